Context: an optimization exercise on an open-source flow, tuned for small area, a short achievable clock period and few clock cycles. The choices shown serve that exercise and are no tape-out recipe. At most, simulation tests tie the RTL to the original design; equivalence was not proved. Order is by start time. A run may have started before the one above it ended, and the first run may already hold edits. Not every run is shown, and edits may drop behaviour that the tests do not exercise. Only the layout flow was run in runs 9 and 13 to 15; the RTL was not checked for function there.

===== flow/design.v =====
module twos_complement(
    input [7:0] in,
    output [7:0] out);
        assign out = in[7] ? ~in + 1 : in ;
endmodule
module shift_left(
  input [7:0] in,
  output reg [14:0] out,
  input clk,
  input en,
  input load
  );
  always @(posedge clk) begin
    if (load) begin
      out <= in;
    end else if (en) begin
      out <= {out[13:0], 1'b0};
      end
  end
endmodule
module shift_right(
  input [7:0] in,
  output reg [7:0] out,
  input clk,
  input en,
  input load
  );
  always @(posedge clk) begin
    if (load) begin
      out <= in;
    end else if (en) begin
      out <= {1'b0, out[7:1]};
    end
  end
endmodule
module unsigned_multiplier(
  input [7:0] multiplier,
  input [7:0] multiplicand,
  input clk,  
  input shift_en,  
  input reg_en,  
  input load,  
  input psel,  
  output reg [14:0] product,
  output zflag
);
  wire [7:0] shifted_multiplier;
  wire [14:0] shifted_multiplicand;
  shift_left sl(.in(multiplicand), .out(shifted_multiplicand), .clk(clk), .en(shift_en), .load(load));
  shift_right sr(.in(multiplier), .out(shifted_multiplier), .clk(clk), .en(shift_en), .load(load));
  assign zflag = (shifted_multiplier == 8'b0);
  always @(posedge clk) begin
    if (reg_en && psel) begin  
        product <=  shifted_multiplier[0]? product + shifted_multiplicand : product;
    end else if (reg_en && !psel) begin
        product <= 0;
    end
  end
endmodule
module signed_multiplier(
  input [7:0] multiplier,
  input [7:0] multiplicand,
  input clk,  
  input shift_en,  
  input reg_en,  
  input load,  
  input psel,  
  output [14:0] product,
  output reg sign,
  output  zflag
  );
  always @(posedge clk) begin
    if (load) begin
        if(multiplicand == 0 || multiplier == 0) begin
            sign <=0;    
        end else
             sign <= multiplicand[7] ^ multiplier[7];
    end
  end
  wire [7:0] comp_multiplier;
  wire [7:0] comp_multiplicand;
  twos_complement tc_multiplier(.in(multiplier), .out(comp_multiplier));
  twos_complement tc_multiplicand(.in(multiplicand), .out(comp_multiplicand));
  unsigned_multiplier um(comp_multiplier, comp_multiplicand,
    clk, shift_en, reg_en, load, psel, product, zflag);
endmodule
module ctrl_unit(
  input BTNC,
  input z_flag_multiplier,
  input clk,
  input rst,  
  output shift_en,
  output reg_en,
  output load,
  output psel,
  output led
);
reg [1:0] state;
reg [1:0] next;
parameter [1:0] A = 2'b00;
parameter [1:0] B = 2'b01;
parameter [1:0] C = 2'b10;
parameter [1:0] D = 2'b11;
always @(*) begin
  case (state)
    A: begin
      if (BTNC) begin
        next = B;
      end else begin
        next = A;
      end
    end
    B: begin
      if (BTNC) begin
        next = B;
      end else begin
        next = C;
      end
    end
    C: begin
      if (BTNC) begin
        next = B;
      end else if (z_flag_multiplier) begin
        next = D;
      end else begin
        next = C;
      end
    end
    D: begin
      if (BTNC) begin
        next = B;
      end else begin
        next = D;
      end
    end
  endcase
end
always @(posedge clk) begin
    if (rst)
      state <= A;
    else
      state <= next;
end
assign shift_en = (state == C) ? 1'b1 : 1'b0 ; 
assign reg_en = (state == C || state == B) ? 1'b1 : 1'b0 ; 
assign load = (state == B) ? 1'b1 : 1'b0 ; 
assign psel = (state == C || state == D) ? 1'b1 : 1'b0 ; 
assign led = (state == D) ? 1'b1 : 1'b0 ; 
endmodule
module bin_to_bcd #(parameter W = 18) (
    input[14:0] in,
    output reg [19:0] bcd
    );
    integer i;
    always @(in) begin
        bcd = 20'b0;
        for (i = 14; i >= 0; i = i - 1) begin
            if (bcd[3:0] > 4) begin
                bcd[3:0] = bcd[3:0] + 3;
            end if (bcd[7:4] > 4) begin
                bcd[7:4] = bcd[7:4] + 3;
            end if (bcd[11:8] > 4) begin
                bcd[11:8] = bcd[11:8] + 3;
            end if (bcd[15:12] > 4) begin
                bcd[15:12] = bcd[15:12] + 3;
            end if (bcd[19:16] > 4) begin
                bcd[19:16] = bcd[19:16] + 3;
            end
            bcd = {bcd[18:0], in[i]};
        end
    end
endmodule
module seq_signed_mult(
  input         clk,
  input         rst,           
  input         start,         
  input  [7:0]  multiplier,    
  input  [7:0]  multiplicand,  
  output [14:0] product,       
  output [19:0] bcd,           
  output        sign,          
  output        done           
);
  wire shift_en, reg_en, load, psel, zflag;
  ctrl_unit cu(.BTNC(start), .z_flag_multiplier(zflag), .clk(clk), .rst(rst),
    .shift_en(shift_en), .reg_en(reg_en), .load(load), .psel(psel), .led(done));
  signed_multiplier sm(.multiplier(multiplier), .multiplicand(multiplicand),
    .clk(clk), .shift_en(shift_en), .reg_en(reg_en), .load(load), .psel(psel),
    .product(product), .sign(sign), .zflag(zflag));
  bin_to_bcd binary_bcd(.in(product), .bcd(bcd));
endmodule

===== flow/run.sh =====
#!/bin/bash
# synth_recipe.tcl (not shown) runs the flow's synth.tcl, then flattens the netlist and writes it again
# the make line also repeats each setting of config.mk as NAME=value (left out here)
make -C /OpenROAD-flow-scripts/flow DESIGN_CONFIG=/design/flow/config.mk WORK_HOME=/design/flow/orfs CLKGATE_MAP_FILE= SYNTH_SCRIPT=/design/flow/synth_recipe.tcl finish

===== flow/config.mk =====
export PLATFORM = sky130hd
export DESIGN_NAME = seq_signed_mult
export DESIGN_NICKNAME = seq_signed_mult
export VERILOG_FILES = /design/flow/design.v
export SDC_FILE = /design/flow/constraint.sdc
export NUM_CORES = 4
export LEC_CHECK = 0
export CAP_MARGIN = 20
export CORE_MARGIN = 2
export CORE_UTILIZATION = 40
export SLEW_MARGIN = 20

===== flow/constraint.sdc =====
create_clock -name core_clock -period 12.0 [get_ports {clk}]
set_input_delay 2.4000 -clock core_clock [delete_from_list [all_inputs] [get_ports {clk}]]
set_output_delay 2.4000 -clock core_clock [all_outputs]
set_load 0.01 [all_outputs]

==> impl_metrics.toml, run 1 <==
[cts]
cts.htree.levels = 2
cts_tree = "yes"
clk_pin_slew_worst_paths_ns = 0.06
clockRootBuffer = "clkbuf_16"
cts_buffers = 5
cts_num_sinks = 41
cts_hold_buf = 0
clock_tree.buffer_depth = 2
clk-insertion-delay-late_ns = 0.29

[yosys]
yosys-top-cells-area = "edfxtp_1, ha_1, a21oi_1"
synth_area_leader_cell = "edfxtp_1"
synthDistinctLibCells = 105
synth_top_cell_area_share = 0.138
syn_area_sq_mm = 0.00698
synth-seq-cells = 41
synth_edf_count = 32
ys_warn_count = 6
synthArstFlopShare = 0
ys_seq_area_frac = 0.164
synth.avg_cell_area_sq_um = 7.94
synthFlopType = "edfxtp_1"
synth_cells = 878

[sta]
timing.fmax_ghz = 0.0871
fin_crit_sh = 0.957
tightest_slew_ns = 0.689
setup_viol = 0
clock_skew_ns = 0.00564
finalHoldViolCount = 0
rsz0062_at_grt = "yes"
period_needed_ns = 11.49
slew-limit-headroom = 0.537
fin_setup_tns_ns = 0
final_max_slew_viol_count = 0

[drt]
drt_first_pass_iters = 6
vias = 6782
drcViolationCount = 0
viasPerCell = 5.89
detail_route.iter0.violations = 299
wirelength_mm = 16.7
final_antenna_net_count = 0
wl_per_cell_microns = 14.5

[worst_hold_path]
holdPathStages = 2
min_path_type = "reg2reg"

[worst_setup_path]
cp_common_cell = "inv_1"
cp_slowest_stage_delay_ns = 0.57
crit_path_end_kind = "output port"
startpoint_type = "flip-flop"
path_class = "reg2out"
crit_arrival_ns = 9.09
crit_slowest_cell = "clkdlybuf4s50_1"
crit_fanout = 12
path_buf_inv = 6
required_ns = 9.60
worstRegToRegCells = 17
path_depth = 39
path_delay_family = "simple AND/OR/NAND/NOR gates"

[cells_and_area]
final_cell_count_no_fill = 1152
layout-drive-gt1-share = 0.147
syn2layout_area_growth_pct = 18.1
final_cell_mix = "nor2_1, a21oi_1, clkdlybuf4s50_1, nand2_1, ha_1"
finalNetCount = 998
nFillCells = 1711
layout_commonest_cell = "nor2_1"
antenna_cells = 0

[placement]
gp_congestion = 0.855
io_buffers = 54
placed_cells = 1136
dp_hpwl_mm = 12.4

[floorplan]
chipWidth_microns = 136
design.die.area_sq_mm = 0.0185
boundaryPins = 56
initial_core_util = 0.406
core-area_sq_mm = 0.0172
die_h_microns = 136
rows = 48

[grt]
antenna_found_initial = 0
overflow = 0
grt_pass1_wl_mm = 28.2
grt_max_degree = 35
grt.total_usage = 0.178
first_global_vias = 6157

[run]
cap_violations = 0

[run_status]
status = "no timing/DRC/antenna violations"
==> cells in the mapped netlist (15+ instances only) <==
master and instances:
ha_1 52, inv_1 43, nand2_1 50, nor3_1 30, clkbuf_1 27, o21ai_1 15, nor2_1 70, xor2_1 21
edfxtp_1 32, a21oi_1 61, nand4_1 18, and2_1 24, nand3_1 29, xnor2_1 30, o21ai_0 27, nand2b_1 16
o211ai_1 15, mux2i_1 24
==> logic make-up (layout without fill, tap and decap cells) <==
logic type	count (synthesis)	after routing	synth area share
buf+inv	91	140	0.0578
mux	37	37	0.0560
xor+xnor	53	53	0.0696
flops	41	41	0.164
fa+ha+maj	53	53	0.0961
other cells	1	1	0.000538
compound gates	291	291	0.317
simple gates	311	311	0.239
==> metal layers <==
| layer | routed length (microns) | track usage | vias to the layer above | share of wire |
|---|---|---|---|---|
| met4 | 213 | 0.0475 | 0 | 0.013 |
| met5 | 0 | 0 | - | 0 |
| li1 | - | - | 3467 | - |
| met2 | 8010 | 0.307 | 126 | 0.48 |
| met1 | 7960 | 0.236 | 3171 | 0.48 |
| met3 | 485 | 0.0183 | 18 | 0.029 |
==> path summary, 6_finish.rpt <==
kind	from	to	slack [ns]
worst min register to register	sm.um.sl.out[7]	sm.um.sl.out[8]	0.51
worst max register to register	sm.um.product[1]	sm.um.product[14]	8.69
worst min-delay path	sm.um.sl.out[7]	sm.um.sl.out[8]	0.51
worst max-delay path	sm.um.product[13]	bcd[14]	0.51
==> final cells by class <==
cell class	count	area [sq um]	share of cell area
repair buffers	88	796	0.0966
clock buffers	7	154	0.0187
well taps	225	282	0.0342
flip-flops and latches	41	1140	0.139
clock inverters	1	5.00	0.000608
multi-input cells	746	5690	0.691
inverters	44	165	0.0201
==> through the flow <==
stage	utilization	worst slack (ns)	hold WS (ns)	area, sq um
final	0.479	0.513	0.514	8240
after global placement	0.452	0.387	0.498	7760
after floorplan	-	0.417	0.481	6980
after CTS	0.463	0.0168	0.524	7960
after global routing	0.479	-0.0738	0.552	8240
after detailed placement	0.452	0.126	0.514	7760
==> worst reg2reg max path: cells and delay by family, from the launching register on <==
family / cells / cell delay, ns
flops: 1 / 0.43
xor+xnor: 1 / 0.12
compound gates: 11 / 1.54
simple gates: 3 / 0.42
fa+ha+maj: 1 / 0.45
buf+inv: 1 / 0.12
==> sequential cells by signal, summed over array words and instances (netlist names) <==
name and count:
cu.state 2, sm.um.product 15, sm.um.sr.out 8, sm.um.sl.out 15, sm.sign 1
==> timing repair <==
item,in CTS,in global routing
setup buffers,0,8
setup endpoints to repair,3,16
gates resized for setup,7,42
pin swaps,0,11
Testbench counts, summed over its fixed seeds: cycles 28,971.
Power of run 1 is not shown: the default activity estimate is doubtful for this run.
==> run 2: changes to the inputs <==
==> flow/design.v (replaced) <==
module unsigned_multiplier(
  input  [7:0]  multiplier,
  input  [7:0]  multiplicand,
  output [14:0] product
);
  wire sa = multiplier[7];
  wire sb = multiplicand[7];
  wire [6:0] a = multiplier[6:0] ^ {7{sa}};
  wire [6:0] b = multiplicand[6:0] ^ {7{sb}};
  wire pp_0_0 = a[0] & b[0];
  wire pp_0_1 = a[0] & b[1];
  wire pp_0_2 = a[0] & b[2];
  wire pp_0_3 = a[0] & b[3];
  wire pp_0_4 = a[0] & b[4];
  wire pp_0_5 = a[0] & b[5];
  wire pp_0_6 = a[0] & b[6];
  wire pp_1_0 = a[1] & b[0];
  wire pp_1_1 = a[1] & b[1];
  wire pp_1_2 = a[1] & b[2];
  wire pp_1_3 = a[1] & b[3];
  wire pp_1_4 = a[1] & b[4];
  wire pp_1_5 = a[1] & b[5];
  wire pp_1_6 = a[1] & b[6];
  wire pp_2_0 = a[2] & b[0];
  wire pp_2_1 = a[2] & b[1];
  wire pp_2_2 = a[2] & b[2];
  wire pp_2_3 = a[2] & b[3];
  wire pp_2_4 = a[2] & b[4];
  wire pp_2_5 = a[2] & b[5];
  wire pp_2_6 = a[2] & b[6];
  wire pp_3_0 = a[3] & b[0];
  wire pp_3_1 = a[3] & b[1];
  wire pp_3_2 = a[3] & b[2];
  wire pp_3_3 = a[3] & b[3];
  wire pp_3_4 = a[3] & b[4];
  wire pp_3_5 = a[3] & b[5];
  wire pp_3_6 = a[3] & b[6];
  wire pp_4_0 = a[4] & b[0];
  wire pp_4_1 = a[4] & b[1];
  wire pp_4_2 = a[4] & b[2];
  wire pp_4_3 = a[4] & b[3];
  wire pp_4_4 = a[4] & b[4];
  wire pp_4_5 = a[4] & b[5];
  wire pp_4_6 = a[4] & b[6];
  wire pp_5_0 = a[5] & b[0];
  wire pp_5_1 = a[5] & b[1];
  wire pp_5_2 = a[5] & b[2];
  wire pp_5_3 = a[5] & b[3];
  wire pp_5_4 = a[5] & b[4];
  wire pp_5_5 = a[5] & b[5];
  wire pp_5_6 = a[5] & b[6];
  wire pp_6_0 = a[6] & b[0];
  wire pp_6_1 = a[6] & b[1];
  wire pp_6_2 = a[6] & b[2];
  wire pp_6_3 = a[6] & b[3];
  wire pp_6_4 = a[6] & b[4];
  wire pp_6_5 = a[6] & b[5];
  wire pp_6_6 = a[6] & b[6];
  wire ca_0 = sa & b[0];
  wire cb_0 = sb & a[0];
  wire ca_1 = sa & b[1];
  wire cb_1 = sb & a[1];
  wire ca_2 = sa & b[2];
  wire cb_2 = sb & a[2];
  wire ca_3 = sa & b[3];
  wire cb_3 = sb & a[3];
  wire ca_4 = sa & b[4];
  wire cb_4 = sb & a[4];
  wire ca_5 = sa & b[5];
  wire cb_5 = sb & a[5];
  wire ca_6 = sa & b[6];
  wire cb_6 = sb & a[6];
  wire cab = sa & sb;
  wire s1, c2;
  mul_ha u_s1(.a(pp_0_4), .b(pp_1_3), .s(s1), .co(c2));
  wire s3, c4;
  mul_fa u_s3(.a(pp_0_5), .b(pp_1_4), .c(pp_2_3), .s(s3), .co(c4));
  wire s5, c6;
  mul_ha u_s5(.a(pp_3_2), .b(pp_4_1), .s(s5), .co(c6));
  wire s7, c8;
  mul_fa u_s7(.a(pp_0_6), .b(pp_1_5), .c(pp_2_4), .s(s7), .co(c8));
  wire s9, c10;
  mul_fa u_s9(.a(pp_3_3), .b(pp_4_2), .c(pp_5_1), .s(s9), .co(c10));
  wire s11, c12;
  mul_ha u_s11(.a(pp_6_0), .b(ca_6), .s(s11), .co(c12));
  wire s13, c14;
  mul_fa u_s13(.a(pp_1_6), .b(pp_2_5), .c(pp_3_4), .s(s13), .co(c14));
  wire s15, c16;
  mul_ha u_s15(.a(pp_4_3), .b(pp_5_2), .s(s15), .co(c16));
  wire s17, c18;
  mul_ha u_s17(.a(pp_2_6), .b(pp_3_5), .s(s17), .co(c18));
  wire s19, c20;
  mul_ha u_s19(.a(pp_0_2), .b(pp_1_1), .s(s19), .co(c20));
  wire s21, c22;
  mul_fa u_s21(.a(pp_0_3), .b(pp_1_2), .c(pp_2_1), .s(s21), .co(c22));
  wire s23, c24;
  mul_ha u_s23(.a(pp_3_0), .b(ca_3), .s(s23), .co(c24));
  wire s25, c26;
  mul_fa u_s25(.a(s1), .b(pp_2_2), .c(pp_3_1), .s(s25), .co(c26));
  wire s27, c28;
  mul_fa u_s27(.a(pp_4_0), .b(ca_4), .c(cb_4), .s(s27), .co(c28));
  wire s29, c30;
  mul_fa u_s29(.a(c2), .b(s3), .c(s5), .s(s29), .co(c30));
  wire s31, c32;
  mul_fa u_s31(.a(pp_5_0), .b(ca_5), .c(cb_5), .s(s31), .co(c32));
  wire s33, c34;
  mul_fa u_s33(.a(c4), .b(c6), .c(s7), .s(s33), .co(c34));
  wire s35, c36;
  mul_fa u_s35(.a(s9), .b(s11), .c(cb_6), .s(s35), .co(c36));
  wire s37, c38;
  mul_fa u_s37(.a(c8), .b(c10), .c(c12), .s(s37), .co(c38));
  wire s39, c40;
  mul_fa u_s39(.a(s13), .b(s15), .c(pp_6_1), .s(s39), .co(c40));
  wire s41, c42;
  mul_fa u_s41(.a(c14), .b(c16), .c(s17), .s(s41), .co(c42));
  wire s43, c44;
  mul_fa u_s43(.a(pp_4_4), .b(pp_5_3), .c(pp_6_2), .s(s43), .co(c44));
  wire s45, c46;
  mul_fa u_s45(.a(c18), .b(pp_3_6), .c(pp_4_5), .s(s45), .co(c46));
  wire s47, c48;
  mul_ha u_s47(.a(pp_5_4), .b(pp_6_3), .s(s47), .co(c48));
  wire s49, c50;
  mul_ha u_s49(.a(pp_4_6), .b(pp_5_5), .s(s49), .co(c50));
  wire s51, c52;
  mul_ha u_s51(.a(pp_0_0), .b(ca_0), .s(s51), .co(c52));
  wire s53, c54;
  mul_fa u_s53(.a(pp_0_1), .b(pp_1_0), .c(ca_1), .s(s53), .co(c54));
  wire s55, c56;
  mul_fa u_s55(.a(s19), .b(pp_2_0), .c(ca_2), .s(s55), .co(c56));
  wire s57, c58;
  mul_fa u_s57(.a(c20), .b(s21), .c(s23), .s(s57), .co(c58));
  wire s59, c60;
  mul_fa u_s59(.a(c22), .b(c24), .c(s25), .s(s59), .co(c60));
  wire s61, c62;
  mul_fa u_s61(.a(c26), .b(c28), .c(s29), .s(s61), .co(c62));
  wire s63, c64;
  mul_fa u_s63(.a(c30), .b(c32), .c(s33), .s(s63), .co(c64));
  wire s65, c66;
  mul_fa u_s65(.a(c34), .b(c36), .c(s37), .s(s65), .co(c66));
  wire s67, c68;
  mul_fa u_s67(.a(c38), .b(c40), .c(s41), .s(s67), .co(c68));
  wire s69, c70;
  mul_fa u_s69(.a(c42), .b(c44), .c(s45), .s(s69), .co(c70));
  wire s71, c72;
  mul_fa u_s71(.a(c46), .b(c48), .c(s49), .s(s71), .co(c72));
  wire s73, c74;
  mul_ha u_s73(.a(c50), .b(pp_5_6), .s(s73), .co(c74));
  wire s75, c76;
  mul_ha u_s75(.a(s51), .b(cb_0), .s(s75), .co(c76));
  wire s77, c78;
  mul_fa u_s77(.a(c52), .b(s53), .c(cb_1), .s(s77), .co(c78));
  wire s79, c80;
  mul_fa u_s79(.a(c54), .b(s55), .c(cb_2), .s(s79), .co(c80));
  wire s81, c82;
  mul_fa u_s81(.a(c56), .b(s57), .c(cb_3), .s(s81), .co(c82));
  wire s83, c84;
  mul_fa u_s83(.a(c58), .b(s59), .c(s27), .s(s83), .co(c84));
  wire s85, c86;
  mul_fa u_s85(.a(c60), .b(s61), .c(s31), .s(s85), .co(c86));
  wire s87, c88;
  mul_fa u_s87(.a(c62), .b(s63), .c(s35), .s(s87), .co(c88));
  wire s89, c90;
  mul_fa u_s89(.a(c64), .b(s65), .c(s39), .s(s89), .co(c90));
  wire s91, c92;
  mul_fa u_s91(.a(c66), .b(s67), .c(s43), .s(s91), .co(c92));
  wire s93, c94;
  mul_fa u_s93(.a(c68), .b(s69), .c(s47), .s(s93), .co(c94));
  wire s95, c96;
  mul_fa u_s95(.a(c70), .b(s71), .c(pp_6_4), .s(s95), .co(c96));
  wire s97, c98;
  mul_fa u_s97(.a(c72), .b(s73), .c(pp_6_5), .s(s97), .co(c98));
  wire s99, c100;
  mul_ha u_s99(.a(c74), .b(pp_6_6), .s(s99), .co(c100));
  wire [14:0] r0 = {1'b0, c100, c98, c96, c94, c92, c90, c88, c86, c84, c82, c80, c78, c76, s75};
  wire [14:0] r1 = {1'b0, 1'b0, s99, s97, s95, s93, s91, s89, s87, s85, s83, s81, s79, s77, cab};
  assign product = r0 + r1;
endmodule
module mul_fa(input a, input b, input c, output s, output co);
  assign s = a ^ b ^ c;
  assign co = (a & b) | (a & c) | (b & c);
endmodule
module mul_ha(input a, input b, output s, output co);
  assign s = a ^ b;
  assign co = a & b;
endmodule
module bin_to_bcd(
    input  [14:0] in,
    output [19:0] bcd
    );
  function [3:0] add3(input [3:0] i);
    begin
      add3[3] = i[3] | (i[2] & (i[1] | i[0]));
      add3[2] = (i[2] & ~i[1] & ~i[0]) | (i[3] & i[0]);
      add3[1] = (i[1] & (~i[2] | i[0])) | (i[3] & ~i[0]);
      add3[0] = (~i[3] & ~i[2] & i[0]) | (i[2] & i[1] & ~i[0]) | (i[3] & ~i[0]);
    end
  endfunction
  reg [19:0] st;
  integer k;
  always @(*) begin
    st = 20'd0;
    for (k = 13; k >= 0; k = k - 1) begin
      st = {add3(st[19:16]), add3(st[15:12]), add3(st[11:8]), add3(st[7:4]), add3(st[3:0])};
      st = {st[18:0], in[k]};
    end
  end
  assign bcd = st | (in[14] ? 20'h16384 : 20'h0);
endmodule
module seq_signed_mult(
  input         clk,
  input         rst,           
  input         start,         
  input  [7:0]  multiplier,    
  input  [7:0]  multiplicand,  
  output [14:0] product,       
  output [19:0] bcd,           
  output        sign,          
  output        done           
);
  wire [14:0] mag;
  unsigned_multiplier um(.multiplier(multiplier), .multiplicand(multiplicand),
    .product(mag));
  reg [14:0] product_r;
  reg        sign_r;
  reg        done_r;
  always @(posedge clk) begin
    if (start) begin
      product_r <= mag;
      sign_r    <= (multiplier[7] ^ multiplicand[7]) &&
                   (multiplier != 8'd0) && (multiplicand != 8'd0);
    end
  end
  always @(posedge clk) begin
    if (rst)
      done_r <= 1'b0;
    else if (start)
      done_r <= 1'b1;
  end
  bin_to_bcd binary_bcd(.in(product_r), .bcd(bcd));
  assign product = product_r;
  assign sign    = sign_r;
  assign done    = done_r;
endmodule
--- a/flow/config.mk
+++ b/flow/config.mk
@@ -5,7 +5,10 @@
 export SDC_FILE = /design/flow/constraint.sdc
 export NUM_CORES = 4
 export LEC_CHECK = 0
+export ABC_AREA = 1
 export CAP_MARGIN = 20
 export CORE_MARGIN = 2
-export CORE_UTILIZATION = 40
+export CORE_UTILIZATION = 60
 export SLEW_MARGIN = 20
+export SYNTH_HIERARCHICAL = 1
+export SYNTH_MINIMUM_KEEP_SIZE = 0
==> impl_metrics.toml, run 2 <==
[run_status]
status = "no timing/DRC/antenna violations"

[grt]
grt.total_usage = 0.260
grt_max_degree = 18
overflow = 0
grt_pass1_wl_mm = 18.7
first_global_vias = 4546
antenna_found_initial = 0

[drt]
detail_route.iter0.violations = 200
wirelength_mm = 10.5
final_antenna_net_count = 0
dr_wl_met2_mm = 5.51
wl_per_cell_microns = 12.0
wl_met3_microns = 281
vias = 4690
drcViolationCount = 0
met1_length_mm = 4.49
top_layer_used = "met4"
viasPerCell = 5.37
drt_first_pass_iters = 4

[floorplan]
boundaryPins = 56
rows = 32
die_h_microns = 92.7
core-area_sq_mm = 0.00769
design.die.area_sq_mm = 0.00859
initial_core_util = 0.614
chipWidth_microns = 92.7

[worst_setup_path]
crit_arrival_ns = 6.90
worstRegToRegCells = 2
path_class = "in2reg"
required_ns = 12.01
crit_path_end_kind = "flip-flop"
crit_fanout = 11
startpoint_type = "primary input"

[cts]
cts_buffers = 3
cts_num_sinks = 17
clock_tree.buffer_depth = 2
cts_resized = 0
cts_tree = "yes"
cts_hold_buf = 0
cts.htree.levels = 1
post_cts_buffers = 0
clk_pin_slew_worst_paths_ns = 0.06
clockRootBuffer = "clkbuf_8"
clk-insertion-delay-late_ns = 0.24

[yosys]
yosysMostFrequentCell = "nand2_1"
synthArstFlopShare = 0
synth_area_leader_cell = "nand2_1"
synth_top_cell_area_share = 0.168
ys_seq_area_frac = 0.106
ys_warn_count = 8
synth-seq-cells = 17
syn_area_sq_mm = 0.00472
synthDistinctLibCells = 38
synth_cells = 719
synthFlopType = "edfxtp_1"
synth_commonest_cells = "nand2_1, nor2_1, inv_1, nand3_1, fa_1"
yosys-top-cells-area = "nand2_1, fa_1, nor2_1"
synth_edf_count = 16
synth.avg_cell_area_sq_um = 6.56

[cells_and_area]
syn2layout_area_growth_pct = 13.8
finalNetCount = 856
final_cell_mix = "nand2_1, nor2_1, inv_1, nand3_1, clkdlybuf4s50_1"
layout-drive-gt1-share = 0.105
layout_commonest_cell = "nand2_1"
largest_reg_flops = 15
antenna_cells = 0

[worst_hold_path]
holdPathStages = 2
min_path_type = "reg2reg"

[sta]
clock_skew_ns = 0
fin_crit_sh = 0.574
final_max_slew_viol_count = 0
finalHoldViolCount = 0
period_needed_ns = 6.89
slew-limit-headroom = 0.469
fin_setup_tns_ns = 0
setup_viol = 0
timing.fmax_ghz = 0.145
rsz0062_at_grt = "no"
tightest_slew_ns = 0.793

[run]
cap_violations = 0

[placement]
dp_hpwl_mm = 9.05
gp_congestion = 0.898
io_buffers = 52
run 2: cell count changes in the layout (fill, tap and decap cells not counted), moves of 22 or more:
cell | before | now
buf_4 | 34 | 1
nand3_1 | 28 | 67
inv_1 | 42 | 70
fa_1 | 1 | 38
mux2i_1 | 24 | 0
nand2_1 | 49 | 211
a21oi_1 | 60 | 23
nor3_1 | 30 | 1
xnor2_1 | 25 | 3
nor2_1 | 67 | 132
run 2: area by class of cell:
class | count | area (sq um)
inverter | 82 | 308
clock buffer | 3 | 41.3
multi-input combinational | 616 | 3860
clock inverter | 1 | 5.00
timing repair buffer | 53 | 528
fill | 672 | 2320
sequential | 17 | 500
tap | 102 | 128
run 2: worst paths after layout:
kind                            slack, ns            end             from
worst min-delay path                 0.48         done_r           done_r
worst max register to register      11.44         done_r           done_r
worst max-delay path                 5.11  product_r[13]  multiplicand[7]
worst min register to register       0.48         done_r           done_r
run 2: cell families after synthesis:
logic type      after synthesis  synth area share
simple gates                470             0.431
buf+inv                      88            0.0775
other cells                   1          0.000795
compound gates               57            0.0743
xor+xnor                     22            0.0798
fa+ha+maj                    64             0.230
flops                        17             0.106
run 2: stage by stage:
stage                     cell area (sq um)   util  setup WS, ns  hold slack, ns  std cells
after floorplan                        4720      -          5.95           0.503        721
after global placement                 5320  0.692          4.91           0.448        870
after detailed placement               5320  0.692          4.82           0.466        870
after CTS                              5370  0.698          5.10           0.481        874
after global routing                   5370  0.698          4.69           0.549        874
final                                  5370  0.698          5.11           0.480        874
run 2: layer usage:
metal / global-route usage / vias to the layer above
li1: - / 2411
met1: 0.312 / 2174
met2: 0.495 / 87
met3: 0.0114 / 18
met4: 0.0846 / 0
met5: 0 / -
run 2: critical path, stage by stage:
cell	delay, ns
clkdlybuf4s50_1	0.81
xnor2_2	0.57
nor2_1	0.12
fa_1	0.52
fa_1	0.44
fa_1	0.60
fa_1	0.45
ha_1	0.35
nand2_1	0.08
nand2_1	0.06
nand2_1	0.07
nand2_1	0.08
a21oi_1	0.17
nand2_1	0.07
nand2_1	0.06
nand2_1	0.04
run 2: per-module statistics from Yosys, one instance, submodules excluded:
module,area [sq um],flops+latches,cells,times used
mul_ha,12.5,0,1,13
mul_fa,20.0,0,1,37
unsigned_multiplier,1380,0,232,1
bin_to_bcd,1860,0,402,1
seq_signed_mult,574,17,35,1
Testbench counts for the RTL of run 2, summed over its fixed seeds: cycles 3,200.
Power of run 2 is not shown: default switching activity piles up to over one toggle a cycle in this logic, so the estimate is an artifact.
==> run 3: changes to the inputs <==
==> flow/flow/run.sh (new file) <==
#!/bin/bash
# The standard layout, with plain buffers (not delay buffers) on the ports.
set -euo pipefail
export BUFFER_PORTS_ARGS="-buffer_cell sky130_fd_sc_hd__buf_2"
bash standard.sh > standard_flow.log 2>&1
==> flow/standard.sh (new file) <==
#!/bin/bash
# synth_recipe.tcl (not shown) runs the flow's synth.tcl, then flattens the netlist and writes it again
# the make line also repeats each setting of config.mk as NAME=value (left out here)
make -C /OpenROAD-flow-scripts/flow DESIGN_CONFIG=/design/flow/config.mk WORK_HOME=/design/flow/orfs CLKGATE_MAP_FILE= SYNTH_SCRIPT=/design/flow/synth_recipe.tcl "${@:-finish}"
--- a/flow/config.mk
+++ b/flow/config.mk
@@ -9,6 +9,7 @@
 export CAP_MARGIN = 20
 export CORE_MARGIN = 2
 export CORE_UTILIZATION = 60
+export SETUP_SLACK_MARGIN = 5
 export SLEW_MARGIN = 20
 export SYNTH_HIERARCHICAL = 1
 export SYNTH_MINIMUM_KEEP_SIZE = 0
removed: flow/run.sh
==> impl_metrics.toml, run 3 <==
[worst_setup_path]
regToRegStartpoint = "done_r"
r2r_slack_ns = 11.44
crit_path_end_kind = "output port"
required_ns = 9.60
crit_arrival_ns = 3.94
startpoint_type = "flip-flop"
setup.worst_path.end = "bcd[14]"
path_class = "reg2out"
critPathLaunch = "product_r[13]"
r2r-end = "done_r"
worstRegToRegCells = 2
crit_fanout = 8

[worst_hold_path]
min_path_type = "reg2reg"

[floorplan]
rows = 32
design.die.area_sq_mm = 0.00859
core-area_sq_mm = 0.00769
boundaryPins = 56
die_h_microns = 92.7
chipWidth_microns = 92.7
initial_core_util = 0.614

[yosys]
synth_top_cell_area_share = 0.168
yosys-top-cells-area = "nand2_1, fa_1, nor2_1"
ys_warn_count = 8
synth_cells = 719
synth_xor_area_frac = 0.0798
synth_edf_count = 16
syn_area_sq_mm = 0.00472
synthArstFlopShare = 0
synthDistinctLibCells = 38
synth_compound_area_frac = 0.0743
synth_area_leader_cell = "nand2_1"
yosysMostFrequentCell = "nand2_1"
synth_top_family_by_area = "simple AND/OR/NAND/NOR gates"
synth-adder-area-share = 0.230
muxShareOfSynthArea = 0
synthSimpleGateAreaFrac = 0.431
synth.avg_cell_area_sq_um = 6.56
ys_seq_area_frac = 0.106
synth-seq-cells = 17
synth_commonest_cells = "nand2_1, nor2_1, inv_1, nand3_1, fa_1"
synthFlopType = "edfxtp_1"

[sta]
final_max_slew_viol_count = 0
fin_crit_sh = 0.528
rsz0062_at_grt = "no"
fin_setup_tns_ns = 0
period_needed_ns = 6.34
slew-limit-headroom = 0.540
timing.fmax_ghz = 0.158
hold_ws_ns = 0.498
setup_viol = 0
setup_slack_ns = 5.66
clock_skew_ns = 0
finalHoldViolCount = 0
tightest_slew_ns = 0.690

[cts]
cts_buffers = 3
cts.htree.levels = 1
clk-insertion-delay-late_ns = 0.25
clk_pin_slew_worst_paths_ns = 0.07
cts_resized = 0
clock_tree.buffer_depth = 2
post_cts_buffers = 0
cts_hold_buf = 0
cts_num_sinks = 17
clockRootBuffer = "clkbuf_8"
cts_tree = "yes"

[drt]
wirelength_mm = 10.6
final_antenna_net_count = 0
drcViolationCount = 0
vias = 4671
viasPerCell = 5.35
wl_per_cell_microns = 12.1
drt_first_pass_iters = 5
detail_route.iter0.violations = 178

[placement]
io_buffers = 52
post-place-ws_ns = 5.48
gp_congestion = 0.865
placed_cells = 869
dp_hpwl_mm = 9.01

[grt]
grt.total_usage = 0.259
antenna_found_initial = 0
grt_max_degree = 18
first_global_vias = 4520
overflow = 0
grt_pass1_wl_mm = 18.7

[cells_and_area]
antenna_cells = 0
syn2layout_area_growth_pct = 8.14
layout-drive-gt1-share = 0.171
final_cell_count_no_fill = 873
final_cell_mix = "nand2_1, nor2_1, inv_1, nand3_1, buf_2"
layout_commonest_cell = "nand2_1"
finalNetCount = 855
largest_reg_flops = 15
nFillCells = 687

[run]
cap_violations = 0

[run_status]
status = "no timing/DRC/antenna violations"
run 3: changes by cell type in the layout (fill, tap and decap cells not counted):
| cell | delta |
|---|---|
| buf_2 | +52 |
| buf_4 | -1 |
| clkdlybuf4s50_1 | -52 |
run 3: stage by stage:
step / area [sq um] / util
final: 5100 / 0.664
after CTS: 5100 / 0.664
after global routing: 5100 / 0.664
after floorplan: 4720 / -
after detailed placement: 5050 / 0.658
after global placement: 5050 / 0.658
run 3: critical path, cell delays in order, from the launching register on:
cell and delay, ns:
edfxtp_1 0.51, inv_2 0.13, a21oi_1 0.08, nand2_1 0.14, nand2_1 0.09, inv_2 0.11
nor2_4 0.04, nor2_2 0.22, nand3_1 0.16, nand3_1 0.15, nand2_1 0.07, nand2_1 0.12
nor2_1 0.06, nor2_1 0.17, nand3_1 0.14, a21oi_2 0.21, nand2_1 0.07, nand2_1 0.10
nand2_1 0.12, nand2_1 0.11, nand3_1 0.14, o21ai_1 0.25, nand2_1 0.14, o21ai_1 0.14
nand2_1 0.06, buf_2 0.14
run 3: Yosys stat by module (local to each module, per instance):
module               cells inside  cell area (sq um)
bin_to_bcd                    402               1860
mul_fa                          1               20.0
mul_ha                          1               12.5
seq_signed_mult                35                574
unsigned_multiplier           232               1380
run 3: worst min-delay path by stage:
stage,slack [ns],from,depth (start not counted),end
2_1_floorplan,0.50,done_r,2,done_r
4_1_cts,0.51,done_r,2,done_r
3_5_place_dp,0.50,done_r,2,done_r
6_report,0.50,done_r,2,done_r
3_3_place_gp,0.44,done_r,2,done_r
5_1_grt,0.54,done_r,2,done_r
run 3: logic make-up (layout without fill, tap and decap cells):
family                     count (synthesis)  count (layout)
AOI/OAI and AO/OA                         57              57
xor gates and xnor gates                  22              22
adders and majority gates                 64              64
buffers and inverters                     88             138
DFF                                       17              17
other                                      1               3
and+or+nand+nor                          470             470
run 3: layer usage:
metal  routed length, microns  global-route usage
met2                     5630               0.506
met1                     4470               0.309
met3                      292              0.0114
met4                      185              0.0674
met5                        0                   0
run 3: layout make-up:
class                   instances  area [sq um]  share of cell area
clock buffers                   3          41.3             0.00809
well taps                     102           128              0.0250
inverters                      82           308              0.0603
clock inverters                 1          5.00            0.000981
repair buffers                 52           260              0.0510
multi-input cells             616          3860               0.756
flip-flops and latches         17           500              0.0981
Power of run 3 is left out for the same reason.
==> run 4: changes to the inputs <==
==> flow/flow/run.sh (replaced) <==
#!/bin/bash
# The standard layout, with plain buffers (not delay buffers) on the ports, and
# timing repair aiming at a slack margin beyond what the clock period asks.
set -euo pipefail
export BUFFER_PORTS_ARGS="-buffer_cell sky130_fd_sc_hd__buf_2"
export SETUP_SLACK_MARGIN=6.8
bash standard.sh > standard_flow.log 2>&1
--- a/flow/config.mk
+++ b/flow/config.mk
@@ -9,7 +9,6 @@
 export CAP_MARGIN = 20
 export CORE_MARGIN = 2
 export CORE_UTILIZATION = 60
-export SETUP_SLACK_MARGIN = 5
 export SLEW_MARGIN = 20
 export SYNTH_HIERARCHICAL = 1
 export SYNTH_MINIMUM_KEEP_SIZE = 0
==> impl_metrics.toml, run 4 <==
[cells_and_area]
nFillCells = 251
antenna_cells = 0
finalNetCount = 931
syn2layout_area_growth_pct = 51.6
largest_reg_flops = 15
layout-drive-gt1-share = 0.506
final_cell_mix = "nand2_1, nor2_1, nand2_2, buf_4, inv_1"
layout_commonest_cell = "nand2_1"

[yosys]
synthDistinctLibCells = 38
synthFlopType = "edfxtp_1"
synth_top_cell_area_share = 0.168
synthArstFlopShare = 0
ys_seq_area_frac = 0.106
synth.avg_cell_area_sq_um = 6.56
synth_area_leader_cell = "nand2_1"
synth_cells = 719
synth_edf_count = 16
yosysMostFrequentCell = "nand2_1"
yosys-top-cells-area = "nand2_1, fa_1, nor2_1"
syn_area_sq_mm = 0.00472
synth-seq-cells = 17
ys_warn_count = 8
synth_commonest_cells = "nand2_1, nor2_1, inv_1, nand3_1, fa_1"

[cts]
clockRootBuffer = "clkbuf_8"
cts.htree.levels = 1
clk_pin_slew_worst_paths_ns = 0.08
cts_tree = "yes"
cts_buffers = 3
clock_tree.buffer_depth = 2
cts_num_sinks = 17
clk-insertion-delay-late_ns = 0.26

[worst_hold_path]
min_path_type = "reg2reg"

[sta]
fin_setup_tns_ns = 0
final_max_slew_viol_count = 0
period_needed_ns = 6.79
fin_crit_sh = 0.566
timing.fmax_ghz = 0.147
finalHoldViolCount = 0
clock_skew_ns = 0
rsz0062_at_grt = "yes"
setup_viol = 0

[drt]
wirelength_mm = 21.3
detail_route.iter0.violations = 608
wl_per_cell_microns = 22.5
viasPerCell = 6.69
drcViolationCount = 0
vias = 6345
drt_first_pass_iters = 6
final_antenna_net_count = 0

[grt]
grt_max_degree = 18
antenna_found_initial = 0
first_global_vias = 5341
grt_pass1_wl_mm = 24.2
overflow = 0
grt.total_usage = 0.348

[run]
cap_violations = 0

[worst_setup_path]
setup.worst_path.end = "bcd[7]"
path_class = "reg2out"
cp_common_cell = "nor2_4"
r2r-end = "done_r"
path_depth = 27
regToRegStartpoint = "done_r"
crit_arrival_ns = 4.39
path_delay_family = "simple AND/OR/NAND/NOR gates"
startpoint_type = "flip-flop"
r2r_slack_ns = 11.36
worstRegToRegCells = 2
path_buf_inv = 3
crit_fanout = 6
cp_slowest_stage_delay_ns = 0.53
required_ns = 9.60
crit_path_end_kind = "output port"
critPathLaunch = "product_r[11]"
crit_slowest_cell = "edfxtp_1"

[placement]
io_buffers = 52
dp_hpwl_mm = 9.35
gp_congestion = 0.939

[floorplan]
initial_core_util = 0.614
die_h_microns = 92.7
design.die.area_sq_mm = 0.00859
boundaryPins = 56
rows = 32
core-area_sq_mm = 0.00769
chipWidth_microns = 92.7

[run_status]
status = "no timing/DRC/antenna violations"
## run 4: per-module statistics from Yosys (local to each module, per instance)
module               area [sq um]  flip-flops and latches
mul_fa                       20.0                       0
mul_ha                       12.5                       0
unsigned_multiplier          1380                       0
bin_to_bcd                   1860                       0
seq_signed_mult               574                      17
## run 4: worst min-delay path by stage
stage / endpoint / slack (ns) / cells after the start / start
2_1_floorplan: done_r / 0.50 / 2 / done_r
3_3_place_gp: done_r / 0.44 / 2 / done_r
3_5_place_dp: done_r / 0.45 / 2 / done_r
4_1_cts: done_r / 0.47 / 2 / done_r
5_1_grt: done_r / 0.58 / 2 / done_r
6_report: done_r / 0.55 / 2 / done_r
## run 4: worst register-to-register path, cell delays in order (launching register included)
cell     delay [ns]
dfxtp_1        0.31
nor2_1         0.14
nor2_1         0.07
## run 4: repair_timing
action	CTS	global route
endpoints found under the hold margin	0	0
setup endpoints to repair	28	28
buffers inserted	55	20
hold buffers	0	0
gates cloned	1	0
pin swaps	100	98
gates resized for setup	145	118
## run 4: kinds of logic (layout without fill, tap and decap cells)
family,count (synthesis),count (layout),synth area share
DFF,17,17,0.106
adders and majority gates,64,64,0.230
other,1,3,0.000795
and+or+nand+nor,470,470,0.431
AOI/OAI and AO/OA,57,57,0.0743
buffers and inverters,88,214,0.0775
xor gates and xnor gates,22,22,0.0798
## run 4: per-stage QoR
stage	utilization	hold WS [ns]	area, sq um	cells	setup WS, ns
2_1_floorplan	-	0.503	5160	721	6.20
3_3_place_gp	0.713	0.444	5480	869	5.64
3_5_place_dp	0.713	0.453	5480	869	5.61
4_1_cts	0.849	0.471	6530	929	5.87
5_1_grt	0.930	0.582	7150	949	4.95
6_report	0.930	0.547	7150	949	5.21
## run 4: per-layer routing
layer  global-route usage  routed length [microns]  vias to the layer above
met5                    0                        0                        -
met4                0.168                     2390                        0
met3               0.0195                     2120                      233
met2                0.681                    10100                      631
met1                0.379                     6710                     2912
li1                     -                        -                     2569
## run 4: layout make-up
type / instances / area, sq um / share of cell area
clock inverters: 1 / 5.00 / 0.000700
repair buffers: 128 / 1000 / 0.140
clock buffers: 3 / 41.3 / 0.00577
inverters: 82 / 318 / 0.0444
well taps: 102 / 128 / 0.0178
multi-input cells: 616 / 5150 / 0.721
flip-flops and latches: 17 / 500 / 0.0700
Power of run 4 is left out for the same reason.
==> run 5: changes to the inputs <==
==> flow/flow/run.sh (replaced) <==
#!/bin/bash
# The standard layout, with plain buffers (not delay buffers) on the ports, and
# timing repair aiming at a slack margin beyond what the clock period asks.
set -euo pipefail
export BUFFER_PORTS_ARGS="-buffer_cell sky130_fd_sc_hd__buf_2"
export SETUP_SLACK_MARGIN=6.0
bash standard.sh > standard_flow.log 2>&1
==> impl_metrics.toml, run 5 <==
[drt]
viasPerCell = 6.03
drcViolationCount = 0
drt_first_pass_iters = 8
wl_per_cell_microns = 16.6
vias = 5653
final_antenna_net_count = 0
wirelength_mm = 15.5
detail_route.iter0.violations = 339

[cts]
clk-insertion-delay-late_ns = 0.26
clk_pin_slew_worst_paths_ns = 0.07
cts_tree = "yes"
cts_hold_buf = 0
clock_tree.buffer_depth = 2
cts_buffers = 3
clockRootBuffer = "clkbuf_8"
cts_num_sinks = 17
cts.htree.levels = 1

[floorplan]
die_h_microns = 92.7
chipWidth_microns = 92.7
initial_core_util = 0.614
core-area_sq_mm = 0.00769
boundaryPins = 56
rows = 32
design.die.area_sq_mm = 0.00859

[sta]
final_max_slew_viol_count = 0
tightest_slew_ns = 0.532
fin_setup_tns_ns = 0
rsz0062_at_grt = "yes"
timing.fmax_ghz = 0.151
slew-limit-headroom = 0.641
setup_viol = 0
period_needed_ns = 6.63
finalHoldViolCount = 0
fin_crit_sh = 0.553
clock_skew_ns = 0

[yosys]
synthArstFlopShare = 0
ys_warn_count = 8
yosysMostFrequentCell = "nand2_1"
synth.avg_cell_area_sq_um = 6.56
synth_commonest_cells = "nand2_1, nor2_1, inv_1, nand3_1, fa_1"
synthFlopType = "edfxtp_1"
ys_seq_area_frac = 0.106
synth-seq-cells = 17
synth_edf_count = 16
yosys-top-cells-area = "nand2_1, fa_1, nor2_1"
synth_cells = 719
synth_area_leader_cell = "nand2_1"
synth_top_cell_area_share = 0.168
synthDistinctLibCells = 38
syn_area_sq_mm = 0.00472

[cells_and_area]
finalNetCount = 919
final_util = 0.841
final_cell_mix = "nand2_1, nor2_1, inv_1, buf_4, nand2_2"
final_cell_count_no_fill = 937
layout-drive-gt1-share = 0.392
syn2layout_area_growth_pct = 37.1
antenna_cells = 0
layout_commonest_cell = "nand2_1"
largest_reg_flops = 15

[placement]
placed_cells = 869
gp_congestion = 0.885
io_buffers = 52
dp_hpwl_mm = 9.28

[worst_setup_path]
r2r_slack_ns = 11.45
crit_slowest_cell = "edfxtp_1"
cp_common_cell = "nand2_4"
crit_arrival_ns = 4.23
required_ns = 9.60
path_class = "reg2out"
cp_slowest_stage_delay_ns = 0.56
crit_path_end_kind = "output port"
crit_fanout = 5
startpoint_type = "flip-flop"

[grt]
first_global_vias = 4847
grt_max_degree = 18
overflow = 0
grt_pass1_wl_mm = 20.9
antenna_found_initial = 0
grt.total_usage = 0.293

[run_status]
status = "no timing/DRC/antenna violations"

[worst_hold_path]
min_path_type = "reg2reg"

[run]
cap_violations = 0
run 5: cell counts after synthesis:
No cell type changed its count.
run 5: final timing paths:
| kind | from | to | cells after the start |
|---|---|---|---|
| max reg2reg | done_r | done_r | 2 |
| min | done_r | done_r | 2 |
| min reg2reg | done_r | done_r | 2 |
| max | product_r[11] | bcd[9] | 34 |
run 5: routing by layer:
| metal | track usage | share of wire | vias to the layer above |
|---|---|---|---|
| li1 | - | - | 2551 |
| met1 | 0.333 | 0.37 | 2646 |
| met3 | 0.0163 | 0.059 | 104 |
| met4 | 0.115 | 0.052 | 0 |
| met5 | 0 | 0 | - |
| met2 | 0.569 | 0.51 | 352 |
run 5: cells by family (layout without fill, tap and decap cells):
family / after synthesis / count (layout) / synth area share
AND/OR/NAND/NOR: 470 / 470 / 0.431
XOR/XNOR: 22 / 22 / 0.0798
buffers and inverters: 88 / 202 / 0.0775
AO/OA/AOI/OAI: 57 / 57 / 0.0743
adder cells (fa/ha/maj): 64 / 64 / 0.230
flip-flops: 17 / 17 / 0.106
other: 1 / 3 / 0.000795
run 5: worst max-delay path: cells and delay by family (launching register included):
family / cells / cell delay, ns
AND/OR/NAND/NOR: 28 / 2.94
flip-flops: 1 / 0.56
buffers and inverters: 6 / 0.45
run 5: what timing repair did:
action                                  in CTS  in global routing
endpoints found under the setup margin      25                 24
hold endpoints to repair                     0                  0
setup buffers                               23                 41
pin swaps                                   54                 85
gates resized for setup                     81                125
run 5: per-stage QoR:
| stage | setup slack (ns) | instance area (sq um) | hold slack [ns] |
|---|---|---|---|
| floorplan | 6.04 | 4800 | 0.503 |
| global placement | 5.52 | 5120 | 0.451 |
| detailed placement | 5.47 | 5120 | 0.464 |
| CTS | 5.86 | 5670 | 0.483 |
| global route | 5.15 | 6470 | 0.511 |
| finish | 5.37 | 6470 | 0.478 |
run 5: area by class of cell:
class	count	area [sq um]
Fill cell	437	1220
Inverter	82	310
Clock buffer	3	41.3
Sequential cell	17	500
Timing Repair Buffer	116	787
Multi-Input combinational cell	616	4700
Tap cell	102	128
Clock inverter	1	5.00
run 5: per-module statistics from Yosys, one instance, submodules excluded:
| module | flops+latches | cells | cell area, sq um | copies in the design |
|---|---|---|---|---|
| mul_fa | 0 | 1 | 20.0 | 37 |
| seq_signed_mult | 17 | 35 | 574 | 1 |
| unsigned_multiplier | 0 | 232 | 1380 | 1 |
| mul_ha | 0 | 1 | 12.5 | 13 |
| bin_to_bcd | 0 | 402 | 1860 | 1 |
Power of run 5 is left out for the same reason.
==> run 6: changes to the inputs <==
==> flow/flow/run.sh (replaced) <==
#!/bin/bash
# The standard layout, with plain buffers (not delay buffers) on the ports.
set -euo pipefail
export BUFFER_PORTS_ARGS="-buffer_cell sky130_fd_sc_hd__buf_2"
bash standard.sh > standard_flow.log 2>&1
==> impl_metrics.toml, run 6 <==
[cells_and_area]
finalNetCount = 855
syn2layout_area_growth_pct = 8.14
final_cell_mix = "nand2_1, nor2_1, inv_1, nand3_1, buf_2"
layout-drive-gt1-share = 0.171
largest_reg_flops = 15
antenna_cells = 0
layout_commonest_cell = "nand2_1"

[sta]
rsz0062_at_grt = "no"
finalHoldViolCount = 0
fin_setup_tns_ns = 0
period_needed_ns = 6.34
clock_skew_ns = 0
timing.fmax_ghz = 0.158
final_max_slew_viol_count = 0
fin_crit_sh = 0.528
setup_viol = 0
tightest_slew_ns = 0.690
slew-limit-headroom = 0.540

[worst_setup_path]
cp_common_cell = "nand2_1"
crit_arrival_ns = 3.94
path_delay_family = "simple AND/OR/NAND/NOR gates"
startpoint_type = "flip-flop"
crit_fanout = 8
crit_slowest_cell = "edfxtp_1"
path_class = "reg2out"
crit_path_end_kind = "output port"
required_ns = 9.60
path_buf_inv = 3
cp_slowest_stage_delay_ns = 0.51

[floorplan]
core-area_sq_mm = 0.00769
design.die.area_sq_mm = 0.00859
initial_core_util = 0.614
boundaryPins = 56
chipWidth_microns = 92.7
rows = 32
die_h_microns = 92.7

[yosys]
synth.avg_cell_area_sq_um = 6.56
synth_top_cell_area_share = 0.168
yosys-top-cells-area = "nand2_1, fa_1, nor2_1"
synth_edf_count = 16
ys_warn_count = 8
ys_seq_area_frac = 0.106
synth_commonest_cells = "nand2_1, nor2_1, inv_1, nand3_1, fa_1"
synthArstFlopShare = 0
synth_cells = 719
yosysMostFrequentCell = "nand2_1"
syn_area_sq_mm = 0.00472
synthFlopType = "edfxtp_1"
synthDistinctLibCells = 38
synth-seq-cells = 17
synth_area_leader_cell = "nand2_1"

[cts]
cts_tree = "yes"
post_cts_buffers = 0
clk_pin_slew_worst_paths_ns = 0.07
clockRootBuffer = "clkbuf_8"
cts_buffers = 3
cts_resized = 0
cts_num_sinks = 17
clk-insertion-delay-late_ns = 0.25
cts_hold_buf = 0
clock_tree.buffer_depth = 2
cts.htree.levels = 1

[run_status]
status = "no timing/DRC/antenna violations"

[grt]
grt.total_usage = 0.259
grt_pass1_wl_mm = 18.7
first_global_vias = 4520
antenna_found_initial = 0
grt_max_degree = 18
overflow = 0

[drt]
drt_first_pass_iters = 5
final_antenna_net_count = 0
viasPerCell = 5.35
vias = 4671
wirelength_mm = 10.6
drcViolationCount = 0
detail_route.iter0.violations = 178
wl_per_cell_microns = 12.1

[placement]
io_buffers = 52
dp_hpwl_mm = 9.01
gp_congestion = 0.865

[worst_hold_path]
min_path_type = "reg2reg"

[run]
cap_violations = 0
==> run 6: cell count changes in the layout (fill, tap and decap cells not counted), sizes merged <==
cell | previous run | this run
buf | 116 | 52
==> run 6: cell type report <==
cell class,count,area (sq um)
multi-input combinational,616,3860
fill,687,2590
sequential,17,500
inverter,82,308
timing repair buffer,52,260
tap,102,128
clock buffer,3,41.3
clock inverter,1,5.00
==> run 6: cell families (layout without fill, tap and decap cells) <==
group | after synthesis | count (layout) | share of synthesized area
and+or+nand+nor | 470 | 470 | 0.431
buffers and inverters | 88 | 138 | 0.0775
adders and majority gates | 64 | 64 | 0.230
AOI/OAI and AO/OA | 57 | 57 | 0.0743
xor gates and xnor gates | 22 | 22 | 0.0798
DFF | 17 | 17 | 0.106
other | 1 | 3 | 0.000795
==> run 6: metrics by stage <==
step / instances / hold slack (ns) / setup slack (ns) / util / instance area, sq um
global route: 873 / 0.543 / 5.11 / 0.664 / 5100
CTS: 873 / 0.506 / 5.68 / 0.664 / 5100
detailed placement: 869 / 0.496 / 5.48 / 0.658 / 5050
floorplan: 721 / 0.503 / 5.95 / - / 4720
finish: 873 / 0.498 / 5.66 / 0.664 / 5100
global placement: 869 / 0.445 / 5.57 / 0.658 / 5050
==> run 6: routing by layer <==
layer	wire length (microns)	share of wire	GRT usage
met1	4470	0.42	0.309
met2	5630	0.53	0.506
met3	292	0.028	0.0114
met4	185	0.017	0.0674
met5	0	0	0
==> run 6: per-module statistics from Yosys, one instance, submodules excluded <==
module               cell area (sq um)  copies in the design  cells
bin_to_bcd                        1860                     1    402
unsigned_multiplier               1380                     1    232
seq_signed_mult                    574                     1     35
mul_fa                            20.0                    37      1
mul_ha                            12.5                    13      1
==> run 6: path summary, 6_finish.rpt <==
check	to	cells after the start	start	slack (ns)
setup / recovery	bcd[14]	25	product_r[13]	5.66
hold / removal	done_r	2	done_r	0.50
setup reg to reg	done_r	2	done_r	11.44
hold reg to reg	done_r	2	done_r	0.50
==> run 6: worst reg2reg max path, delay by kind of cell, from the launching register on <==
family | cells | cell delay [ns]
flip-flops | 1 | 0.32
AND/OR/NAND/NOR | 2 | 0.15
Power of run 6 is left out for the same reason.
==> run 7: changes to the inputs <==
--- a/flow/config.mk
+++ b/flow/config.mk
@@ -8,7 +8,7 @@
 export ABC_AREA = 1
 export CAP_MARGIN = 20
 export CORE_MARGIN = 2
-export CORE_UTILIZATION = 60
+export CORE_UTILIZATION = 75
 export SLEW_MARGIN = 20
 export SYNTH_HIERARCHICAL = 1
 export SYNTH_MINIMUM_KEEP_SIZE = 0
==> impl_metrics.toml, run 7 <==
[run_status]
status = "no timing/DRC/antenna violations"

[cts]
post_cts_buffers = 0
cts_tree = "yes"
cts_resized = 0
cts_hold_buf = 0
clk-insertion-delay-late_ns = 0.25
cts.htree.levels = 1
cts_num_sinks = 17
cts_buffers = 3
clock_tree.buffer_depth = 2
clockRootBuffer = "clkbuf_8"
clk_pin_slew_worst_paths_ns = 0.06

[worst_setup_path]
crit_slowest_cell = "edfxtp_1"
path_class = "reg2out"
setup.worst_path.end = "bcd[2]"
r2r_slack_ns = 11.45
cp_slowest_stage_delay_ns = 0.47
critPathLaunch = "product_r[11]"
startpoint_type = "flip-flop"
crit_fanout = 6
crit_path_end_kind = "output port"
worstRegToRegCells = 2
required_ns = 9.60
regToRegStartpoint = "done_r"
crit_arrival_ns = 3.93
r2r-end = "done_r"

[placement]
gp_congestion = 0.901
io_buffers = 52
dp_hpwl_mm = 9.18

[drt]
final_antenna_net_count = 0
wl_per_cell_microns = 13.1
drcViolationCount = 0
vias = 4778
detail_route.iter0.violations = 316
viasPerCell = 5.65
drt_first_pass_iters = 5
wirelength_mm = 11.1

[worst_hold_path]
min_path_type = "reg2reg"

[yosys]
syn_area_sq_mm = 0.00472
synth_cells = 719
synth_edf_count = 16
ys_warn_count = 8
ys_seq_area_frac = 0.106
synthArstFlopShare = 0
yosysMostFrequentCell = "nand2_1"
synth_commonest_cells = "nand2_1, nor2_1, inv_1, nand3_1, fa_1"
synth_area_leader_cell = "nand2_1"
synth.avg_cell_area_sq_um = 6.56
synthDistinctLibCells = 38
synthFlopType = "edfxtp_1"
yosys-top-cells-area = "nand2_1, fa_1, nor2_1"
synth_top_cell_area_share = 0.168
synth-seq-cells = 17

[sta]
slew-limit-headroom = 0.539
tightest_slew_ns = 0.692
final_max_slew_viol_count = 0
rsz0062_at_grt = "no"
period_needed_ns = 6.33
timing.fmax_ghz = 0.158
fin_setup_tns_ns = 0
clock_skew_ns = 0
fin_crit_sh = 0.528
finalHoldViolCount = 0
setup_viol = 0

[floorplan]
design.die.area_sq_mm = 0.00694
core-area_sq_mm = 0.00599
chipWidth_microns = 83.3
initial_core_util = 0.787
die_h_microns = 83.3
boundaryPins = 56
rows = 28

[grt]
grt_max_degree = 18
use_met2 = 0.638
grt_pass1_wl_mm = 19.6
grtUsageMet1 = 0.386
grt.total_usage = 0.332
overflow = 0
grt.busiest_layer = "met2"
antenna_found_initial = 0
met3_usage = 0.0169
first_global_vias = 4653

[run]
cap_violations = 0

[cells_and_area]
final_cell_mix = "nand2_1, nor2_1, inv_1, nand3_1, buf_2"
layout_commonest_cell = "nand2_1"
finalNetCount = 855
largest_reg_flops = 15
antenna_cells = 0
layout-drive-gt1-share = 0.171
syn2layout_area_growth_pct = 7.43
-- run 7: cell counts after synthesis --
Identical to the previous run, type by type.
-- run 7: final cells by class --
type                            count  area (sq um)
Clock inverter                      1          5.00
Clock buffer                        3          41.3
Multi-Input combinational cell    616          3860
Fill cell                         405           923
Sequential cell                    17           500
Timing Repair Buffer               52           260
Inverter                           82           308
Tap cell                           75          93.8
-- run 7: critical path, delay by kind of cell, from the launching register on --
family | cells | cell delay, ns
simple gates | 20 | 2.36
compound gates | 3 | 0.51
buf+inv | 4 | 0.31
flops | 1 | 0.47
-- run 7: layer usage --
metal | wire (microns) | part of all wire | up-vias
li1 | - | - | 2407
met1 | 4430 | 0.40 | 2190
met2 | 5890 | 0.53 | 152
met3 | 474 | 0.043 | 29
met4 | 292 | 0.026 | 0
met5 | 0 | 0 | -
-- run 7: worst min-delay path by stage --
| stage | slack [ns] | endpoint | depth (start not counted) | startpoint |
|---|---|---|---|---|
| floorplan | 0.50 | done_r | 2 | done_r |
| global placement | 0.44 | done_r | 2 | done_r |
| detailed placement | 0.47 | done_r | 2 | done_r |
| CTS | 0.48 | done_r | 2 | done_r |
| global route | 0.50 | done_r | 2 | done_r |
| finish | 0.48 | done_r | 2 | done_r |
-- run 7: cells by family after synthesis --
group | Yosys count | share of synthesized area
other | 1 | 0.000795
XOR/XNOR | 22 | 0.0798
adder cells (fa/ha/maj) | 64 | 0.230
AND/OR/NAND/NOR | 470 | 0.431
AO/OA/AOI/OAI | 57 | 0.0743
flip-flops | 17 | 0.106
buffers and inverters | 88 | 0.0775
-- run 7: per-module statistics from Yosys (local to each module, per instance) --
module / times used / cells
mul_ha: 13 / 1
bin_to_bcd: 1 / 402
mul_fa: 37 / 1
unsigned_multiplier: 1 / 232
seq_signed_mult: 1 / 35
-- run 7: stage by stage --
stage	utilization	setup slack (ns)	cells	area [sq um]	hold slack, ns
global route	0.846	5.18	846	5070	0.498
detailed placement	0.838	5.47	842	5020	0.465
CTS	0.846	5.70	846	5070	0.480
floorplan	-	5.95	721	4720	0.503
finish	0.846	5.67	846	5070	0.476
global placement	0.838	5.60	842	5020	0.444
Power of run 7 is left out for the same reason.
==> run 8: changes to the inputs <==
==> flow/flow/run.sh (replaced) <==
#!/bin/bash
# The standard layout, with plain buffers (not delay buffers) on the ports.
set -euo pipefail
export BUFFER_PORTS_ARGS="-buffer_cell sky130_fd_sc_hd__buf_1"
bash standard.sh > standard_flow.log 2>&1
--- a/flow/config.mk
+++ b/flow/config.mk
@@ -8,7 +8,7 @@
 export ABC_AREA = 1
 export CAP_MARGIN = 20
 export CORE_MARGIN = 2
-export CORE_UTILIZATION = 75
+export CORE_UTILIZATION = 60
 export SLEW_MARGIN = 20
 export SYNTH_HIERARCHICAL = 1
 export SYNTH_MINIMUM_KEEP_SIZE = 0
==> impl_metrics.toml, run 8 <==
[run_status]
status = "no timing/DRC/antenna violations"

[cts]
cts_resized = 0
clock_tree.buffer_depth = 2
cts_tree = "yes"
cts_hold_buf = 0
cts.htree.levels = 1
cts_num_sinks = 17
post_cts_buffers = 0
cts_buffers = 3
clk_pin_slew_worst_paths_ns = 0.06
clk-insertion-delay-late_ns = 0.25
clockRootBuffer = "clkbuf_8"

[yosys]
ys_warn_count = 8
syn_area_sq_mm = 0.00472
synthFlopType = "edfxtp_1"
muxShareOfSynthArea = 0
synth_top_family_by_area = "simple AND/OR/NAND/NOR gates"
synth-seq-cells = 17
synth_xor_area_frac = 0.0798
synthArstFlopShare = 0
ys_seq_area_frac = 0.106
yosysMostFrequentCell = "nand2_1"
synth_compound_area_frac = 0.0743
synth_cells = 719
synth.avg_cell_area_sq_um = 6.56
synth_area_leader_cell = "nand2_1"
synthSimpleGateAreaFrac = 0.431
synth-adder-area-share = 0.230
synth_commonest_cells = "nand2_1, nor2_1, inv_1, nand3_1, fa_1"
yosys-top-cells-area = "nand2_1, fa_1, nor2_1"
synth_edf_count = 16
synthDistinctLibCells = 38
synth_top_cell_area_share = 0.168

[worst_hold_path]
hold_start = "done_r"
min_path_type = "reg2reg"
hold_end = "done_r"
holdPathStages = 2

[run]
cap_violations = 0

[grt]
grt.total_usage = 0.252
grt_max_degree = 18
antenna_found_initial = 0
first_global_vias = 4286
grt_pass1_wl_mm = 18.1
overflow = 0

[drt]
viasPerCell = 5.30
wl_per_cell_microns = 12.1
drcViolationCount = 0
wirelength_mm = 10.5
detail_route.iter0.violations = 145
vias = 4625
drt_first_pass_iters = 5
final_antenna_net_count = 0

[placement]
post-place-ws_ns = 5.22
gp_congestion = 0.938
placed_cells = 869
io_buffers = 52
dp_hpwl_mm = 8.92

[sta]
clock_skew_ns = 0
fin_crit_sh = 0.545
tightest_slew_ns = 0.951
setup_slack_ns = 5.46
period_needed_ns = 6.54
timing.fmax_ghz = 0.153
rsz0062_at_grt = "no"
finalHoldViolCount = 0
final_max_slew_viol_count = 0
setup_viol = 0
fin_setup_tns_ns = 0
slew-limit-headroom = 0.366

[cells_and_area]
final_cell_mix = "nand2_1, nor2_1, inv_1, nand3_1, buf_1"
largest_reg_flops = 15
finalNetCount = 855
antenna_cells = 0
layout_commonest_cell = "nand2_1"
layout-drive-gt1-share = 0.104
nFillCells = 703
final_cell_count_no_fill = 873
syn2layout_area_growth_pct = 6.76

[worst_setup_path]
required_ns = 12.01
crit_arrival_ns = 6.54
path_class = "in2reg"
crit_path_end_kind = "flip-flop"
r2r_slack_ns = 11.42
crit_fanout = 11
regToRegStartpoint = "done_r"
worstRegToRegCells = 2
startpoint_type = "primary input"
r2r-end = "done_r"

[floorplan]
design.die.area_sq_mm = 0.00859
rows = 32
core-area_sq_mm = 0.00769
chipWidth_microns = 92.7
boundaryPins = 56
initial_core_util = 0.614
die_h_microns = 92.7
-- run 8: area by class of cell --
type                            instances  area (sq um)  share of cell area
Timing Repair Buffer                   52           196              0.0390
Clock buffer                            4          45.0             0.00894
Inverter                               82           308              0.0611
Tap cell                              102           128              0.0253
Sequential cell                        17           500              0.0994
Multi-Input combinational cell        616          3860               0.766
-- run 8: worst max-delay path by stage --
| stage | cells past startpoint | startpoint | end | slack [ns] |
|---|---|---|---|---|
| finish | 16 | multiplicand[7] | product_r[10] | 5.46 |
| global route | 26 | product_r[13] | bcd[11] | 5.08 |
| CTS | 16 | multiplicand[7] | product_r[10] | 5.48 |
| detailed placement | 16 | multiplicand[7] | product_r[10] | 5.22 |
| global placement | 16 | multiplicand[7] | product_r[13] | 5.27 |
| floorplan | 16 | multiplicand[7] | product_r[13] | 5.95 |
-- run 8: worst max-delay path: stages --
cell,delay (ns)
buf_1,0.69
xnor2_2,0.31
nor2_1,0.22
fa_1,0.46
fa_1,0.53
fa_1,0.44
fa_1,0.47
ha_1,0.34
nand2_1,0.15
inv_1,0.09
nand2_1,0.07
nand2_1,0.05
nand2_1,0.10
nand3_1,0.11
nand2_1,0.07
nand2_1,0.05
-- run 8: stage by stage --
stage	util	hold slack [ns]	cell area (sq um)
global placement	0.649	0.449	4990
detailed placement	0.649	0.497	4990
floorplan	-	0.503	4720
CTS	0.655	0.509	5040
global route	0.655	0.556	5040
finish	0.655	0.508	5040
-- run 8: modules after synthesis (local to each module, per instance) --
module               times used  cells  area, sq um
bin_to_bcd                    1    402         1860
seq_signed_mult               1     35          574
unsigned_multiplier           1    232         1380
mul_ha                       13      1         12.5
mul_fa                       37      1         20.0
-- run 8: layer usage --
| layer | global-route usage | part of all wire | up-vias |
|---|---|---|---|
| li1 | - | - | 2404 |
| met1 | 0.301 | 0.42 | 2115 |
| met2 | 0.500 | 0.54 | 94 |
| met3 | 0.00407 | 0.024 | 12 |
| met4 | 0.0588 | 0.014 | 0 |
| met5 | 0 | 0 | - |
-- run 8: logic make-up after synthesis --
kind of cell             after synthesis
other                                  1
adder cells (fa/ha/maj)               64
AO/OA/AOI/OAI                         57
AND/OR/NAND/NOR                      470
flip-flops                            17
XOR/XNOR                              22
buffers and inverters                 88
Power of run 8 is left out for the same reason.
==> run 9: changes to the inputs <==
--- a/flow/design.v
+++ b/flow/design.v
@@ -223,12 +223,13 @@
   reg [14:0] product_r;
   reg        sign_r;
   reg        done_r;
+  wire        sign_d = (multiplier[7] ^ multiplicand[7]) &&
+                       (multiplier != 8'd0) && (multiplicand != 8'd0);
+  wire [15:0] next_r;
+  hold_mux #(.W(16)) hm(.sel(start), .a({sign_d, mag}), .b({sign_r, product_r}),
+    .y(next_r));
   always @(posedge clk) begin
-    if (start) begin
-      product_r <= mag;
-      sign_r    <= (multiplier[7] ^ multiplicand[7]) &&
-                   (multiplier != 8'd0) && (multiplicand != 8'd0);
-    end
+    {sign_r, product_r} <= next_r;
   end
   always @(posedge clk) begin
     if (rst)
@@ -241,3 +242,11 @@
   assign sign    = sign_r;
   assign done    = done_r;
 endmodule
+module hold_mux #(parameter W = 1) (
+  input          sel,
+  input  [W-1:0] a,
+  input  [W-1:0] b,
+  output [W-1:0] y
+);
+  assign y = sel ? a : b;
+endmodule
==> flow/flow/run.sh (replaced) <==
#!/bin/bash
# The standard layout, with plain buffers (not delay buffers) on the ports.
set -euo pipefail
export BUFFER_PORTS_ARGS="-buffer_cell sky130_fd_sc_hd__buf_2"
bash standard.sh > standard_flow.log 2>&1
==> impl_metrics.toml, run 9 <==
[drt]
drcViolationCount = 0
vias = 4900
drt_first_pass_iters = 5
wirelength_mm = 10.9
final_antenna_net_count = 0
viasPerCell = 5.31
detail_route.iter0.violations = 188
wl_per_cell_microns = 11.8

[cells_and_area]
layout-drive-gt1-share = 0.168
largest_reg_flops = 15
antenna_cells = 0
syn2layout_area_growth_pct = 7.11
final_util = 0.665
finalNetCount = 904
layout_commonest_cell = "nand2_1"
final_cell_mix = "nand2_1, nor2_1, inv_1, nand3_1, buf_2"
nFillCells = 707
final_cell_count_no_fill = 922

[cts]
post_cts_buffers = 0
cts_resized = 0
cts_tree = "yes"
cts_buffers = 3
cts.htree.levels = 1
clock_tree.buffer_depth = 2
clk_pin_slew_worst_paths_ns = 0.07
clk-insertion-delay-late_ns = 0.26
cts_num_sinks = 17
clockRootBuffer = "clkbuf_8"
cts_hold_buf = 0

[sta]
fin_crit_sh = 0.532
slew-limit-headroom = 0.544
finalHoldViolCount = 0
rsz0062_at_grt = "no"
final_max_slew_viol_count = 0
setup_viol = 0
timing.fmax_ghz = 0.157
hold_ws_ns = 0.452
clock_skew_ns = 0
period_needed_ns = 6.38
fin_setup_tns_ns = 0
tightest_slew_ns = 0.684

[yosys]
synth_area_leader_cell = "nand2_1"
synthSimpleGateAreaFrac = 0.464
synthFlopType = "dfxtp_1"
syn_area_sq_mm = 0.00480
synth-adder-area-share = 0.226
muxShareOfSynthArea = 0
synth_compound_area_frac = 0.0730
synth_top_family_by_area = "simple AND/OR/NAND/NOR gates"
synth_commonest_cells = "nand2_1, nor2_1, inv_1, nand3_1, fa_1"
synth_cells = 771
synthArstFlopShare = 0
synth_top_cell_area_share = 0.199
synth_edf_count = 0
synth.avg_cell_area_sq_um = 6.23
ys_seq_area_frac = 0.0709
yosysMostFrequentCell = "nand2_1"
synthDistinctLibCells = 39
synth-seq-cells = 17
ys_warn_count = 8
synth_xor_area_frac = 0.0784
yosys-top-cells-area = "nand2_1, fa_1, nor2_1"

[worst_hold_path]
min_path_type = "reg2reg"

[floorplan]
design.die.area_sq_mm = 0.00873
boundaryPins = 56
die_h_microns = 93.5
rows = 32
initial_core_util = 0.621
chipWidth_microns = 93.5
core-area_sq_mm = 0.00773

[placement]
gp_congestion = 0.918
placed_cells = 918
io_buffers = 52
dp_hpwl_mm = 9.28

[worst_setup_path]
crit_arrival_ns = 3.98
cp_common_cell = "nand2_1"
required_ns = 9.60
cp_slowest_stage_delay_ns = 0.52
startpoint_type = "flip-flop"
path_class = "reg2out"
crit_fanout = 9
crit_path_end_kind = "output port"
crit_slowest_cell = "dfxtp_1"

[run]
cap_violations = 0

[grt]
antenna_found_initial = 0
first_global_vias = 4627
grt_pass1_wl_mm = 19.2
grt_max_degree = 19
grt.total_usage = 0.262
overflow = 0

[run_status]
status = "no timing/DRC/antenna violations"
[run 9: Yosys stat by module (local to each module, per instance), excerpt]
module	copies in the design	flops+latches
mul_fa	37	0
seq_signed_mult	1	17
mul_ha	13	0
unsigned_multiplier	1	0
bin_to_bcd	1	0
[run 9: worst max-delay path: cells and delay by family (launching register included)]
kind                   cells  cell delay (ns)
buffers and inverters      3             0.33
AO/OA/AOI/OAI              3             0.61
flip-flops                 1             0.52
AND/OR/NAND/NOR           22             2.27
[run 9: metrics by stage]
step / cell area, sq um / setup WS (ns)
after floorplan: 4810 / 6.00
after global placement: 5100 / 5.61
after detailed placement: 5100 / 5.54
after CTS: 5140 / 5.76
after global routing: 5140 / 5.18
final: 5140 / 5.62
[run 9: path summary, 6_finish.rpt]
kind	start	to	slack [ns]	depth (start not counted)
worst max-delay path	product_r[13]	bcd[14]	5.62	28
worst min-delay path	sign_r	sign_r	0.45	2
worst max register to register	product_r[14]	product_r[14]	11.26	2
worst min register to register	sign_r	sign_r	0.45	2
[run 9: layer usage]
metal / up-vias / global-route usage / wire (microns)
li1: 2542 / - / -
met1: 2240 / 0.311 / 4710
met2: 106 / 0.517 / 5730
met3: 12 / 0.0121 / 302
met4: 0 / 0.0539 / 110
met5: - / 0 / 0
[run 9: cell families (layout without fill, tap and decap cells)]
kind of cell	after synthesis	in the layout
other	1	3
flip-flops	17	17
AND/OR/NAND/NOR	518	518
XOR/XNOR	22	22
adder cells (fa/ha/maj)	64	64
AO/OA/AOI/OAI	57	57
buffers and inverters	92	139
[run 9: final cells by class]
class	instances	area, sq um	area share
timing repair buffer	52	260	0.0506
tap	102	128	0.0248
inverter	83	317	0.0616
clock buffer	3	41.3	0.00803
clock inverter	1	5.00	0.000973
multi-input combinational	664	4050	0.788
sequential	17	340	0.0662
Power of run 9 is left out for the same reason.
==> run 10: changes to the inputs <==
--- a/flow/design.v
+++ b/flow/design.v
@@ -5,72 +5,158 @@
 );
   wire sa = multiplier[7];
   wire sb = multiplicand[7];
-  wire [6:0] a = multiplier[6:0] ^ {7{sa}};
-  wire [6:0] b = multiplicand[6:0] ^ {7{sb}};
-  wire pp_0_0 = a[0] & b[0];
-  wire pp_0_1 = a[0] & b[1];
-  wire pp_0_2 = a[0] & b[2];
-  wire pp_0_3 = a[0] & b[3];
-  wire pp_0_4 = a[0] & b[4];
-  wire pp_0_5 = a[0] & b[5];
-  wire pp_0_6 = a[0] & b[6];
-  wire pp_1_0 = a[1] & b[0];
-  wire pp_1_1 = a[1] & b[1];
-  wire pp_1_2 = a[1] & b[2];
-  wire pp_1_3 = a[1] & b[3];
-  wire pp_1_4 = a[1] & b[4];
-  wire pp_1_5 = a[1] & b[5];
-  wire pp_1_6 = a[1] & b[6];
-  wire pp_2_0 = a[2] & b[0];
-  wire pp_2_1 = a[2] & b[1];
-  wire pp_2_2 = a[2] & b[2];
-  wire pp_2_3 = a[2] & b[3];
-  wire pp_2_4 = a[2] & b[4];
-  wire pp_2_5 = a[2] & b[5];
-  wire pp_2_6 = a[2] & b[6];
-  wire pp_3_0 = a[3] & b[0];
-  wire pp_3_1 = a[3] & b[1];
-  wire pp_3_2 = a[3] & b[2];
-  wire pp_3_3 = a[3] & b[3];
-  wire pp_3_4 = a[3] & b[4];
-  wire pp_3_5 = a[3] & b[5];
-  wire pp_3_6 = a[3] & b[6];
-  wire pp_4_0 = a[4] & b[0];
-  wire pp_4_1 = a[4] & b[1];
-  wire pp_4_2 = a[4] & b[2];
-  wire pp_4_3 = a[4] & b[3];
-  wire pp_4_4 = a[4] & b[4];
-  wire pp_4_5 = a[4] & b[5];
-  wire pp_4_6 = a[4] & b[6];
-  wire pp_5_0 = a[5] & b[0];
-  wire pp_5_1 = a[5] & b[1];
-  wire pp_5_2 = a[5] & b[2];
-  wire pp_5_3 = a[5] & b[3];
-  wire pp_5_4 = a[5] & b[4];
-  wire pp_5_5 = a[5] & b[5];
-  wire pp_5_6 = a[5] & b[6];
-  wire pp_6_0 = a[6] & b[0];
-  wire pp_6_1 = a[6] & b[1];
-  wire pp_6_2 = a[6] & b[2];
-  wire pp_6_3 = a[6] & b[3];
-  wire pp_6_4 = a[6] & b[4];
-  wire pp_6_5 = a[6] & b[5];
-  wire pp_6_6 = a[6] & b[6];
-  wire ca_0 = sa & b[0];
-  wire cb_0 = sb & a[0];
-  wire ca_1 = sa & b[1];
-  wire cb_1 = sb & a[1];
-  wire ca_2 = sa & b[2];
-  wire cb_2 = sb & a[2];
-  wire ca_3 = sa & b[3];
-  wire cb_3 = sb & a[3];
-  wire ca_4 = sa & b[4];
-  wire cb_4 = sb & a[4];
-  wire ca_5 = sa & b[5];
-  wire cb_5 = sb & a[5];
-  wire ca_6 = sa & b[6];
-  wire cb_6 = sb & a[6];
-  wire cab = sa & sb;
+  wire na0, nb0;
+  mul_xnor ua0(.a(multiplier[0]), .b(sa), .y(na0));
+  mul_xnor ub0(.a(multiplicand[0]), .b(sb), .y(nb0));
+  wire na1, nb1;
+  mul_xnor ua1(.a(multiplier[1]), .b(sa), .y(na1));
+  mul_xnor ub1(.a(multiplicand[1]), .b(sb), .y(nb1));
+  wire na2, nb2;
+  mul_xnor ua2(.a(multiplier[2]), .b(sa), .y(na2));
+  mul_xnor ub2(.a(multiplicand[2]), .b(sb), .y(nb2));
+  wire na3, nb3;
+  mul_xnor ua3(.a(multiplier[3]), .b(sa), .y(na3));
+  mul_xnor ub3(.a(multiplicand[3]), .b(sb), .y(nb3));
+  wire na4, nb4;
+  mul_xnor ua4(.a(multiplier[4]), .b(sa), .y(na4));
+  mul_xnor ub4(.a(multiplicand[4]), .b(sb), .y(nb4));
+  wire na5, nb5;
+  mul_xnor ua5(.a(multiplier[5]), .b(sa), .y(na5));
+  mul_xnor ub5(.a(multiplicand[5]), .b(sb), .y(nb5));
+  wire na6, nb6;
+  mul_xnor ua6(.a(multiplier[6]), .b(sa), .y(na6));
+  mul_xnor ub6(.a(multiplicand[6]), .b(sb), .y(nb6));
+  wire nsa, nsb;
+  mul_inv usa(.a(sa), .y(nsa));
+  mul_inv usb(.a(sb), .y(nsb));
+  wire pp_0_0;
+  mul_nor u_pp_0_0(.a(na0), .b(nb0), .y(pp_0_0));
+  wire pp_0_1;
+  mul_nor u_pp_0_1(.a(na0), .b(nb1), .y(pp_0_1));
+  wire pp_0_2;
+  mul_nor u_pp_0_2(.a(na0), .b(nb2), .y(pp_0_2));
+  wire pp_0_3;
+  mul_nor u_pp_0_3(.a(na0), .b(nb3), .y(pp_0_3));
+  wire pp_0_4;
+  mul_nor u_pp_0_4(.a(na0), .b(nb4), .y(pp_0_4));
+  wire pp_0_5;
+  mul_nor u_pp_0_5(.a(na0), .b(nb5), .y(pp_0_5));
+  wire pp_0_6;
+  mul_nor u_pp_0_6(.a(na0), .b(nb6), .y(pp_0_6));
+  wire pp_1_0;
+  mul_nor u_pp_1_0(.a(na1), .b(nb0), .y(pp_1_0));
+  wire pp_1_1;
+  mul_nor u_pp_1_1(.a(na1), .b(nb1), .y(pp_1_1));
+  wire pp_1_2;
+  mul_nor u_pp_1_2(.a(na1), .b(nb2), .y(pp_1_2));
+  wire pp_1_3;
+  mul_nor u_pp_1_3(.a(na1), .b(nb3), .y(pp_1_3));
+  wire pp_1_4;
+  mul_nor u_pp_1_4(.a(na1), .b(nb4), .y(pp_1_4));
+  wire pp_1_5;
+  mul_nor u_pp_1_5(.a(na1), .b(nb5), .y(pp_1_5));
+  wire pp_1_6;
+  mul_nor u_pp_1_6(.a(na1), .b(nb6), .y(pp_1_6));
+  wire pp_2_0;
+  mul_nor u_pp_2_0(.a(na2), .b(nb0), .y(pp_2_0));
+  wire pp_2_1;
+  mul_nor u_pp_2_1(.a(na2), .b(nb1), .y(pp_2_1));
+  wire pp_2_2;
+  mul_nor u_pp_2_2(.a(na2), .b(nb2), .y(pp_2_2));
+  wire pp_2_3;
+  mul_nor u_pp_2_3(.a(na2), .b(nb3), .y(pp_2_3));
+  wire pp_2_4;
+  mul_nor u_pp_2_4(.a(na2), .b(nb4), .y(pp_2_4));
+  wire pp_2_5;
+  mul_nor u_pp_2_5(.a(na2), .b(nb5), .y(pp_2_5));
+  wire pp_2_6;
+  mul_nor u_pp_2_6(.a(na2), .b(nb6), .y(pp_2_6));
+  wire pp_3_0;
+  mul_nor u_pp_3_0(.a(na3), .b(nb0), .y(pp_3_0));
+  wire pp_3_1;
+  mul_nor u_pp_3_1(.a(na3), .b(nb1), .y(pp_3_1));
+  wire pp_3_2;
+  mul_nor u_pp_3_2(.a(na3), .b(nb2), .y(pp_3_2));
+  wire pp_3_3;
+  mul_nor u_pp_3_3(.a(na3), .b(nb3), .y(pp_3_3));
+  wire pp_3_4;
+  mul_nor u_pp_3_4(.a(na3), .b(nb4), .y(pp_3_4));
+  wire pp_3_5;
+  mul_nor u_pp_3_5(.a(na3), .b(nb5), .y(pp_3_5));
+  wire pp_3_6;
+  mul_nor u_pp_3_6(.a(na3), .b(nb6), .y(pp_3_6));
+  wire pp_4_0;
+  mul_nor u_pp_4_0(.a(na4), .b(nb0), .y(pp_4_0));
+  wire pp_4_1;
+  mul_nor u_pp_4_1(.a(na4), .b(nb1), .y(pp_4_1));
+  wire pp_4_2;
+  mul_nor u_pp_4_2(.a(na4), .b(nb2), .y(pp_4_2));
+  wire pp_4_3;
+  mul_nor u_pp_4_3(.a(na4), .b(nb3), .y(pp_4_3));
+  wire pp_4_4;
+  mul_nor u_pp_4_4(.a(na4), .b(nb4), .y(pp_4_4));
+  wire pp_4_5;
+  mul_nor u_pp_4_5(.a(na4), .b(nb5), .y(pp_4_5));
+  wire pp_4_6;
+  mul_nor u_pp_4_6(.a(na4), .b(nb6), .y(pp_4_6));
+  wire pp_5_0;
+  mul_nor u_pp_5_0(.a(na5), .b(nb0), .y(pp_5_0));
+  wire pp_5_1;
+  mul_nor u_pp_5_1(.a(na5), .b(nb1), .y(pp_5_1));
+  wire pp_5_2;
+  mul_nor u_pp_5_2(.a(na5), .b(nb2), .y(pp_5_2));
+  wire pp_5_3;
+  mul_nor u_pp_5_3(.a(na5), .b(nb3), .y(pp_5_3));
+  wire pp_5_4;
+  mul_nor u_pp_5_4(.a(na5), .b(nb4), .y(pp_5_4));
+  wire pp_5_5;
+  mul_nor u_pp_5_5(.a(na5), .b(nb5), .y(pp_5_5));
+  wire pp_5_6;
+  mul_nor u_pp_5_6(.a(na5), .b(nb6), .y(pp_5_6));
+  wire pp_6_0;
+  mul_nor u_pp_6_0(.a(na6), .b(nb0), .y(pp_6_0));
+  wire pp_6_1;
+  mul_nor u_pp_6_1(.a(na6), .b(nb1), .y(pp_6_1));
+  wire pp_6_2;
+  mul_nor u_pp_6_2(.a(na6), .b(nb2), .y(pp_6_2));
+  wire pp_6_3;
+  mul_nor u_pp_6_3(.a(na6), .b(nb3), .y(pp_6_3));
+  wire pp_6_4;
+  mul_nor u_pp_6_4(.a(na6), .b(nb4), .y(pp_6_4));
+  wire pp_6_5;
+  mul_nor u_pp_6_5(.a(na6), .b(nb5), .y(pp_6_5));
+  wire pp_6_6;
+  mul_nor u_pp_6_6(.a(na6), .b(nb6), .y(pp_6_6));
+  wire ca_0;
+  mul_nor u_ca_0(.a(nsa), .b(nb0), .y(ca_0));
+  wire cb_0;
+  mul_nor u_cb_0(.a(nsb), .b(na0), .y(cb_0));
+  wire ca_1;
+  mul_nor u_ca_1(.a(nsa), .b(nb1), .y(ca_1));
+  wire cb_1;
+  mul_nor u_cb_1(.a(nsb), .b(na1), .y(cb_1));
+  wire ca_2;
+  mul_nor u_ca_2(.a(nsa), .b(nb2), .y(ca_2));
+  wire cb_2;
+  mul_nor u_cb_2(.a(nsb), .b(na2), .y(cb_2));
+  wire ca_3;
+  mul_nor u_ca_3(.a(nsa), .b(nb3), .y(ca_3));
+  wire cb_3;
+  mul_nor u_cb_3(.a(nsb), .b(na3), .y(cb_3));
+  wire ca_4;
+  mul_nor u_ca_4(.a(nsa), .b(nb4), .y(ca_4));
+  wire cb_4;
+  mul_nor u_cb_4(.a(nsb), .b(na4), .y(cb_4));
+  wire ca_5;
+  mul_nor u_ca_5(.a(nsa), .b(nb5), .y(ca_5));
+  wire cb_5;
+  mul_nor u_cb_5(.a(nsb), .b(na5), .y(cb_5));
+  wire ca_6;
+  mul_nor u_ca_6(.a(nsa), .b(nb6), .y(ca_6));
+  wire cb_6;
+  mul_nor u_cb_6(.a(nsb), .b(na6), .y(cb_6));
+  wire cab;
+  mul_nor u_cab(.a(nsa), .b(nsb), .y(cab));
   wire s1, c2;
   mul_ha u_s1(.a(pp_0_4), .b(pp_1_3), .s(s1), .co(c2));
   wire s3, c4;
@@ -183,6 +269,15 @@
   assign s = a ^ b;
   assign co = a & b;
 endmodule
+module mul_xnor(input a, input b, output y);
+  assign y = ~(a ^ b);
+endmodule
+module mul_nor(input a, input b, output y);
+  assign y = ~(a | b);
+endmodule
+module mul_inv(input a, output y);
+  assign y = ~a;
+endmodule
 module bin_to_bcd(
     input  [14:0] in,
     output [19:0] bcd
@@ -223,13 +318,12 @@
   reg [14:0] product_r;
   reg        sign_r;
   reg        done_r;
-  wire        sign_d = (multiplier[7] ^ multiplicand[7]) &&
-                       (multiplier != 8'd0) && (multiplicand != 8'd0);
-  wire [15:0] next_r;
-  hold_mux #(.W(16)) hm(.sel(start), .a({sign_d, mag}), .b({sign_r, product_r}),
-    .y(next_r));
   always @(posedge clk) begin
-    {sign_r, product_r} <= next_r;
+    if (start) begin
+      product_r <= mag;
+      sign_r    <= (multiplier[7] ^ multiplicand[7]) &&
+                   (multiplier != 8'd0) && (multiplicand != 8'd0);
+    end
   end
   always @(posedge clk) begin
     if (rst)
@@ -242,11 +336,3 @@
   assign sign    = sign_r;
   assign done    = done_r;
 endmodule
-module hold_mux #(parameter W = 1) (
-  input          sel,
-  input  [W-1:0] a,
-  input  [W-1:0] b,
-  output [W-1:0] y
-);
-  assign y = sel ? a : b;
-endmodule
--- a/flow/config.mk
+++ b/flow/config.mk
@@ -9,6 +9,7 @@
 export CAP_MARGIN = 20
 export CORE_MARGIN = 2
 export CORE_UTILIZATION = 60
+export PLACE_DENSITY = 0.8
 export SLEW_MARGIN = 20
 export SYNTH_HIERARCHICAL = 1
 export SYNTH_MINIMUM_KEEP_SIZE = 0
==> impl_metrics.toml, run 10 <==
[cells_and_area]
layout-drive-gt1-share = 0.134
final_util = 0.685
seqCellArea_sq_um = 500
final_cell_mix = "nand2_1, nor2_1, inv_1, nand3_1, buf_2"
final_cell_area_sq_mm = 0.00502
nFillCells = 650
largest_reg_flops = 15
syn2layout_area_growth_pct = 8.84
layout_commonest_cell = "nand2_1"
multiInputGateArea_sq_mm = 0.00369
antenna_cells = 0
finalNetCount = 907

[yosys]
synth-seq-cells = 17
synth_top_cell_area_share = 0.205
yosysMostFrequentCell = "nand2_1"
synthFlopType = "edfxtp_1"
synth_commonest_cells = "nand2_1, nor2_1, inv_1, nand3_1, fa_1"
synthDistinctLibCells = 34
ys_warn_count = 8
syn_area_sq_mm = 0.00461
synthArstFlopShare = 0
synth_cells = 769
yosys-top-cells-area = "nand2_1, fa_1, nor2_1"
synth.avg_cell_area_sq_um = 6.00
ys_seq_area_frac = 0.109
synth_edf_count = 16
synth_area_leader_cell = "nand2_1"

[grt]
antenna_found_initial = 0
grt_max_degree = 18
first_global_vias = 4551
grt.total_usage = 0.264
grt_pass1_wl_mm = 18.8
overflow = 0

[cts]
cts_num_sinks = 17
clk_pin_slew_worst_paths_ns = 0.07
cts_buffers = 3
clock_tree.buffer_depth = 2
post_cts_buffers = 0
clockRootBuffer = "clkbuf_8"
cts.htree.levels = 1
clk-insertion-delay-late_ns = 0.25
cts_tree = "yes"
cts_resized = 0
cts_hold_buf = 0

[drt]
wirelength_mm = 10.6
vias = 4829
drt_first_pass_iters = 5
drcViolationCount = 0
detail_route.iter0.violations = 140
final_antenna_net_count = 0
viasPerCell = 5.24
wl_per_cell_microns = 11.5

[sta]
slew-limit-headroom = 0.646
period_needed_ns = 6.35
setup_viol = 0
clock_skew_ns = 0
fin_crit_sh = 0.529
tightest_slew_ns = 0.526
fin_setup_tns_ns = 0
timing.fmax_ghz = 0.158
final_max_slew_viol_count = 0
finalHoldViolCount = 0
rsz0062_at_grt = "no"

[worst_setup_path]
regToRegStartpoint = "done_r"
critPathLaunch = "product_r[13]"
r2r_slack_ns = 11.45
startpoint_type = "flip-flop"
crit_path_end_kind = "output port"
crit_arrival_ns = 3.95
worstRegToRegCells = 2
r2r-end = "done_r"
crit_fanout = 8
setup.worst_path.end = "bcd[14]"
path_class = "reg2out"
required_ns = 9.60

[floorplan]
die_h_microns = 91.7
rows = 31
initial_core_util = 0.629
design.die.area_sq_mm = 0.00840
boundaryPins = 56
core-area_sq_mm = 0.00733
chipWidth_microns = 91.7

[run]
cap_violations = 0

[placement]
placed_area_sq_mm = 0.00497
gp_congestion = 0.894
dp_hpwl_mm = 8.99
io_buffers = 52

[worst_hold_path]
min_path_type = "reg2reg"

[run_status]
status = "no timing/DRC/antenna violations"
run 10: cell count changes in the layout (fill, tap and decap cells not counted), sizes merged:
cell / previous run / this run
a21oi: 31 / 32
clkinv: 2 / 1
dfxtp: 17 / 1
edfxtp: 0 / 16
inv: 82 / 107
nand2: 278 / 269
nor2: 142 / 143
xnor2: 17 / 3
run 10: through the flow:
step | hold slack, ns | std cells | setup WS (ns)
after global placement | 0.444 | 918 | 5.73
after CTS | 0.479 | 922 | 5.72
final | 0.475 | 922 | 5.65
after floorplan | 0.503 | 771 | 6.26
after global routing | 0.521 | 922 | 5.04
after detailed placement | 0.462 | 918 | 5.63
run 10: how the worst min path moves through the flow:
stage,start,to,cells after the start
after global placement,done_r,done_r,2
after detailed placement,done_r,done_r,2
after global routing,done_r,done_r,2
final,done_r,done_r,2
after floorplan,done_r,done_r,2
after CTS,done_r,done_r,2
run 10: kinds of logic (layout without fill, tap and decap cells):
logic type                 count (synthesis)  count (layout)  synth area share
and+or+nand+nor                          510             510             0.469
buffers and inverters                    111             163            0.0936
adders and majority gates                 64              64             0.235
AOI/OAI and AO/OA                         58              58            0.0771
DFF                                       17              17             0.109
xor gates and xnor gates                   8               8            0.0152
other                                      1               3          0.000813
run 10: critical path: stages, from the launching register on:
cell      delay (ns)
edfxtp_1        0.51
inv_2           0.14
a21oi_1         0.08
nand2_1         0.12
nand2_1         0.10
inv_2           0.11
nor2_4          0.04
nor2_2          0.22
nand3_1         0.16
nand3_1         0.16
nand2_1         0.07
nand2_1         0.12
nor2_1          0.05
nor2_1          0.19
nand3_1         0.15
a21oi_2         0.23
nand2_1         0.08
nand2_1         0.10
nand2_1         0.12
nand2_1         0.12
nand3_1         0.14
o21ai_1         0.22
nand2_1         0.14
o21ai_1         0.14
nand2_1         0.05
buf_2           0.13
run 10: modules after synthesis (local to each module, per instance):
module | flip-flops and latches | cells
mul_inv | 0 | 1
seq_signed_mult | 17 | 35
mul_nor | 0 | 1
mul_xnor | 0 | 5
bin_to_bcd | 0 | 402
unsigned_multiplier | 0 | 146
mul_ha | 0 | 1
mul_fa | 0 | 1
run 10: cell type report:
| type | instances | area share |
|---|---|---|
| clock buffer | 3 | 0.00823 |
| clock inverter | 1 | 0.000997 |
| inverter | 107 | 0.0800 |
| multi-input combinational | 643 | 0.735 |
| sequential | 17 | 0.0997 |
| tap | 99 | 0.0247 |
| timing repair buffer | 52 | 0.0518 |
run 10: layer usage:
metal	wire (microns)	vias to the layer above	GRT usage
li1	-	2536	-
met1	4670	2196	0.322
met2	5450	81	0.510
met3	272	16	0.0115
met4	176	0	0.0556
met5	0	-	0
Testbench counts for the RTL of run 10, summed over its fixed seeds: cycles 3,200.
Power of run 10 is left out for the same reason.
==> run 11: changes to the inputs <==
==> flow/flow/run.sh (replaced) <==
#!/bin/bash
# The standard layout, with plain buffers (not delay buffers) on the ports.
set -euo pipefail
export BUFFER_PORTS_ARGS="-buffer_cell sky130_fd_sc_hd__buf_2"
export SETUP_SLACK_MARGIN=5.7
bash standard.sh > standard_flow.log 2>&1
--- a/flow/config.mk
+++ b/flow/config.mk
@@ -9,7 +9,6 @@
 export CAP_MARGIN = 20
 export CORE_MARGIN = 2
 export CORE_UTILIZATION = 60
-export PLACE_DENSITY = 0.8
 export SLEW_MARGIN = 20
 export SYNTH_HIERARCHICAL = 1
 export SYNTH_MINIMUM_KEEP_SIZE = 0
==> impl_metrics.toml, run 11 <==
[grt]
overflow = 0
grt_pass1_wl_mm = 19.0
grt.total_usage = 0.265
grt_max_degree = 18
antenna_found_initial = 0
first_global_vias = 4558

[cts]
cts_num_sinks = 17
clock_tree.buffer_depth = 2
clockRootBuffer = "clkbuf_8"
clk-insertion-delay-late_ns = 0.25
cts_buffers = 3
clk_pin_slew_worst_paths_ns = 0.07
cts_tree = "yes"
cts.htree.levels = 1

[drt]
vias = 5875
drcViolationCount = 0
final_antenna_net_count = 0
wirelength_mm = 16.5
viasPerCell = 6.16
wl_per_cell_microns = 17.3
drt_first_pass_iters = 10
detail_route.iter0.violations = 598

[cells_and_area]
layout_commonest_cell = "nand2_1"
largest_reg_flops = 15
antenna_cells = 0
finalNetCount = 939
final_cell_mix = "nand2_1, nor2_1, inv_1, nand2_2, buf_2"
syn2layout_area_growth_pct = 32.7
layout-drive-gt1-share = 0.319

[yosys]
synth_edf_count = 16
yosysMostFrequentCell = "nand2_1"
ys_warn_count = 8
synth-seq-cells = 17
synth_top_cell_area_share = 0.205
synthFlopType = "edfxtp_1"
yosys-top-cells-area = "nand2_1, fa_1, nor2_1"
synth_cells = 769
synthArstFlopShare = 0
synth.avg_cell_area_sq_um = 6.00
ys_seq_area_frac = 0.109
synth_area_leader_cell = "nand2_1"
syn_area_sq_mm = 0.00461
synth_commonest_cells = "nand2_1, nor2_1, inv_1, nand3_1, fa_1"
synthDistinctLibCells = 34

[worst_setup_path]
path_delay_family = "simple AND/OR/NAND/NOR gates"
regToRegStartpoint = "done_r"
r2r_slack_ns = 11.45
r2r-end = "done_r"
required_ns = 9.60
worstRegToRegCells = 2
path_class = "reg2out"
cp_slowest_stage_delay_ns = 0.53
crit_path_end_kind = "output port"
crit_fanout = 6
crit_slowest_cell = "edfxtp_1"
path_buf_inv = 3
cp_common_cell = "nor2_4"
startpoint_type = "flip-flop"
crit_arrival_ns = 4.41

[sta]
rsz0062_at_grt = "yes"
setup_viol = 0
timing.fmax_ghz = 0.147
fin_crit_sh = 0.567
tightest_slew_ns = 0.544
slew-limit-headroom = 0.634
fin_setup_tns_ns = 0
period_needed_ns = 6.81
clock_skew_ns = 0
finalHoldViolCount = 0
final_max_slew_viol_count = 0

[run]
cap_violations = 0

[run_status]
status = "no timing/DRC/antenna violations"

[floorplan]
design.die.area_sq_mm = 0.00840
die_h_microns = 91.7
rows = 31
chipWidth_microns = 91.7
core-area_sq_mm = 0.00733
initial_core_util = 0.629
boundaryPins = 56

[worst_hold_path]
hold_end = "done_r"
min_path_type = "reg2reg"
holdPathStages = 2
hold_start = "done_r"

[placement]
dp_hpwl_mm = 9.12
gp_congestion = 0.877
io_buffers = 52
run 11: cell families after synthesis:
group	count (synthesis)	synth area share
buffers and inverters	111	0.0936
AND/OR/NAND/NOR	510	0.469
flip-flops	17	0.109
other	1	0.000813
XOR/XNOR	8	0.0152
AO/OA/AOI/OAI	58	0.0771
adder cells (fa/ha/maj)	64	0.235
run 11: area by class of cell:
| cell class | count | area, sq um |
|---|---|---|
| inverters | 107 | 409 |
| well taps | 99 | 124 |
| clock buffers | 4 | 45.0 |
| fillers | 433 | 1210 |
| multi-input cells | 643 | 4500 |
| flip-flops and latches | 17 | 500 |
| repair buffers | 84 | 538 |
run 11: tightest hold or removal path, cell delays in order, from the launching register on:
cell and delay (ns):
dfxtp_1 0.33, nor2_1 0.05, nor2_1 0.07
run 11: metrics by stage:
step | cells | util | worst slack, ns | instance area [sq um] | hold slack [ns]
after floorplan | 771 | - | 6.26 | 4620 | 0.503
after global placement | 918 | 0.678 | 5.63 | 4970 | 0.446
after detailed placement | 918 | 0.678 | 5.62 | 4970 | 0.462
after CTS | 922 | 0.685 | 5.75 | 5020 | 0.478
after global routing | 954 | 0.835 | 5.00 | 6120 | 0.512
final | 954 | 0.835 | 5.19 | 6120 | 0.472
run 11: layer usage:
metal  vias to the layer above  global-route usage  part of all wire
met5                         -                   0                 0
met1                      2683               0.316              0.37
met3                       138             0.00657             0.083
li1                       2601                   -                 -
met4                         0              0.0694             0.060
met2                       453               0.520              0.49
run 11: timing repair:
item	4_1_cts	5_1_grt
resized for setup	0	216
setup buffers	0	32
setup endpoints to repair	0	19
hold buffers	0	0
run 11: per-module statistics from Yosys (local to each module, per instance):
| module | flip-flops and latches | area (sq um) | cells inside |
|---|---|---|---|
| mul_nor | 0 | 3.75 | 1 |
| seq_signed_mult | 17 | 574 | 35 |
| mul_fa | 0 | 20.0 | 1 |
| mul_ha | 0 | 12.5 | 1 |
| unsigned_multiplier | 0 | 763 | 146 |
| bin_to_bcd | 0 | 1860 | 402 |
| mul_xnor | 0 | 18.8 | 5 |
| mul_inv | 0 | 3.75 | 1 |
run 11: worst max path at each step:
stage | from | to | cells after the start
after floorplan | multiplicand[3] | product_r[13] | 17
after global placement | multiplicand[7] | product_r[14] | 16
after detailed placement | multiplicand[7] | product_r[14] | 16
after CTS | product_r[12] | bcd[9] | 27
after global routing | product_r[11] | bcd[7] | 23
final | product_r[11] | bcd[7] | 27
Power of run 11 is left out for the same reason.
==> run 12: changes to the inputs <==
==> flow/flow/run.sh (replaced) <==
#!/bin/bash
# The standard layout, with plain buffers (not delay buffers) on the ports.
set -euo pipefail
export BUFFER_PORTS_ARGS="-buffer_cell sky130_fd_sc_hd__buf_2"
bash standard.sh > standard_flow.log 2>&1
==> impl_metrics.toml, run 12 <==
[yosys]
synth_top_cell_area_share = 0.205
syn_area_sq_mm = 0.00461
yosysMostFrequentCell = "nand2_1"
synth_area_leader_cell = "nand2_1"
synthArstFlopShare = 0
synthFlopType = "edfxtp_1"
synth_cells = 769
synthDistinctLibCells = 34
synth-seq-cells = 17
yosys-top-cells-area = "nand2_1, fa_1, nor2_1"
synth_edf_count = 16
synth_commonest_cells = "nand2_1, nor2_1, inv_1, nand3_1, fa_1"
synth.avg_cell_area_sq_um = 6.00
ys_seq_area_frac = 0.109
ys_warn_count = 8

[floorplan]
boundaryPins = 56
design.die.area_sq_mm = 0.00840
chipWidth_microns = 91.7
die_h_microns = 91.7
initial_core_util = 0.629
rows = 31
core-area_sq_mm = 0.00733

[cts]
post_cts_buffers = 0
cts_buffers = 3
cts_num_sinks = 17
cts_hold_buf = 0
cts_tree = "yes"
clk_pin_slew_worst_paths_ns = 0.07
clock_tree.buffer_depth = 2
cts.htree.levels = 1
clockRootBuffer = "clkbuf_8"
cts_resized = 0
clk-insertion-delay-late_ns = 0.25

[grt]
grtUsageMet1 = 0.316
overflow = 0
grt.busiest_layer = "met2"
grt.total_usage = 0.265
antenna_found_initial = 0
grt_pass1_wl_mm = 19.0
use_met2 = 0.520
first_global_vias = 4558
met3_usage = 0.00657
grt_max_degree = 18

[drt]
wl_per_cell_microns = 11.8
detail_route.iter0.violations = 191
vias = 4889
drt_first_pass_iters = 5
viasPerCell = 5.30
drcViolationCount = 0
wirelength_mm = 10.9
final_antenna_net_count = 0

[sta]
fin_crit_sh = 0.528
fin_setup_tns_ns = 0
timing.fmax_ghz = 0.158
finalHoldViolCount = 0
final_max_slew_viol_count = 0
clock_skew_ns = 0
period_needed_ns = 6.34
setup_viol = 0
rsz0062_at_grt = "no"

[cells_and_area]
antenna_cells = 0
syn2layout_area_growth_pct = 8.82
layout_commonest_cell = "nand2_1"
finalNetCount = 907
final_cell_count_no_fill = 922
final_cell_area_sq_mm = 0.00502
layout-drive-gt1-share = 0.132
final_cell_mix = "nand2_1, nor2_1, inv_1, nand3_1, buf_2"
largest_reg_flops = 15

[worst_setup_path]
regToRegStartpoint = "done_r"
crit_fanout = 7
critPathLaunch = "product_r[12]"
required_ns = 9.60
path_class = "reg2out"
crit_arrival_ns = 3.94
startpoint_type = "flip-flop"
crit_path_end_kind = "output port"

[run]
cap_violations = 0

[placement]
io_buffers = 52
placed_area_sq_mm = 0.00497
placed_cells = 918
gp_congestion = 0.877
dp_hpwl_mm = 9.12

[worst_hold_path]
hold_start = "done_r"
min_path_type = "reg2reg"

[run_status]
status = "no timing/DRC/antenna violations"
-- run 12: cell counts after synthesis --
Identical to the previous run, type by type.
-- run 12: Yosys stat by module (local to each module, per instance) --
module,cells,area [sq um]
mul_xnor,5,18.8
bin_to_bcd,402,1860
seq_signed_mult,35,574
mul_ha,1,12.5
mul_fa,1,20.0
unsigned_multiplier,146,763
mul_inv,1,3.75
mul_nor,1,3.75
-- run 12: metal layers --
metal / up-vias / wire, microns
met5: - / 0
met2: 124 / 5680
met4: 0 / 139
met1: 2214 / 4720
met3: 14 / 324
li1: 2537 / -
-- run 12: critical path, cell delays in order, from the launching register on --
cell and delay (ns):
edfxtp_1 0.49, nor2_2 0.19, nand3_1 0.17, nand2_2 0.16, nand2_2 0.09, nand2_1 0.11
nand2_1 0.09, nand2_1 0.07, nand2_1 0.10, inv_1 0.07, nand3_1 0.10, a21oi_2 0.23
nor2_1 0.08, nor2_1 0.13, nand3_1 0.12, nand2_1 0.08, nand2_1 0.08, nor2_1 0.22
inv_1 0.11, a21oi_1 0.18, nand2_1 0.07, nand3_1 0.14, nor2_1 0.09, nor2_2 0.16
nor2_1 0.06, nor2_1 0.10, o21ai_1 0.07, buf_2 0.14
-- run 12: worst paths after layout --
path                  to  slack [ns]  cells past startpoint
setup reg to reg  done_r       11.45                      2
hold / removal    done_r        0.47                      2
hold reg to reg   done_r        0.47                      2
setup / recovery  bcd[7]        5.66                     27
-- run 12: cells by family after synthesis --
kind of cell             count (synthesis)  share of synthesized area
AO/OA/AOI/OAI                           58                     0.0771
XOR/XNOR                                 8                     0.0152
adder cells (fa/ha/maj)                 64                      0.235
buffers and inverters                  111                     0.0936
flip-flops                              17                      0.109
other                                    1                   0.000813
AND/OR/NAND/NOR                        510                      0.469
-- run 12: layout make-up --
cell class / instances / area [sq um]
well taps: 99 / 124
inverters: 107 / 402
fillers: 651 / 2310
multi-input cells: 643 / 3690
flip-flops and latches: 17 / 500
clock buffers: 4 / 45.0
repair buffers: 52 / 260
-- run 12: metrics by stage --
stage                     hold slack (ns)  utilization  setup slack, ns
final                               0.471        0.685             5.66
after global routing                0.513        0.685             5.14
after CTS                           0.478        0.685             5.75
after detailed placement            0.462        0.678             5.62
after global placement              0.446        0.678             5.63
after floorplan                     0.503            -             6.26
Power of run 12 is left out for the same reason.
==> run 13: changes to the inputs <==
--- a/flow/design.v
+++ b/flow/design.v
@@ -278,28 +278,841 @@
 module mul_inv(input a, output y);
   assign y = ~a;
 endmodule
-module bin_to_bcd(
-    input  [14:0] in,
-    output [19:0] bcd
-    );
-  function [3:0] add3(input [3:0] i);
-    begin
-      add3[3] = i[3] | (i[2] & (i[1] | i[0]));
-      add3[2] = (i[2] & ~i[1] & ~i[0]) | (i[3] & i[0]);
-      add3[1] = (i[1] & (~i[2] | i[0])) | (i[3] & ~i[0]);
-      add3[0] = (~i[3] & ~i[2] & i[0]) | (i[2] & i[1] & ~i[0]) | (i[3] & ~i[0]);
-    end
-  endfunction
-  reg [19:0] st;
-  integer k;
-  always @(*) begin
-    st = 20'd0;
-    for (k = 13; k >= 0; k = k - 1) begin
-      st = {add3(st[19:16]), add3(st[15:12]), add3(st[11:8]), add3(st[7:4]), add3(st[3:0])};
-      st = {st[18:0], in[k]};
-    end
-  end
-  assign bcd = st | (in[14] ? 20'h16384 : 20'h0);
+module bin_to_bcd(in, bcd);
+  input [14:0] in;
+  wire [14:0] in;
+  output [19:0] bcd;
+  wire [19:0] bcd;
+  wire _000_;
+  wire _001_;
+  wire _002_;
+  wire _003_;
+  wire _004_;
+  wire _005_;
+  wire _006_;
+  wire _007_;
+  wire _008_;
+  wire _009_;
+  wire _010_;
+  wire _011_;
+  wire _012_;
+  wire _013_;
+  wire _014_;
+  wire _015_;
+  wire _016_;
+  wire _017_;
+  wire _018_;
+  wire _019_;
+  wire _020_;
+  wire _021_;
+  wire _022_;
+  wire _023_;
+  wire _024_;
+  wire _025_;
+  wire _026_;
+  wire _027_;
+  wire _028_;
+  wire _029_;
+  wire _030_;
+  wire _031_;
+  wire _032_;
+  wire _033_;
+  wire _034_;
+  wire _035_;
+  wire _036_;
+  wire _037_;
+  wire _038_;
+  wire _039_;
+  wire _040_;
+  wire _041_;
+  wire _042_;
+  wire _043_;
+  wire _044_;
+  wire _045_;
+  wire _046_;
+  wire _047_;
+  wire _048_;
+  wire _049_;
+  wire _050_;
+  wire _051_;
+  wire _052_;
+  wire _053_;
+  wire _054_;
+  wire _055_;
+  wire _056_;
+  wire _057_;
+  wire _058_;
+  wire _059_;
+  wire _060_;
+  wire _061_;
+  wire _062_;
+  wire _063_;
+  wire _064_;
+  wire _065_;
+  wire _066_;
+  wire _067_;
+  wire _068_;
+  wire _069_;
+  wire _070_;
+  wire _071_;
+  wire _072_;
+  wire _073_;
+  wire _074_;
+  wire _075_;
+  wire _076_;
+  wire _077_;
+  wire _078_;
+  wire _079_;
+  wire _080_;
+  wire _081_;
+  wire _082_;
+  wire _083_;
+  wire _084_;
+  wire _085_;
+  wire _086_;
+  wire _087_;
+  wire _088_;
+  wire _089_;
+  wire _090_;
+  wire _091_;
+  wire _092_;
+  wire _093_;
+  wire _094_;
+  wire _095_;
+  wire _096_;
+  wire _097_;
+  wire _098_;
+  wire _099_;
+  wire _100_;
+  wire _101_;
+  wire _102_;
+  wire _103_;
+  wire _104_;
+  wire _105_;
+  wire _106_;
+  wire _107_;
+  wire _108_;
+  wire _109_;
+  wire _110_;
+  wire _111_;
+  wire _112_;
+  wire _113_;
+  wire _114_;
+  wire _115_;
+  wire _116_;
+  wire _117_;
+  wire _118_;
+  wire _119_;
+  wire _120_;
+  wire _121_;
+  wire _122_;
+  wire _123_;
+  wire _124_;
+  wire _125_;
+  wire _126_;
+  wire _127_;
+  wire _128_;
+  wire _129_;
+  wire _130_;
+  wire _131_;
+  wire _132_;
+  wire _133_;
+  wire _134_;
+  wire _135_;
+  wire _136_;
+  wire _137_;
+  wire _138_;
+  wire _139_;
+  wire _140_;
+  wire _141_;
+  wire _142_;
+  wire _143_;
+  wire _144_;
+  wire _145_;
+  wire _146_;
+  wire _147_;
+  wire _148_;
+  wire _149_;
+  wire _150_;
+  wire _151_;
+  wire _152_;
+  wire _153_;
+  wire _154_;
+  wire _155_;
+  wire _156_;
+  wire _157_;
+  wire _158_;
+  wire _159_;
+  wire _160_;
+  wire _161_;
+  wire _162_;
+  wire _163_;
+  wire _164_;
+  wire _165_;
+  wire _166_;
+  wire _167_;
+  wire _168_;
+  wire _169_;
+  wire _170_;
+  wire _171_;
+  wire _172_;
+  wire _173_;
+  wire _174_;
+  wire _175_;
+  wire _176_;
+  wire _177_;
+  wire _178_;
+  wire _179_;
+  wire _180_;
+  wire _181_;
+  wire _182_;
+  wire _183_;
+  wire _184_;
+  wire _185_;
+  wire _186_;
+  wire _187_;
+  wire _188_;
+  wire _189_;
+  wire _190_;
+  wire _191_;
+  wire _192_;
+  wire _193_;
+  wire _194_;
+  wire _195_;
+  wire _196_;
+  wire _197_;
+  wire _198_;
+  wire _199_;
+  wire _200_;
+  wire _201_;
+  wire _202_;
+  wire _203_;
+  wire _204_;
+  wire _205_;
+  wire _206_;
+  wire _207_;
+  wire _208_;
+  wire _209_;
+  wire _210_;
+  wire _211_;
+  wire _212_;
+  wire _213_;
+  wire _214_;
+  wire _215_;
+  wire _216_;
+  wire _217_;
+  wire _218_;
+  wire _219_;
+  wire _220_;
+  wire _221_;
+  wire _222_;
+  wire _223_;
+  wire _224_;
+  wire _225_;
+  wire _226_;
+  wire _227_;
+  wire _228_;
+  wire _229_;
+  wire _230_;
+  wire _231_;
+  wire _232_;
+  wire _233_;
+  wire _234_;
+  wire _235_;
+  wire _236_;
+  wire _237_;
+  wire _238_;
+  wire _239_;
+  wire _240_;
+  wire _241_;
+  wire _242_;
+  wire _243_;
+  wire _244_;
+  wire _245_;
+  wire _246_;
+  wire _247_;
+  wire _248_;
+  wire _249_;
+  wire _250_;
+  wire _251_;
+  wire _252_;
+  wire _253_;
+  wire _254_;
+  wire _255_;
+  wire _256_;
+  wire _257_;
+  wire _258_;
+  wire _259_;
+  wire _260_;
+  wire _261_;
+  wire _262_;
+  wire _263_;
+  wire _264_;
+  wire _265_;
+  wire _266_;
+  wire _267_;
+  wire _268_;
+  wire _269_;
+  wire _270_;
+  wire _271_;
+  wire _272_;
+  wire _273_;
+  wire _274_;
+  wire _275_;
+  wire _276_;
+  wire _277_;
+  wire _278_;
+  wire _279_;
+  wire _280_;
+  wire _281_;
+  wire _282_;
+  wire _283_;
+  wire _284_;
+  wire _285_;
+  wire _286_;
+  wire _287_;
+  wire _288_;
+  wire _289_;
+  wire _290_;
+  wire _291_;
+  wire _292_;
+  wire _293_;
+  wire _294_;
+  wire _295_;
+  wire _296_;
+  wire _297_;
+  wire _298_;
+  wire _299_;
+  wire _300_;
+  wire _301_;
+  wire _302_;
+  wire _303_;
+  wire _304_;
+  wire _305_;
+  wire _306_;
+  wire _307_;
+  wire _308_;
+  wire _309_;
+  wire _310_;
+  wire _311_;
+  wire _312_;
+  wire _313_;
+  wire _314_;
+  wire _315_;
+  wire _316_;
+  wire _317_;
+  wire _318_;
+  wire _319_;
+  wire _320_;
+  wire _321_;
+  wire _322_;
+  wire _323_;
+  wire _324_;
+  wire _325_;
+  wire _326_;
+  wire _327_;
+  wire _328_;
+  wire _329_;
+  wire _330_;
+  wire _331_;
+  wire _332_;
+  wire _333_;
+  wire _334_;
+  wire _335_;
+  wire _336_;
+  wire _337_;
+  wire _338_;
+  wire _339_;
+  wire _340_;
+  wire _341_;
+  wire _342_;
+  wire _343_;
+  wire _344_;
+  wire _345_;
+  wire _346_;
+  wire _347_;
+  wire _348_;
+  wire _349_;
+  wire _350_;
+  wire _351_;
+  wire _352_;
+  wire _353_;
+  wire _354_;
+  wire _355_;
+  wire _356_;
+  wire _357_;
+  wire _358_;
+  wire _359_;
+  wire _360_;
+  wire _361_;
+  wire _362_;
+  wire _363_;
+  wire _364_;
+  wire _365_;
+  wire _366_;
+  wire _367_;
+  wire _368_;
+  wire _369_;
+  wire _370_;
+  wire _371_;
+  wire _372_;
+  wire _373_;
+  wire _374_;
+  wire _375_;
+  wire _376_;
+  wire _377_;
+  wire _378_;
+  wire _379_;
+  wire _380_;
+  wire _381_;
+  b2b_inv b2b_u_382_ ( .A(in[11]), .Y(_218_) );
+  b2b_nand2 b2b_u_383_ ( .A(_218_), .B(in[13]), .Y(_229_) );
+  b2b_inv b2b_u_384_ ( .A(in[10]), .Y(_240_) );
+  b2b_nand3 b2b_u_385_ ( .A(_229_), .B(in[12]), .C(_240_), .Y(_251_) );
+  b2b_nand3 b2b_u_386_ ( .A(_218_), .B(in[12]), .C(in[13]), .Y(_261_) );
+  b2b_inv b2b_u_387_ ( .A(in[13]), .Y(_272_) );
+  b2b_nand2 b2b_u_388_ ( .A(_272_), .B(in[11]), .Y(_283_) );
+  b2b_nand2 b2b_u_389_ ( .A(_261_), .B(_283_), .Y(_292_) );
+  b2b_nand2 b2b_u_390_ ( .A(_251_), .B(_292_), .Y(_303_) );
+  b2b_nor2 b2b_u_391_ ( .A(in[11]), .B(in[12]), .Y(_309_) );
+  b2b_nand3 b2b_u_392_ ( .A(_309_), .B(in[13]), .C(_240_), .Y(_316_) );
+  b2b_nand2 b2b_u_393_ ( .A(_303_), .B(_316_), .Y(_324_) );
+  b2b_inv b2b_u_394_ ( .A(in[9]), .Y(_325_) );
+  b2b_nand2 b2b_u_395_ ( .A(_324_), .B(_325_), .Y(_326_) );
+  b2b_nand2 b2b_u_396_ ( .A(_229_), .B(in[12]), .Y(_327_) );
+  b2b_nand2 b2b_u_397_ ( .A(_309_), .B(in[13]), .Y(_328_) );
+  b2b_nand3 b2b_u_398_ ( .A(_327_), .B(_328_), .C(in[10]), .Y(_329_) );
+  b2b_nand4 b2b_u_399_ ( .A(_272_), .B(_240_), .C(in[11]), .D(in[12]), .Y(_330_) );
+  b2b_nand3 b2b_u_400_ ( .A(_329_), .B(_330_), .C(_316_), .Y(_331_) );
+  b2b_nand2 b2b_u_401_ ( .A(_326_), .B(_331_), .Y(_332_) );
+  b2b_a21boi b2b_u_402_ ( .A1(_218_), .A2(in[13]), .B1_N(in[12]), .Y(_333_) );
+  b2b_a21oi b2b_u_403_ ( .A1(_272_), .A2(in[11]), .B1(in[10]), .Y(_334_) );
+  b2b_nand2 b2b_u_404_ ( .A(_333_), .B(_334_), .Y(_335_) );
+  b2b_nand3 b2b_u_405_ ( .A(_309_), .B(in[13]), .C(in[10]), .Y(_336_) );
+  b2b_nand2 b2b_u_406_ ( .A(_335_), .B(_336_), .Y(_337_) );
+  b2b_nand2 b2b_u_407_ ( .A(_337_), .B(_325_), .Y(_338_) );
+  b2b_a21oi b2b_u_408_ ( .A1(_332_), .A2(_338_), .B1(in[8]), .Y(_339_) );
+  b2b_a21oi b2b_u_409_ ( .A1(_335_), .A2(_336_), .B1(in[9]), .Y(_340_) );
+  b2b_nand3 b2b_u_410_ ( .A(_335_), .B(in[9]), .C(_336_), .Y(_341_) );
+  b2b_nor2 b2b_u_411_ ( .A(_324_), .B(_341_), .Y(_342_) );
+  b2b_nor2 b2b_u_412_ ( .A(_340_), .B(_342_), .Y(_343_) );
+  b2b_nand3 b2b_u_413_ ( .A(_331_), .B(_325_), .C(_324_), .Y(_344_) );
+  b2b_nand2 b2b_u_414_ ( .A(_343_), .B(_344_), .Y(_345_) );
+  b2b_nand2 b2b_u_415_ ( .A(_339_), .B(_345_), .Y(_346_) );
+  b2b_inv b2b_u_416_ ( .A(_337_), .Y(_347_) );
+  b2b_nor2 b2b_u_417_ ( .A(_325_), .B(_347_), .Y(_348_) );
+  b2b_nor2 b2b_u_418_ ( .A(_331_), .B(_326_), .Y(_349_) );
+  b2b_nor2 b2b_u_419_ ( .A(_348_), .B(_349_), .Y(_350_) );
+  b2b_a21oi b2b_u_420_ ( .A1(_326_), .A2(_331_), .B1(_340_), .Y(_351_) );
+  b2b_nand3 b2b_u_421_ ( .A(_350_), .B(_351_), .C(in[8]), .Y(_352_) );
+  b2b_inv b2b_u_422_ ( .A(in[7]), .Y(_353_) );
+  b2b_inv b2b_u_423_ ( .A(_348_), .Y(_354_) );
+  b2b_o21ai b2b_u_424_ ( .A1(_331_), .A2(_326_), .B1(_354_), .Y(_355_) );
+  b2b_inv b2b_u_425_ ( .A(in[8]), .Y(_356_) );
+  b2b_nand2 b2b_u_426_ ( .A(_355_), .B(_356_), .Y(_357_) );
+  b2b_nand4 b2b_u_427_ ( .A(_346_), .B(_352_), .C(_353_), .D(_357_), .Y(_358_) );
+  b2b_nand2 b2b_u_428_ ( .A(_332_), .B(_338_), .Y(_359_) );
+  b2b_nand2 b2b_u_429_ ( .A(_359_), .B(_356_), .Y(_360_) );
+  b2b_nand2 b2b_u_430_ ( .A(_345_), .B(_360_), .Y(_361_) );
+  b2b_nand2 b2b_u_431_ ( .A(_361_), .B(_357_), .Y(_362_) );
+  b2b_nand2 b2b_u_432_ ( .A(_358_), .B(_362_), .Y(_363_) );
+  b2b_inv b2b_u_433_ ( .A(_332_), .Y(_364_) );
+  b2b_nand2 b2b_u_434_ ( .A(_343_), .B(_364_), .Y(_365_) );
+  b2b_nand2 b2b_u_435_ ( .A(_365_), .B(_356_), .Y(_366_) );
+  b2b_nand2 b2b_u_436_ ( .A(_350_), .B(in[8]), .Y(_367_) );
+  b2b_nand2 b2b_u_437_ ( .A(_366_), .B(_367_), .Y(_368_) );
+  b2b_nand2 b2b_u_438_ ( .A(_363_), .B(_368_), .Y(_369_) );
+  b2b_nand4 b2b_u_439_ ( .A(_329_), .B(_325_), .C(_330_), .D(_316_), .Y(_370_) );
+  b2b_nand2 b2b_u_440_ ( .A(_370_), .B(_324_), .Y(_371_) );
+  b2b_nand2 b2b_u_441_ ( .A(_371_), .B(_347_), .Y(_372_) );
+  b2b_nor2 b2b_u_442_ ( .A(_272_), .B(_309_), .Y(_373_) );
+  b2b_inv b2b_u_443_ ( .A(_373_), .Y(_374_) );
+  b2b_nand2 b2b_u_444_ ( .A(_372_), .B(_374_), .Y(_375_) );
+  b2b_o21ai b2b_u_445_ ( .A1(_327_), .A2(_334_), .B1(_328_), .Y(_376_) );
+  b2b_nand2 b2b_u_446_ ( .A(_376_), .B(_373_), .Y(_377_) );
+  b2b_nand3 b2b_u_447_ ( .A(_371_), .B(_347_), .C(_373_), .Y(_378_) );
+  b2b_nand2 b2b_u_448_ ( .A(_378_), .B(_376_), .Y(_379_) );
+  b2b_a21oi b2b_u_449_ ( .A1(_375_), .A2(_377_), .B1(_379_), .Y(_380_) );
+  b2b_nand3 b2b_u_450_ ( .A(_343_), .B(_356_), .C(_344_), .Y(_000_) );
+  b2b_a21oi b2b_u_451_ ( .A1(_000_), .A2(_359_), .B1(_355_), .Y(_001_) );
+  b2b_nand2 b2b_u_452_ ( .A(_380_), .B(_001_), .Y(_002_) );
+  b2b_nor2 b2b_u_453_ ( .A(_374_), .B(_376_), .Y(_003_) );
+  b2b_nand3 b2b_u_454_ ( .A(_371_), .B(_347_), .C(_003_), .Y(_004_) );
+  b2b_nand2 b2b_u_455_ ( .A(_379_), .B(_004_), .Y(_005_) );
+  b2b_inv b2b_u_456_ ( .A(_005_), .Y(_006_) );
+  b2b_nand2 b2b_u_457_ ( .A(_000_), .B(_359_), .Y(_007_) );
+  b2b_nand2 b2b_u_458_ ( .A(_007_), .B(_350_), .Y(_008_) );
+  b2b_nand2 b2b_u_459_ ( .A(_006_), .B(_008_), .Y(_009_) );
+  b2b_inv b2b_u_460_ ( .A(_004_), .Y(_010_) );
+  b2b_nand3 b2b_u_461_ ( .A(_007_), .B(_010_), .C(_350_), .Y(_011_) );
+  b2b_nand3 b2b_u_462_ ( .A(_002_), .B(_009_), .C(_011_), .Y(_012_) );
+  b2b_inv b2b_u_463_ ( .A(_379_), .Y(_013_) );
+  b2b_nand3 b2b_u_464_ ( .A(_013_), .B(_007_), .C(_350_), .Y(_014_) );
+  b2b_nand2 b2b_u_465_ ( .A(_375_), .B(_377_), .Y(_015_) );
+  b2b_nand2 b2b_u_466_ ( .A(_014_), .B(_015_), .Y(_016_) );
+  b2b_nand2 b2b_u_467_ ( .A(_016_), .B(_011_), .Y(_017_) );
+  b2b_nand2 b2b_u_468_ ( .A(_012_), .B(_017_), .Y(_018_) );
+  b2b_nor2 b2b_u_469_ ( .A(_369_), .B(_018_), .Y(_019_) );
+  b2b_nand2 b2b_u_470_ ( .A(_008_), .B(_004_), .Y(_020_) );
+  b2b_nand4 b2b_u_471_ ( .A(_371_), .B(_347_), .C(_376_), .D(_374_), .Y(_021_) );
+  b2b_nand3 b2b_u_472_ ( .A(_007_), .B(_350_), .C(_021_), .Y(_022_) );
+  b2b_nand2 b2b_u_473_ ( .A(_020_), .B(_022_), .Y(_023_) );
+  b2b_inv b2b_u_474_ ( .A(_023_), .Y(_024_) );
+  b2b_nor2 b2b_u_475_ ( .A(_024_), .B(_017_), .Y(_025_) );
+  b2b_nand2 b2b_u_476_ ( .A(_025_), .B(_369_), .Y(_026_) );
+  b2b_inv b2b_u_477_ ( .A(_368_), .Y(_027_) );
+  b2b_a21oi b2b_u_478_ ( .A1(_358_), .A2(_362_), .B1(_027_), .Y(_028_) );
+  b2b_nand2 b2b_u_479_ ( .A(_028_), .B(_024_), .Y(_029_) );
+  b2b_nand2 b2b_u_480_ ( .A(_026_), .B(_029_), .Y(_030_) );
+  b2b_nor2 b2b_u_481_ ( .A(_019_), .B(_030_), .Y(_031_) );
+  b2b_nand2 b2b_u_482_ ( .A(_362_), .B(_353_), .Y(_032_) );
+  b2b_inv b2b_u_483_ ( .A(_032_), .Y(_033_) );
+  b2b_nand3 b2b_u_484_ ( .A(_346_), .B(_352_), .C(_357_), .Y(_034_) );
+  b2b_nand2 b2b_u_485_ ( .A(_033_), .B(_034_), .Y(_035_) );
+  b2b_nand4 b2b_u_486_ ( .A(_368_), .B(in[7]), .C(_357_), .D(_361_), .Y(_036_) );
+  b2b_inv b2b_u_487_ ( .A(in[6]), .Y(_037_) );
+  b2b_nand2 b2b_u_488_ ( .A(_027_), .B(_353_), .Y(_038_) );
+  b2b_nand4 b2b_u_489_ ( .A(_035_), .B(_036_), .C(_037_), .D(_038_), .Y(_039_) );
+  b2b_nand2 b2b_u_490_ ( .A(_034_), .B(_032_), .Y(_040_) );
+  b2b_nand2 b2b_u_491_ ( .A(_040_), .B(_038_), .Y(_041_) );
+  b2b_inv b2b_u_492_ ( .A(_361_), .Y(_042_) );
+  b2b_nand3 b2b_u_493_ ( .A(_042_), .B(_357_), .C(_352_), .Y(_043_) );
+  b2b_nand2 b2b_u_494_ ( .A(_368_), .B(in[7]), .Y(_044_) );
+  b2b_inv b2b_u_495_ ( .A(_044_), .Y(_045_) );
+  b2b_a21oi b2b_u_496_ ( .A1(_043_), .A2(_353_), .B1(_045_), .Y(_046_) );
+  b2b_a21oi b2b_u_497_ ( .A1(_039_), .A2(_041_), .B1(_046_), .Y(_047_) );
+  b2b_nand2 b2b_u_498_ ( .A(_031_), .B(_047_), .Y(_048_) );
+  b2b_nand3 b2b_u_499_ ( .A(_017_), .B(_368_), .C(_363_), .Y(_049_) );
+  b2b_nand2 b2b_u_500_ ( .A(_049_), .B(_012_), .Y(_050_) );
+  b2b_nand2 b2b_u_501_ ( .A(_050_), .B(_029_), .Y(_051_) );
+  b2b_nand2 b2b_u_502_ ( .A(_048_), .B(_051_), .Y(_052_) );
+  b2b_nand4 b2b_u_503_ ( .A(_009_), .B(_014_), .C(_015_), .D(_011_), .Y(_053_) );
+  b2b_nand2 b2b_u_504_ ( .A(_028_), .B(_053_), .Y(_054_) );
+  b2b_nand2 b2b_u_505_ ( .A(_369_), .B(_023_), .Y(_055_) );
+  b2b_nand2 b2b_u_506_ ( .A(_054_), .B(_055_), .Y(_056_) );
+  b2b_o21ai b2b_u_507_ ( .A1(_012_), .A2(_369_), .B1(_017_), .Y(_057_) );
+  b2b_nand2 b2b_u_508_ ( .A(_057_), .B(_023_), .Y(_058_) );
+  b2b_o21ai b2b_u_509_ ( .A1(_376_), .A2(_372_), .B1(_373_), .Y(_059_) );
+  b2b_nand2 b2b_u_510_ ( .A(_058_), .B(_059_), .Y(_060_) );
+  b2b_nand3 b2b_u_511_ ( .A(_052_), .B(_056_), .C(_060_), .Y(_061_) );
+  b2b_nand2 b2b_u_512_ ( .A(_001_), .B(_375_), .Y(_062_) );
+  b2b_a21oi b2b_u_513_ ( .A1(_062_), .A2(_013_), .B1(_010_), .Y(_063_) );
+  b2b_inv b2b_u_514_ ( .A(_063_), .Y(_064_) );
+  b2b_nor2 b2b_u_515_ ( .A(_059_), .B(_058_), .Y(_065_) );
+  b2b_a21oi b2b_u_516_ ( .A1(_061_), .A2(_064_), .B1(_065_), .Y(_066_) );
+  b2b_nand2 b2b_u_517_ ( .A(_043_), .B(_353_), .Y(_067_) );
+  b2b_nand2 b2b_u_518_ ( .A(_067_), .B(_044_), .Y(_068_) );
+  b2b_nor2 b2b_u_519_ ( .A(in[6]), .B(_068_), .Y(_069_) );
+  b2b_nand3 b2b_u_520_ ( .A(_040_), .B(in[6]), .C(_038_), .Y(_070_) );
+  b2b_nor2 b2b_u_521_ ( .A(_046_), .B(_070_), .Y(_071_) );
+  b2b_nor2 b2b_u_522_ ( .A(_069_), .B(_071_), .Y(_072_) );
+  b2b_inv b2b_u_523_ ( .A(in[5]), .Y(_073_) );
+  b2b_nand2 b2b_u_524_ ( .A(_041_), .B(_037_), .Y(_074_) );
+  b2b_inv b2b_u_525_ ( .A(_074_), .Y(_075_) );
+  b2b_nand3 b2b_u_526_ ( .A(_035_), .B(_036_), .C(_038_), .Y(_076_) );
+  b2b_nand2 b2b_u_527_ ( .A(_075_), .B(_076_), .Y(_077_) );
+  b2b_nand3 b2b_u_528_ ( .A(_072_), .B(_073_), .C(_077_), .Y(_078_) );
+  b2b_nand2 b2b_u_529_ ( .A(_076_), .B(_074_), .Y(_079_) );
+  b2b_nand2 b2b_u_530_ ( .A(_046_), .B(_037_), .Y(_080_) );
+  b2b_nand2 b2b_u_531_ ( .A(_079_), .B(_080_), .Y(_081_) );
+  b2b_nand2 b2b_u_532_ ( .A(_078_), .B(_081_), .Y(_082_) );
+  b2b_nand4 b2b_u_533_ ( .A(_036_), .B(_034_), .C(_038_), .D(_032_), .Y(_083_) );
+  b2b_nand2 b2b_u_534_ ( .A(_083_), .B(_037_), .Y(_084_) );
+  b2b_nand2 b2b_u_535_ ( .A(_068_), .B(in[6]), .Y(_085_) );
+  b2b_nand2 b2b_u_536_ ( .A(_084_), .B(_085_), .Y(_086_) );
+  b2b_nand2 b2b_u_537_ ( .A(_082_), .B(_086_), .Y(_087_) );
+  b2b_nand2 b2b_u_538_ ( .A(_039_), .B(_041_), .Y(_088_) );
+  b2b_nand2 b2b_u_539_ ( .A(_088_), .B(_068_), .Y(_089_) );
+  b2b_nor2 b2b_u_540_ ( .A(_050_), .B(_030_), .Y(_090_) );
+  b2b_nand2 b2b_u_541_ ( .A(_089_), .B(_056_), .Y(_091_) );
+  b2b_o21ai b2b_u_542_ ( .A1(_089_), .A2(_090_), .B1(_091_), .Y(_092_) );
+  b2b_nor2 b2b_u_543_ ( .A(_087_), .B(_092_), .Y(_093_) );
+  b2b_nand2 b2b_u_544_ ( .A(_047_), .B(_051_), .Y(_094_) );
+  b2b_nor2 b2b_u_545_ ( .A(_031_), .B(_094_), .Y(_095_) );
+  b2b_nor2 b2b_u_546_ ( .A(_023_), .B(_369_), .Y(_096_) );
+  b2b_a21oi b2b_u_547_ ( .A1(_049_), .A2(_012_), .B1(_096_), .Y(_097_) );
+  b2b_nand3 b2b_u_548_ ( .A(_097_), .B(_056_), .C(_089_), .Y(_098_) );
+  b2b_nand4 b2b_u_549_ ( .A(_088_), .B(_054_), .C(_055_), .D(_068_), .Y(_099_) );
+  b2b_nand2 b2b_u_550_ ( .A(_098_), .B(_099_), .Y(_100_) );
+  b2b_nor2 b2b_u_551_ ( .A(_095_), .B(_100_), .Y(_101_) );
+  b2b_nand3 b2b_u_552_ ( .A(_028_), .B(_012_), .C(_017_), .Y(_102_) );
+  b2b_nand3 b2b_u_553_ ( .A(_102_), .B(_029_), .C(_026_), .Y(_103_) );
+  b2b_nand2 b2b_u_554_ ( .A(_094_), .B(_103_), .Y(_104_) );
+  b2b_nand2 b2b_u_555_ ( .A(_104_), .B(_099_), .Y(_105_) );
+  b2b_nor2b b2b_u_556_ ( .A(_032_), .B_N(_034_), .Y(_106_) );
+  b2b_nand2 b2b_u_557_ ( .A(_036_), .B(_038_), .Y(_107_) );
+  b2b_nor2 b2b_u_558_ ( .A(_106_), .B(_107_), .Y(_108_) );
+  b2b_nand2 b2b_u_559_ ( .A(_075_), .B(_108_), .Y(_109_) );
+  b2b_nand2 b2b_u_560_ ( .A(_046_), .B(in[6]), .Y(_110_) );
+  b2b_nand2 b2b_u_561_ ( .A(_109_), .B(_110_), .Y(_111_) );
+  b2b_a21oi b2b_u_562_ ( .A1(_078_), .A2(_081_), .B1(_111_), .Y(_112_) );
+  b2b_nand2 b2b_u_563_ ( .A(_105_), .B(_112_), .Y(_113_) );
+  b2b_nor2 b2b_u_564_ ( .A(_101_), .B(_113_), .Y(_114_) );
+  b2b_nor2 b2b_u_565_ ( .A(_093_), .B(_114_), .Y(_115_) );
+  b2b_nand4 b2b_u_566_ ( .A(_092_), .B(_087_), .C(_099_), .D(_104_), .Y(_116_) );
+  b2b_nor2 b2b_u_567_ ( .A(in[5]), .B(_086_), .Y(_117_) );
+  b2b_nand3 b2b_u_568_ ( .A(_079_), .B(in[5]), .C(_080_), .Y(_118_) );
+  b2b_nor2 b2b_u_569_ ( .A(_111_), .B(_118_), .Y(_119_) );
+  b2b_nor2 b2b_u_570_ ( .A(_117_), .B(_119_), .Y(_120_) );
+  b2b_inv b2b_u_571_ ( .A(in[4]), .Y(_121_) );
+  b2b_nand2 b2b_u_572_ ( .A(_072_), .B(_077_), .Y(_122_) );
+  b2b_nand3 b2b_u_573_ ( .A(_122_), .B(_073_), .C(_081_), .Y(_123_) );
+  b2b_nand3 b2b_u_574_ ( .A(_120_), .B(_121_), .C(_123_), .Y(_124_) );
+  b2b_inv b2b_u_575_ ( .A(_117_), .Y(_125_) );
+  b2b_nand2 b2b_u_576_ ( .A(_081_), .B(_073_), .Y(_126_) );
+  b2b_nand2 b2b_u_577_ ( .A(_122_), .B(_126_), .Y(_127_) );
+  b2b_nand2 b2b_u_578_ ( .A(_125_), .B(_127_), .Y(_128_) );
+  b2b_nand2 b2b_u_579_ ( .A(_124_), .B(_128_), .Y(_129_) );
+  b2b_nand2 b2b_u_580_ ( .A(_111_), .B(in[5]), .Y(_130_) );
+  b2b_o21ai b2b_u_581_ ( .A1(_126_), .A2(_122_), .B1(_130_), .Y(_131_) );
+  b2b_inv b2b_u_582_ ( .A(_131_), .Y(_132_) );
+  b2b_nand2 b2b_u_583_ ( .A(_129_), .B(_132_), .Y(_133_) );
+  b2b_inv b2b_u_584_ ( .A(_133_), .Y(_134_) );
+  b2b_nand3 b2b_u_585_ ( .A(_115_), .B(_116_), .C(_134_), .Y(_135_) );
+  b2b_nand3 b2b_u_586_ ( .A(_103_), .B(_047_), .C(_051_), .Y(_136_) );
+  b2b_nand3 b2b_u_587_ ( .A(_136_), .B(_099_), .C(_098_), .Y(_137_) );
+  b2b_nand2 b2b_u_588_ ( .A(_113_), .B(_137_), .Y(_138_) );
+  b2b_inv b2b_u_589_ ( .A(_093_), .Y(_139_) );
+  b2b_nand2 b2b_u_590_ ( .A(_138_), .B(_139_), .Y(_140_) );
+  b2b_nand2 b2b_u_591_ ( .A(_135_), .B(_140_), .Y(_141_) );
+  b2b_nand4 b2b_u_592_ ( .A(_098_), .B(_099_), .C(_094_), .D(_103_), .Y(_142_) );
+  b2b_nand2 b2b_u_593_ ( .A(_142_), .B(_112_), .Y(_143_) );
+  b2b_nand2 b2b_u_594_ ( .A(_092_), .B(_087_), .Y(_144_) );
+  b2b_nand2 b2b_u_595_ ( .A(_143_), .B(_144_), .Y(_145_) );
+  b2b_nand2 b2b_u_596_ ( .A(_141_), .B(_145_), .Y(_146_) );
+  b2b_nand3 b2b_u_597_ ( .A(_052_), .B(_056_), .C(_064_), .Y(_147_) );
+  b2b_inv b2b_u_598_ ( .A(_060_), .Y(_148_) );
+  b2b_nand2 b2b_u_599_ ( .A(_147_), .B(_148_), .Y(_149_) );
+  b2b_nand3 b2b_u_600_ ( .A(_052_), .B(_056_), .C(_065_), .Y(_150_) );
+  b2b_nand2 b2b_u_601_ ( .A(_149_), .B(_150_), .Y(_151_) );
+  b2b_nand2 b2b_u_602_ ( .A(_052_), .B(_056_), .Y(_152_) );
+  b2b_o21ai b2b_u_603_ ( .A1(_059_), .A2(_058_), .B1(_063_), .Y(_153_) );
+  b2b_inv b2b_u_604_ ( .A(_153_), .Y(_154_) );
+  b2b_nand2 b2b_u_605_ ( .A(_152_), .B(_154_), .Y(_155_) );
+  b2b_nor2 b2b_u_606_ ( .A(_063_), .B(_060_), .Y(_156_) );
+  b2b_nand3 b2b_u_607_ ( .A(_052_), .B(_156_), .C(_056_), .Y(_157_) );
+  b2b_nand3 b2b_u_608_ ( .A(_155_), .B(_157_), .C(_150_), .Y(_158_) );
+  b2b_nand2 b2b_u_609_ ( .A(_151_), .B(_158_), .Y(_159_) );
+  b2b_inv b2b_u_610_ ( .A(_159_), .Y(_160_) );
+  b2b_nand2 b2b_u_611_ ( .A(_101_), .B(_112_), .Y(_161_) );
+  b2b_nand2 b2b_u_612_ ( .A(_161_), .B(_105_), .Y(_162_) );
+  b2b_nand2 b2b_u_613_ ( .A(_162_), .B(_092_), .Y(_163_) );
+  b2b_inv b2b_u_614_ ( .A(_163_), .Y(_164_) );
+  b2b_nand2 b2b_u_615_ ( .A(_160_), .B(_164_), .Y(_165_) );
+  b2b_nand4 b2b_u_616_ ( .A(_052_), .B(_056_), .C(_064_), .D(_060_), .Y(_166_) );
+  b2b_nand2 b2b_u_617_ ( .A(_152_), .B(_065_), .Y(_167_) );
+  b2b_nand2 b2b_u_618_ ( .A(_166_), .B(_167_), .Y(_168_) );
+  b2b_nand3 b2b_u_619_ ( .A(_162_), .B(_168_), .C(_092_), .Y(_169_) );
+  b2b_nor2 b2b_u_620_ ( .A(_168_), .B(_151_), .Y(_170_) );
+  b2b_nand2 b2b_u_621_ ( .A(_170_), .B(_163_), .Y(_171_) );
+  b2b_nand3 b2b_u_622_ ( .A(_165_), .B(_169_), .C(_171_), .Y(_172_) );
+  b2b_nand3 b2b_u_623_ ( .A(_151_), .B(_162_), .C(_092_), .Y(_173_) );
+  b2b_nand2 b2b_u_624_ ( .A(_173_), .B(_158_), .Y(_174_) );
+  b2b_nand2 b2b_u_625_ ( .A(_174_), .B(_169_), .Y(_175_) );
+  b2b_o21ai b2b_u_626_ ( .A1(_146_), .A2(_172_), .B1(_175_), .Y(_176_) );
+  b2b_inv b2b_u_627_ ( .A(_158_), .Y(_177_) );
+  b2b_nand2 b2b_u_628_ ( .A(_177_), .B(_151_), .Y(_178_) );
+  b2b_nand2 b2b_u_629_ ( .A(_178_), .B(_164_), .Y(_179_) );
+  b2b_inv b2b_u_630_ ( .A(_168_), .Y(_180_) );
+  b2b_nand2 b2b_u_631_ ( .A(_163_), .B(_180_), .Y(_181_) );
+  b2b_nand2 b2b_u_632_ ( .A(_179_), .B(_181_), .Y(_182_) );
+  b2b_nand2 b2b_u_633_ ( .A(_176_), .B(_182_), .Y(_183_) );
+  b2b_nand2 b2b_u_634_ ( .A(_164_), .B(_177_), .Y(_184_) );
+  b2b_a21oi b2b_u_635_ ( .A1(_184_), .A2(_151_), .B1(_168_), .Y(_185_) );
+  b2b_inv b2b_u_636_ ( .A(_185_), .Y(_186_) );
+  b2b_o21ai b2b_u_637_ ( .A1(_066_), .A2(_183_), .B1(_186_), .Y(_187_) );
+  b2b_inv b2b_u_638_ ( .A(_058_), .Y(_188_) );
+  b2b_nor2 b2b_u_639_ ( .A(_059_), .B(_188_), .Y(_189_) );
+  b2b_nor2 b2b_u_640_ ( .A(in[14]), .B(_189_), .Y(_190_) );
+  b2b_nand2 b2b_u_641_ ( .A(_187_), .B(_190_), .Y(bcd[14]) );
+  b2b_inv b2b_u_642_ ( .A(_066_), .Y(_191_) );
+  b2b_nand4 b2b_u_643_ ( .A(_176_), .B(_186_), .C(_182_), .D(_191_), .Y(_192_) );
+  b2b_nor2 b2b_u_644_ ( .A(_189_), .B(_191_), .Y(_193_) );
+  b2b_nand2 b2b_u_645_ ( .A(_183_), .B(_193_), .Y(_194_) );
+  b2b_nand3 b2b_u_646_ ( .A(_192_), .B(_194_), .C(_190_), .Y(bcd[13]) );
+  b2b_inv b2b_u_647_ ( .A(_182_), .Y(_195_) );
+  b2b_nand2 b2b_u_648_ ( .A(_146_), .B(_195_), .Y(_196_) );
+  b2b_inv b2b_u_649_ ( .A(_196_), .Y(_197_) );
+  b2b_nand4 b2b_u_650_ ( .A(_171_), .B(_173_), .C(_169_), .D(_158_), .Y(_198_) );
+  b2b_nor2 b2b_u_651_ ( .A(_146_), .B(_198_), .Y(_199_) );
+  b2b_nor2 b2b_u_652_ ( .A(_197_), .B(_199_), .Y(_200_) );
+  b2b_inv b2b_u_653_ ( .A(_128_), .Y(_201_) );
+  b2b_nand3 b2b_u_654_ ( .A(_132_), .B(in[4]), .C(_201_), .Y(_202_) );
+  b2b_nand2 b2b_u_655_ ( .A(_120_), .B(_123_), .Y(_203_) );
+  b2b_nand3 b2b_u_656_ ( .A(_203_), .B(_121_), .C(_128_), .Y(_204_) );
+  b2b_inv b2b_u_657_ ( .A(in[3]), .Y(_205_) );
+  b2b_nand2 b2b_u_658_ ( .A(_131_), .B(_121_), .Y(_206_) );
+  b2b_nand4 b2b_u_659_ ( .A(_202_), .B(_204_), .C(_205_), .D(_206_), .Y(_207_) );
+  b2b_o21ai b2b_u_660_ ( .A1(in[4]), .A2(_201_), .B1(_203_), .Y(_208_) );
+  b2b_nand2 b2b_u_661_ ( .A(_208_), .B(_206_), .Y(_209_) );
+  b2b_nand2 b2b_u_662_ ( .A(_207_), .B(_209_), .Y(_210_) );
+  b2b_nand4 b2b_u_663_ ( .A(_120_), .B(_121_), .C(_122_), .D(_126_), .Y(_211_) );
+  b2b_nand2 b2b_u_664_ ( .A(_131_), .B(in[4]), .Y(_212_) );
+  b2b_nand2 b2b_u_665_ ( .A(_211_), .B(_212_), .Y(_213_) );
+  b2b_inv b2b_u_666_ ( .A(_213_), .Y(_214_) );
+  b2b_nand2 b2b_u_667_ ( .A(_210_), .B(_214_), .Y(_215_) );
+  b2b_a21oi b2b_u_668_ ( .A1(_138_), .A2(_139_), .B1(_133_), .Y(_216_) );
+  b2b_nand3 b2b_u_669_ ( .A(_137_), .B(_105_), .C(_112_), .Y(_217_) );
+  b2b_nand3 b2b_u_670_ ( .A(_116_), .B(_217_), .C(_139_), .Y(_219_) );
+  b2b_nand2 b2b_u_671_ ( .A(_216_), .B(_219_), .Y(_220_) );
+  b2b_inv b2b_u_672_ ( .A(_145_), .Y(_221_) );
+  b2b_nand2 b2b_u_673_ ( .A(_221_), .B(_134_), .Y(_222_) );
+  b2b_a21oi b2b_u_674_ ( .A1(_113_), .A2(_137_), .B1(_093_), .Y(_223_) );
+  b2b_nand3 b2b_u_675_ ( .A(_223_), .B(_133_), .C(_145_), .Y(_224_) );
+  b2b_nand3 b2b_u_676_ ( .A(_220_), .B(_222_), .C(_224_), .Y(_225_) );
+  b2b_o21ai b2b_u_677_ ( .A1(_133_), .A2(_223_), .B1(_219_), .Y(_226_) );
+  b2b_nand2 b2b_u_678_ ( .A(_226_), .B(_222_), .Y(_227_) );
+  b2b_o21ai b2b_u_679_ ( .A1(_215_), .A2(_225_), .B1(_227_), .Y(_228_) );
+  b2b_nor2 b2b_u_680_ ( .A(_145_), .B(_134_), .Y(_230_) );
+  b2b_nor2 b2b_u_681_ ( .A(_138_), .B(_135_), .Y(_231_) );
+  b2b_nor2 b2b_u_682_ ( .A(_230_), .B(_231_), .Y(_232_) );
+  b2b_nand2 b2b_u_683_ ( .A(_228_), .B(_232_), .Y(_233_) );
+  b2b_nor2 b2b_u_684_ ( .A(_200_), .B(_233_), .Y(_234_) );
+  b2b_nor2 b2b_u_685_ ( .A(in[14]), .B(_234_), .Y(_235_) );
+  b2b_inv b2b_u_686_ ( .A(_233_), .Y(_236_) );
+  b2b_a21oi b2b_u_687_ ( .A1(_135_), .A2(_140_), .B1(_221_), .Y(_237_) );
+  b2b_nand3 b2b_u_688_ ( .A(_237_), .B(_175_), .C(_172_), .Y(_238_) );
+  b2b_nor2 b2b_u_689_ ( .A(_180_), .B(_163_), .Y(_239_) );
+  b2b_a21oi b2b_u_690_ ( .A1(_173_), .A2(_158_), .B1(_239_), .Y(_241_) );
+  b2b_nand3 b2b_u_691_ ( .A(_146_), .B(_241_), .C(_182_), .Y(_242_) );
+  b2b_nand2 b2b_u_692_ ( .A(_237_), .B(_195_), .Y(_243_) );
+  b2b_nand3 b2b_u_693_ ( .A(_238_), .B(_242_), .C(_243_), .Y(_244_) );
+  b2b_nand2 b2b_u_694_ ( .A(_237_), .B(_175_), .Y(_245_) );
+  b2b_nand2 b2b_u_695_ ( .A(_245_), .B(_172_), .Y(_246_) );
+  b2b_nand2 b2b_u_696_ ( .A(_246_), .B(_243_), .Y(_247_) );
+  b2b_nand3 b2b_u_697_ ( .A(_236_), .B(_244_), .C(_247_), .Y(_248_) );
+  b2b_nor2 b2b_u_698_ ( .A(_182_), .B(_146_), .Y(_249_) );
+  b2b_a21oi b2b_u_699_ ( .A1(_245_), .A2(_172_), .B1(_249_), .Y(_250_) );
+  b2b_nand3 b2b_u_700_ ( .A(_250_), .B(_233_), .C(_200_), .Y(_252_) );
+  b2b_nand3 b2b_u_701_ ( .A(_235_), .B(_248_), .C(_252_), .Y(bcd[9]) );
+  b2b_nand3 b2b_u_702_ ( .A(_202_), .B(_204_), .C(_206_), .Y(_253_) );
+  b2b_nand3 b2b_u_703_ ( .A(_253_), .B(_205_), .C(_209_), .Y(_254_) );
+  b2b_inv b2b_u_704_ ( .A(_209_), .Y(_255_) );
+  b2b_nor2 b2b_u_705_ ( .A(_205_), .B(_213_), .Y(_256_) );
+  b2b_nand2 b2b_u_706_ ( .A(_255_), .B(_256_), .Y(_257_) );
+  b2b_inv b2b_u_707_ ( .A(in[2]), .Y(_258_) );
+  b2b_nand2 b2b_u_708_ ( .A(_213_), .B(_205_), .Y(_259_) );
+  b2b_nand4 b2b_u_709_ ( .A(_254_), .B(_257_), .C(_258_), .D(_259_), .Y(_260_) );
+  b2b_nand2 b2b_u_710_ ( .A(_209_), .B(_205_), .Y(_262_) );
+  b2b_nand2 b2b_u_711_ ( .A(_262_), .B(_253_), .Y(_263_) );
+  b2b_nand2 b2b_u_712_ ( .A(_263_), .B(_259_), .Y(_264_) );
+  b2b_o22ai b2b_u_713_ ( .A1(_205_), .A2(_214_), .B1(_208_), .B2(_207_), .Y(_265_) );
+  b2b_a21oi b2b_u_714_ ( .A1(_260_), .A2(_264_), .B1(_265_), .Y(_266_) );
+  b2b_inv b2b_u_715_ ( .A(_266_), .Y(_267_) );
+  b2b_a21oi b2b_u_716_ ( .A1(_207_), .A2(_209_), .B1(_213_), .Y(_268_) );
+  b2b_nor2 b2b_u_717_ ( .A(_227_), .B(_268_), .Y(_269_) );
+  b2b_nand2 b2b_u_718_ ( .A(_269_), .B(_232_), .Y(_270_) );
+  b2b_o21ai b2b_u_719_ ( .A1(_230_), .A2(_231_), .B1(_268_), .Y(_271_) );
+  b2b_nand3 b2b_u_720_ ( .A(_225_), .B(_227_), .C(_268_), .Y(_273_) );
+  b2b_nand3 b2b_u_721_ ( .A(_270_), .B(_271_), .C(_273_), .Y(_274_) );
+  b2b_nand2 b2b_u_722_ ( .A(_268_), .B(_227_), .Y(_275_) );
+  b2b_nand2 b2b_u_723_ ( .A(_275_), .B(_225_), .Y(_276_) );
+  b2b_nand2 b2b_u_724_ ( .A(_276_), .B(_271_), .Y(_277_) );
+  b2b_o21ai b2b_u_725_ ( .A1(_267_), .A2(_274_), .B1(_277_), .Y(_278_) );
+  b2b_nor2 b2b_u_726_ ( .A(_268_), .B(_232_), .Y(_279_) );
+  b2b_nor2 b2b_u_727_ ( .A(_225_), .B(_275_), .Y(_280_) );
+  b2b_nor2 b2b_u_728_ ( .A(_279_), .B(_280_), .Y(_281_) );
+  b2b_inv b2b_u_729_ ( .A(_281_), .Y(_282_) );
+  b2b_nor2 b2b_u_730_ ( .A(in[14]), .B(_282_), .Y(_284_) );
+  b2b_nand2 b2b_u_731_ ( .A(_278_), .B(_284_), .Y(bcd[8]) );
+  b2b_nand2 b2b_u_732_ ( .A(_277_), .B(_266_), .Y(_285_) );
+  b2b_nor2 b2b_u_733_ ( .A(_266_), .B(_281_), .Y(_286_) );
+  b2b_nor2 b2b_u_734_ ( .A(in[14]), .B(_286_), .Y(_287_) );
+  b2b_o21ai b2b_u_735_ ( .A1(_274_), .A2(_285_), .B1(_287_), .Y(bcd[7]) );
+  b2b_nand3 b2b_u_736_ ( .A(_254_), .B(_257_), .C(_259_), .Y(_288_) );
+  b2b_inv b2b_u_737_ ( .A(_288_), .Y(_289_) );
+  b2b_a21oi b2b_u_738_ ( .A1(_263_), .A2(_259_), .B1(in[2]), .Y(_290_) );
+  b2b_nand2 b2b_u_739_ ( .A(_265_), .B(_258_), .Y(_291_) );
+  b2b_o21ai b2b_u_740_ ( .A1(_289_), .A2(_290_), .B1(_291_), .Y(_293_) );
+  b2b_inv b2b_u_741_ ( .A(in[1]), .Y(_294_) );
+  b2b_nand2 b2b_u_742_ ( .A(_293_), .B(_294_), .Y(_295_) );
+  b2b_inv b2b_u_743_ ( .A(_265_), .Y(_296_) );
+  b2b_nor2 b2b_u_744_ ( .A(_258_), .B(_264_), .Y(_297_) );
+  b2b_nand2 b2b_u_745_ ( .A(_296_), .B(_297_), .Y(_298_) );
+  b2b_nand2 b2b_u_746_ ( .A(_290_), .B(_288_), .Y(_299_) );
+  b2b_nand3 b2b_u_747_ ( .A(_298_), .B(_291_), .C(_299_), .Y(_300_) );
+  b2b_a21oi b2b_u_748_ ( .A1(_295_), .A2(_300_), .B1(in[14]), .Y(_301_) );
+  b2b_nand2 b2b_u_749_ ( .A(_290_), .B(_289_), .Y(_302_) );
+  b2b_o21a b2b_u_750_ ( .A1(_258_), .A2(_296_), .B1(_302_), .X(_304_) );
+  b2b_inv b2b_u_751_ ( .A(_304_), .Y(_305_) );
+  b2b_nand2 b2b_u_752_ ( .A(_305_), .B(_294_), .Y(_306_) );
+  b2b_nand2 b2b_u_753_ ( .A(_301_), .B(_306_), .Y(bcd[2]) );
+  b2b_o21ai b2b_u_754_ ( .A1(in[1]), .A2(_300_), .B1(_293_), .Y(_307_) );
+  b2b_nand2 b2b_u_755_ ( .A(_307_), .B(_304_), .Y(bcd[4]) );
+  b2b_o21ai b2b_u_756_ ( .A1(_233_), .A2(_244_), .B1(_247_), .Y(_308_) );
+  b2b_nand2 b2b_u_757_ ( .A(_308_), .B(_200_), .Y(bcd[12]) );
+  b2b_o22ai b2b_u_758_ ( .A1(_294_), .A2(_304_), .B1(_300_), .B2(_295_), .Y(bcd[3]) );
+  b2b_nor2 b2b_u_759_ ( .A(_233_), .B(_250_), .Y(_310_) );
+  b2b_inv b2b_u_760_ ( .A(_244_), .Y(_311_) );
+  b2b_nand2 b2b_u_761_ ( .A(_310_), .B(_311_), .Y(_312_) );
+  b2b_o21ai b2b_u_762_ ( .A1(_197_), .A2(_199_), .B1(_233_), .Y(_313_) );
+  b2b_nand2 b2b_u_763_ ( .A(_312_), .B(_313_), .Y(bcd[11]) );
+  b2b_nor3 b2b_u_764_ ( .A(_186_), .B(_066_), .C(_183_), .Y(bcd[15]) );
+  b2b_nand2 b2b_u_765_ ( .A(_282_), .B(_266_), .Y(_314_) );
+  b2b_nand2 b2b_u_766_ ( .A(_285_), .B(_274_), .Y(_315_) );
+  b2b_nand2 b2b_u_767_ ( .A(_314_), .B(_315_), .Y(bcd[6]) );
+  b2b_o21bai b2b_u_768_ ( .A1(_311_), .A2(_310_), .B1_N(_234_), .Y(bcd[10]) );
+  b2b_nor2 b2b_u_769_ ( .A(_294_), .B(_293_), .Y(_317_) );
+  b2b_nand2 b2b_u_770_ ( .A(_317_), .B(_304_), .Y(_318_) );
+  b2b_nand3 b2b_u_771_ ( .A(_300_), .B(_293_), .C(_294_), .Y(_319_) );
+  b2b_nand3 b2b_u_772_ ( .A(_306_), .B(_318_), .C(_319_), .Y(bcd[1]) );
+  b2b_nand3 b2b_u_773_ ( .A(_274_), .B(_277_), .C(_266_), .Y(_320_) );
+  b2b_nor2 b2b_u_774_ ( .A(_266_), .B(_277_), .Y(_321_) );
+  b2b_nand2 b2b_u_775_ ( .A(_321_), .B(_281_), .Y(_322_) );
+  b2b_nand3 b2b_u_776_ ( .A(_320_), .B(_322_), .C(_314_), .Y(bcd[5]) );
+  b2b_o21ai b2b_u_777_ ( .A1(_186_), .A2(_183_), .B1(_191_), .Y(_323_) );
+  b2b_nand2 b2b_u_778_ ( .A(_323_), .B(_190_), .Y(bcd[16]) );
+  b2b_conb b2b_u_779_ ( .LO(_381_) );
+  b2b_buf b2b_u_780_ ( .A(in[0]), .X(bcd[0]) );
+  b2b_buf b2b_u_781_ ( .A(_381_), .X(bcd[17]) );
+  b2b_buf b2b_u_782_ ( .A(_381_), .X(bcd[18]) );
+  b2b_buf b2b_u_783_ ( .A(_381_), .X(bcd[19]) );
+endmodule
+module b2b_a21boi(input A1, input A2, input B1_N, output Y);
+  assign Y = (~A1&B1_N) | (~A2&B1_N);
+endmodule
+module b2b_a21oi(input A1, input A2, input B1, output Y);
+  assign Y = (~A1&~B1) | (~A2&~B1);
+endmodule
+module b2b_buf(input A, output X);
+  assign X = (A);
+endmodule
+module b2b_conb(output HI, output LO);
+  assign HI = 1;
+  assign LO = 0;
+endmodule
+module b2b_inv(input A, output Y);
+  assign Y = (~A);
+endmodule
+module b2b_nand2(input A, input B, output Y);
+  assign Y = (~A) | (~B);
+endmodule
+module b2b_nand3(input A, input B, input C, output Y);
+  assign Y = (~A) | (~B) | (~C);
+endmodule
+module b2b_nand4(input A, input B, input C, input D, output Y);
+  assign Y = (~A) | (~B) | (~C) | (~D);
+endmodule
+module b2b_nor2(input A, input B, output Y);
+  assign Y = (~A&~B);
+endmodule
+module b2b_nor2b(input A, input B_N, output Y);
+  assign Y = (~A&B_N);
+endmodule
+module b2b_nor3(input A, input B, input C, output Y);
+  assign Y = (~A&~B&~C);
+endmodule
+module b2b_o21a(input A1, input A2, input B1, output X);
+  assign X = (A1&B1) | (A2&B1);
+endmodule
+module b2b_o21ai(input A1, input A2, input B1, output Y);
+  assign Y = (~A1&~A2) | (~B1);
+endmodule
+module b2b_o21bai(input A1, input A2, input B1_N, output Y);
+  assign Y = (~A1&~A2) | (B1_N);
+endmodule
+module b2b_o22ai(input A1, input A2, input B1, input B2, output Y);
+  assign Y = (~B1&~B2) | (~A1&~A2);
 endmodule
 module seq_signed_mult(
   input         clk,
--- a/flow/config.mk
+++ b/flow/config.mk
@@ -5,7 +5,6 @@
 export SDC_FILE = /design/flow/constraint.sdc
 export NUM_CORES = 4
 export LEC_CHECK = 0
-export ABC_AREA = 1
 export CAP_MARGIN = 20
 export CORE_MARGIN = 2
 export CORE_UTILIZATION = 60
==> impl_metrics.toml, run 13 <==
[drt]
final_antenna_net_count = 0
vias = 4401
dr_wl_met2_mm = 5.04
drcViolationCount = 0
drt_first_pass_iters = 5
viasPerCell = 5.53
wl_per_cell_microns = 12.3
top_layer_used = "met4"
detail_route.iter0.violations = 150
wl_met3_microns = 350
met1_length_mm = 4.18
wirelength_mm = 9.75

[placement]
dp_hpwl_mm = 8.13
io_buffers = 52
placed_area_sq_mm = 0.00463
gp_congestion = 0.854
placed_cells = 792

[sta]
rsz0062_at_grt = "no"
hold_ws_ns = 0.470
fin_crit_sh = 0.574
fin_setup_tns_ns = 0
final_max_slew_viol_count = 0
slew-limit-headroom = 0.456
finalHoldViolCount = 0
tightest_slew_ns = 0.810
clock_skew_ns = 0
timing.fmax_ghz = 0.145
setup_viol = 0
period_needed_ns = 6.89

[yosys]
syn_area_sq_mm = 0.00430
synth.avg_cell_area_sq_um = 6.61
ys_warn_count = 7
synth_cells = 650

[cts]
clk-insertion-delay-late_ns = 0.26
cts_buffers = 3
clk_pin_slew_worst_paths_ns = 0.07
cts_hold_buf = 0
clockRootBuffer = "clkbuf_8"
cts.htree.levels = 1
cts_num_sinks = 17
post_cts_buffers = 0
cts_resized = 0
clock_tree.buffer_depth = 2
cts_tree = "yes"

[floorplan]
chipWidth_microns = 88.6
core-area_sq_mm = 0.00687
initial_core_util = 0.626
boundaryPins = 56
design.die.area_sq_mm = 0.00786
die_h_microns = 88.6
rows = 30

[worst_setup_path]
cp_slowest_stage_delay_ns = 0.48
crit_fanout = 7
r2r-end = "done_r"
startpoint_type = "flip-flop"
worstRegToRegCells = 2
r2r_slack_ns = 11.45
regToRegStartpoint = "done_r"
crit_arrival_ns = 4.49
required_ns = 9.60
crit_path_end_kind = "output port"
path_class = "reg2out"
crit_slowest_cell = "edfxtp_1"
cp_common_cell = "nand2_1"

[cells_and_area]
layout-drive-gt1-share = 0.123
layout_commonest_cell = "nand2_1"
final_cell_count_no_fill = 796
largest_reg_flops = 15
final_cell_mix = "nand2_1, nor2_1, nand3_1, inv_1, buf_2"
finalNetCount = 784
syn2layout_area_growth_pct = 8.88
antenna_cells = 0
final_cell_area_sq_mm = 0.00468

[grt]
antenna_found_initial = 0
grt_pass1_wl_mm = 16.3
grt.total_usage = 0.253
grt_max_degree = 18
overflow = 0
first_global_vias = 4110

[run_status]
status = "no timing/DRC/antenna violations"

[worst_hold_path]
holdPathStages = 2
min_path_type = "reg2reg"
hold_start = "done_r"
hold_end = "done_r"

[run]
cap_violations = 0
[run 13: through the flow]
step	setup WS, ns	util
6_report	5.11	0.681
5_1_grt	4.51	0.681
4_1_cts	5.17	0.681
3_5_place_dp	5.02	0.674
3_3_place_gp	5.12	0.674
2_1_floorplan	5.65	-
[run 13: per-layer routing]
metal,track usage,vias up
met4,0.0661,0
li1,-,2256
met5,0,-
met1,0.287,2010
met2,0.505,114
met3,0.0159,21
[run 13: area by class of cell]
| class | count | area (sq um) |
|---|---|---|
| clock buffers | 3 | 41.3 |
| repair buffers | 53 | 268 |
| flip-flops and latches | 17 | 500 |
| multi-input cells | 570 | 3530 |
| inverters | 56 | 210 |
| well taps | 96 | 120 |
| clock inverters | 1 | 5.00 |
| fillers | 601 | 2190 |
[run 13: how the worst max path moves through the flow]
stage                                from  slack [ns]  depth (start not counted)       endpoint
after detailed placement  multiplicand[7]        5.02                         13  product_r[11]
after floorplan           multiplicand[7]        5.65                         12  product_r[11]
after global routing        product_r[12]        4.51                         27         bcd[2]
after global placement    multiplicand[7]        5.12                         13  product_r[11]
final                       product_r[12]        5.11                         26         bcd[3]
after CTS                   product_r[12]        5.17                         26         bcd[3]
[run 13: critical path: cells and delay by family, from the launching register on]
family | cells | cell delay [ns]
AO/OA/AOI/OAI | 4 | 0.93
buffers and inverters | 2 | 0.24
flip-flops | 1 | 0.48
AND/OR/NAND/NOR | 20 | 2.56
Power of run 13 is left out for the same reason.
==> run 14: changes to the inputs <==
--- a/flow/design.v
+++ b/flow/design.v
@@ -259,7 +259,7 @@
   mul_ha u_s99(.a(c74), .b(pp_6_6), .s(s99), .co(c100));
   wire [14:0] r0 = {1'b0, c100, c98, c96, c94, c92, c90, c88, c86, c84, c82, c80, c78, c76, s75};
   wire [14:0] r1 = {1'b0, 1'b0, s99, s97, s95, s93, s91, s89, s87, s85, s83, s81, s79, s77, cab};
-  assign product = r0 + r1;
+  mul_cpa cpa(.r0(r0[13:0]), .r1(r1[12:0]), .s(product));
 endmodule
 module mul_fa(input a, input b, input c, output s, output co);
   assign s = a ^ b ^ c;
@@ -278,6 +278,344 @@
 module mul_inv(input a, output y);
   assign y = ~a;
 endmodule
+module mul_cpa(r0, r1, s);
+  input [13:0] r0;
+  wire [13:0] r0;
+  input [12:0] r1;
+  wire [12:0] r1;
+  output [14:0] s;
+  wire [14:0] s;
+  wire _000_;
+  wire _001_;
+  wire _002_;
+  wire _003_;
+  wire _004_;
+  wire _005_;
+  wire _006_;
+  wire _007_;
+  wire _008_;
+  wire _009_;
+  wire _010_;
+  wire _011_;
+  wire _012_;
+  wire _013_;
+  wire _014_;
+  wire _015_;
+  wire _016_;
+  wire _017_;
+  wire _018_;
+  wire _019_;
+  wire _020_;
+  wire _021_;
+  wire _022_;
+  wire _023_;
+  wire _024_;
+  wire _025_;
+  wire _026_;
+  wire _027_;
+  wire _028_;
+  wire _029_;
+  wire _030_;
+  wire _031_;
+  wire _032_;
+  wire _033_;
+  wire _034_;
+  wire _035_;
+  wire _036_;
+  wire _037_;
+  wire _038_;
+  wire _039_;
+  wire _040_;
+  wire _041_;
+  wire _042_;
+  wire _043_;
+  wire _044_;
+  wire _045_;
+  wire _046_;
+  wire _047_;
+  wire _048_;
+  wire _049_;
+  wire _050_;
+  wire _051_;
+  wire _052_;
+  wire _053_;
+  wire _054_;
+  wire _055_;
+  wire _056_;
+  wire _057_;
+  wire _058_;
+  wire _059_;
+  wire _060_;
+  wire _061_;
+  wire _062_;
+  wire _063_;
+  wire _064_;
+  wire _065_;
+  wire _066_;
+  wire _067_;
+  wire _068_;
+  wire _069_;
+  wire _070_;
+  wire _071_;
+  wire _072_;
+  wire _073_;
+  wire _074_;
+  wire _075_;
+  wire _076_;
+  wire _077_;
+  wire _078_;
+  wire _079_;
+  wire _080_;
+  wire _081_;
+  wire _082_;
+  wire _083_;
+  wire _084_;
+  wire _085_;
+  wire _086_;
+  wire _087_;
+  wire _088_;
+  wire _089_;
+  wire _090_;
+  wire _091_;
+  wire _092_;
+  wire _093_;
+  wire _094_;
+  wire _095_;
+  wire _096_;
+  wire _097_;
+  wire _098_;
+  wire _099_;
+  wire _100_;
+  wire _101_;
+  wire _102_;
+  wire _103_;
+  wire _104_;
+  wire _105_;
+  wire _106_;
+  wire _107_;
+  wire _108_;
+  wire _109_;
+  wire _110_;
+  wire _111_;
+  wire _112_;
+  wire _113_;
+  wire _114_;
+  wire _115_;
+  wire _116_;
+  wire _117_;
+  wire _118_;
+  wire _119_;
+  wire _120_;
+  wire _121_;
+  wire _122_;
+  wire _123_;
+  wire _124_;
+  wire _125_;
+  wire _126_;
+  wire _127_;
+  wire _128_;
+  wire _129_;
+  wire _130_;
+  wire _131_;
+  wire _132_;
+  wire _133_;
+  wire _134_;
+  wire _135_;
+  wire _136_;
+  wire _137_;
+  wire _138_;
+  wire _139_;
+  wire _140_;
+  cpa_inv cpa_u_141_ ( .A(r0[13]), .Y(_083_) );
+  cpa_inv cpa_u_142_ ( .A(_006_), .Y(_084_) );
+  cpa_inv cpa_u_143_ ( .A(_005_), .Y(_085_) );
+  cpa_o21bai cpa_u_144_ ( .A1(_084_), .A2(_085_), .B1_N(_004_), .Y(_086_) );
+  cpa_a21oi cpa_u_145_ ( .A1(_086_), .A2(_003_), .B1(_002_), .Y(_087_) );
+  cpa_nand2 cpa_u_146_ ( .A(_016_), .B(_015_), .Y(_088_) );
+  cpa_inv cpa_u_147_ ( .A(_014_), .Y(_089_) );
+  cpa_nand2 cpa_u_148_ ( .A(_088_), .B(_089_), .Y(_090_) );
+  cpa_nand2 cpa_u_149_ ( .A(_025_), .B(_013_), .Y(_091_) );
+  cpa_inv cpa_u_150_ ( .A(_091_), .Y(_092_) );
+  cpa_nand2 cpa_u_151_ ( .A(_090_), .B(_092_), .Y(_093_) );
+  cpa_nand2 cpa_u_152_ ( .A(_025_), .B(_012_), .Y(_094_) );
+  cpa_inv cpa_u_153_ ( .A(_024_), .Y(_095_) );
+  cpa_nand2 cpa_u_154_ ( .A(_094_), .B(_095_), .Y(_096_) );
+  cpa_inv cpa_u_155_ ( .A(_096_), .Y(_097_) );
+  cpa_nand2 cpa_u_156_ ( .A(_093_), .B(_097_), .Y(_098_) );
+  cpa_nand2 cpa_u_157_ ( .A(_009_), .B(_011_), .Y(_099_) );
+  cpa_nand2 cpa_u_158_ ( .A(_023_), .B(_021_), .Y(_100_) );
+  cpa_nor2 cpa_u_159_ ( .A(_099_), .B(_100_), .Y(_101_) );
+  cpa_nand2 cpa_u_160_ ( .A(_098_), .B(_101_), .Y(_102_) );
+  cpa_nand2 cpa_u_161_ ( .A(_022_), .B(_021_), .Y(_103_) );
+  cpa_inv cpa_u_162_ ( .A(_020_), .Y(_104_) );
+  cpa_nand2 cpa_u_163_ ( .A(_103_), .B(_104_), .Y(_105_) );
+  cpa_inv cpa_u_164_ ( .A(_099_), .Y(_106_) );
+  cpa_nand2 cpa_u_165_ ( .A(_009_), .B(_010_), .Y(_107_) );
+  cpa_inv cpa_u_166_ ( .A(_008_), .Y(_108_) );
+  cpa_nand2 cpa_u_167_ ( .A(_107_), .B(_108_), .Y(_109_) );
+  cpa_a21oi cpa_u_168_ ( .A1(_105_), .A2(_106_), .B1(_109_), .Y(_110_) );
+  cpa_nand2 cpa_u_169_ ( .A(_017_), .B(_015_), .Y(_111_) );
+  cpa_nor2 cpa_u_170_ ( .A(_091_), .B(_111_), .Y(_112_) );
+  cpa_nand3 cpa_u_171_ ( .A(_112_), .B(_101_), .C(_001_), .Y(_113_) );
+  cpa_nand3 cpa_u_172_ ( .A(_102_), .B(_110_), .C(_113_), .Y(_114_) );
+  cpa_inv cpa_u_173_ ( .A(_003_), .Y(_115_) );
+  cpa_nand2 cpa_u_174_ ( .A(_007_), .B(_005_), .Y(_116_) );
+  cpa_nor3 cpa_u_175_ ( .A(_115_), .B(_083_), .C(_116_), .Y(_117_) );
+  cpa_nand2 cpa_u_176_ ( .A(_114_), .B(_117_), .Y(_118_) );
+  cpa_o21ai cpa_u_177_ ( .A1(_083_), .A2(_087_), .B1(_118_), .Y(s[14]) );
+  cpa_nand2 cpa_u_178_ ( .A(_024_), .B(_023_), .Y(_119_) );
+  cpa_inv cpa_u_179_ ( .A(_022_), .Y(_120_) );
+  cpa_nand2 cpa_u_180_ ( .A(_119_), .B(_120_), .Y(_121_) );
+  cpa_nand2 cpa_u_181_ ( .A(_021_), .B(_011_), .Y(_122_) );
+  cpa_inv cpa_u_182_ ( .A(_122_), .Y(_123_) );
+  cpa_nand2 cpa_u_183_ ( .A(_121_), .B(_123_), .Y(_124_) );
+  cpa_a21oi cpa_u_184_ ( .A1(_020_), .A2(_011_), .B1(_010_), .Y(_125_) );
+  cpa_nand2 cpa_u_185_ ( .A(_124_), .B(_125_), .Y(_126_) );
+  cpa_nand2 cpa_u_186_ ( .A(_007_), .B(_009_), .Y(_127_) );
+  cpa_nand2 cpa_u_187_ ( .A(_003_), .B(_005_), .Y(_128_) );
+  cpa_nor2 cpa_u_188_ ( .A(_127_), .B(_128_), .Y(_129_) );
+  cpa_nand2 cpa_u_189_ ( .A(_007_), .B(_008_), .Y(_130_) );
+  cpa_nand2 cpa_u_190_ ( .A(_130_), .B(_084_), .Y(_131_) );
+  cpa_inv cpa_u_191_ ( .A(_128_), .Y(_132_) );
+  cpa_nand2 cpa_u_192_ ( .A(_131_), .B(_132_), .Y(_133_) );
+  cpa_a21oi cpa_u_193_ ( .A1(_003_), .A2(_004_), .B1(_002_), .Y(_134_) );
+  cpa_nand2 cpa_u_194_ ( .A(_133_), .B(_134_), .Y(_135_) );
+  cpa_a21oi cpa_u_195_ ( .A1(_126_), .A2(_129_), .B1(_135_), .Y(_136_) );
+  cpa_nor2 cpa_u_196_ ( .A(_016_), .B(_017_), .Y(_137_) );
+  cpa_nor2 cpa_u_197_ ( .A(_018_), .B(_016_), .Y(_138_) );
+  cpa_nand2 cpa_u_198_ ( .A(_019_), .B(_000_), .Y(_139_) );
+  cpa_nand2 cpa_u_199_ ( .A(_138_), .B(_139_), .Y(_140_) );
+  cpa_nand2 cpa_u_200_ ( .A(_015_), .B(_013_), .Y(_026_) );
+  cpa_clkinv cpa_u_201_ ( .A(_026_), .Y(_027_) );
+  cpa_nand3b cpa_u_202_ ( .A_N(_137_), .B(_140_), .C(_027_), .Y(_028_) );
+  cpa_nand2 cpa_u_203_ ( .A(_014_), .B(_013_), .Y(_029_) );
+  cpa_inv cpa_u_204_ ( .A(_012_), .Y(_030_) );
+  cpa_nand2 cpa_u_205_ ( .A(_029_), .B(_030_), .Y(_031_) );
+  cpa_inv cpa_u_206_ ( .A(_031_), .Y(_032_) );
+  cpa_nand2 cpa_u_207_ ( .A(_028_), .B(_032_), .Y(_033_) );
+  cpa_nand2 cpa_u_208_ ( .A(_025_), .B(_023_), .Y(_034_) );
+  cpa_inv cpa_u_209_ ( .A(_034_), .Y(_035_) );
+  cpa_nand2 cpa_u_210_ ( .A(_035_), .B(_123_), .Y(_036_) );
+  cpa_nor3 cpa_u_211_ ( .A(_127_), .B(_128_), .C(_036_), .Y(_037_) );
+  cpa_nand2 cpa_u_212_ ( .A(_033_), .B(_037_), .Y(_038_) );
+  cpa_nand2 cpa_u_213_ ( .A(_136_), .B(_038_), .Y(_039_) );
+  cpa_nand2 cpa_u_214_ ( .A(_039_), .B(_083_), .Y(_040_) );
+  cpa_nand3 cpa_u_215_ ( .A(_136_), .B(_038_), .C(r0[13]), .Y(_041_) );
+  cpa_nand2 cpa_u_216_ ( .A(_040_), .B(_041_), .Y(s[13]) );
+  cpa_nand3 cpa_u_217_ ( .A(_017_), .B(_015_), .C(_001_), .Y(_042_) );
+  cpa_nand3 cpa_u_218_ ( .A(_042_), .B(_089_), .C(_088_), .Y(_043_) );
+  cpa_nor2 cpa_u_219_ ( .A(_116_), .B(_099_), .Y(_044_) );
+  cpa_nor2 cpa_u_220_ ( .A(_091_), .B(_100_), .Y(_045_) );
+  cpa_nand3 cpa_u_221_ ( .A(_043_), .B(_044_), .C(_045_), .Y(_046_) );
+  cpa_inv cpa_u_222_ ( .A(_100_), .Y(_047_) );
+  cpa_nand2 cpa_u_223_ ( .A(_096_), .B(_047_), .Y(_048_) );
+  cpa_inv cpa_u_224_ ( .A(_105_), .Y(_049_) );
+  cpa_nand2 cpa_u_225_ ( .A(_048_), .B(_049_), .Y(_050_) );
+  cpa_nand2 cpa_u_226_ ( .A(_050_), .B(_044_), .Y(_051_) );
+  cpa_a21oi cpa_u_227_ ( .A1(_107_), .A2(_108_), .B1(_116_), .Y(_052_) );
+  cpa_nor2 cpa_u_228_ ( .A(_086_), .B(_052_), .Y(_053_) );
+  cpa_nand3 cpa_u_229_ ( .A(_046_), .B(_051_), .C(_053_), .Y(_054_) );
+  cpa_nand2 cpa_u_230_ ( .A(_054_), .B(_115_), .Y(_055_) );
+  cpa_nand4 cpa_u_231_ ( .A(_046_), .B(_051_), .C(_003_), .D(_053_), .Y(_056_) );
+  cpa_nand2 cpa_u_232_ ( .A(_055_), .B(_056_), .Y(s[12]) );
+  cpa_a21oi cpa_u_233_ ( .A1(_138_), .A2(_139_), .B1(_137_), .Y(_057_) );
+  cpa_nor2 cpa_u_234_ ( .A(_127_), .B(_122_), .Y(_058_) );
+  cpa_nor2 cpa_u_235_ ( .A(_026_), .B(_034_), .Y(_059_) );
+  cpa_nand3 cpa_u_236_ ( .A(_057_), .B(_058_), .C(_059_), .Y(_060_) );
+  cpa_nand2 cpa_u_237_ ( .A(_031_), .B(_035_), .Y(_061_) );
+  cpa_inv cpa_u_238_ ( .A(_121_), .Y(_062_) );
+  cpa_nand2 cpa_u_239_ ( .A(_061_), .B(_062_), .Y(_063_) );
+  cpa_nand2 cpa_u_240_ ( .A(_063_), .B(_058_), .Y(_064_) );
+  cpa_nor2 cpa_u_241_ ( .A(_127_), .B(_125_), .Y(_065_) );
+  cpa_nor2 cpa_u_242_ ( .A(_131_), .B(_065_), .Y(_066_) );
+  cpa_nand3 cpa_u_243_ ( .A(_060_), .B(_064_), .C(_066_), .Y(_067_) );
+  cpa_nand2 cpa_u_244_ ( .A(_067_), .B(_085_), .Y(_068_) );
+  cpa_nand4 cpa_u_245_ ( .A(_060_), .B(_066_), .C(_064_), .D(_005_), .Y(_069_) );
+  cpa_nand2 cpa_u_246_ ( .A(_068_), .B(_069_), .Y(s[11]) );
+  cpa_inv cpa_u_247_ ( .A(_007_), .Y(_070_) );
+  cpa_nand2 cpa_u_248_ ( .A(_114_), .B(_070_), .Y(_071_) );
+  cpa_nand4 cpa_u_249_ ( .A(_102_), .B(_110_), .C(_113_), .D(_007_), .Y(_072_) );
+  cpa_nand2 cpa_u_250_ ( .A(_071_), .B(_072_), .Y(s[10]) );
+  cpa_inv cpa_u_251_ ( .A(_036_), .Y(_073_) );
+  cpa_nand2 cpa_u_252_ ( .A(_033_), .B(_073_), .Y(_074_) );
+  cpa_inv cpa_u_253_ ( .A(_126_), .Y(_075_) );
+  cpa_nand2 cpa_u_254_ ( .A(_074_), .B(_075_), .Y(_076_) );
+  cpa_inv cpa_u_255_ ( .A(_009_), .Y(_077_) );
+  cpa_nand2 cpa_u_256_ ( .A(_076_), .B(_077_), .Y(_078_) );
+  cpa_nand3 cpa_u_257_ ( .A(_074_), .B(_009_), .C(_075_), .Y(_079_) );
+  cpa_nand2 cpa_u_258_ ( .A(_078_), .B(_079_), .Y(s[9]) );
+  cpa_a21oi cpa_u_259_ ( .A1(_043_), .A2(_045_), .B1(_050_), .Y(_080_) );
+  cpa_xnor2 cpa_u_260_ ( .A(_011_), .B(_080_), .Y(s[8]) );
+  cpa_a21oi cpa_u_261_ ( .A1(_057_), .A2(_059_), .B1(_063_), .Y(_081_) );
+  cpa_xnor2 cpa_u_262_ ( .A(_021_), .B(_081_), .Y(s[7]) );
+  cpa_a21oi cpa_u_263_ ( .A1(_043_), .A2(_092_), .B1(_096_), .Y(_082_) );
+  cpa_xnor2 cpa_u_264_ ( .A(_023_), .B(_082_), .Y(s[6]) );
+  cpa_xor2 cpa_u_265_ ( .A(_025_), .B(_033_), .X(s[5]) );
+  cpa_xor2 cpa_u_266_ ( .A(_013_), .B(_043_), .X(s[4]) );
+  cpa_xor2 cpa_u_267_ ( .A(_015_), .B(_057_), .X(s[3]) );
+  cpa_xor2 cpa_u_268_ ( .A(_017_), .B(_001_), .X(s[2]) );
+  cpa_fa cpa_u_269_ ( .A(r0[1]), .B(r1[1]), .CIN(_000_), .COUT(_001_), .SUM(s[1]) );
+  cpa_ha cpa_u_270_ ( .A(r0[0]), .B(r1[0]), .COUT(_000_), .SUM(s[0]) );
+  cpa_ha cpa_u_271_ ( .A(r0[12]), .B(r1[12]), .COUT(_002_), .SUM(_003_) );
+  cpa_ha cpa_u_272_ ( .A(r0[11]), .B(r1[11]), .COUT(_004_), .SUM(_005_) );
+  cpa_ha cpa_u_273_ ( .A(r0[10]), .B(r1[10]), .COUT(_006_), .SUM(_007_) );
+  cpa_ha cpa_u_274_ ( .A(r0[9]), .B(r1[9]), .COUT(_008_), .SUM(_009_) );
+  cpa_ha cpa_u_275_ ( .A(r0[8]), .B(r1[8]), .COUT(_010_), .SUM(_011_) );
+  cpa_ha cpa_u_276_ ( .A(r0[4]), .B(r1[4]), .COUT(_012_), .SUM(_013_) );
+  cpa_ha cpa_u_277_ ( .A(r0[3]), .B(r1[3]), .COUT(_014_), .SUM(_015_) );
+  cpa_ha cpa_u_278_ ( .A(r0[2]), .B(r1[2]), .COUT(_016_), .SUM(_017_) );
+  cpa_ha cpa_u_279_ ( .A(r0[1]), .B(r1[1]), .COUT(_018_), .SUM(_019_) );
+  cpa_ha cpa_u_280_ ( .A(r0[7]), .B(r1[7]), .COUT(_020_), .SUM(_021_) );
+  cpa_ha cpa_u_281_ ( .A(r0[6]), .B(r1[6]), .COUT(_022_), .SUM(_023_) );
+  cpa_ha cpa_u_282_ ( .A(r0[5]), .B(r1[5]), .COUT(_024_), .SUM(_025_) );
+endmodule
+module cpa_a21oi(input A1, input A2, input B1, output Y);
+  assign Y = (~A1&~B1) | (~A2&~B1);
+endmodule
+module cpa_clkinv(input A, output Y);
+  assign Y = (~A);
+endmodule
+module cpa_fa(input A, input B, input CIN, output COUT, output SUM);
+  assign COUT = (A&B) | (A&CIN) | (B&CIN);
+  assign SUM = (A&~B&~CIN) | (~A&B&~CIN) | (~A&~B&CIN) | (A&B&CIN);
+endmodule
+module cpa_ha(input A, input B, output COUT, output SUM);
+  assign COUT = (A&B);
+  assign SUM = (A&~B) | (~A&B);
+endmodule
+module cpa_inv(input A, output Y);
+  assign Y = (~A);
+endmodule
+module cpa_nand2(input A, input B, output Y);
+  assign Y = (~A) | (~B);
+endmodule
+module cpa_nand3(input A, input B, input C, output Y);
+  assign Y = (~A) | (~B) | (~C);
+endmodule
+module cpa_nand3b(input A_N, input B, input C, output Y);
+  assign Y = (A_N) | (~B) | (~C);
+endmodule
+module cpa_nand4(input A, input B, input C, input D, output Y);
+  assign Y = (~A) | (~B) | (~C) | (~D);
+endmodule
+module cpa_nor2(input A, input B, output Y);
+  assign Y = (~A&~B);
+endmodule
+module cpa_nor3(input A, input B, input C, output Y);
+  assign Y = (~A&~B&~C);
+endmodule
+module cpa_o21ai(input A1, input A2, input B1, output Y);
+  assign Y = (~A1&~A2) | (~B1);
+endmodule
+module cpa_o21bai(input A1, input A2, input B1_N, output Y);
+  assign Y = (~A1&~A2) | (B1_N);
+endmodule
+module cpa_xnor2(input A, input B, output Y);
+  assign Y = (~A&~B) | (A&B);
+endmodule
+module cpa_xor2(input A, input B, output X);
+  assign X = (A&~B) | (~A&B);
+endmodule
 module bin_to_bcd(in, bcd);
   input [14:0] in;
   wire [14:0] in;
@@ -1062,11 +1400,11 @@
   b2b_nand3 b2b_u_776_ ( .A(_320_), .B(_322_), .C(_314_), .Y(bcd[5]) );
   b2b_o21ai b2b_u_777_ ( .A1(_186_), .A2(_183_), .B1(_191_), .Y(_323_) );
   b2b_nand2 b2b_u_778_ ( .A(_323_), .B(_190_), .Y(bcd[16]) );
-  b2b_conb b2b_u_779_ ( .LO(_381_) );
-  b2b_buf b2b_u_780_ ( .A(in[0]), .X(bcd[0]) );
-  b2b_buf b2b_u_781_ ( .A(_381_), .X(bcd[17]) );
-  b2b_buf b2b_u_782_ ( .A(_381_), .X(bcd[18]) );
-  b2b_buf b2b_u_783_ ( .A(_381_), .X(bcd[19]) );
+  assign _381_ = 1'b0;
+  assign bcd[0] = in[0];
+  assign bcd[17] = _381_;
+  assign bcd[18] = _381_;
+  assign bcd[19] = _381_;
 endmodule
 module b2b_a21boi(input A1, input A2, input B1_N, output Y);
   assign Y = (~A1&B1_N) | (~A2&B1_N);
@@ -1074,13 +1412,6 @@
 module b2b_a21oi(input A1, input A2, input B1, output Y);
   assign Y = (~A1&~B1) | (~A2&~B1);
 endmodule
-module b2b_buf(input A, output X);
-  assign X = (A);
-endmodule
-module b2b_conb(output HI, output LO);
-  assign HI = 1;
-  assign LO = 0;
-endmodule
 module b2b_inv(input A, output Y);
   assign Y = (~A);
 endmodule
==> flow/flow/run.sh (replaced) <==
#!/bin/bash
# The standard layout with plain buffers (not delay buffers) on the ports.
# The floorplan step's gate sizing (sizing and pin swaps only, no new
# buffers) aims at a slack margin of 7.0 ns; the later steps repair as usual.
set -euo pipefail
export BUFFER_PORTS_ARGS="-buffer_cell sky130_fd_sc_hd__buf_2"
bash standard.sh synth > standard_synth.log 2>&1
SETUP_SLACK_MARGIN=7.0 bash standard.sh floorplan > standard_floorplan.log 2>&1
bash standard.sh > standard_rest.log 2>&1
==> impl_metrics.toml, run 14 <==
[yosys]
synth.avg_cell_area_sq_um = 6.34
yosysMostFrequentCell = "nand2_1"
syn_area_sq_mm = 0.00444
synth_top_cell_area_share = 0.186
synthArstFlopShare = 0
synthFlopType = "edfxtp_1"
synth-seq-cells = 17
synth_area_leader_cell = "nand2_1"
synth_commonest_cells = "nand2_1, nor2_1, inv_1, nand3_1, fa_1"
ys_warn_count = 7
synthDistinctLibCells = 26
ys_seq_area_frac = 0.113
yosys-top-cells-area = "nand2_1, fa_1, nor2_1"
synth_edf_count = 16
synth_cells = 700

[sta]
final_max_slew_viol_count = 0
fin_setup_tns_ns = 0
timing.fmax_ghz = 0.155
fin_crit_sh = 0.538
period_needed_ns = 6.45
slew-limit-headroom = 0.548
finalHoldViolCount = 0
rsz0062_at_grt = "no"
tightest_slew_ns = 0.673
setup_viol = 0
clock_skew_ns = 0

[worst_setup_path]
path_buf_inv = 3
cp_common_cell = "nand2_1"
crit_fanout = 6
required_ns = 9.60
path_class = "reg2out"
crit_arrival_ns = 4.05
startpoint_type = "flip-flop"
path_delay_family = "simple AND/OR/NAND/NOR gates"
worstRegToRegCells = 2
regToRegStartpoint = "done_r"
r2r_slack_ns = 11.45
crit_path_end_kind = "output port"
cp_slowest_stage_delay_ns = 0.52
r2r-end = "done_r"
crit_slowest_cell = "edfxtp_1"

[cts]
clockRootBuffer = "clkbuf_8"
cts_buffers = 3
clk_pin_slew_worst_paths_ns = 0.07
cts_num_sinks = 17
clk-insertion-delay-late_ns = 0.25
post_cts_buffers = 0
cts_hold_buf = 0
cts.htree.levels = 1
cts_resized = 0
cts_tree = "yes"
clock_tree.buffer_depth = 2

[cells_and_area]
nFillCells = 561
final_cell_area_sq_mm = 0.00557
final_cell_mix = "nand2_1, nor2_1, inv_1, buf_2, nand3_1"
syn2layout_area_growth_pct = 25.5
largest_reg_flops = 15
layout-drive-gt1-share = 0.301
seqCellArea_sq_um = 500
antenna_cells = 0
finalNetCount = 838
multiInputGateArea_sq_mm = 0.00435
layout_commonest_cell = "nand2_1"
final_cell_count_no_fill = 853

[grt]
antenna_found_initial = 0
overflow = 0
first_global_vias = 4457
grt_max_degree = 18
grt.total_usage = 0.270
grt_pass1_wl_mm = 18.8

[run_status]
status = "no timing/DRC/antenna violations"

[placement]
placed_area_sq_mm = 0.00553
placed_cells = 849
dp_hpwl_mm = 9.46
gp_congestion = 0.909
io_buffers = 52

[floorplan]
design.die.area_sq_mm = 0.00811
core-area_sq_mm = 0.00721
rows = 31
chipWidth_microns = 90.0
initial_core_util = 0.616
boundaryPins = 56
die_h_microns = 90.0

[drt]
viasPerCell = 5.50
wirelength_mm = 11.0
vias = 4689
wl_per_cell_microns = 12.9
final_antenna_net_count = 0
drcViolationCount = 0
drt_first_pass_iters = 4
detail_route.iter0.violations = 156

[worst_hold_path]
hold_start = "done_r"
min_path_type = "reg2reg"
holdPathStages = 2
hold_end = "done_r"

[run]
cap_violations = 0
==> run 14: cell count changes in the layout (fill, tap and decap cells not counted), sizes merged, moves of 3 or more <==
cell | before | now
inv | 56 | 79
nand4 | 17 | 20
a21oi | 37 | 34
nand3 | 66 | 72
o21ai | 27 | 22
nand2 | 173 | 220
==> run 14: metrics by stage <==
| step | setup slack, ns | hold slack [ns] | util |
|---|---|---|---|
| 5_1_grt | 5.10 | 0.540 | 0.772 |
| 6_report | 5.55 | 0.477 | 0.772 |
| 4_1_cts | 5.60 | 0.480 | 0.772 |
| 3_5_place_dp | 5.66 | 0.465 | 0.766 |
| 2_1_floorplan | 6.36 | 0.503 | - |
| 3_3_place_gp | 5.71 | 0.445 | 0.766 |
==> run 14: worst max-delay path by stage <==
stage	startpoint	to	slack, ns	cells past startpoint
finish	product_r[11]	bcd[14]	5.55	29
global route	product_r[11]	bcd[10]	5.10	31
global placement	multiplier[7]	product_r[13]	5.71	16
floorplan	multiplier[0]	product_r[13]	6.36	15
CTS	product_r[13]	bcd[2]	5.60	28
detailed placement	multiplier[7]	product_r[10]	5.66	13
==> run 14: layout make-up <==
type                            count  share of cell area
Inverter                           79              0.0532
Multi-Input combinational cell    602               0.780
Timing Repair Buffer               52              0.0467
Clock buffer                        4             0.00808
Sequential cell                    17              0.0898
Tap cell                           99              0.0222
==> run 14: per-module statistics from Yosys (local to each module, per instance), a selection <==
module,flip-flops and latches,cells inside
cpa_nand4,0,1
cpa_nand3,0,1
b2b_o21a,0,1
cpa_clkinv,0,1
b2b_nand2,0,1
cpa_nand3b,0,1
b2b_o21bai,0,1
cpa_a21oi,0,1
b2b_nand4,0,1
==> run 14: worst register-to-register path: cells and delay by family, from the launching register on <==
family / cells / cell delay (ns)
AND/OR/NAND/NOR: 2 / 0.15
flip-flops: 1 / 0.31
==> run 14: cell families after synthesis <==
kind of cell | count (synthesis) | share of synthesized area
simple gates | 451 | 0.424
buf+inv | 83 | 0.0735
fa+ha+maj | 64 | 0.245
compound gates | 62 | 0.101
xor+xnor | 22 | 0.0434
flops | 17 | 0.113
other cells | 1 | 0.000844
==> run 14: routing by layer <==
| layer | share of wire | up-vias | track usage |
|---|---|---|---|
| li1 | - | 2376 | - |
| met1 | 0.42 | 2180 | 0.326 |
| met2 | 0.53 | 119 | 0.528 |
| met3 | 0.036 | 14 | 0.00922 |
| met4 | 0.015 | 0 | 0.0628 |
| met5 | 0 | - | 0 |
Power of run 14 is left out for the same reason.
==> run 15: changes to the inputs <==
==> flow/flow/run.sh (replaced) <==
#!/bin/bash
# The standard layout with plain buffers (not delay buffers) on the ports.
# The floorplan step's gate sizing (sizing and pin swaps only, no new
# buffers) aims at a slack margin of 6.0 ns; the later steps repair as usual.
set -euo pipefail
export BUFFER_PORTS_ARGS="-buffer_cell sky130_fd_sc_hd__buf_2"
bash standard.sh synth > standard_synth.log 2>&1
SETUP_SLACK_MARGIN=6.0 bash standard.sh floorplan > standard_floorplan.log 2>&1
bash standard.sh > standard_rest.log 2>&1
==> impl_metrics.toml, run 15 <==
[run_status]
status = "no timing/DRC/antenna violations"

[yosys]
synth_commonest_cells = "nand2_1, nor2_1, inv_1, nand3_1, fa_1"
syn_area_sq_mm = 0.00444
synth.avg_cell_area_sq_um = 6.34
synth_edf_count = 16
synth_area_leader_cell = "nand2_1"
synth_top_cell_area_share = 0.186
ys_seq_area_frac = 0.113
yosys-top-cells-area = "nand2_1, fa_1, nor2_1"
ys_warn_count = 7
synthFlopType = "edfxtp_1"
synthArstFlopShare = 0
synth-seq-cells = 17
yosysMostFrequentCell = "nand2_1"
synthDistinctLibCells = 26
synth_cells = 700

[sta]
setup_viol = 0
fin_setup_tns_ns = 0
clock_skew_ns = 0
final_max_slew_viol_count = 0
tightest_slew_ns = 0.805
rsz0062_at_grt = "no"
timing.fmax_ghz = 0.148
period_needed_ns = 6.77
slew-limit-headroom = 0.460
fin_crit_sh = 0.564
finalHoldViolCount = 0

[worst_setup_path]
regToRegStartpoint = "done_r"
startpoint_type = "flip-flop"
crit_path_end_kind = "output port"
crit_arrival_ns = 4.37
crit_fanout = 6
required_ns = 9.60
cp_common_cell = "nand2_1"
worstRegToRegCells = 2
cp_slowest_stage_delay_ns = 0.50
r2r-end = "done_r"
r2r_slack_ns = 11.46
crit_slowest_cell = "edfxtp_1"
path_class = "reg2out"

[worst_hold_path]
min_path_type = "reg2reg"
hold_end = "done_r"
hold_start = "done_r"
holdPathStages = 2

[cts]
cts_hold_buf = 0
cts_num_sinks = 17
cts.htree.levels = 1
cts_resized = 0
cts_buffers = 3
clk_pin_slew_worst_paths_ns = 0.06
cts_tree = "yes"
post_cts_buffers = 0
clk-insertion-delay-late_ns = 0.25
clockRootBuffer = "clkbuf_8"
clock_tree.buffer_depth = 2

[drt]
wl_per_cell_microns = 12.4
drcViolationCount = 0
drt_first_pass_iters = 5
detail_route.iter0.violations = 190
final_antenna_net_count = 0
vias = 4635
wirelength_mm = 10.6
viasPerCell = 5.43

[placement]
placed_cells = 849
placed_area_sq_mm = 0.00481
io_buffers = 52
dp_hpwl_mm = 8.98
gp_congestion = 0.925

[cells_and_area]
finalNetCount = 838
final_cell_mix = "nand2_1, nor2_1, inv_1, nand3_1, buf_2"
layout-drive-gt1-share = 0.129
largest_reg_flops = 15
final_cell_count_no_fill = 853
layout_commonest_cell = "nand2_1"
syn2layout_area_growth_pct = 9.44
nFillCells = 672
antenna_cells = 0
final_cell_area_sq_mm = 0.00486

[floorplan]
boundaryPins = 56
rows = 31
initial_core_util = 0.616
core-area_sq_mm = 0.00721
chipWidth_microns = 90.0
die_h_microns = 90.0
design.die.area_sq_mm = 0.00811

[grt]
first_global_vias = 4360
antenna_found_initial = 0
grt_max_degree = 18
grt.total_usage = 0.264
overflow = 0
grt_pass1_wl_mm = 18.4

[run]
cap_violations = 0
## run 15: changes by cell type in the layout (fill, tap and decap cells not counted), moves of 13 or more
cell and delta:
inv_1 +13, inv_2 -13, nand2_1 +52, nand2_2 -45, nand3_1 +23, nand3_2 -22
## run 15: worst max-delay path by stage
stage | startpoint | endpoint | slack (ns) | cells after the start
final | product_r[11] | bcd[9] | 5.23 | 33
after global routing | product_r[13] | bcd[9] | 4.56 | 32
after CTS | product_r[11] | bcd[9] | 5.25 | 33
after detailed placement | multiplier[7] | product_r[14] | 5.35 | 16
after global placement | multiplier[7] | product_r[14] | 5.45 | 14
after floorplan | product_r[13] | bcd[3] | 6.02 | 26
## run 15: logic make-up after synthesis
kind of cell	Yosys count	share of synthesized area
other cells	1	0.000844
compound gates	62	0.101
xor+xnor	22	0.0434
flops	17	0.113
buf+inv	83	0.0735
fa+ha+maj	64	0.245
simple gates	451	0.424
## run 15: final cells by class
type,count,area [sq um],area share
Timing Repair Buffer,52,260,0.0536
Tap cell,99,124,0.0255
Multi-Input combinational cell,602,3630,0.747
Sequential cell,17,500,0.103
Inverter,79,297,0.0610
Clock inverter,1,5.00,0.00103
Clock buffer,3,41.3,0.00850
## run 15: metal layers
metal,global-route usage,part of all wire,up-vias
li1,-,-,2371
met1,0.312,0.42,2143
met2,0.518,0.53,107
met3,0.0101,0.032,14
met4,0.0731,0.017,0
met5,0,0,-
## run 15: stage by stage
stage	setup slack (ns)	hold slack, ns	util
after floorplan	6.02	0.503	-
after global placement	5.45	0.445	0.667
after detailed placement	5.35	0.457	0.667
after CTS	5.25	0.472	0.674
after global routing	4.56	0.516	0.674
final	5.23	0.465	0.674
## run 15: critical path, delay by kind of cell (launching register included)
family | cells | cell delay (ns)
buffers and inverters | 6 | 0.63
DFF | 1 | 0.50
and+or+nand+nor | 27 | 3.03
## run 15: per-module statistics from Yosys (local to each module, per instance), excerpt
module           times used  cells inside  cell area (sq um)
cpa_clkinv                1             1               3.75
cpa_fa                    1             1               20.0
cpa_inv                  24             1               3.75
cpa_o21bai                1             1               7.51
seq_signed_mult           1            26                557
b2b_nand3                62             1               5.00
cpa_xor2                  4             1               8.76
Power of run 15 is left out for the same reason.
==> run 16: changes to the inputs <==
==> flow/design.v (replaced) <==
module unsigned_multiplier(
  input  [7:0]  multiplier,
  input  [7:0]  multiplicand,
  output [14:0] product
);
  wire sa = multiplier[7];
  wire sb = multiplicand[7];
  wire na0, nb0;
  mul_xnor ua0(.a(multiplier[0]), .b(sa), .y(na0));
  mul_xnor ub0(.a(multiplicand[0]), .b(sb), .y(nb0));
  wire na1, nb1;
  mul_xnor ua1(.a(multiplier[1]), .b(sa), .y(na1));
  mul_xnor ub1(.a(multiplicand[1]), .b(sb), .y(nb1));
  wire na2, nb2;
  mul_xnor ua2(.a(multiplier[2]), .b(sa), .y(na2));
  mul_xnor ub2(.a(multiplicand[2]), .b(sb), .y(nb2));
  wire na3, nb3;
  mul_xnor ua3(.a(multiplier[3]), .b(sa), .y(na3));
  mul_xnor ub3(.a(multiplicand[3]), .b(sb), .y(nb3));
  wire na4, nb4;
  mul_xnor ua4(.a(multiplier[4]), .b(sa), .y(na4));
  mul_xnor ub4(.a(multiplicand[4]), .b(sb), .y(nb4));
  wire na5, nb5;
  mul_xnor ua5(.a(multiplier[5]), .b(sa), .y(na5));
  mul_xnor ub5(.a(multiplicand[5]), .b(sb), .y(nb5));
  wire na6, nb6;
  mul_xnor ua6(.a(multiplier[6]), .b(sa), .y(na6));
  mul_xnor ub6(.a(multiplicand[6]), .b(sb), .y(nb6));
  wire nsa, nsb;
  mul_inv usa(.a(sa), .y(nsa));
  mul_inv usb(.a(sb), .y(nsb));
  wire pp_0_0;
  mul_nor u_pp_0_0(.a(na0), .b(nb0), .y(pp_0_0));
  wire pp_0_1;
  mul_nor u_pp_0_1(.a(na0), .b(nb1), .y(pp_0_1));
  wire pp_0_2;
  mul_nor u_pp_0_2(.a(na0), .b(nb2), .y(pp_0_2));
  wire pp_0_3;
  mul_nor u_pp_0_3(.a(na0), .b(nb3), .y(pp_0_3));
  wire pp_0_4;
  mul_nor u_pp_0_4(.a(na0), .b(nb4), .y(pp_0_4));
  wire pp_0_5;
  mul_nor u_pp_0_5(.a(na0), .b(nb5), .y(pp_0_5));
  wire pp_0_6;
  mul_nor u_pp_0_6(.a(na0), .b(nb6), .y(pp_0_6));
  wire pp_1_0;
  mul_nor u_pp_1_0(.a(na1), .b(nb0), .y(pp_1_0));
  wire pp_1_1;
  mul_nor u_pp_1_1(.a(na1), .b(nb1), .y(pp_1_1));
  wire pp_1_2;
  mul_nor u_pp_1_2(.a(na1), .b(nb2), .y(pp_1_2));
  wire pp_1_3;
  mul_nor u_pp_1_3(.a(na1), .b(nb3), .y(pp_1_3));
  wire pp_1_4;
  mul_nor u_pp_1_4(.a(na1), .b(nb4), .y(pp_1_4));
  wire pp_1_5;
  mul_nor u_pp_1_5(.a(na1), .b(nb5), .y(pp_1_5));
  wire pp_1_6;
  mul_nor u_pp_1_6(.a(na1), .b(nb6), .y(pp_1_6));
  wire pp_2_0;
  mul_nor u_pp_2_0(.a(na2), .b(nb0), .y(pp_2_0));
  wire pp_2_1;
  mul_nor u_pp_2_1(.a(na2), .b(nb1), .y(pp_2_1));
  wire pp_2_2;
  mul_nor u_pp_2_2(.a(na2), .b(nb2), .y(pp_2_2));
  wire pp_2_3;
  mul_nor u_pp_2_3(.a(na2), .b(nb3), .y(pp_2_3));
  wire pp_2_4;
  mul_nor u_pp_2_4(.a(na2), .b(nb4), .y(pp_2_4));
  wire pp_2_5;
  mul_nor u_pp_2_5(.a(na2), .b(nb5), .y(pp_2_5));
  wire pp_2_6;
  mul_nor u_pp_2_6(.a(na2), .b(nb6), .y(pp_2_6));
  wire pp_3_0;
  mul_nor u_pp_3_0(.a(na3), .b(nb0), .y(pp_3_0));
  wire pp_3_1;
  mul_nor u_pp_3_1(.a(na3), .b(nb1), .y(pp_3_1));
  wire pp_3_2;
  mul_nor u_pp_3_2(.a(na3), .b(nb2), .y(pp_3_2));
  wire pp_3_3;
  mul_nor u_pp_3_3(.a(na3), .b(nb3), .y(pp_3_3));
  wire pp_3_4;
  mul_nor u_pp_3_4(.a(na3), .b(nb4), .y(pp_3_4));
  wire pp_3_5;
  mul_nor u_pp_3_5(.a(na3), .b(nb5), .y(pp_3_5));
  wire pp_3_6;
  mul_nor u_pp_3_6(.a(na3), .b(nb6), .y(pp_3_6));
  wire pp_4_0;
  mul_nor u_pp_4_0(.a(na4), .b(nb0), .y(pp_4_0));
  wire pp_4_1;
  mul_nor u_pp_4_1(.a(na4), .b(nb1), .y(pp_4_1));
  wire pp_4_2;
  mul_nor u_pp_4_2(.a(na4), .b(nb2), .y(pp_4_2));
  wire pp_4_3;
  mul_nor u_pp_4_3(.a(na4), .b(nb3), .y(pp_4_3));
  wire pp_4_4;
  mul_nor u_pp_4_4(.a(na4), .b(nb4), .y(pp_4_4));
  wire pp_4_5;
  mul_nor u_pp_4_5(.a(na4), .b(nb5), .y(pp_4_5));
  wire pp_4_6;
  mul_nor u_pp_4_6(.a(na4), .b(nb6), .y(pp_4_6));
  wire pp_5_0;
  mul_nor u_pp_5_0(.a(na5), .b(nb0), .y(pp_5_0));
  wire pp_5_1;
  mul_nor u_pp_5_1(.a(na5), .b(nb1), .y(pp_5_1));
  wire pp_5_2;
  mul_nor u_pp_5_2(.a(na5), .b(nb2), .y(pp_5_2));
  wire pp_5_3;
  mul_nor u_pp_5_3(.a(na5), .b(nb3), .y(pp_5_3));
  wire pp_5_4;
  mul_nor u_pp_5_4(.a(na5), .b(nb4), .y(pp_5_4));
  wire pp_5_5;
  mul_nor u_pp_5_5(.a(na5), .b(nb5), .y(pp_5_5));
  wire pp_5_6;
  mul_nor u_pp_5_6(.a(na5), .b(nb6), .y(pp_5_6));
  wire pp_6_0;
  mul_nor u_pp_6_0(.a(na6), .b(nb0), .y(pp_6_0));
  wire pp_6_1;
  mul_nor u_pp_6_1(.a(na6), .b(nb1), .y(pp_6_1));
  wire pp_6_2;
  mul_nor u_pp_6_2(.a(na6), .b(nb2), .y(pp_6_2));
  wire pp_6_3;
  mul_nor u_pp_6_3(.a(na6), .b(nb3), .y(pp_6_3));
  wire pp_6_4;
  mul_nor u_pp_6_4(.a(na6), .b(nb4), .y(pp_6_4));
  wire pp_6_5;
  mul_nor u_pp_6_5(.a(na6), .b(nb5), .y(pp_6_5));
  wire pp_6_6;
  mul_nor u_pp_6_6(.a(na6), .b(nb6), .y(pp_6_6));
  wire ca_0;
  mul_nor u_ca_0(.a(nsa), .b(nb0), .y(ca_0));
  wire cb_0;
  mul_nor u_cb_0(.a(nsb), .b(na0), .y(cb_0));
  wire ca_1;
  mul_nor u_ca_1(.a(nsa), .b(nb1), .y(ca_1));
  wire cb_1;
  mul_nor u_cb_1(.a(nsb), .b(na1), .y(cb_1));
  wire ca_2;
  mul_nor u_ca_2(.a(nsa), .b(nb2), .y(ca_2));
  wire cb_2;
  mul_nor u_cb_2(.a(nsb), .b(na2), .y(cb_2));
  wire ca_3;
  mul_nor u_ca_3(.a(nsa), .b(nb3), .y(ca_3));
  wire cb_3;
  mul_nor u_cb_3(.a(nsb), .b(na3), .y(cb_3));
  wire ca_4;
  mul_nor u_ca_4(.a(nsa), .b(nb4), .y(ca_4));
  wire cb_4;
  mul_nor u_cb_4(.a(nsb), .b(na4), .y(cb_4));
  wire ca_5;
  mul_nor u_ca_5(.a(nsa), .b(nb5), .y(ca_5));
  wire cb_5;
  mul_nor u_cb_5(.a(nsb), .b(na5), .y(cb_5));
  wire ca_6;
  mul_nor u_ca_6(.a(nsa), .b(nb6), .y(ca_6));
  wire cb_6;
  mul_nor u_cb_6(.a(nsb), .b(na6), .y(cb_6));
  wire cab;
  mul_nor u_cab(.a(nsa), .b(nsb), .y(cab));
  wire s1, c2;
  mul_fa u_s1(.a(ca_0), .b(cab), .c(cb_0), .s(s1), .co(c2));
  wire s3, c4;
  mul_ha u_s3(.a(pp_0_0), .b(s1), .s(s3), .co(c4));
  wire s5, c6;
  mul_fa u_s5(.a(ca_1), .b(cb_1), .c(pp_0_1), .s(s5), .co(c6));
  wire s7, c8;
  mul_fa u_s7(.a(pp_1_0), .b(c2), .c(s5), .s(s7), .co(c8));
  wire s9, c10;
  mul_ha u_s9(.a(c4), .b(s7), .s(s9), .co(c10));
  wire s11, c12;
  mul_fa u_s11(.a(ca_2), .b(cb_2), .c(pp_0_2), .s(s11), .co(c12));
  wire s13, c14;
  mul_fa u_s13(.a(pp_1_1), .b(pp_2_0), .c(c6), .s(s13), .co(c14));
  wire s15, c16;
  mul_fa u_s15(.a(s11), .b(c8), .c(s13), .s(s15), .co(c16));
  wire s17, c18;
  mul_ha u_s17(.a(c10), .b(s15), .s(s17), .co(c18));
  wire s19, c20;
  mul_fa u_s19(.a(ca_3), .b(cb_3), .c(pp_0_3), .s(s19), .co(c20));
  wire s21, c22;
  mul_fa u_s21(.a(pp_1_2), .b(pp_2_1), .c(pp_3_0), .s(s21), .co(c22));
  wire s23, c24;
  mul_fa u_s23(.a(c12), .b(s19), .c(s21), .s(s23), .co(c24));
  wire s25, c26;
  mul_fa u_s25(.a(c14), .b(s23), .c(c16), .s(s25), .co(c26));
  wire s27, c28;
  mul_fa u_s27(.a(ca_4), .b(cb_4), .c(pp_0_4), .s(s27), .co(c28));
  wire s29, c30;
  mul_fa u_s29(.a(pp_1_3), .b(pp_2_2), .c(pp_3_1), .s(s29), .co(c30));
  wire s31, c32;
  mul_fa u_s31(.a(pp_4_0), .b(c20), .c(c22), .s(s31), .co(c32));
  wire s33, c34;
  mul_fa u_s33(.a(s27), .b(s29), .c(c24), .s(s33), .co(c34));
  wire s35, c36;
  mul_ha u_s35(.a(s31), .b(s33), .s(s35), .co(c36));
  wire s37, c38;
  mul_fa u_s37(.a(ca_5), .b(cb_5), .c(pp_0_5), .s(s37), .co(c38));
  wire s39, c40;
  mul_fa u_s39(.a(pp_1_4), .b(pp_2_3), .c(pp_3_2), .s(s39), .co(c40));
  wire s41, c42;
  mul_fa u_s41(.a(pp_4_1), .b(pp_5_0), .c(c28), .s(s41), .co(c42));
  wire s43, c44;
  mul_fa u_s43(.a(c30), .b(s37), .c(s39), .s(s43), .co(c44));
  wire s45, c46;
  mul_fa u_s45(.a(c32), .b(s41), .c(s43), .s(s45), .co(c46));
  wire s47, c48;
  mul_ha u_s47(.a(c34), .b(s45), .s(s47), .co(c48));
  wire s49, c50;
  mul_fa u_s49(.a(ca_6), .b(cb_6), .c(pp_0_6), .s(s49), .co(c50));
  wire s51, c52;
  mul_fa u_s51(.a(pp_1_5), .b(pp_2_4), .c(pp_3_3), .s(s51), .co(c52));
  wire s53, c54;
  mul_fa u_s53(.a(pp_4_2), .b(pp_5_1), .c(pp_6_0), .s(s53), .co(c54));
  wire s55, c56;
  mul_fa u_s55(.a(c38), .b(c40), .c(s49), .s(s55), .co(c56));
  wire s57, c58;
  mul_fa u_s57(.a(s51), .b(s53), .c(c42), .s(s57), .co(c58));
  wire s59, c60;
  mul_fa u_s59(.a(c44), .b(s55), .c(s57), .s(s59), .co(c60));
  wire s61, c62;
  mul_ha u_s61(.a(c46), .b(c48), .s(s61), .co(c62));
  wire s63, c64;
  mul_fa u_s63(.a(pp_1_6), .b(pp_2_5), .c(pp_3_4), .s(s63), .co(c64));
  wire s65, c66;
  mul_fa u_s65(.a(pp_4_3), .b(pp_5_2), .c(pp_6_1), .s(s65), .co(c66));
  wire s67, c68;
  mul_fa u_s67(.a(c50), .b(c52), .c(c54), .s(s67), .co(c68));
  wire s69, c70;
  mul_fa u_s69(.a(s63), .b(s65), .c(c56), .s(s69), .co(c70));
  wire s71, c72;
  mul_fa u_s71(.a(s67), .b(c58), .c(s69), .s(s71), .co(c72));
  wire s73, c74;
  mul_ha u_s73(.a(c60), .b(s71), .s(s73), .co(c74));
  wire s75, c76;
  mul_fa u_s75(.a(pp_2_6), .b(pp_3_5), .c(pp_4_4), .s(s75), .co(c76));
  wire s77, c78;
  mul_fa u_s77(.a(pp_5_3), .b(pp_6_2), .c(c64), .s(s77), .co(c78));
  wire s79, c80;
  mul_fa u_s79(.a(c66), .b(s75), .c(c68), .s(s79), .co(c80));
  wire s81, c82;
  mul_fa u_s81(.a(s77), .b(c70), .c(s79), .s(s81), .co(c82));
  wire s83, c84;
  mul_ha u_s83(.a(s81), .b(c72), .s(s83), .co(c84));
  wire s85, c86;
  mul_fa u_s85(.a(pp_3_6), .b(pp_4_5), .c(pp_5_4), .s(s85), .co(c86));
  wire s87, c88;
  mul_fa u_s87(.a(pp_6_3), .b(c76), .c(s85), .s(s87), .co(c88));
  wire s89, c90;
  mul_fa u_s89(.a(c78), .b(s87), .c(c80), .s(s89), .co(c90));
  wire s91, c92;
  mul_ha u_s91(.a(s89), .b(c82), .s(s91), .co(c92));
  wire s93, c94;
  mul_fa u_s93(.a(pp_4_6), .b(pp_5_5), .c(pp_6_4), .s(s93), .co(c94));
  wire s95, c96;
  mul_fa u_s95(.a(c86), .b(s93), .c(c88), .s(s95), .co(c96));
  wire s97, c98;
  mul_ha u_s97(.a(s95), .b(c90), .s(s97), .co(c98));
  wire s99, c100;
  mul_fa u_s99(.a(pp_5_6), .b(pp_6_5), .c(c94), .s(s99), .co(c100));
  wire s101, c102;
  mul_ha u_s101(.a(s99), .b(c96), .s(s101), .co(c102));
  wire s103, c104;
  mul_ha u_s103(.a(pp_6_6), .b(c100), .s(s103), .co(c104));
  wire [14:0] r0 = {1'b0, c104, s103, s101, c92, c84, c74, c62, s59, c36, s35, c18, s17, s9, s3};
  wire [14:0] r1 = {1'b0, 1'b0, c102, c98, s97, s91, s83, s73, s61, s47, c26, s25, 1'b0, 1'b0, 1'b0};
  assign product = r0 + r1;
endmodule
module mul_fa(input a, input b, input c, output s, output co);
  assign s = a ^ b ^ c;
  assign co = (a & b) | (a & c) | (b & c);
endmodule
module mul_ha(input a, input b, output s, output co);
  assign s = a ^ b;
  assign co = a & b;
endmodule
module mul_xnor(input a, input b, output y);
  assign y = ~(a ^ b);
endmodule
module mul_nor(input a, input b, output y);
  assign y = ~(a | b);
endmodule
module mul_inv(input a, output y);
  assign y = ~a;
endmodule
module bin_to_bcd(
    input  [14:0] in,
    output [19:0] bcd
    );
  function [3:0] add3(input [3:0] i);
    begin
      add3[3] = i[3] | (i[2] & (i[1] | i[0]));
      add3[2] = (i[2] & ~i[1] & ~i[0]) | (i[3] & i[0]);
      add3[1] = (i[1] & (~i[2] | i[0])) | (i[3] & ~i[0]);
      add3[0] = (~i[3] & ~i[2] & i[0]) | (i[2] & i[1] & ~i[0]) | (i[3] & ~i[0]);
    end
  endfunction
  reg [19:0] st;
  integer k;
  always @(*) begin
    st = 20'd0;
    for (k = 13; k >= 0; k = k - 1) begin
      st = {add3(st[19:16]), add3(st[15:12]), add3(st[11:8]), add3(st[7:4]), add3(st[3:0])};
      st = {st[18:0], in[k]};
    end
  end
  assign bcd = st | (in[14] ? 20'h16384 : 20'h0);
endmodule
module seq_signed_mult(
  input         clk,
  input         rst,           
  input         start,         
  input  [7:0]  multiplier,    
  input  [7:0]  multiplicand,  
  output [14:0] product,       
  output [19:0] bcd,           
  output        sign,          
  output        done           
);
  wire [14:0] mag;
  unsigned_multiplier um(.multiplier(multiplier), .multiplicand(multiplicand),
    .product(mag));
  reg [14:0] product_r;
  reg        sign_r;
  reg        done_r;
  always @(posedge clk) begin
    if (start) begin
      product_r <= mag;
      sign_r    <= (multiplier[7] ^ multiplicand[7]) &&
                   (multiplier != 8'd0) && (multiplicand != 8'd0);
    end
  end
  always @(posedge clk) begin
    if (rst)
      done_r <= 1'b0;
    else if (start)
      done_r <= 1'b1;
  end
  bin_to_bcd binary_bcd(.in(product_r), .bcd(bcd));
  assign product = product_r;
  assign sign    = sign_r;
  assign done    = done_r;
endmodule
==> flow/flow/run.sh (replaced) <==
#!/bin/bash
# The standard layout, with plain buffers (not delay buffers) on the ports.
set -euo pipefail
export BUFFER_PORTS_ARGS="-buffer_cell sky130_fd_sc_hd__buf_2"
bash standard.sh > standard_flow.log 2>&1
--- a/flow/config.mk
+++ b/flow/config.mk
@@ -5,6 +5,7 @@
 export SDC_FILE = /design/flow/constraint.sdc
 export NUM_CORES = 4
 export LEC_CHECK = 0
+export ABC_AREA = 1
 export CAP_MARGIN = 20
 export CORE_MARGIN = 2
 export CORE_UTILIZATION = 60
==> impl_metrics.toml, run 16 <==
[cts]
clk_pin_slew_worst_paths_ns = 0.07
clockRootBuffer = "clkbuf_8"
cts_resized = 0
cts_buffers = 3
cts_tree = "yes"
clock_tree.buffer_depth = 2
cts_hold_buf = 0
post_cts_buffers = 0
cts_num_sinks = 17
clk-insertion-delay-late_ns = 0.25
cts.htree.levels = 1

[yosys]
synthFlopType = "edfxtp_1"
yosysMostFrequentCell = "nand2_1"
synth-seq-cells = 17
yosys-top-cells-area = "nand2_1, fa_1, edfxtp_1"
synth_area_leader_cell = "nand2_1"
synth_top_cell_area_share = 0.198
synth.avg_cell_area_sq_um = 6.10
synth_cells = 739
synthArstFlopShare = 0
synth_edf_count = 16
ys_warn_count = 8
synth_commonest_cells = "nand2_1, nor2_1, inv_1, nand3_1, fa_1"
syn_area_sq_mm = 0.00451
synthDistinctLibCells = 31
ys_seq_area_frac = 0.111

[worst_setup_path]
required_ns = 12.01
crit_arrival_ns = 6.43
crit_path_cell_trace = "buf_2, nand2_1, nand2_1, nor2_1, fa_1, fa_1, fa_1, fa_1, ha_1, inv_1, fa_1, inv_1, nand3_1, nand3_1, nand2_1, nand3_1, nand2_1"
path_buf_inv = 3
regToRegStartpoint = "done_r"
crit_slowest_cell = "fa_1"
cp_slowest_stage_delay_ns = 0.51
crit_fanout = 17
r2r_slack_ns = 11.45
startpoint_type = "primary input"
crit_path_end_kind = "flip-flop"
worstRegToRegCells = 2
cp_common_cell = "fa_1"
r2r-end = "done_r"
path_delay_family = "adder cells"
path_class = "in2reg"

[sta]
slew-limit-headroom = 0.610
final_max_slew_viol_count = 0
clock_skew_ns = 0
fin_crit_sh = 0.535
timing.fmax_ghz = 0.156
tightest_slew_ns = 0.579
period_needed_ns = 6.42
fin_setup_tns_ns = 0
hold_ws_ns = 0.478
finalHoldViolCount = 0
rsz0062_at_grt = "no"
setup_viol = 0

[drt]
drt_first_pass_iters = 4
viasPerCell = 5.23
detail_route.iter0.violations = 156
final_antenna_net_count = 0
vias = 4646
wirelength_mm = 10.3
wl_per_cell_microns = 11.5
drcViolationCount = 0

[floorplan]
rows = 31
initial_core_util = 0.621
chipWidth_microns = 90.7
core-area_sq_mm = 0.00725
boundaryPins = 56
die_h_microns = 90.7
design.die.area_sq_mm = 0.00822

[worst_hold_path]
min_path_type = "reg2reg"
hold_end = "done_r"
holdPathStages = 2
hold_start = "done_r"

[cells_and_area]
final_cell_area_sq_mm = 0.00489
final_cell_mix = "nand2_1, nor2_1, inv_1, nand3_1, buf_2"
syn2layout_area_growth_pct = 8.55
final_util = 0.674
layout-drive-gt1-share = 0.143
nFillCells = 679
layout_commonest_cell = "nand2_1"
largest_reg_flops = 15
antenna_cells = 0
finalNetCount = 873

[placement]
placed_area_sq_mm = 0.00484
dp_hpwl_mm = 8.76
gp_congestion = 0.924
io_buffers = 52

[grt]
antenna_found_initial = 0
grt_pass1_wl_mm = 18.1
overflow = 0
grt_max_degree = 18
grt.total_usage = 0.257
first_global_vias = 4380

[run_status]
status = "no timing/DRC/antenna violations"

[run]
cap_violations = 0
## run 16: final cells by class
| class | count | area (sq um) | share of cell area |
|---|---|---|---|
| multi-input combinational | 615 | 3580 | 0.731 |
| sequential | 17 | 500 | 0.102 |
| inverter | 102 | 383 | 0.0783 |
| timing repair buffer | 52 | 260 | 0.0532 |
| tap | 99 | 124 | 0.0253 |
| clock buffer | 3 | 41.3 | 0.00844 |
| clock inverter | 1 | 5.00 | 0.00102 |
## run 16: tightest hold or removal path, cell delays in order, from the launching register on
cell and delay, ns:
dfxtp_1 0.33, nor2_1 0.05, nor2_1 0.07
## run 16: kinds of logic (layout without fill, tap and decap cells)
kind of cell             count (synthesis)  in the layout  share of synthesized area
flip-flops                              17             17                      0.111
AND/OR/NAND/NOR                        489            489                      0.463
adder cells (fa/ha/maj)                 63             63                      0.243
other                                    1              3                   0.000832
buffers and inverters                  109            158                     0.0966
AO/OA/AOI/OAI                           55             55                     0.0755
XOR/XNOR                                 5              5                    0.00972
## run 16: how the worst max path moves through the flow
stage                               start            end  slack (ns)  cells past startpoint
after CTS                   multiplier[7]  product_r[11]        5.58                     18
final                     multiplicand[7]  product_r[11]        5.58                     17
after floorplan           multiplicand[5]  product_r[14]        6.10                     16
after detailed placement    multiplier[7]  product_r[11]        5.32                     18
after global routing        product_r[11]         bcd[9]        5.13                     27
after global placement      multiplier[7]  product_r[11]        5.37                     18
## run 16: Yosys stat by module (local to each module, per instance), excerpt
module	flops+latches	cells inside	area, sq um	copies in the design
mul_xnor	0	5	18.8	14
bin_to_bcd	0	402	1860	1
mul_inv	0	1	3.75	2
mul_nor	0	1	3.75	64
seq_signed_mult	17	35	574	1
unsigned_multiplier	0	114	609	1
## run 16: stage by stage
| stage | worst slack (ns) | instances |
|---|---|---|
| after floorplan | 6.10 | 741 |
| after global placement | 5.37 | 885 |
| after detailed placement | 5.32 | 885 |
| after CTS | 5.58 | 889 |
| after global routing | 5.13 | 889 |
| final | 5.58 | 889 |
## run 16: routing by layer
metal,share of wire,track usage
met3,0.026,0.0100
met2,0.52,0.499
met4,0.010,0.0603
met1,0.44,0.312
met5,0,0
Testbench counts for the RTL of run 16, summed over its fixed seeds: cycles 3,200.
Power of run 16 is left out for the same reason.
==> run 17: changes to the inputs <==
--- a/flow/design.v
+++ b/flow/design.v
@@ -192,7 +192,7 @@
   wire s33, c34;
   mul_fa u_s33(.a(s27), .b(s29), .c(c24), .s(s33), .co(c34));
   wire s35, c36;
-  mul_ha u_s35(.a(s31), .b(s33), .s(s35), .co(c36));
+  mul_fa u_s35(.a(s31), .b(s33), .c(c26), .s(s35), .co(c36));
   wire s37, c38;
   mul_fa u_s37(.a(ca_5), .b(cb_5), .c(pp_0_5), .s(s37), .co(c38));
   wire s39, c40;
@@ -218,7 +218,7 @@
   wire s59, c60;
   mul_fa u_s59(.a(c44), .b(s55), .c(s57), .s(s59), .co(c60));
   wire s61, c62;
-  mul_ha u_s61(.a(c46), .b(c48), .s(s61), .co(c62));
+  mul_fa u_s61(.a(c46), .b(c48), .c(s59), .s(s61), .co(c62));
   wire s63, c64;
   mul_fa u_s63(.a(pp_1_6), .b(pp_2_5), .c(pp_3_4), .s(s63), .co(c64));
   wire s65, c66;
@@ -260,9 +260,9 @@
   wire s101, c102;
   mul_ha u_s101(.a(s99), .b(c96), .s(s101), .co(c102));
   wire s103, c104;
-  mul_ha u_s103(.a(pp_6_6), .b(c100), .s(s103), .co(c104));
-  wire [14:0] r0 = {1'b0, c104, s103, s101, c92, c84, c74, c62, s59, c36, s35, c18, s17, s9, s3};
-  wire [14:0] r1 = {1'b0, 1'b0, c102, c98, s97, s91, s83, s73, s61, s47, c26, s25, 1'b0, 1'b0, 1'b0};
+  mul_fa u_s103(.a(pp_6_6), .b(c100), .c(c102), .s(s103), .co(c104));
+  wire [14:0] r0 = {1'b0, c104, s103, s101, c92, c84, c74, s73, s61, s47, s35, c18, s17, s9, s3};
+  wire [14:0] r1 = {1'b0, 1'b0, 1'b0, c98, s97, s91, s83, c62, 1'b0, c36, 1'b0, s25, 1'b0, 1'b0, 1'b0};
   assign product = r0 + r1;
 endmodule
 module mul_fa(input a, input b, input c, output s, output co);
==> impl_metrics.toml, run 17 <==
[cts]
cts_tree = "yes"
clk_pin_slew_worst_paths_ns = 0.07
post_cts_buffers = 0
clk-insertion-delay-late_ns = 0.25
cts_num_sinks = 17
clock_tree.buffer_depth = 2
cts_hold_buf = 0
cts.htree.levels = 1
cts_resized = 0
cts_buffers = 3
clockRootBuffer = "clkbuf_8"

[worst_setup_path]
startpoint_type = "flip-flop"
crit_path_end_kind = "output port"
cp_slowest_stage_delay_ns = 0.51
cp_common_cell = "nand2_1"
path_buf_inv = 6
crit_fanout = 8
path_class = "reg2out"
required_ns = 9.60
crit_slowest_cell = "edfxtp_1"
path_delay_family = "simple AND/OR/NAND/NOR gates"
crit_arrival_ns = 3.91

[yosys]
syn_area_sq_mm = 0.00439
synth.avg_cell_area_sq_um = 6.19
synth_cells = 710
synth_top_cell_area_share = 0.196
yosys-top-cells-area = "fa_1, nand2_1, edfxtp_1"
yosysMostFrequentCell = "nand2_1"
ys_seq_area_frac = 0.114
synth_edf_count = 16
synthFlopType = "edfxtp_1"
ys_warn_count = 8
synth_commonest_cells = "nand2_1, nor2_1, inv_1, nand3_1, fa_1"
synthDistinctLibCells = 31
synthArstFlopShare = 0
synth_area_leader_cell = "fa_1"
synth-seq-cells = 17

[grt]
use_met2 = 0.511
grt_pass1_wl_mm = 16.4
met3_usage = 0.00823
grt.busiest_layer = "met2"
overflow = 0
first_global_vias = 4098
grt.total_usage = 0.254
grt_max_degree = 18
grtUsageMet1 = 0.286
antenna_found_initial = 0

[drt]
drt_first_pass_iters = 5
drcViolationCount = 0
detail_route.iter0.violations = 150
vias = 4503
final_antenna_net_count = 0
wl_per_cell_microns = 11.5
wirelength_mm = 9.90
viasPerCell = 5.24

[sta]
period_needed_ns = 6.31
setup_slack_ns = 5.69
final_max_slew_viol_count = 0
fin_setup_tns_ns = 0
finalHoldViolCount = 0
slew-limit-headroom = 0.609
timing.fmax_ghz = 0.159
tightest_slew_ns = 0.580
setup_viol = 0
rsz0062_at_grt = "no"
clock_skew_ns = 0
fin_crit_sh = 0.526

[floorplan]
core-area_sq_mm = 0.00718
boundaryPins = 56
chipWidth_microns = 89.6
initial_core_util = 0.612
design.die.area_sq_mm = 0.00802
rows = 31
die_h_microns = 89.6

[worst_hold_path]
min_path_type = "reg2reg"

[cells_and_area]
layout-drive-gt1-share = 0.147
final_cell_mix = "nand2_1, nor2_1, inv_1, nand3_1, buf_2"
antenna_cells = 0
layout_commonest_cell = "nand2_1"
nFillCells = 662
largest_reg_flops = 15
finalNetCount = 841
syn2layout_area_growth_pct = 8.83

[placement]
gp_congestion = 0.886
post-place-ws_ns = 5.47
dp_hpwl_mm = 8.37
io_buffers = 52

[run_status]
status = "no timing/DRC/antenna violations"

[run]
cap_violations = 0
run 17: cell types whose count changed after synthesis, sizes merged:
cell	previous run	this run
nor3	2	1
inv	102	93
nand2	256	242
fa	41	43
o21bai	1	2
xor2	4	6
nor2	138	137
a21oi	28	27
o21ai	22	21
nand3	73	71
ha	22	17
run 17: cell families (layout without fill, tap and decap cells):
family,count (synthesis),in the layout,synth area share
and+or+nand+nor,471,471,0.460
adders and majority gates,60,60,0.244
buffers and inverters,100,149,0.0914
AOI/OAI and AO/OA,54,54,0.0760
DFF,17,17,0.114
xor gates and xnor gates,7,7,0.0140
other,1,3,0.000853
run 17: area by class of cell:
class                      count  area, sq um  share of cell area
multi-input combinational    595         3500               0.732
timing repair buffer          52          260              0.0544
clock inverter                 1         7.51             0.00157
tap                           99          124              0.0259
inverter                      93          349              0.0730
clock buffer                   3         41.3             0.00863
sequential                    17          500               0.105
run 17: per-module statistics from Yosys, one instance, submodules excluded, excerpt:
module / copies in the design / cells inside / flip-flops and latches / cell area, sq um
mul_nor: 64 / 1 / 0 / 3.75
unsigned_multiplier: 1 / 85 / 0 / 475
bin_to_bcd: 1 / 402 / 0 / 1860
mul_ha: 9 / 1 / 0 / 12.5
seq_signed_mult: 1 / 35 / 17 / 574
mul_inv: 2 / 1 / 0 / 3.75
run 17: metal layers:
layer  vias up  wire [microns]
met5         -               0
met4         0             102
met3         9             220
met2        82            5340
met1      2068            4240
li1       2344               -
run 17: worst register-to-register path, cell delays in order, from the launching register on:
cell	delay, ns
dfxtp_1	0.31
nor2_1	0.09
nor2_1	0.04
run 17: worst paths after layout:
check                 from  endpoint  slack, ns  cells after the start
min                 done_r    done_r       0.47                      2
min reg2reg         done_r    done_r       0.47                      2
max          product_r[13]    bcd[8]       5.69                     27
max reg2reg         done_r    done_r      11.46                      2
run 17: stage by stage:
| stage | cell area (sq um) | instances | utilization | hold WS (ns) |
|---|---|---|---|---|
| 6_report | 4780 | 860 | 0.666 | 0.467 |
| 5_1_grt | 4780 | 860 | 0.666 | 0.512 |
| 4_1_cts | 4780 | 860 | 0.666 | 0.475 |
| 3_5_place_dp | 4730 | 856 | 0.660 | 0.458 |
| 3_3_place_gp | 4730 | 856 | 0.660 | 0.447 |
| 2_1_floorplan | 4400 | 712 | - | 0.503 |
Testbench counts for the RTL of run 17, summed over its fixed seeds: cycles 3,200.
Power of run 17 is left out for the same reason.
==> run 18: changes to the inputs <==
--- a/flow/config.mk
+++ b/flow/config.mk
@@ -9,6 +9,7 @@
 export CAP_MARGIN = 20
 export CORE_MARGIN = 2
 export CORE_UTILIZATION = 60
+export CTS_BUF_LIST = sky130_fd_sc_hd__clkbuf_4
 export SLEW_MARGIN = 20
 export SYNTH_HIERARCHICAL = 1
 export SYNTH_MINIMUM_KEEP_SIZE = 0
==> impl_metrics.toml, run 18 <==
[drt]
top_layer_used = "met4"
viasPerCell = 5.24
met1_length_mm = 4.18
vias = 4504
detail_route.iter0.violations = 147
drcViolationCount = 0
dr_wl_met2_mm = 5.29
wl_per_cell_microns = 11.4
drt_first_pass_iters = 5
wl_met3_microns = 189
wirelength_mm = 9.78
final_antenna_net_count = 0

[worst_hold_path]
holdPathStages = 2
min_path_type = "reg2reg"
hold_end = "done_r"
hold_start = "done_r"

[cts]
cts_hold_buf = 0
cts_num_sinks = 17
cts_buffers = 3
cts.htree.levels = 1
clk_pin_slew_worst_paths_ns = 0.10
clockRootBuffer = "clkbuf_4"
clock_tree.buffer_depth = 2
post_cts_buffers = 0
cts_resized = 0
clk-insertion-delay-late_ns = 0.29
cts_tree = "yes"

[sta]
slew-limit-headroom = 0.605
fin_crit_sh = 0.530
tightest_slew_ns = 0.586
final_max_slew_viol_count = 0
fin_setup_tns_ns = 0
setup_slack_ns = 5.64
timing.fmax_ghz = 0.157
period_needed_ns = 6.36
clock_skew_ns = 0
setup_viol = 0
rsz0062_at_grt = "no"
finalHoldViolCount = 0

[cells_and_area]
layout_commonest_cell = "nand2_1"
final_cell_mix = "nand2_1, nor2_1, inv_1, nand3_1, buf_2"
antenna_cells = 0
layout-drive-gt1-share = 0.147
finalNetCount = 841
final_cell_count_no_fill = 860
largest_reg_flops = 15
final_util = 0.664
syn2layout_area_growth_pct = 8.40
seqCellArea_sq_um = 500
multiInputGateArea_sq_mm = 0.00350
nFillCells = 665

[placement]
placed_cells = 856
io_buffers = 52
gp_congestion = 0.886
post-place-ws_ns = 5.47
dp_hpwl_mm = 8.37

[yosys]
yosysMostFrequentCell = "nand2_1"
ys_seq_area_frac = 0.114
synth_top_cell_area_share = 0.196
syn_area_sq_mm = 0.00439
synth_edf_count = 16
synth_commonest_cells = "nand2_1, nor2_1, inv_1, nand3_1, fa_1"
synth_cells = 710
synthArstFlopShare = 0
synth-seq-cells = 17
synth.avg_cell_area_sq_um = 6.19
synthFlopType = "edfxtp_1"
synth_area_leader_cell = "fa_1"
synthDistinctLibCells = 31
yosys-top-cells-area = "fa_1, nand2_1, edfxtp_1"
ys_warn_count = 8

[grt]
first_global_vias = 4098
overflow = 0
grt_max_degree = 18
antenna_found_initial = 0
grt_pass1_wl_mm = 16.4
grt.total_usage = 0.252

[worst_setup_path]
required_ns = 9.60
r2r_slack_ns = 11.45
path_class = "reg2out"
regToRegStartpoint = "done_r"
crit_fanout = 8
r2r-end = "done_r"
crit_arrival_ns = 3.96
crit_path_end_kind = "output port"
worstRegToRegCells = 2
startpoint_type = "flip-flop"

[floorplan]
chipWidth_microns = 89.6
boundaryPins = 56
core-area_sq_mm = 0.00718
design.die.area_sq_mm = 0.00802
rows = 31
die_h_microns = 89.6
initial_core_util = 0.612

[run]
cap_violations = 0

[run_status]
status = "no timing/DRC/antenna violations"
run 18: area by class of cell:
cell class | instances | share of cell area
clock buffers | 3 | 0.00473
repair buffers | 52 | 0.0546
inverters | 93 | 0.0733
well taps | 99 | 0.0260
multi-input cells | 595 | 0.735
clock inverters | 1 | 0.00158
flip-flops and latches | 17 | 0.105
run 18: critical path, cell delays in order, from the launching register on:
cell and delay, ns:
edfxtp_1 0.52, inv_2 0.13, a21oi_1 0.08, nand2_1 0.13, nand2_1 0.09, inv_2 0.11, nor2_4 0.04, nor2_2 0.22
nand3_1 0.16, nand3_1 0.22, nand2_2 0.09, nand2_2 0.08, nand2_1 0.07, inv_1 0.08, nand2_1 0.07, nand2_1 0.14
nand2_1 0.08, nand2_2 0.10, inv_2 0.05, o21ai_2 0.15, nand2_2 0.11, nand3_1 0.14, nand4_1 0.13, a21oi_2 0.27
inv_1 0.06, o21ai_1 0.15, nand2_1 0.06, buf_2 0.13
run 18: modules after synthesis (local to each module, per instance):
| module | flops+latches | cells |
|---|---|---|
| mul_ha | 0 | 1 |
| mul_nor | 0 | 1 |
| mul_xnor | 0 | 5 |
| seq_signed_mult | 17 | 35 |
| unsigned_multiplier | 0 | 85 |
| mul_inv | 0 | 1 |
| bin_to_bcd | 0 | 402 |
| mul_fa | 0 | 1 |
run 18: routing by layer:
| layer | vias to the layer above | global-route usage |
|---|---|---|
| met4 | 0 | 0.0611 |
| met1 | 2068 | 0.285 |
| met2 | 79 | 0.511 |
| met3 | 12 | 0.00823 |
| met5 | - | 0 |
| li1 | 2345 | - |
run 18: stage by stage:
step	cell area, sq um	hold WS [ns]
6_report	4760	0.475
5_1_grt	4760	0.522
4_1_cts	4760	0.484
3_5_place_dp	4730	0.458
3_3_place_gp	4730	0.447
2_1_floorplan	4400	0.503
run 18: how the worst max path moves through the flow:
stage	from	to	slack, ns
floorplan	multiplicand[6]	product_r[11]	6.11
global placement	multiplicand[7]	product_r[11]	5.53
detailed placement	multiplicand[7]	product_r[13]	5.47
CTS	product_r[13]	bcd[8]	5.65
global route	product_r[13]	bcd[8]	5.09
finish	product_r[13]	bcd[8]	5.64
run 18: cell families after synthesis:
logic type,synth area share
AND/OR/NAND/NOR,0.460
buffers and inverters,0.0914
adder cells (fa/ha/maj),0.244
AO/OA/AOI/OAI,0.0760
flip-flops,0.114
XOR/XNOR,0.0140
other,0.000853
Power of run 18 is left out for the same reason.
==> run 19: changes to the inputs <==
--- a/flow/config.mk
+++ b/flow/config.mk
@@ -9,7 +9,6 @@
 export CAP_MARGIN = 20
 export CORE_MARGIN = 2
 export CORE_UTILIZATION = 60
-export CTS_BUF_LIST = sky130_fd_sc_hd__clkbuf_4
-export SLEW_MARGIN = 20
+export SLEW_MARGIN = 60
 export SYNTH_HIERARCHICAL = 1
 export SYNTH_MINIMUM_KEEP_SIZE = 0
==> impl_metrics.toml, run 19 <==
[sta]
timing.fmax_ghz = 0.159
setup_viol = 0
fin_crit_sh = 0.526
finalHoldViolCount = 0
period_needed_ns = 6.31
clock_skew_ns = 0
final_max_slew_viol_count = 0
fin_setup_tns_ns = 0
tightest_slew_ns = 0.580
rsz0062_at_grt = "no"
hold_ws_ns = 0.467
slew-limit-headroom = 0.609

[run]
cap_violations = 0

[yosys]
synth_edf_count = 16
ys_seq_area_frac = 0.114
synth_commonest_cells = "nand2_1, nor2_1, inv_1, nand3_1, fa_1"
synth_top_family_by_area = "simple AND/OR/NAND/NOR gates"
synth_top_cell_area_share = 0.196
synth-adder-area-share = 0.244
synthFlopType = "edfxtp_1"
synthSimpleGateAreaFrac = 0.460
syn_area_sq_mm = 0.00439
synth_cells = 710
synth-seq-cells = 17
synthArstFlopShare = 0
muxShareOfSynthArea = 0
synth_xor_area_frac = 0.0140
synth.avg_cell_area_sq_um = 6.19
yosysMostFrequentCell = "nand2_1"
synth_area_leader_cell = "fa_1"
yosys-top-cells-area = "fa_1, nand2_1, edfxtp_1"
synth_compound_area_frac = 0.0760
synthDistinctLibCells = 31
ys_warn_count = 8

[cells_and_area]
multiInputGateArea_sq_mm = 0.00350
largest_reg_flops = 15
final_cell_area_sq_mm = 0.00478
final_cell_mix = "nand2_1, nor2_1, inv_1, nand3_1, buf_2"
finalNetCount = 841
seqCellArea_sq_um = 500
syn2layout_area_growth_pct = 8.83
nFillCells = 662
layout-drive-gt1-share = 0.147
layout_commonest_cell = "nand2_1"
antenna_cells = 0

[cts]
clockRootBuffer = "clkbuf_8"
cts_buffers = 3
clock_tree.buffer_depth = 2
clk-insertion-delay-late_ns = 0.25
cts_tree = "yes"
cts_hold_buf = 0
post_cts_buffers = 0
cts_num_sinks = 17
cts.htree.levels = 1
cts_resized = 0
clk_pin_slew_worst_paths_ns = 0.07

[worst_setup_path]
crit_arrival_ns = 3.91
path_delay_family = "simple AND/OR/NAND/NOR gates"
path_class = "reg2out"
crit_slowest_cell = "edfxtp_1"
crit_fanout = 8
crit_path_end_kind = "output port"
path_buf_inv = 6
startpoint_type = "flip-flop"
cp_common_cell = "nand2_1"
cp_slowest_stage_delay_ns = 0.51
required_ns = 9.60

[floorplan]
rows = 31
boundaryPins = 56
design.die.area_sq_mm = 0.00802
initial_core_util = 0.612
die_h_microns = 89.6
core-area_sq_mm = 0.00718
chipWidth_microns = 89.6

[placement]
io_buffers = 52
placed_area_sq_mm = 0.00473
gp_congestion = 0.886
dp_hpwl_mm = 8.37

[grt]
grt.total_usage = 0.254
overflow = 0
antenna_found_initial = 0
first_global_vias = 4098
grt_pass1_wl_mm = 16.4
grt_max_degree = 18

[drt]
wirelength_mm = 9.90
final_antenna_net_count = 0
wl_per_cell_microns = 11.5
drcViolationCount = 0
vias = 4503
detail_route.iter0.violations = 150
drt_first_pass_iters = 5
viasPerCell = 5.24

[worst_hold_path]
min_path_type = "reg2reg"

[run_status]
status = "no timing/DRC/antenna violations"
[run 19: through the flow]
stage,worst slack [ns],std cells,utilization
after floorplan,6.11,712,-
after global placement,5.53,856,0.660
after detailed placement,5.47,856,0.660
after CTS,5.71,860,0.666
after global routing,5.16,860,0.666
final,5.69,860,0.666
[run 19: modules after synthesis (local to each module, per instance)]
module / cell area [sq um] / flip-flops and latches / copies in the design
mul_fa: 20.0 / 0 / 43
mul_ha: 12.5 / 0 / 9
mul_xnor: 18.8 / 0 / 14
mul_nor: 3.75 / 0 / 64
mul_inv: 3.75 / 0 / 2
bin_to_bcd: 1860 / 0 / 1
seq_signed_mult: 574 / 17 / 1
unsigned_multiplier: 475 / 0 / 1
[run 19: area by class of cell]
class                   instances  area share
multi-input cells             595       0.732
flip-flops and latches         17       0.105
inverters                      93      0.0730
repair buffers                 52      0.0544
well taps                      99      0.0259
clock buffers                   3     0.00863
clock inverters                 1     0.00157
[run 19: cells by family (layout without fill, tap and decap cells)]
logic type	Yosys count	count (layout)
xor+xnor	7	7
fa+ha+maj	60	60
flops	17	17
compound gates	54	54
buf+inv	100	149
other cells	1	3
simple gates	471	471
[run 19: worst reg2reg max path, delay by kind of cell (launching register included)]
family,cells,cell delay [ns]
DFF,1,0.31
and+or+nand+nor,2,0.13
[run 19: layer usage]
layer	global-route usage	vias up	wire, microns
met2	0.511	82	5340
met5	0	-	0
met1	0.286	2068	4240
met4	0.0733	0	102
met3	0.00823	9	220
li1	-	2344	-
[run 19: path summary, 6_finish.rpt]
check	startpoint	end	slack (ns)	depth (start not counted)
worst max-delay path	product_r[13]	bcd[8]	5.69	27
worst min-delay path	done_r	done_r	0.47	2
worst max register to register	done_r	done_r	11.46	2
worst min register to register	done_r	done_r	0.47	2
Power of run 19 is left out for the same reason.

-- afterwards: timing with drivers on the ports --
The results above use ideal ports. As a check the final layouts listed here were re-extracted and re-timed, cells and wires unchanged.
Step 1 assumes that a clkbuf_16 drives the clock port and a buf_2 every other input.
Step 2 also shifts input and output timing later by t, the mid clock arrival at the registers, as if the neighbouring blocks saw the same clock.
a / b / c = no drivers / after step 1 / after step 2; a / b = the first two.
| run | shift t [ns] | setup slack, ns | clock arrival spread, ns | slew at the worst register clock pin (ns) | pins driven straight from the clock port |
|---|---|---|---|---|---|
| run 1 | 0.317 | 0.513 / 0.482 / 0.799 | 0.006 / 0.006 | 0.06 / 0.06 | 1 |
| run 2 | 0.272 | 5.109 / 5.115 / 4.843 | 0.004 / 0.004 | 0.07 / 0.07 | 1 |
| run 3 | 0.272 | 5.661 / 5.634 / 5.480 | 0.002 / 0.002 | 0.07 / 0.07 | 1 |
| run 4 | 0.285 | 5.211 / 5.186 / 5.471 | 0.005 / 0.005 | 0.08 / 0.08 | 1 |
| run 5 | 0.284 | 5.369 / 5.340 / 5.624 | 0.002 / 0.002 | 0.07 / 0.07 | 1 |
| run 6 | 0.272 | 5.661 / 5.634 / 5.480 | 0.002 / 0.002 | 0.07 / 0.07 | 1 |
| run 7 | 0.281 | 5.669 / 5.642 / 5.426 | 0.004 / 0.004 | 0.07 / 0.07 | 1 |
| run 8 | 0.275 | 5.462 / 5.461 / 5.186 | 0.008 / 0.008 | 0.07 / 0.07 | 1 |
| run 9 | 0.284 | 5.619 / 5.592 / 5.531 | 0.001 / 0.002 | 0.07 / 0.07 | 1 |
| run 10 | 0.279 | 5.651 / 5.626 / 5.586 | 0.001 / 0.002 | 0.07 / 0.07 | 1 |
| run 11 | 0.280 | 5.191 / 5.162 / 5.442 | 0.004 / 0.003 | 0.07 / 0.07 | 1 |
| run 12 | 0.275 | 5.662 / 5.636 / 5.571 | 0.002 / 0.002 | 0.07 / 0.07 | 1 |
| run 13 | 0.284 | 5.115 / 5.086 / 4.984 | 0.002 / 0.003 | 0.07 / 0.07 | 1 |
| run 14 | 0.274 | 5.550 / 5.523 / 5.634 | 0.003 / 0.003 | 0.07 / 0.07 | 1 |
| run 15 | 0.270 | 5.232 / 5.208 / 5.291 | 0.001 / 0.002 | 0.06 / 0.06 | 1 |
| run 16 | 0.277 | 5.578 / 5.582 / 5.306 | 0.003 / 0.003 | 0.07 / 0.07 | 1 |
| run 17 | 0.280 | 5.692 / 5.667 / 5.441 | 0.003 / 0.003 | 0.07 / 0.07 | 1 |
| run 18 | 0.318 | 5.641 / 5.619 / 5.476 | 0.006 / 0.006 | 0.11 / 0.11 | 1 |
| run 19 | 0.280 | 5.692 / 5.667 / 5.441 | 0.003 / 0.003 | 0.07 / 0.07 | 1 |
After both steps setup and hold are still met in every run listed. The setup slack of run 8, which loses most, moves by -0.001 ns with the drivers and by -0.276 ns with both steps.
